Context: an optimization exercise on an open-source flow, tuned for small area, a short achievable clock period and few clock cycles per item. The choices shown serve that exercise and are no tape-out recipe.
Where RTL was checked, it was by simulation tests only, not by an equivalence proof against the original.
Runs are listed by start time; runs that overlapped did not see each other's results, and the first one shown may already differ from the original design.
Not every run is shown, and edits may drop behaviour that the tests do not exercise.
Only the layout flow was run in run 2; the RTL was not checked for function there.

## run.sh

```bash
#!/bin/bash
# synth_recipe.tcl (not shown) runs the flow's synth.tcl, then flattens the netlist and writes it again
# the make line also repeats each setting of config.mk as NAME=value (left out here)
make -C /OpenROAD-flow-scripts/flow DESIGN_CONFIG=/design/flow/config.mk WORK_HOME=/design/flow/orfs CLKGATE_MAP_FILE= SYNTH_SCRIPT=/design/flow/synth_recipe.tcl finish
```

## config.mk

```make
export PLATFORM = sky130hd
export DESIGN_NAME = top_k_priority_queue
export DESIGN_NICKNAME = top_k_priority_queue
export VERILOG_FILES = /design/flow/design.v
export SDC_FILE = /design/flow/constraint.sdc
export NUM_CORES = 4
export LEC_CHECK = 0
export CAP_MARGIN = 40
export CORE_AREA = 5 5 455 455
export DIE_AREA = 0 0 460 460
export PLACE_DENSITY = 0.45
export SLEW_MARGIN = 50
```

## constraint.sdc

```tcl
create_clock -name core_clock -period 7.0 [get_ports {clk}]
set_input_delay 1.4000 -clock core_clock [delete_from_list [all_inputs] [get_ports {clk}]]
set_output_delay 1.4000 -clock core_clock [all_outputs]
set_load 0.01 [all_outputs]
```

## design.v

```verilog
`timescale 1ns / 1ps
module top_k_priority_queue #(
    parameter int K = 8,
    parameter int EMBEDDING_DIM = 2
) (
    input  logic                                    clk,
    input  logic                                    rst_n,
    input  logic                                    push,
    output logic                                    done,
    input  logic [31:0]                             similarity,
    input  logic [31:0]                             doc_index,
    input  logic [EMBEDDING_DIM-1:0][31:0]          vector,
    output logic [K-1:0][31:0]                      topk_similarities,
    output logic [K-1:0][31:0]                      topk_indices,
    output logic [K-1:0][EMBEDDING_DIM-1:0][31:0]   topk_vectors
);
    typedef enum logic [2:0] {
        PQ_IDLE,
        PQ_FIND_POSITION,
        PQ_SHIFT_ELEMENTS,
        PQ_INSERT,
        PQ_FINISHED
    } pq_state_t;
    pq_state_t current_state, next_state;
    logic [$clog2(K):0] position;        
    logic [$clog2(K):0] shift_idx;       
    logic insertion_needed;              
    logic found;                         
    always_ff @(posedge clk or negedge rst_n) begin
        if (!rst_n) begin
            current_state <= PQ_IDLE;
            position <= K;   
            shift_idx <= '0;
            insertion_needed <= 1'b0;
            done <= 1'b0;
            for (int i = 0; i < K; i++) begin
                topk_similarities[i] <= '0;
                topk_indices[i] <= '0;
                topk_vectors[i] <= '0;
            end
        end else begin
            current_state <= next_state;
            case (current_state)
                PQ_IDLE: begin
                    if (push) begin
                        position <= K;   
                        shift_idx <= K - 1;
                        insertion_needed <= 1'b0;
                        done <= 1'b0;
                    end
                end
                PQ_FIND_POSITION: begin
                    insertion_needed <= 1'b0;
                    found = 1'b0;
                    for (int i = 0; i < K; i++) begin
                        if (!found && similarity > topk_similarities[i]) begin
                            position <= i;
                            insertion_needed <= 1'b1;
                            found = 1'b1;
                        end
                    end
                end
                PQ_SHIFT_ELEMENTS: begin
                    if (insertion_needed) begin
                        if (shift_idx > position) begin
                            topk_similarities[shift_idx] <= topk_similarities[shift_idx-1];
                            topk_indices[shift_idx] <= topk_indices[shift_idx-1];
                            topk_vectors[shift_idx] <= topk_vectors[shift_idx-1];
                            shift_idx <= shift_idx - 1;
                        end
                    end
                end
                PQ_INSERT: begin
                    if (insertion_needed) begin
                        topk_similarities[position] <= similarity;
                        topk_indices[position] <= doc_index;
                        topk_vectors[position] <= vector;
                    end
                end
                PQ_FINISHED: begin
                    done <= 1'b1;
                end
            endcase
        end
    end
    always_comb begin
        next_state = current_state;
        case (current_state)
            PQ_IDLE: begin
                if (push) begin
                    next_state = PQ_FIND_POSITION;
                end
            end
            PQ_FIND_POSITION: begin
                next_state = PQ_SHIFT_ELEMENTS;
            end
            PQ_SHIFT_ELEMENTS: begin
                if (!insertion_needed || shift_idx <= position) begin
                    next_state = PQ_INSERT;
                end
            end
            PQ_INSERT: begin
                next_state = PQ_FINISHED;
            end
            PQ_FINISHED: begin
                next_state = PQ_IDLE;
            end
            default: next_state = PQ_IDLE;
        endcase
    end
endmodule
```

==> notes.md, run 1 <==
async set-or-reset flop fraction in the synthesized netlist: 1.00
first-pass GRT wire length: 568,000 microns
CP max-delay cell: dfrtp_4
total global-route track usage: 0.372
R2R cell count: 12
r2r startpoint: shift_idx[0]
crit path kind: reg -> reg
Critical Path RT: 7660 ps
post-synth top area share: 0.392
clock slew at reported path FFs: 60 ps
post-route setup TNS: 0 ps
reg2reg end: topk_vectors[330]
largest area contributor in the netlist: dfrtp_1
GPL Wtd Cong: 0.919
adder and majority cell fraction of the synthesized area: 0.0506
Max clock buf depth: 3
flop2flop setup slack: 2570 ps
Post-DRT Antenna Nets: 0
unrepaired setup endpoints after global routing: no
delay-heaviest family, CP: buffers and inverters
Distinct cells, synth: 68
Pre-antenna DRT Iters: 7
register area share after synthesis: 0.392
std cell rows: 165
CTS Buf Count: 138
Final setup viols: 0
Initial Utilization: 0.328
slew margin rel.: 0.461
FF/Latch Area: 0.0260 sq mm
fmax: 0.226 GHz
Post-synth top flop: dfrtp_1
Critical Path Sink Type: flop
Yosys reg bits: 1,037
status: complete, no violations
worst-margin pin slew: 809 ps
Mapped Area: 0.0662 sq mm
Simple-Gate Fraction of Synth Area: 0.0960
cts hold-fix bufs: 0
Layout area overhead: 29.6%
Filler Cell Count: 19,678
Top Ports: 1,156
final hold slack: 505 ps
mux cell area share after synthesis: 0.0876
average wire per standard cell: 37.9 microns
largest stage delay on the critical path: 650 ps
# clock sinks: 1,037
DR vias/cell: 6.58
Detailed Route Iter0 Violations: 9,384
xor-xnor portion of the synthesized cell area: 0.000132
type of the worst min-delay path: in -> async
buffer count from post-CTS setup fixing: 0
clock skew: 27.8 ps
Total Wirelength: 409,000 microns
Mapped Avg Cell Area: 9.10 sq um
fin crit share: 0.633
ratio of cells with drive above 1 in the final layout: 0.105
Multi-input gate area: 0.0367 sq mm
Chip Width: 460 microns
Layout Cells excl Fill: 10,789
Slew Viols, Final: 0
Compound-Gate Fraction of Synth Area: 0.312
CTS tree: done
CTS Root Cell: clkbuf_16
worst-path fanout max: 76
top post-synthesis cells by area: dfrtp_1, a22oi_1, mux4_2
detailed-route DRC error count: 0
worst-path cell chain: inv_1 -> ha_1 -> nor2b_1 -> o21a_1 -> o21a_1 -> o21ai_1 -> a211o_4 -> buf_12 -> buf_16 -> buf_12 -> buf_16 -> o21ai_0
yosys synthesis warning count: 1
largest net degree at the start of global routing: 108
Post-synth EDFFs: 0
crit path DAT: 5090 ps
most common cell after layout, fill and taps aside: clkdlybuf4s50_1
commonest cells after routing, fill and taps aside: clkdlybuf4s50_1, dfrtp_1, nand2_1
Cells after DPL: 10,528
Nets: 8,397
initial antenna violation count: 31
hpwl dp: 260,000 microns
vias in the first global route: 68,439
crit path buf inv count: 5
depth of the CTS H-tree: 4
core area: 0.202 sq mm
crit path time final: 4430 ps
CP startpoint kind: flop
Max Cap Violations: 0
largest family of logic cells by synthesized area: compound AO/OA/AOI/OAI gates
I/O Buffers: 1,155
post-layout util: 0.425
Worst-Skew Late Latency: 820 ps
Hold Vio Cnt, Final: 0
via count: 70,948
PostCTS Resize Cnt: 0
Die Height: 460 microns
Post-Syn Instances: 7,274
GR Overflow Total: 0
die area: 0.212 sq mm
==> cells in the mapped netlist, types with 9 or more instances <==
cell type / instances
o21ai_0: 480
clkbuf_1: 546
nor4_1: 15
buf_2: 141
dfrtp_1: 1036
nand2_1: 890
and3_1: 9
a22o_1: 411
a21o_1: 20
a21oi_1: 604
a21oi_2: 110
buf_1: 63
nor2_2: 9
nor3_1: 17
nor2_1: 493
a22oi_1: 768
o22ai_1: 269
nand4_1: 53
ha_1: 268
nor2b_1: 13
buf_4: 9
mux4_2: 256
nand3_1: 43
o21ai_1: 258
inv_1: 269
a221o_1: 124
a221oi_1: 9
==> per-layer routing <==
metal | vias up | wire (microns) | GRT usage
li1 | 28788 | - | -
met1 | 36600 | 162000 | 0.485
met2 | 4617 | 179000 | 0.560
met3 | 925 | 42900 | 0.106
met4 | 18 | 24900 | 0.195
met5 | - | 127 | 0
==> sequential cells by signal (all words and copies together), names as in the netlist <==
signal and flops:
topk_vectors 512, topk_indices 256, topk_similarities 256, position 4, shift_idx 4, current_state 3
done 1, insertion_needed 1
==> worst register-to-register path, delay by kind of cell, from the launching register on <==
kind / cells / cell delay, ps
simple gates: 1 / 50
flops: 1 / 650
compound gates: 5 / 1660
buf+inv: 5 / 1760
fa+ha+maj: 1 / 200
==> cell type report <==
class                           count  share of cell area
Multi-Input combinational cell   5205               0.427
Clock inverter                     39             0.00589
Clock buffer                      202              0.0473
Timing Repair Buffer             1345               0.166
Inverter                          271              0.0120
Tap cell                         2672              0.0390
Antenna cell                       18            0.000525
Sequential cell                  1037               0.302
==> worst max-delay path by stage <==
stage | from | end | slack (ps) | cells past startpoint
after floorplan | similarity[27] | position[3] | 3390 | 9
after global placement | similarity[9] | position[0] | 1400 | 9
after detailed placement | similarity[15] | position[3] | 1930 | 10
after CTS | shift_idx[0] | topk_vectors[330] | 2610 | 12
after global routing | shift_idx[0] | topk_vectors[86] | 2400 | 12
final | shift_idx[0] | topk_vectors[330] | 2570 | 12
==> stage by stage <==
stage | instance area (sq um) | setup WS, ps
2_1_floorplan | 66200 | 3390
3_3_place_gp | 79900 | 1400
3_5_place_dp | 81100 | 1930
4_1_cts | 85700 | 2610
5_1_grt | 85800 | 2400
6_report | 85800 | 2570
==> cell families (layout without fill, tap and decap cells) <==
logic type,count (synthesis),after routing
and+or+nand+nor,1572,1572
xor gates and xnor gates,1,1
other,0,18
adders and majority gates,268,268
DFF,1037,1037
AOI/OAI and AO/OA,3105,3105
buffers and inverters,1032,1857
muxes,259,259
Testbench counts, summed over its fixed seeds: cycles 121,005, items 24,000.
Power of run 1 is not shown: the default activity estimate is doubtful for this run.
==> run 2, diff against run 1 <==
==> design.v (replaced) <==
`timescale 1ns / 1ps
module top_k_priority_queue #(
    parameter int K = 8,
    parameter int EMBEDDING_DIM = 2
) (
    input  logic                                    clk,
    input  logic                                    rst_n,
    input  logic                                    push,
    output logic                                    done,
    input  logic [31:0]                             similarity,
    input  logic [31:0]                             doc_index,
    input  logic [EMBEDDING_DIM-1:0][31:0]          vector,
    output logic [K-1:0][31:0]                      topk_similarities,
    output logic [K-1:0][31:0]                      topk_indices,
    output logic [K-1:0][EMBEDDING_DIM-1:0][31:0]   topk_vectors
);
    localparam int W = 64 + 32 * EMBEDDING_DIM;    
    logic [W-1:0] entry [K];
    logic [W-1:0] item;
    logic [K-1:0] gt;           
    assign item = {vector, doc_index, similarity};
    always_ff @(posedge clk or negedge rst_n) begin
        if (!rst_n) done <= 1'b0;
        else if (push) done <= 1'b1;
    end
    for (genvar i = 0; i < K; i++) begin : g_entry
        logic [W-1:0] prev;
        logic         sel_prev, sel_new, sel_hold;
        assign gt[i] = push && (similarity > entry[i][31:0]);
        if (i == 0) begin : g_first
            assign prev     = '0;
            assign sel_prev = 1'b0;
        end else begin : g_rest
            assign prev     = entry[i-1];
            assign sel_prev = gt[i-1];
        end
        assign sel_new  = gt[i] && !sel_prev;
        assign sel_hold = !gt[i];
        logic [W-1:0] nxt;
        topk_sel3 #(.W(W)) u_sel (
            .sel_a(sel_prev), .a(prev),
            .sel_b(sel_new),  .b(item),
            .sel_c(sel_hold), .c(entry[i]),
            .y(nxt)
        );
        always_ff @(posedge clk or negedge rst_n) begin
            if (!rst_n) entry[i] <= '0;
            else        entry[i] <= nxt;
        end
        assign topk_similarities[i] = entry[i][31:0];
        assign topk_indices[i]      = entry[i][63:32];
        assign topk_vectors[i]      = entry[i][W-1:64];
    end
endmodule
module topk_sel3 #(
    parameter int W = 128
) (
    input  logic         sel_a,
    input  logic [W-1:0] a,
    input  logic         sel_b,
    input  logic [W-1:0] b,
    input  logic         sel_c,
    input  logic [W-1:0] c,
    output logic [W-1:0] y
);
    assign y = ({W{sel_a}} & a) | ({W{sel_b}} & b) | ({W{sel_c}} & c);
endmodule
--- a/config.mk
+++ b/config.mk
@@ -6,7 +6,8 @@
 export NUM_CORES = 4
 export LEC_CHECK = 0
 export CAP_MARGIN = 40
-export CORE_AREA = 5 5 455 455
-export DIE_AREA = 0 0 460 460
-export PLACE_DENSITY = 0.45
+export CORE_AREA = 5 5 325 325
+export DIE_AREA = 0 0 330 330
+export PLACE_DENSITY = 0.6
 export SLEW_MARGIN = 50
+export SYNTH_HIERARCHICAL = 1
==> run 2 against run 1 <==
- global-route usage up 6.4 points
- clock-buffer cell count fell by 28
- area after synthesis decreased by 25%
- clock skew shrank 0.81 ps
- register-to-register slack better by 540 ps
- highest routed layer unchanged
- via count shrank 35%
- hold slack got worse by 26 ps
- die area fell by 49%
- maximum frequency fell by 12%
- cell count shrank 35%
- sequential share of layout area rose by 8.7 points
==> notes.md, run 2 <==
CTS tree: done (unchanged)
GPL Wtd Cong: 0.970 (was 0.919)
worst-path fanout max: 59 (was 76)
Post-Syn Instances: 4,343 (was 7,274)
CTS Root Cell: clkbuf_16 (unchanged)
post-route setup TNS: 0 ps (unchanged)
post-synth top area share: 0.518 (was 0.392)
most frequent cell after synthesis: inv_1 (was dfrtp_1)
slew margin rel.: 0.493 (was 0.461)
worst-margin pin slew: 760 ps (was 809 ps)
largest stage delay on the critical path: 800 ps (was 650 ps)
flop2flop setup slack: 3110 ps (was 2570 ps)
GR Overflow Total: 0 (unchanged)
cts hold-fix bufs: 0 (unchanged)
Critical Path RT: 7650 ps (was 7660 ps)
Slew Viols, Final: 0 (unchanged)
clock slew at reported path FFs: 60 ps (about the same)
largest area contributor in the netlist: dfrtp_1 (unchanged)
average wire per standard cell: 35.3 microns (was 37.9 microns)
Worst-Skew Late Latency: 720 ps (was 820 ps)
detailed-route DRC error count: 0 (unchanged)
async set-or-reset flop fraction in the synthesized netlist: 1.00 (unchanged)
yosys synthesis warning count: 9 (was 1)
Chip Width: 330 microns (was 460 microns)
top post-synthesis cells by area: dfrtp_1, a222oi_1, inv_1 (was dfrtp_1, a22oi_1, mux4_2)
reg2reg end: entry[0][88] (was topk_vectors[330])
R2R cell count: 11 (was 12)
Post-DRT Antenna Nets: 0 (unchanged)
largest net degree at the start of global routing: 109 (was 108)
crit path time final: 5020 ps (was 4430 ps)
placed inst area: 0.0617 sq mm (was 0.0811 sq mm)
Hold Vio Cnt, Final: 0 (unchanged)
max FFs per register: 1,024 (was 512)
fin crit share: 0.718 (was 0.633)
DR vias/cell: 6.60 (was 6.58)
Top Ports: 1,156 (unchanged)
std cell rows: 117 (was 165)
register area share after synthesis: 0.518 (was 0.392)
core area: 0.102 sq mm (was 0.202 sq mm)
Largest Register: entry (was topk_vectors)
unrepaired setup endpoints after global routing: no (unchanged)
Total Wirelength: 248,000 microns (was 409,000 microns)
commonest cells after routing, fill and taps aside: inv_1, clkdlybuf4s50_1, dfrtp_1 (was clkdlybuf4s50_1, dfrtp_1, nand2_1)
Max Cap Violations: 0 (unchanged)
total global-route track usage: 0.435 (was 0.372)
fmax: 0.199 GHz (was 0.226 GHz)
depth of the CTS H-tree: 3 (was 4)
CP max-delay cell: clkdlybuf4s50_1 (was dfrtp_4)
crit path DAT: 5670 ps (was 5090 ps)
Design Area, Final: 0.0658 sq mm (was 0.0858 sq mm)
crit path kind: in -> reg (was reg -> reg)
Distinct cells, synth: 56 (was 68)
status: complete, no violations (unchanged)
post-layout util: 0.647 (was 0.425)
Mapped Avg Cell Area: 11.4 sq um (was 9.10 sq um)
Initial Utilization: 0.487 (was 0.328)
CTS Buf Count: 112 (was 138)
Yosys reg bits: 1,025 (was 1,037)
Detailed Route Iter0 Violations: 10,557 (was 9,384)
synth cell count leaders: inv_1, dfrtp_1, a222oi_1 (was dfrtp_1, nand2_1, a22oi_1)
buffer count from post-CTS setup fixing: 0 (unchanged)
ratio of cells with drive above 1 in the final layout: 0.0594 (was 0.105)
die area: 0.109 sq mm (was 0.212 sq mm)
r2r startpoint: entry[0][27] (was shift_idx[0])
clock skew: 27.0 ps (was 27.8 ps)
Layout area overhead: 32.9% (was 29.6%)
Critical Path Sink Type: flop (unchanged)
CP startpoint kind: input port (was flop)
hpwl dp: 179,000 microns (was 260,000 microns)
hold_sp: done
Die Height: 330 microns (was 460 microns)
I/O Buffers: 1,155 (unchanged)
first-pass GRT wire length: 343,000 microns (was 568,000 microns)
via count: 46,301 (was 70,948)
hold path cells: 1
most common cell after layout, fill and taps aside: inv_1 (was clkdlybuf4s50_1)
Filler Cell Count: 8,083 (was 19,678)
Mapped Area: 0.0495 sq mm (was 0.0662 sq mm)
Post-synth top flop: dfrtp_1 (unchanged)
Largest regs: entry: 1024 flops, done: 1 flops (was topk_vectors: 512 flops, topk_indices: 256 flops, topk_similarities: 256 flops)
# clock sinks: 1,025 (was 1,037)
initial antenna violation count: 60 (was 31)
Max clock buf depth: 3 (unchanged)
WHS Endpoint: done
Nets: 5,894 (was 8,397)
worst-path cell chain: clkdlybuf4s50_1 -> ha_1 -> nand4_1 -> nor4_1 -> o41ai_1 -> a41oi_2 -> o21ai_4 -> inv_6 -> buf_4 -> a222oi_1 -> inv_1 (was inv_1 -> ha_1 -> nor2b_1 -> o21a_1 -> o21a_1 -> o21ai_1 -> a211o_4 -> buf_12 -> buf_16 -> buf_12 -> buf_16 -> o21ai_0)
Post-synth EDFFs: 0 (unchanged)
Pre-antenna DRT Iters: 14 (was 7)
Final setup viols: 0 (unchanged)
type of the worst min-delay path: reg -> reg (was in -> async)
vias in the first global route: 43,002 (was 68,439)
PostCTS Resize Cnt: 0 (unchanged)
## run 2: cell count changes in the layout (fill, tap and decap cells not counted), sizes merged, moves of 480 or more
cell    before   now
o21ai      739    41
a21oi      716   105
nor2       502    22
nand2      890    49
a222oi       0  1024
inv        275  1285
a22oi      768     1
## run 2: layout make-up
class / count / area, sq um / area share
clock inverter: 36 / 489 / 0.00744
clock buffer: 174 / 3450 / 0.0524
multi-input combinational: 1828 / 16600 / 0.252
tap: 1368 / 1710 / 0.0260
antenna: 44 / 110 / 0.00167
sequential: 1025 / 25600 / 0.390
inverter: 1282 / 4830 / 0.0734
timing repair buffer: 1258 / 13000 / 0.197
## run 2: worst max-delay path: cells and delay by family
kind                       cells  cell delay (ps)
and+or+nand+nor                2              920
adders and majority gates      1              550
buffers and inverters          4             1900
AOI/OAI and AO/OA              4              850
## run 2: cell families after synthesis
group,count (synthesis),synth area share
buf+inv,1619,0.160
compound gates,1249,0.235
flops,1025,0.518
fa+ha+maj,256,0.0647
simple gates,193,0.0221
other cells,1,0.0000758
## run 2: worst max-delay path by stage
| stage | slack [ps] | end | startpoint |
|---|---|---|---|
| after floorplan | 3300 | entry[1][10] | similarity[31] |
| after global placement | 1250 | entry[3][6] | similarity[29] |
| after detailed placement | 1280 | entry[7][116] | similarity[23] |
| after CTS | 2020 | entry[7][124] | similarity[23] |
| after global routing | 1850 | entry[0][65] | similarity[9] |
| final | 1980 | entry[7][124] | similarity[23] |
## run 2: per-layer routing
metal	wire length [microns]	vias up	track usage
met5	266	-	0
met4	21400	24	0.295
met3	37300	731	0.182
met2	104000	3772	0.618
met1	84500	23019	0.541
li1	-	18755	-
## run 2: metrics by stage
| stage | worst slack, ps | cells | hold WS (ps) |
|---|---|---|---|
| 6_report | 1980 | 7015 | 480 |
| 5_1_grt | 1850 | 6999 | 499 |
| 4_1_cts | 2020 | 6970 | 483 |
| 3_5_place_dp | 1280 | 6760 | 452 |
| 3_3_place_gp | 1250 | 6743 | 451 |
| 2_1_floorplan | 3300 | 4472 | 510 |
Power of run 2 is not shown: the default activity estimate is doubtful for this run.
==> run 3, diff against run 2 <==
--- a/design.v
+++ b/design.v
@@ -17,32 +17,34 @@
     localparam int W = 64 + 32 * EMBEDDING_DIM;    
     logic [W-1:0] entry [K];
     logic [W-1:0] item;
-    logic [K-1:0] gt;           
-    assign item = {vector, doc_index, similarity};
+    logic [K-1:0] above;        
+    assign item  = {vector, doc_index, similarity};
     always_ff @(posedge clk or negedge rst_n) begin
         if (!rst_n) done <= 1'b0;
         else if (push) done <= 1'b1;
     end
     for (genvar i = 0; i < K; i++) begin : g_entry
-        logic [W-1:0] prev;
+        logic [W-1:0] nxt;
         logic         sel_prev, sel_new, sel_hold;
-        assign gt[i] = push && (similarity > entry[i][31:0]);
+        topk_gt32 u_cmp (.a(similarity), .b(entry[i][31:0]), .gt(above[i]));
+        assign sel_hold = !(push && above[i]);
         if (i == 0) begin : g_first
-            assign prev     = '0;
-            assign sel_prev = 1'b0;
+            assign sel_new = push && above[i];
+            topk_sel2 #(.W(W)) u_sel (
+                .sel_a(sel_new),  .a(item),
+                .sel_b(sel_hold), .b(entry[i]),
+                .y(nxt)
+            );
         end else begin : g_rest
-            assign prev     = entry[i-1];
-            assign sel_prev = gt[i-1];
+            assign sel_prev = push && above[i-1];
+            assign sel_new  = push && above[i] && !above[i-1];
+            topk_sel3 #(.W(W)) u_sel (
+                .sel_a(sel_prev), .a(entry[i-1]),
+                .sel_b(sel_new),  .b(item),
+                .sel_c(sel_hold), .c(entry[i]),
+                .y(nxt)
+            );
         end
-        assign sel_new  = gt[i] && !sel_prev;
-        assign sel_hold = !gt[i];
-        logic [W-1:0] nxt;
-        topk_sel3 #(.W(W)) u_sel (
-            .sel_a(sel_prev), .a(prev),
-            .sel_b(sel_new),  .b(item),
-            .sel_c(sel_hold), .c(entry[i]),
-            .y(nxt)
-        );
         always_ff @(posedge clk or negedge rst_n) begin
             if (!rst_n) entry[i] <= '0;
             else        entry[i] <= nxt;
@@ -63,5 +65,103 @@
     input  logic [W-1:0] c,
     output logic [W-1:0] y
 );
-    assign y = ({W{sel_a}} & a) | ({W{sel_b}} & b) | ({W{sel_c}} & c);
+    logic [W-1:0] ab_n, c_n;
+    topk_aoi22 #(.W(W)) u_ab (.s0(sel_a), .d0(a), .s1(sel_b), .d1(b), .y_n(ab_n));
+    topk_nand2 #(.W(W)) u_c  (.a({W{sel_c}}), .b(c), .y_n(c_n));
+    topk_nand2 #(.W(W)) u_y  (.a(ab_n), .b(c_n), .y_n(y));
 endmodule
+module topk_aoi22 #(
+    parameter int W = 128
+) (
+    input  logic         s0,
+    input  logic [W-1:0] d0,
+    input  logic         s1,
+    input  logic [W-1:0] d1,
+    output logic [W-1:0] y_n
+);
+    assign y_n = ~(({W{s0}} & d0) | ({W{s1}} & d1));
+endmodule
+module topk_nand2 #(
+    parameter int W = 128
+) (
+    input  logic [W-1:0] a,
+    input  logic [W-1:0] b,
+    output logic [W-1:0] y_n
+);
+    assign y_n = ~(a & b);
+endmodule
+module topk_sel2 #(
+    parameter int W = 128
+) (
+    input  logic         sel_a,
+    input  logic [W-1:0] a,
+    input  logic         sel_b,
+    input  logic [W-1:0] b,
+    output logic [W-1:0] y
+);
+    assign y = ({W{sel_a}} & a) | ({W{sel_b}} & b);
+endmodule
+module topk_gt32 (
+    input  logic [31:0] a,
+    input  logic [31:0] b,
+    output logic        gt
+);
+    logic [31:0] b_n;
+    logic [31:0] g0_n, e0_n;
+    logic [15:0] g1, e1;
+    logic [7:0]  g2_n, e2_n;
+    logic [3:0]  g3, e3;
+    logic [1:0]  g4_n, e4_n;
+    assign b_n = ~b;
+    for (genvar j = 0; j < 32; j++) begin : g_l0
+        topk_cmp_leaf u (.a(a[j]), .b_n(b_n[j]), .g_n(g0_n[j]), .e_n(e0_n[j]));
+    end
+    for (genvar j = 0; j < 16; j++) begin : g_l1
+        topk_cmp_oai u (.g_hi_n(g0_n[2*j+1]), .e_hi_n(e0_n[2*j+1]),
+                        .g_lo_n(g0_n[2*j]), .e_lo_n(e0_n[2*j]), .g(g1[j]), .e(e1[j]));
+    end
+    for (genvar j = 0; j < 8; j++) begin : g_l2
+        topk_cmp_aoi u (.g_hi(g1[2*j+1]), .e_hi(e1[2*j+1]), .g_lo(g1[2*j]), .e_lo(e1[2*j]),
+                        .g_n(g2_n[j]), .e_n(e2_n[j]));
+    end
+    for (genvar j = 0; j < 4; j++) begin : g_l3
+        topk_cmp_oai u (.g_hi_n(g2_n[2*j+1]), .e_hi_n(e2_n[2*j+1]),
+                        .g_lo_n(g2_n[2*j]), .e_lo_n(e2_n[2*j]), .g(g3[j]), .e(e3[j]));
+    end
+    for (genvar j = 0; j < 2; j++) begin : g_l4
+        topk_cmp_aoi u (.g_hi(g3[2*j+1]), .e_hi(e3[2*j+1]), .g_lo(g3[2*j]), .e_lo(e3[2*j]),
+                        .g_n(g4_n[j]), .e_n(e4_n[j]));
+    end
+    assign gt = !(g4_n[1] && (e4_n[1] || g4_n[0]));
+endmodule
+module topk_cmp_leaf (
+    input  logic a,
+    input  logic b_n,
+    output logic g_n,
+    output logic e_n
+);
+    assign g_n = !(a && b_n);
+    assign e_n = !(a || b_n);
+endmodule
+module topk_cmp_aoi (
+    input  logic g_hi,
+    input  logic e_hi,
+    input  logic g_lo,
+    input  logic e_lo,
+    output logic g_n,
+    output logic e_n
+);
+    assign g_n = !(g_hi || (e_hi && g_lo));
+    assign e_n = !(g_hi || (e_hi && e_lo));
+endmodule
+module topk_cmp_oai (
+    input  logic g_hi_n,
+    input  logic e_hi_n,
+    input  logic g_lo_n,
+    input  logic e_lo_n,
+    output logic g,
+    output logic e
+);
+    assign g = !(g_hi_n && (e_hi_n || g_lo_n));
+    assign e = !(g_hi_n && (e_hi_n || e_lo_n));
+endmodule
==> flow/run.sh (new file) <==
#!/bin/bash
export BUFFER_PORTS_ARGS="-buffer_cell sky130_fd_sc_hd__buf_1"
bash standard.sh > standard.log 2>&1
==> standard.sh (new file) <==
#!/bin/bash
# synth_recipe.tcl (not shown) runs the flow's synth.tcl, then flattens the netlist and writes it again
# the make line also repeats each setting of config.mk as NAME=value (left out here)
make -C /OpenROAD-flow-scripts/flow DESIGN_CONFIG=/design/flow/config.mk WORK_HOME=/design/flow/orfs CLKGATE_MAP_FILE= SYNTH_SCRIPT=/design/flow/synth_recipe.tcl "${@:-finish}"
--- a/config.mk
+++ b/config.mk
@@ -6,8 +6,9 @@
 export NUM_CORES = 4
 export LEC_CHECK = 0
 export CAP_MARGIN = 40
-export CORE_AREA = 5 5 325 325
-export DIE_AREA = 0 0 330 330
-export PLACE_DENSITY = 0.6
+export CORE_AREA = 5 5 395 395
+export DIE_AREA = 0 0 400 400
+export PLACE_DENSITY = 0.45
+export SETUP_SLACK_MARGIN = 3.9
 export SLEW_MARGIN = 50
 export SYNTH_HIERARCHICAL = 1
removed: run.sh
==> run 3 against run 2 <==
- still clean
- global-route usage decreased by 13 points
- first-iteration DRC count decreased by 60%
- clock skew increased by 26 ps
- largest cell class unchanged
==> notes.md, run 3 <==
ratio of cells with drive above 1 in the final layout: 0.153 (was 0.0594)
status: complete, no violations (unchanged)
yosys synthesis warning count: 9 (unchanged)
worst-path fanout max: 23 (was 59)
fmax: 0.320 GHz (was 0.199 GHz)
CP startpoint kind: input port (unchanged)
first-pass GRT wire length: 352,000 microns (was 343,000 microns)
CTS Buf Count: 120 (was 112)
most common cell after layout, fill and taps aside: nand2_1 (was inv_1)
Pre-antenna DRT Iters: 6 (was 14)
Critical Path Sink Type: flop (unchanged)
crit path time final: 3130 ps (was 5020 ps)
crit path DAT: 3730 ps (was 5670 ps)
Hold Vio Cnt, Final: 0 (unchanged)
flop2flop setup slack: 4150 ps (was 3110 ps)
GR Overflow Total: 0 (unchanged)
Multi-input gate area: 0.0216 sq mm (was 0.0166 sq mm)
Max clock buf depth: 3 (unchanged)
hpwl dp: 171,000 microns (was 179,000 microns)
Nets: 6,748 (was 5,894)
std cell rows: 143 (was 117)
average wire per standard cell: 30.2 microns (was 35.3 microns)
DR vias/cell: 5.41 (was 6.60)
Filler Cell Count: 15,294 (was 8,083)
crit path kind: in -> reg (unchanged)
post-route setup TNS: 0 ps (unchanged)
Chip Width: 400 microns (was 330 microns)
Detailed Route Iter0 Violations: 4,203 (was 10,557)
Largest regs: entry: 1024 flops, done: 1 flops (unchanged)
Top Ports: 1,156 (unchanged)
Total Wirelength: 264,000 microns (was 248,000 microns)
Slew Viols, Final: 0 (unchanged)
Die Height: 400 microns (was 330 microns)
Max Cap Violations: 0 (unchanged)
type of the worst min-delay path: reg -> reg (unchanged)
Worst-Skew Late Latency: 760 ps (was 720 ps)
clock skew: 53.0 ps (was 27.0 ps)
CP startpoint: similarity[0] (was similarity[23])
I/O Buffers: 1,155 (unchanged)
slew margin rel.: 0.501 (was 0.493)
Final setup viols: 0 (unchanged)
Post-Syn Instances: 5,306 (was 4,343)
# clock sinks: 1,025 (unchanged)
via count: 47,371 (was 46,301)
Design Area, Final: 0.0634 sq mm (was 0.0658 sq mm)
total global-route track usage: 0.303 (was 0.435)
Layout area overhead: 28.7% (was 32.9%)
hold_sp: entry[7][124] (was done)
clock slew at reported path FFs: 60 ps (about the same)
largest net degree at the start of global routing: 112 (was 109)
Mapped Area: 0.0492 sq mm (was 0.0495 sq mm)
vias in the first global route: 44,579 (was 43,002)
max FFs per register: 1,024 (unchanged)
FF/Latch Area: 0.0257 sq mm (was 0.0256 sq mm)
Critical Path RT: 7610 ps (was 7650 ps)
r2r startpoint: entry[4][25] (was entry[0][27])
unrepaired setup endpoints after global routing: yes (was no)
CTS tree: done (unchanged)
detailed-route DRC error count: 0 (unchanged)
worst-margin pin slew: 749 ps (was 760 ps)
Initial Utilization: 0.325 (was 0.487)
commonest cells after routing, fill and taps aside: nand2_1, buf_1, dfrtp_1 (was inv_1, clkdlybuf4s50_1, dfrtp_1)
fin crit share: 0.447 (was 0.718)
initial antenna violation count: 8 (was 60)
CTS Root Cell: clkbuf_16 (unchanged)
die area: 0.160 sq mm (was 0.109 sq mm)
core area: 0.152 sq mm (was 0.102 sq mm)
depth of the CTS H-tree: 3 (unchanged)
GPL Wtd Cong: 0.849 (was 0.970)
post-layout util: 0.418 (was 0.647)
Largest Register: entry (unchanged)
Mapped Avg Cell Area: 9.28 sq um (was 11.4 sq um)
cts hold-fix bufs: 0 (unchanged)
Post-DRT Antenna Nets: 0 (unchanged)
placed inst area: 0.0561 sq mm (was 0.0617 sq mm)
run 3: cell count changes in the layout (fill, tap and decap cells not counted), moves of 582 or more:
| cell | delta |
|---|---|
| clkdlybuf4s50_1 | -1146 |
| inv_1 | -1024 |
| buf_1 | +1110 |
| a222oi_1 | -1024 |
| a22oi_1 | +582 |
| nand2_1 | +2001 |
run 3: area by class of cell:
type                    count  area share
clock buffers             165      0.0526
clock inverters            60     0.00890
multi-input cells        3808       0.341
well taps                2030      0.0401
diodes                      4    0.000158
flip-flops and latches   1025       0.405
inverters                 256      0.0152
repair buffers           1406       0.138
run 3: layer usage:
layer / routed length, microns / up-vias / global-route usage
li1: - / 20924 / -
met1: 107000 / 23968 / 0.388
met2: 123000 / 2052 / 0.496
met3: 22000 / 425 / 0.0742
met4: 12500 / 2 / 0.116
met5: 9 / - / 0
run 3: repair_timing:
| item | 4_1_cts | 5_1_grt |
|---|---|---|
| endpoints found under the setup margin | 1035 | 944 |
| buffers inserted | 58 | 11 |
| gates resized for setup | 159 | 180 |
| cloned | 26 | 34 |
| hold endpoints to repair | 0 | 0 |
| pin swaps | 9 | 39 |
run 3: path summary, 6_finish.rpt:
path / endpoint / cells after the start
max in group asynchronous: entry[2][57] / 4
min in group asynchronous: entry[3][0] / 1
max reg2reg: entry[5][104] / 13
max: entry[0][57] / 11
min: entry[7][124] / 2
min reg2reg: entry[7][124] / 2
run 3: stage by stage:
stage	setup WS (ps)	hold slack, ps	std cells
after detailed placement	1910	453	8393
after global placement	1470	449	8371
after CTS	3890	466	8702
final	3870	463	8754
after floorplan	3530	507	5306
after global routing	3830	476	8752
run 3: worst max-delay path: stages:
cell       delay (ps)
buf_6             160
nand2_1            80
o21ai_2           170
a21oi_1           170
o21ai_4           340
a21oi_4           140
o21ai_4           210
buf_4             170
nand2_8           240
clkbuf_16         370
a22o_1            230
Testbench counts for the RTL of run 3, summed over its fixed seeds: cycles 24,008, items 24,000.
Power of run 3 is not shown: the default activity estimate is doubtful for this run.
==> run 4, diff against run 3 <==
--- a/design.v
+++ b/design.v
@@ -26,18 +26,18 @@
     for (genvar i = 0; i < K; i++) begin : g_entry
         logic [W-1:0] nxt;
         logic         sel_prev, sel_new, sel_hold;
-        topk_gt32 u_cmp (.a(similarity), .b(entry[i][31:0]), .gt(above[i]));
-        assign sel_hold = !(push && above[i]);
+        topk_gt32 u_cmp (.en(push), .a(similarity), .b(entry[i][31:0]), .gt(above[i]));
+        assign sel_hold = !above[i];
         if (i == 0) begin : g_first
-            assign sel_new = push && above[i];
+            assign sel_new = above[i];
             topk_sel2 #(.W(W)) u_sel (
                 .sel_a(sel_new),  .a(item),
                 .sel_b(sel_hold), .b(entry[i]),
                 .y(nxt)
             );
         end else begin : g_rest
-            assign sel_prev = push && above[i-1];
-            assign sel_new  = push && above[i] && !above[i-1];
+            assign sel_prev = above[i-1];
+            assign sel_new  = above[i] && !above[i-1];
             topk_sel3 #(.W(W)) u_sel (
                 .sel_a(sel_prev), .a(entry[i-1]),
                 .sel_b(sel_new),  .b(item),
@@ -102,6 +102,7 @@
     assign y = ({W{sel_a}} & a) | ({W{sel_b}} & b);
 endmodule
 module topk_gt32 (
+    input  logic        en,
     input  logic [31:0] a,
     input  logic [31:0] b,
     output logic        gt
@@ -113,9 +114,10 @@
     logic [3:0]  g3, e3;
     logic [1:0]  g4_n, e4_n;
     assign b_n = ~b;
-    for (genvar j = 0; j < 32; j++) begin : g_l0
+    for (genvar j = 0; j < 31; j++) begin : g_l0
         topk_cmp_leaf u (.a(a[j]), .b_n(b_n[j]), .g_n(g0_n[j]), .e_n(e0_n[j]));
     end
+    topk_cmp_leaf_en u_l0_msb (.en(en), .a(a[31]), .b_n(b_n[31]), .g_n(g0_n[31]), .e_n(e0_n[31]));
     for (genvar j = 0; j < 16; j++) begin : g_l1
         topk_cmp_oai u (.g_hi_n(g0_n[2*j+1]), .e_hi_n(e0_n[2*j+1]),
                         .g_lo_n(g0_n[2*j]), .e_lo_n(e0_n[2*j]), .g(g1[j]), .e(e1[j]));
@@ -143,6 +145,16 @@
     assign g_n = !(a && b_n);
     assign e_n = !(a || b_n);
 endmodule
+module topk_cmp_leaf_en (
+    input  logic en,
+    input  logic a,
+    input  logic b_n,
+    output logic g_n,
+    output logic e_n
+);
+    assign g_n = !(en && a && b_n);
+    assign e_n = !(en && (a || b_n));
+endmodule
 module topk_cmp_aoi (
     input  logic g_hi,
     input  logic e_hi,
--- a/config.mk
+++ b/config.mk
@@ -7,6 +7,8 @@
 export LEC_CHECK = 0
 export CAP_MARGIN = 40
 export CORE_AREA = 5 5 395 395
+export CTS_CLUSTER_DIAMETER = 80
+export CTS_CLUSTER_SIZE = 50
 export DIE_AREA = 0 0 400 400
 export PLACE_DENSITY = 0.45
 export SETUP_SLACK_MARGIN = 3.9
==> run 4 against run 3 <==
- critical path type unchanged
- worst setup slack got worse by 54 ps
- still clean
- clock-buffer cell count decreased by 83
- critical endpoint is now entry[6][5]
- die area unchanged
- clock skew increased by 11 ps
==> notes.md, run 4 <==
status: complete, no violations (unchanged)
initial antenna violation count: 13 (was 8)
depth of the CTS H-tree: 3 (unchanged)
crit path kind: in -> reg (unchanged)
Mapped Avg Cell Area: 9.29 sq um (was 9.28 sq um)
CTS Root Cell: clkbuf_16 (unchanged)
WHS Endpoint: entry[7][87] (was entry[7][124])
# clock sinks: 1,025 (unchanged)
Slew Viols, Final: 0 (unchanged)
core area: 0.152 sq mm (unchanged)
Largest Register: entry (unchanged)
largest net degree at the start of global routing: 114 (was 112)
type of the worst min-delay path: reg -> reg (unchanged)
R2R cell count: 15 (was 13)
Worst-Skew Late Latency: 740 ps (was 760 ps)
GR Overflow Total: 0 (unchanged)
max FFs per register: 1,024 (unchanged)
Final setup viols: 0 (unchanged)
Setup WS post-layout: 3820 ps (was 3870 ps)
Max clock buf depth: 3 (unchanged)
Top Ports: 1,156 (unchanged)
worst-margin pin slew: 762 ps (was 749 ps)
worst-path fanout max: 8 (was 23)
die area: 0.160 sq mm (unchanged)
reg2reg end: entry[6][5] (was entry[5][104])
first-pass GRT wire length: 346,000 microns (was 352,000 microns)
detailed-route DRC error count: 0 (unchanged)
hold path cells: 2 (unchanged)
Detailed Route Iter0 Violations: 4,287 (was 4,203)
Most Frequent Cell on Critical Path: o21ai_4 (unchanged)
Post-Syn Instances: 5,297 (was 5,306)
Filler Cell Count: 15,381 (was 15,294)
crit path DAT: 3820 ps (was 3730 ps)
most common cell after layout, fill and taps aside: nand2_1 (unchanged)
Place WS: 1870 ps (was 1910 ps)
unrepaired setup endpoints after global routing: yes (unchanged)
ratio of cells with drive above 1 in the final layout: 0.171 (was 0.153)
FF/Latch Area: 0.0256 sq mm (was 0.0257 sq mm)
crit path buf inv count: 7 (was 3)
GPL Wtd Cong: 0.864 (was 0.849)
clock slew at reported path FFs: 90 ps (was 60 ps)
Chip Width: 400 microns (unchanged)
average wire per standard cell: 30.8 microns (was 30.2 microns)
slew margin rel.: 0.492 (was 0.501)
CP startpoint kind: input port (unchanged)
Layout area overhead: 31.3% (was 28.7%)
Layout Cells excl Fill: 8,748 (was 8,754)
Hold Vio Cnt, Final: 0 (unchanged)
via count: 48,211 (was 47,371)
Total Wirelength: 269,000 microns (was 264,000 microns)
vias in the first global route: 44,631 (was 44,579)
fin crit share: 0.454 (was 0.447)
hold_sp: entry[7][87] (was entry[7][124])
Critical Path RT: 7640 ps (was 7610 ps)
CTS Buf Count: 74 (was 120)
Max Cap Violations: 0 (unchanged)
Critical Path Sink Type: flop (unchanged)
fmax: 0.314 GHz (was 0.320 GHz)
hpwl dp: 166,000 microns (was 171,000 microns)
largest stage delay on the critical path: 340 ps (was 370 ps)
post-route setup TNS: 0 ps (unchanged)
crit path time final: 3180 ps (was 3130 ps)
Post-DRT Antenna Nets: 0 (unchanged)
worst-path cell chain: buf_16 -> buf_12 -> o21ai_4 -> o21ai_4 -> a21oi_2 -> o21ai_2 -> buf_4 -> a21oi_4 -> o21ai_4 -> buf_6 -> and2b_4 -> buf_12 -> buf_4 -> clkbuf_16 -> a22oi_1 -> nand2_1 (was buf_6 -> nand2_1 -> o21ai_2 -> a21oi_1 -> o21ai_4 -> a21oi_4 -> o21ai_4 -> buf_4 -> nand2_8 -> clkbuf_16 -> a22o_1)
Nets: 6,781 (was 6,748)
total global-route track usage: 0.296 (was 0.303)
Cells after DPL: 8,402 (was 8,393)
Mapped Area: 0.0492 sq mm (about the same)
CP max-delay cell: and2b_4 (was clkbuf_16)
CTS tree: done (unchanged)
CP startpoint: similarity[31] (was similarity[0])
Multi-input gate area: 0.0220 sq mm (was 0.0216 sq mm)
commonest cells after routing, fill and taps aside: nand2_1, buf_1, dfrtp_1 (unchanged)
r2r startpoint: entry[5][31] (was entry[4][25])
flop2flop setup slack: 4230 ps (was 4150 ps)
delay-heaviest family, CP: buffers and inverters (was compound AO/OA/AOI/OAI gates)
DR vias/cell: 5.51 (was 5.41)
Die Height: 400 microns (unchanged)
Initial Utilization: 0.325 (about the same)
yosys synthesis warning count: 9 (unchanged)
std cell rows: 143 (unchanged)
Pre-antenna DRT Iters: 7 (was 6)
clock skew: 64.4 ps (was 53.0 ps)
Largest regs: entry: 1024 flops, done: 1 flops (unchanged)
I/O Buffers: 1,155 (unchanged)
[run 4: cell count changes in the layout (fill, tap and decap cells not counted), sizes merged, moves of 6 or more]
cell	change
o21ai	+8
nor2b	+6
buf	+59
clkinv	-13
nand3	+8
inv	+22
and3b	-8
nand2	-21
clkbuf	-57
bufbuf	+8
and2	-10
nor2	-8
[run 4: layout make-up]
cell class                 count  area share
clock inverter                55      0.0122
timing repair buffer        1499       0.165
clock buffer                  82      0.0301
multi-input combinational   3784       0.340
antenna                        7    0.000271
sequential                  1025       0.397
tap                         2030      0.0393
timing repair inverter         2    0.000310
inverter                     264      0.0162
[run 4: per-layer routing]
| metal | up-vias | part of all wire | track usage |
|---|---|---|---|
| met5 | - | 0.000048 | 0 |
| met4 | 2 | 0.046 | 0.105 |
| met3 | 440 | 0.085 | 0.0800 |
| met2 | 2097 | 0.48 | 0.491 |
| met1 | 24701 | 0.39 | 0.371 |
| li1 | 20971 | - | - |
[run 4: how the worst max path moves through the flow]
stage,to,slack [ps],cells after the start
floorplan,entry[6][100],3250,9
global placement,entry[4][70],1560,11
detailed placement,entry[5][0],1870,11
CTS,entry[6][2],3860,14
global route,entry[6][22],3790,15
finish,entry[6][5],3820,16
[run 4: what timing repair did]
action,4_1_cts,5_1_grt
pin swaps,19,155
buffers inserted,52,43
endpoints found under the setup margin,1024,936
hold buffers,0,0
resized for setup,181,333
cloned,31,74
[run 4: per-stage QoR]
step	util	area, sq um	hold WS (ps)
2_1_floorplan	-	49500	504
3_3_place_gp	0.368	55700	451
3_5_place_dp	0.372	56400	457
4_1_cts	0.404	61200	478
5_1_grt	0.426	64600	494
6_report	0.426	64600	472
[run 4: worst register-to-register path: cells and delay by family, from the launching register on]
kind | cells | cell delay (ps)
buffers and inverters | 6 | 910
AO/OA/AOI/OAI | 7 | 910
flip-flops | 1 | 440
AND/OR/NAND/NOR | 2 | 440
Testbench counts for the RTL of run 4, summed over its fixed seeds: cycles 24,008, items 24,000.
Power of run 4 is not shown: the default activity estimate is doubtful for this run.
==> run 5, diff against run 4 <==
--- a/design.v
+++ b/design.v
@@ -26,18 +26,18 @@
     for (genvar i = 0; i < K; i++) begin : g_entry
         logic [W-1:0] nxt;
         logic         sel_prev, sel_new, sel_hold;
-        topk_gt32 u_cmp (.en(push), .a(similarity), .b(entry[i][31:0]), .gt(above[i]));
-        assign sel_hold = !above[i];
+        topk_gt32 u_cmp (.a(similarity), .b(entry[i][31:0]), .gt(above[i]));
+        assign sel_hold = !(push && above[i]);
         if (i == 0) begin : g_first
-            assign sel_new = above[i];
+            assign sel_new = push && above[i];
             topk_sel2 #(.W(W)) u_sel (
                 .sel_a(sel_new),  .a(item),
                 .sel_b(sel_hold), .b(entry[i]),
                 .y(nxt)
             );
         end else begin : g_rest
-            assign sel_prev = above[i-1];
-            assign sel_new  = above[i] && !above[i-1];
+            assign sel_prev = push && above[i-1];
+            assign sel_new  = push && above[i] && !above[i-1];
             topk_sel3 #(.W(W)) u_sel (
                 .sel_a(sel_prev), .a(entry[i-1]),
                 .sel_b(sel_new),  .b(item),
@@ -102,7 +102,6 @@
     assign y = ({W{sel_a}} & a) | ({W{sel_b}} & b);
 endmodule
 module topk_gt32 (
-    input  logic        en,
     input  logic [31:0] a,
     input  logic [31:0] b,
     output logic        gt
@@ -114,10 +113,9 @@
     logic [3:0]  g3, e3;
     logic [1:0]  g4_n, e4_n;
     assign b_n = ~b;
-    for (genvar j = 0; j < 31; j++) begin : g_l0
+    for (genvar j = 0; j < 32; j++) begin : g_l0
         topk_cmp_leaf u (.a(a[j]), .b_n(b_n[j]), .g_n(g0_n[j]), .e_n(e0_n[j]));
     end
-    topk_cmp_leaf_en u_l0_msb (.en(en), .a(a[31]), .b_n(b_n[31]), .g_n(g0_n[31]), .e_n(e0_n[31]));
     for (genvar j = 0; j < 16; j++) begin : g_l1
         topk_cmp_oai u (.g_hi_n(g0_n[2*j+1]), .e_hi_n(e0_n[2*j+1]),
                         .g_lo_n(g0_n[2*j]), .e_lo_n(e0_n[2*j]), .g(g1[j]), .e(e1[j]));
@@ -145,16 +143,6 @@
     assign g_n = !(a && b_n);
     assign e_n = !(a || b_n);
 endmodule
-module topk_cmp_leaf_en (
-    input  logic en,
-    input  logic a,
-    input  logic b_n,
-    output logic g_n,
-    output logic e_n
-);
-    assign g_n = !(en && a && b_n);
-    assign e_n = !(en && (a || b_n));
-endmodule
 module topk_cmp_aoi (
     input  logic g_hi,
     input  logic e_hi,
--- a/config.mk
+++ b/config.mk
@@ -7,10 +7,8 @@
 export LEC_CHECK = 0
 export CAP_MARGIN = 40
 export CORE_AREA = 5 5 395 395
-export CTS_CLUSTER_DIAMETER = 80
-export CTS_CLUSTER_SIZE = 50
 export DIE_AREA = 0 0 400 400
 export PLACE_DENSITY = 0.45
-export SETUP_SLACK_MARGIN = 3.9
+export SETUP_SLACK_MARGIN = 3.8
 export SLEW_MARGIN = 50
 export SYNTH_HIERARCHICAL = 1
==> run 5 against run 4 <==
- still clean on timing, DRC and antenna
- area after synthesis grew 0.11%
- worst setup slack got worse by 4.3 ps
- sequential share of layout area is 1.3 points higher
- sequential cell count unchanged
- global-route usage grew 0.058 points
- non-clock buffer count fell by 114
- register-to-register slack worse by 150 ps
- synthesized cell count rose by 0.17%
==> notes.md, run 5 <==
status: complete, no violations (unchanged)
CTS tree: done (unchanged)
fin crit share: 0.455 (was 0.454)
final hold slack: 463 ps (was 472 ps)
average wire per standard cell: 29.6 microns (was 30.8 microns)
initial antenna violation count: 12 (was 13)
worst-margin pin slew: 807 ps (was 762 ps)
crit path kind: in -> reg (unchanged)
Largest Register: entry (unchanged)
unrepaired setup endpoints after global routing: yes (unchanged)
std cell rows: 143 (unchanged)
I/O Buffers: 1,155 (unchanged)
max FFs per register: 1,024 (unchanged)
FF/Latch Area: 0.0256 sq mm (unchanged)
type of the worst min-delay path: reg -> reg (unchanged)
hpwl dp: 171,000 microns (was 166,000 microns)
CP startpoint kind: input port (unchanged)
Mapped Avg Cell Area: 9.28 sq um (was 9.29 sq um)
Multi-input gate area: 0.0213 sq mm (was 0.0220 sq mm)
clock slew at reported path FFs: 60 ps (was 90 ps)
Layout Cells excl Fill: 8,736 (was 8,748)
Post-Syn Instances: 5,306 (was 5,297)
Filler Cell Count: 15,382 (was 15,381)
Worst-Skew Late Latency: 760 ps (was 740 ps)
GR Overflow Total: 0 (unchanged)
largest stage delay on the critical path: 420 ps (was 340 ps)
yosys synthesis warning count: 9 (unchanged)
Largest regs: entry: 1024 flops, done: 1 flops (unchanged)
commonest cells after routing, fill and taps aside: nand2_1, buf_1, dfrtp_1 (unchanged)
Detailed Route Iter0 Violations: 4,229 (was 4,287)
CTS Buf Count: 120 (was 74)
worst-path fanout max: 22 (was 8)
fmax: 0.314 GHz (about the same)
Post-DRT Antenna Nets: 0 (unchanged)
ratio of cells with drive above 1 in the final layout: 0.140 (was 0.171)
largest net degree at the start of global routing: 112 (was 114)
Top Ports: 1,156 (unchanged)
delay-heaviest family, CP: compound AO/OA/AOI/OAI gates (was buffers and inverters)
Nets: 6,727 (was 6,781)
post-route setup TNS: 0 ps (unchanged)
first-pass GRT wire length: 346,000 microns (about the same)
Critical Path Sink Type: flop (unchanged)
crit path buf inv count: 3 (was 7)
Cells after DPL: 8,393 (was 8,402)
CP max-delay cell: and3b_4 (was and2b_4)
GPL Wtd Cong: 0.849 (was 0.864)
Max clock buf depth: 3 (unchanged)
Initial Utilization: 0.325 (about the same)
Max Cap Violations: 0 (unchanged)
Hold Vio Cnt, Final: 0 (unchanged)
clock skew: 60.0 ps (was 64.4 ps)
crit path time final: 3180 ps (about the same)
vias in the first global route: 44,269 (was 44,631)
Chip Width: 400 microns (unchanged)
core area: 0.152 sq mm (unchanged)
Layout area overhead: 27.2% (was 31.3%)
detailed-route DRC error count: 0 (unchanged)
Slew Viols, Final: 0 (unchanged)
die area: 0.160 sq mm (unchanged)
Mapped Area: 0.0492 sq mm (about the same)
via count: 47,070 (was 48,211)
CTS Root Cell: clkbuf_16 (unchanged)
slew margin rel.: 0.462 (was 0.492)
depth of the CTS H-tree: 3 (unchanged)
Most Frequent Cell on Critical Path: o21ai_4 (unchanged)
crit path DAT: 3860 ps (was 3820 ps)
most common cell after layout, fill and taps aside: nand2_1 (unchanged)
worst-path cell chain: buf_6 -> nor2_1 -> o21ai_2 -> a21oi_1 -> o21ai_4 -> a21oi_4 -> o21ai_4 -> and3b_4 -> buf_12 -> clkbuf_16 -> a22oi_1 -> nand2_1 (was buf_16 -> buf_12 -> o21ai_4 -> o21ai_4 -> a21oi_2 -> o21ai_2 -> buf_4 -> a21oi_4 -> o21ai_4 -> buf_6 -> and2b_4 -> buf_12 -> buf_4 -> clkbuf_16 -> a22oi_1 -> nand2_1)
Critical Path RT: 7670 ps (was 7640 ps)
Pre-antenna DRT Iters: 6 (was 7)
# clock sinks: 1,025 (unchanged)
Final setup viols: 0 (unchanged)
DR vias/cell: 5.39 (was 5.51)
Die Height: 400 microns (unchanged)
Total Wirelength: 258,000 microns (was 269,000 microns)
total global-route track usage: 0.296 (about the same)
[run 5: cell types whose count changed in the layout (fill, tap and decap cells not counted), sizes merged, moves of 3 or more]
cell,before,now
clkbuf,146,200
nand2,2040,2061
inv,283,261
and2,0,10
buf,1421,1346
and3b,0,8
nor2b,6,0
bufbuf,14,4
o21ai,320,312
nor2,240,248
nand3,8,0
clkinv,28,41
bufinv,2,5
[run 5: path summary, 6_finish.rpt]
kind | from | cells past startpoint | slack [ps] | to
max | similarity[1] | 12 | 3820 | entry[1][73]
min | entry[7][124] | 2 | 460 | entry[7][124]
min in group asynchronous | rst_n | 1 | 600 | entry[3][0]
max reg2reg | entry[0][7] | 12 | 4080 | entry[1][73]
min reg2reg | entry[7][124] | 2 | 460 | entry[7][124]
max in group asynchronous | rst_n | 4 | 4840 | entry[2][57]
[run 5: worst min-delay path: stages, from the launching register on]
cell,delay (ps)
dfrtp_1,330
nand2_1,50
nand2_1,50
[run 5: cell type report]
class,count,area share
antenna,7,0.000280
clock buffer,165,0.0532
clock inverter,60,0.00901
inverter,256,0.0153
multi-input combinational,3808,0.341
sequential,1025,0.410
tap,2030,0.0406
timing repair buffer,1385,0.131
[run 5: timing repair]
item / 4_1_cts / 5_1_grt
gates cloned: 18 / 26
setup endpoints to repair: 1027 / 960
setup buffers: 50 / 15
pin swaps: 7 / 15
gates resized for setup: 96 / 156
hold buffers: 0 / 0
[run 5: per-stage QoR]
step / instance area (sq um) / setup WS (ps) / util
after floorplan: 49300 / 3530 / -
after global placement: 55500 / 1470 / 0.366
after detailed placement: 56100 / 1910 / 0.370
after CTS: 61200 / 3740 / 0.404
after global routing: 62600 / 3750 / 0.413
final: 62600 / 3820 / 0.413
[run 5: layer usage]
layer / track usage / part of all wire / up-vias
li1: - / - / 20897
met1: 0.380 / 0.41 / 23870
met2: 0.485 / 0.47 / 1912
met3: 0.0710 / 0.078 / 389
met4: 0.111 / 0.043 / 2
met5: 0 / 0.000035 / -
Testbench counts for the RTL of run 5, summed over its fixed seeds: cycles 24,008, items 24,000.
Power of run 5 is not shown: the default activity estimate is doubtful for this run.
==> run 6, diff against run 5 <==
--- a/design.v
+++ b/design.v
@@ -113,25 +113,33 @@
     logic [3:0]  g3, e3;
     logic [1:0]  g4_n, e4_n;
     assign b_n = ~b;
-    for (genvar j = 0; j < 32; j++) begin : g_l0
+    topk_cmp_leaf_g u_l0_lsb (.a(a[0]), .b_n(b_n[0]), .g_n(g0_n[0]));
+    assign e0_n[0] = 1'b0;
+    for (genvar j = 1; j < 32; j++) begin : g_l0
         topk_cmp_leaf u (.a(a[j]), .b_n(b_n[j]), .g_n(g0_n[j]), .e_n(e0_n[j]));
     end
-    for (genvar j = 0; j < 16; j++) begin : g_l1
+    topk_cmp_oai_g u_l1_lsb (.g_hi_n(g0_n[1]), .e_hi_n(e0_n[1]), .g_lo_n(g0_n[0]), .g(g1[0]));
+    assign e1[0] = 1'b0;
+    for (genvar j = 1; j < 16; j++) begin : g_l1
         topk_cmp_oai u (.g_hi_n(g0_n[2*j+1]), .e_hi_n(e0_n[2*j+1]),
                         .g_lo_n(g0_n[2*j]), .e_lo_n(e0_n[2*j]), .g(g1[j]), .e(e1[j]));
     end
-    for (genvar j = 0; j < 8; j++) begin : g_l2
+    topk_cmp_aoi_g u_l2_lsb (.g_hi(g1[1]), .e_hi(e1[1]), .g_lo(g1[0]), .g_n(g2_n[0]));
+    assign e2_n[0] = 1'b0;
+    for (genvar j = 1; j < 8; j++) begin : g_l2
         topk_cmp_aoi u (.g_hi(g1[2*j+1]), .e_hi(e1[2*j+1]), .g_lo(g1[2*j]), .e_lo(e1[2*j]),
                         .g_n(g2_n[j]), .e_n(e2_n[j]));
     end
-    for (genvar j = 0; j < 4; j++) begin : g_l3
+    topk_cmp_oai_g u_l3_lsb (.g_hi_n(g2_n[1]), .e_hi_n(e2_n[1]), .g_lo_n(g2_n[0]), .g(g3[0]));
+    assign e3[0] = 1'b0;
+    for (genvar j = 1; j < 4; j++) begin : g_l3
         topk_cmp_oai u (.g_hi_n(g2_n[2*j+1]), .e_hi_n(e2_n[2*j+1]),
                         .g_lo_n(g2_n[2*j]), .e_lo_n(e2_n[2*j]), .g(g3[j]), .e(e3[j]));
     end
-    for (genvar j = 0; j < 2; j++) begin : g_l4
-        topk_cmp_aoi u (.g_hi(g3[2*j+1]), .e_hi(e3[2*j+1]), .g_lo(g3[2*j]), .e_lo(e3[2*j]),
-                        .g_n(g4_n[j]), .e_n(e4_n[j]));
-    end
+    topk_cmp_aoi_g u_l4_lsb (.g_hi(g3[1]), .e_hi(e3[1]), .g_lo(g3[0]), .g_n(g4_n[0]));
+    assign e4_n[0] = 1'b0;
+    topk_cmp_aoi u_l4_msb (.g_hi(g3[3]), .e_hi(e3[3]), .g_lo(g3[2]), .e_lo(e3[2]),
+                           .g_n(g4_n[1]), .e_n(e4_n[1]));
     assign gt = !(g4_n[1] && (e4_n[1] || g4_n[0]));
 endmodule
 module topk_cmp_leaf (
@@ -142,6 +150,29 @@
 );
     assign g_n = !(a && b_n);
     assign e_n = !(a || b_n);
+endmodule
+module topk_cmp_leaf_g (
+    input  logic a,
+    input  logic b_n,
+    output logic g_n
+);
+    assign g_n = !(a && b_n);
+endmodule
+module topk_cmp_aoi_g (
+    input  logic g_hi,
+    input  logic e_hi,
+    input  logic g_lo,
+    output logic g_n
+);
+    assign g_n = !(g_hi || (e_hi && g_lo));
+endmodule
+module topk_cmp_oai_g (
+    input  logic g_hi_n,
+    input  logic e_hi_n,
+    input  logic g_lo_n,
+    output logic g
+);
+    assign g = !(g_hi_n && (e_hi_n || g_lo_n));
 endmodule
 module topk_cmp_aoi (
     input  logic g_hi,
--- a/config.mk
+++ b/config.mk
@@ -7,8 +7,10 @@
 export LEC_CHECK = 0
 export CAP_MARGIN = 40
 export CORE_AREA = 5 5 395 395
+export CTS_CLUSTER_DIAMETER = 70
+export CTS_CLUSTER_SIZE = 40
 export DIE_AREA = 0 0 400 400
 export PLACE_DENSITY = 0.45
-export SETUP_SLACK_MARGIN = 3.8
+export SETUP_SLACK_MARGIN = 3.9
 export SLEW_MARGIN = 50
 export SYNTH_HIERARCHICAL = 1
==> run 6 against run 5 <==
- non-clock buffer count grew 37
- design area rose by 0.51%
- clock-buffer cell count down 60
- global-route usage decreased by 1.0 points
- critical endpoint is now entry[6][54]
==> notes.md, run 6 <==
Post-Syn Instances: 5,306 (unchanged)
Layout Cells excl Fill: 8,736 (unchanged)
final hold slack: 465 ps (was 463 ps)
status: complete, no violations (unchanged)
Cells after DPL: 8,418 (was 8,393)
Distinct cells, synth: 16
largest net degree at the start of global routing: 113 (was 112)
first-pass GRT wire length: 337,000 microns (was 346,000 microns)
GPL Wtd Cong: 0.858 (was 0.849)
Yosys reg bits: 1,025
max FFs per register: 1,024 (unchanged)
CP startpoint kind: input port (unchanged)
worst-path cell chain: buf_4 -> nand2_1 -> o21ai_2 -> a21oi_2 -> o21ai_2 -> a21oi_4 -> o21ai_4 -> and3b_4 -> buf_12 -> clkbuf_16 -> a22oi_1 -> nand2_1 (was buf_6 -> nor2_1 -> o21ai_2 -> a21oi_1 -> o21ai_4 -> a21oi_4 -> o21ai_4 -> and3b_4 -> buf_12 -> clkbuf_16 -> a22oi_1 -> nand2_1)
most frequent cell after synthesis: nand2_1
type of the worst min-delay path: reg -> reg (unchanged)
Largest regs: entry: 1024 flops, done: 1 flops (unchanged)
Critical Path RT: 7620 ps (was 7670 ps)
worst-margin pin slew: 805 ps (was 807 ps)
Total Wirelength: 247,000 microns (was 258,000 microns)
Post-synth top flop: dfrtp_1
cts hold-fix bufs: 0 (unchanged)
Final setup viols: 0 (unchanged)
GR Overflow Total: 0 (unchanged)
r2r startpoint: entry[5][1] (was entry[0][7])
initial antenna violation count: 17 (was 12)
flop2flop setup slack: 4200 ps (was 4080 ps)
hold_sp: entry[7][83] (was entry[7][124])
slew margin rel.: 0.463 (was 0.462)
unrepaired setup endpoints after global routing: yes (unchanged)
Max Cap Violations: 0 (unchanged)
Worst-Skew Late Latency: 770 ps (was 760 ps)
Mapped Area: 0.0493 sq mm (was 0.0492 sq mm)
Post-synth EDFFs: 0
CP max-delay cell: o21ai_4 (was and3b_4)
Detailed Route Iter0 Violations: 3,503 (was 4,229)
fin crit share: 0.447 (was 0.455)
Max clock buf depth: 3 (unchanged)
top post-synthesis cells by area: dfrtp_1, nand2_1, a22oi_1
Top Ports: 1,156 (unchanged)
async set-or-reset flop fraction in the synthesized netlist: 1.00
DR vias/cell: 5.36 (was 5.39)
via count: 46,844 (was 47,070)
detailed-route DRC error count: 0 (unchanged)
worst-path fanout max: 16 (was 22)
crit path DAT: 3750 ps (was 3860 ps)
ratio of cells with drive above 1 in the final layout: 0.149 (was 0.140)
Nets: 6,745 (was 6,727)
clock slew at reported path FFs: 70 ps (was 60 ps)
largest area contributor in the netlist: dfrtp_1
post-synth top area share: 0.520
depth of the CTS H-tree: 3 (unchanged)
# clock sinks: 1,025 (unchanged)
CTS tree: done (unchanged)
CTS Root Cell: clkbuf_16 (unchanged)
Slew Viols, Final: 0 (unchanged)
I/O Buffers: 1,155 (unchanged)
CP startpoint: similarity[0] (was similarity[1])
most common cell after layout, fill and taps aside: nand2_1 (unchanged)
post-route setup TNS: 0 ps (unchanged)
hold path cells: 2 (unchanged)
Mapped Avg Cell Area: 9.29 sq um (was 9.28 sq um)
hpwl dp: 166,000 microns (was 171,000 microns)
Filler Cell Count: 15,399 (was 15,382)
yosys synthesis warning count: 9 (unchanged)
Hold Vio Cnt, Final: 0 (unchanged)
synth cell count leaders: nand2_1, dfrtp_1, a22oi_1
crit path kind: in -> reg (unchanged)
commonest cells after routing, fill and taps aside: nand2_1, buf_1, dfrtp_1 (unchanged)
reg2reg end: entry[6][54] (was entry[1][73])
average wire per standard cell: 28.3 microns (was 29.6 microns)
CTS Buf Count: 98 (was 120)
total global-route track usage: 0.286 (was 0.296)
Critical Path Sink Type: flop (unchanged)
Layout area overhead: 27.6% (was 27.2%)
vias in the first global route: 44,255 (was 44,269)
fmax: 0.320 GHz (was 0.314 GHz)
Die Height: 400 microns (unchanged)
Largest Register: entry (unchanged)
Initial Utilization: 0.325 (about the same)
largest stage delay on the critical path: 300 ps (was 420 ps)
die area: 0.160 sq mm (unchanged)
crit path time final: 3130 ps (was 3180 ps)
Chip Width: 400 microns (unchanged)
register area share after synthesis: 0.520
core area: 0.152 sq mm (unchanged)
R2R cell count: 12 (unchanged)
WHS Endpoint: entry[7][83] (was entry[7][124])
Pre-antenna DRT Iters: 8 (was 6)
clock skew: 59.7 ps (was 60.0 ps)
Post-DRT Antenna Nets: 0 (unchanged)
std cell rows: 143 (unchanged)
## run 6: stage by stage
step	setup WS [ps]	area [sq um]	util
CTS	3850	61400	0.405
global placement	1520	55700	0.368
global route	3860	62900	0.415
floorplan	3530	49300	-
detailed placement	1750	56300	0.372
finish	3870	62900	0.415
## run 6: layout make-up
type                       instances  area (sq um)  area share
clock inverter                    81          1080      0.0171
multi-input combinational       3811         21400       0.340
antenna                            6          15.0    0.000239
inverter                         256           961      0.0153
tap                             2030          2540      0.0404
timing repair buffer            1422          8790       0.140
clock buffer                     105          2530      0.0402
sequential                      1025         25600       0.408
## run 6: timing repair
action,CTS,global route
resized for setup,132,150
endpoints found under the setup margin,1033,893
setup buffers,51,17
gates cloned,21,33
pin swaps,9,32
## run 6: worst max-delay path: cells and delay by family
kind	cells	cell delay (ps)
AO/OA/AOI/OAI	6	1150
buffers and inverters	3	630
AND/OR/NAND/NOR	3	480
## run 6: worst max-delay path by stage
stage / to / cells past startpoint
2_1_floorplan: entry[1][0] / 9
3_3_place_gp: entry[3][29] / 12
3_5_place_dp: entry[6][77] / 11
4_1_cts: entry[0][32] / 12
5_1_grt: entry[5][68] / 14
6_report: entry[6][54] / 12
## run 6: cell families after synthesis
logic type	after synthesis	synth area share
AOI/OAI and AO/OA	1480	0.241
DFF	1025	0.520
and+or+nand+nor	2319	0.178
buffers and inverters	482	0.0608
## run 6: per-module statistics from Yosys, one instance, submodules excluded, excerpt
| module | area [sq um] | flip-flops and latches |
|---|---|---|
| topk_cmp_leaf | 7.51 | 0 |
| topk_cmp_aoi | 13.8 | 0 |
| topk_cmp_oai | 10.0 | 0 |
| topk_gt32 | 125 | 0 |
| topk_cmp_oai_g | 5.00 | 0 |
| topk_cmp_aoi_g | 8.76 | 0 |
| top_k_priority_queue | 25800 | 1025 |
| topk_cmp_leaf_g | 3.75 | 0 |
## run 6: layer usage
| metal | up-vias | wire [microns] | GRT usage |
|---|---|---|---|
| li1 | 20924 | - | - |
| met5 | - | 40 | 0 |
| met4 | 6 | 11300 | 0.112 |
| met1 | 23806 | 101000 | 0.367 |
| met3 | 382 | 19100 | 0.0735 |
| met2 | 1726 | 116000 | 0.464 |
Testbench counts for the RTL of run 6, summed over its fixed seeds: cycles 24,008, items 24,000.
Power of run 6 is not shown: the default activity estimate is doubtful for this run.
==> run 7, diff against run 6 <==
--- a/config.mk
+++ b/config.mk
@@ -5,12 +5,12 @@
 export SDC_FILE = /design/flow/constraint.sdc
 export NUM_CORES = 4
 export LEC_CHECK = 0
-export CAP_MARGIN = 40
+export CAP_MARGIN = 20
 export CORE_AREA = 5 5 395 395
 export CTS_CLUSTER_DIAMETER = 70
 export CTS_CLUSTER_SIZE = 40
 export DIE_AREA = 0 0 400 400
 export PLACE_DENSITY = 0.45
 export SETUP_SLACK_MARGIN = 3.9
-export SLEW_MARGIN = 50
+export SLEW_MARGIN = 20
 export SYNTH_HIERARCHICAL = 1
==> run 7 against run 6 <==
- non-clock buffer count grew 31
- hold slack lost 0.87 ps
- synthesized cell count is the same
- clock skew grew 13 ps
- cell count grew 0.52%
- maximum frequency shrank 0.28%
- clock-buffer cell count shrank 5
- global-route usage grew 1.4 points
- routed wire length grew 6.7%
- utilization grew 0.55 points
- worst setup slack lost 8.8 ps
- die area is the same
==> notes.md, run 7 <==
largest net degree at the start of global routing: 139 (was 113)
status: complete, no violations (unchanged)
r2r startpoint: entry[5][1] (unchanged)
CP startpoint: similarity[18] (was similarity[0])
via count: 48,020 (was 46,844)
hpwl dp: 161,000 microns (was 166,000 microns)
fmax: 0.319 GHz (was 0.320 GHz)
Place WS: 1610 ps (was 1750 ps)
Detailed Route Iter0 Violations: 4,272 (was 3,503)
FF/Latch Area: 0.0256 sq mm (unchanged)
Mapped Avg Cell Area: 9.29 sq um (unchanged)
Yosys reg bits: 1,025 (unchanged)
Hold Vio Cnt, Final: 0 (unchanged)
std cell rows: 143 (unchanged)
die area: 0.160 sq mm (unchanged)
Design Area, Final: 0.0638 sq mm (was 0.0629 sq mm)
DR vias/cell: 5.47 (was 5.36)
CTS Buf Count: 98 (unchanged)
Largest Register: entry (unchanged)
Pre-antenna DRT Iters: 7 (was 8)
GPL Wtd Cong: 0.858 (unchanged)
commonest cells after routing, fill and taps aside: nand2_1, buf_1, dfrtp_1 (unchanged)
Die Height: 400 microns (unchanged)
type of the worst min-delay path: reg -> reg (unchanged)
ratio of cells with drive above 1 in the final layout: 0.169 (was 0.149)
Post-Syn Instances: 5,306 (unchanged)
synth cell count leaders: nand2_1, dfrtp_1, a22oi_1 (unchanged)
clock slew at reported path FFs: 90 ps (was 70 ps)
final hold slack: 464 ps (was 465 ps)
crit path DAT: 3740 ps (was 3750 ps)
Post-DRT Antenna Nets: 0 (unchanged)
placed inst area: 0.0557 sq mm (was 0.0563 sq mm)
GR Overflow Total: 0 (unchanged)
I/O Buffers: 1,155 (unchanged)
Critical Path Sink Type: flop (unchanged)
# clock sinks: 1,025 (unchanged)
most common cell after layout, fill and taps aside: nand2_1 (unchanged)
CTS Root Cell: clkbuf_16 (unchanged)
vias in the first global route: 44,511 (was 44,255)
Nets: 6,794 (was 6,745)
reg2reg end: entry[6][77] (was entry[6][54])
Final setup viols: 0 (unchanged)
critical path depth in cells: 15 (was 12)
top post-synthesis cells by area: dfrtp_1, nand2_1, a22oi_1 (unchanged)
Critical Path RT: 7610 ps (was 7620 ps)
crit path kind: in -> reg (unchanged)
flop2flop setup slack: 4120 ps (was 4200 ps)
core area: 0.152 sq mm (unchanged)
Layout area overhead: 29.3% (was 27.6%)
Total Wirelength: 264,000 microns (was 247,000 microns)
total global-route track usage: 0.300 (was 0.286)
CTS tree: done (unchanged)
largest area contributor in the netlist: dfrtp_1 (unchanged)
Top Ports: 1,156 (unchanged)
Distinct cells, synth: 16 (unchanged)
yosys synthesis warning count: 9 (unchanged)
post-synth top area share: 0.520 (unchanged)
R2R cell count: 14 (was 12)
depth of the CTS H-tree: 3 (unchanged)
worst-path cell chain: clkbuf_4 -> buf_12 -> nor2_2 -> o21ai_2 -> a21oi_2 -> o21ai_1 -> a21oi_2 -> o21ai_4 -> buf_6 -> buf_4 -> and3b_4 -> buf_12 -> clkbuf_16 -> a22oi_1 -> nand2_1 (was buf_4 -> nand2_1 -> o21ai_2 -> a21oi_2 -> o21ai_2 -> a21oi_4 -> o21ai_4 -> and3b_4 -> buf_12 -> clkbuf_16 -> a22oi_1 -> nand2_1)
Filler Cell Count: 15,340 (was 15,399)
crit path buf inv count: 6 (was 3)
largest stage delay on the critical path: 350 ps (was 300 ps)
unrepaired setup endpoints after global routing: yes (unchanged)
CP max-delay cell: a22oi_1 (was o21ai_4)
Max Cap Violations: 0 (unchanged)
Setup crit end: entry[6][77] (was entry[6][54])
max FFs per register: 1,024 (unchanged)
Max clock buf depth: 3 (unchanged)
initial antenna violation count: 15 (was 17)
register area share after synthesis: 0.520 (unchanged)
delay-heaviest family, CP: compound AO/OA/AOI/OAI gates (unchanged)
most frequent cell after synthesis: nand2_1 (unchanged)
clock skew: 72.2 ps (was 59.7 ps)
first-pass GRT wire length: 348,000 microns (was 337,000 microns)
Chip Width: 400 microns (unchanged)
fin crit share: 0.448 (was 0.447)
async set-or-reset flop fraction in the synthesized netlist: 1.00 (unchanged)
CP startpoint kind: input port (unchanged)
cts hold-fix bufs: 0 (unchanged)
Post-synth EDFFs: 0 (unchanged)
Mapped Area: 0.0493 sq mm (unchanged)
Initial Utilization: 0.325 (unchanged)
Post-synth top flop: dfrtp_1 (unchanged)
crit path time final: 3140 ps (was 3130 ps)
worst-margin pin slew: 1200 ps (was 805 ps)
Multi-input gate area: 0.0220 sq mm (was 0.0214 sq mm)
Slew Viols, Final: 0 (unchanged)
Largest regs: entry: 1024 flops, done: 1 flops (unchanged)
worst-path fanout max: 12 (was 16)
post-route setup TNS: 0 ps (unchanged)
Setup WS post-layout: 3860 ps (was 3870 ps)
Worst-Skew Late Latency: 770 ps (about the same)
slew margin rel.: 0.201 (was 0.463)
average wire per standard cell: 30.1 microns (was 28.3 microns)
detailed-route DRC error count: 0 (unchanged)
run 7: cell counts after synthesis:
No cell type changed its count.
run 7: final cells by class:
| cell class | count | area share |
|---|---|---|
| inverters | 256 | 0.0151 |
| well taps | 2030 | 0.0398 |
| clock inverters | 84 | 0.0170 |
| flip-flops and latches | 1025 | 0.402 |
| multi-input cells | 3829 | 0.345 |
| repair buffers | 1453 | 0.142 |
| clock buffers | 100 | 0.0386 |
| diodes | 4 | 0.000157 |
run 7: Yosys stat by module, one instance, submodules excluded, a selection:
module                times used  flops+latches
topk_cmp_leaf_g                8              0
top_k_priority_queue           1           1025
topk_cmp_oai                 144              0
topk_cmp_aoi_g                16              0
topk_cmp_oai_g                16              0
topk_cmp_aoi                  64              0
topk_cmp_leaf                248              0
topk_gt32                      8              0
run 7: worst register-to-register path: cells and delay by family, from the launching register on:
family                 cells  cell delay [ps]
AO/OA/AOI/OAI              6             1190
buffers and inverters      5              710
flip-flops                 1              480
AND/OR/NAND/NOR            3              370
run 7: timing repair:
action	in CTS	in global routing
gates resized for setup	251	230
gates cloned	43	42
setup buffers	78	34
pin swaps	24	77
hold endpoints to repair	0	0
endpoints found under the setup margin	1034	937
run 7: per-stage QoR:
stage	util	instances
after floorplan	-	5306
after global placement	0.368	8395
after detailed placement	0.368	8396
after CTS	0.406	8701
after global routing	0.421	8779
final	0.421	8781
run 7: logic make-up (layout without fill, tap and decap cells):
family / after synthesis / after routing / share of synthesized area
DFF: 1025 / 1025 / 0.520
AOI/OAI and AO/OA: 1480 / 1480 / 0.241
other: 0 / 4 / 0
and+or+nand+nor: 2319 / 2349 / 0.178
buffers and inverters: 482 / 1893 / 0.0608
run 7: how the worst min path moves through the flow:
| stage | startpoint | to | slack (ps) | cells past startpoint |
|---|---|---|---|---|
| 6_report | entry[7][85] | entry[7][85] | 460 | 2 |
| 5_1_grt | entry[7][89] | entry[7][89] | 490 | 2 |
| 4_1_cts | entry[7][85] | entry[7][85] | 470 | 2 |
| 3_5_place_dp | done | done | 450 | 1 |
| 3_3_place_gp | entry[7][89] | entry[7][89] | 450 | 2 |
| 2_1_floorplan | entry[7][100] | entry[7][100] | 510 | 2 |
run 7: routing by layer:
layer / share of wire / vias up / track usage
met5: 0.000072 / - / 0
met4: 0.048 / 4 / 0.117
met3: 0.083 / 444 / 0.0813
met2: 0.46 / 2005 / 0.482
met1: 0.41 / 24532 / 0.386
li1: - / 21035 / -
Power of run 7 is not shown: the default activity estimate is doubtful for this run.
==> run 8, diff against run 7 <==
==> config.mk (replaced) <==
export PLATFORM = sky130hd
export DESIGN_NAME = top_k_priority_queue
export DESIGN_NICKNAME = top_k_priority_queue
export VERILOG_FILES = /design/flow/design.v
export SDC_FILE = /design/flow/constraint.sdc
export NUM_CORES = 4
export LEC_CHECK = 0
export CAP_MARGIN = 40
export CORE_AREA = 5 5 355 355
export CTS_CLUSTER_DIAMETER = 70
export CTS_CLUSTER_SIZE = 40
export DIE_AREA = 0 0 360 360
export PLACE_DENSITY = 0.55
export SETUP_SLACK_MARGIN = 3.9
export SLEW_MARGIN = 50
export SYNTH_HIERARCHICAL = 1
==> run 8 against run 7 <==
- register-to-register slack improved by 200 ps
- hold slack improved by 5.3 ps
- still clean
- critical path type unchanged
- synthesized cell count did not move
- maximum frequency rose by 0.67%
- global-route usage rose by 3.5 points
- clock skew fell by 18 ps
==> notes.md, run 8 <==
total global-route track usage: 0.335 (was 0.300)
most frequent cell after synthesis: nand2_1 (unchanged)
die area: 0.130 sq mm (was 0.160 sq mm)
Post-DRT Antenna Nets: 0 (unchanged)
async set-or-reset flop fraction in the synthesized netlist: 1.00 (unchanged)
initial antenna violation count: 15 (unchanged)
Hold Vio Cnt, Final: 0 (unchanged)
Nets: 6,718 (was 6,794)
CTS Root Cell: clkbuf_16 (unchanged)
CTS tree: done (unchanged)
Largest regs: entry: 1024 flops, done: 1 flops (unchanged)
Compound-Gate Fraction of Synth Area: 0.241 (unchanged)
GPL Wtd Cong: 0.904 (was 0.858)
type of the worst min-delay path: reg -> reg (unchanged)
Worst-Skew Late Latency: 700 ps (was 770 ps)
commonest cells after routing, fill and taps aside: nand2_1, buf_1, dfrtp_1 (unchanged)
mux cell area share after synthesis: 0 (unchanged)
vias in the first global route: 44,076 (was 44,511)
worst-margin pin slew: 774 ps (was 1200 ps)
Yosys reg bits: 1,025 (unchanged)
CP startpoint kind: input port (unchanged)
Largest Register: entry (unchanged)
via count: 48,037 (was 48,020)
Critical Path Sink Type: flop (unchanged)
fmax: 0.321 GHz (was 0.319 GHz)
Final setup viols: 0 (unchanged)
DR vias/cell: 5.79 (was 5.47)
std cell rows: 128 (was 143)
most common cell after layout, fill and taps aside: nand2_1 (unchanged)
ratio of cells with drive above 1 in the final layout: 0.149 (was 0.169)
top post-synthesis cells by area: dfrtp_1, nand2_1, a22oi_1 (unchanged)
crit path kind: in -> reg (unchanged)
Distinct cells, synth: 16 (unchanged)
Die Height: 360 microns (was 400 microns)
Chip Width: 360 microns (was 400 microns)
Critical Path RT: 7550 ps (was 7610 ps)
Max Cap Violations: 0 (unchanged)
Multi-input gate area: 0.0215 sq mm (was 0.0220 sq mm)
# clock sinks: 1,025 (unchanged)
largest family of logic cells by synthesized area: compound AO/OA/AOI/OAI gates (unchanged)
GR Overflow Total: 0 (unchanged)
cts hold-fix bufs: 0 (unchanged)
Simple-Gate Fraction of Synth Area: 0.178 (unchanged)
largest area contributor in the netlist: dfrtp_1 (unchanged)
detailed-route DRC error count: 0 (unchanged)
xor-xnor portion of the synthesized cell area: 0 (unchanged)
CTS Buf Count: 83 (was 98)
first-pass GRT wire length: 326,000 microns (was 348,000 microns)
crit path time final: 3120 ps (was 3140 ps)
largest net degree at the start of global routing: 91 (was 139)
fin crit share: 0.445 (was 0.448)
slew margin rel.: 0.484 (was 0.201)
worst-path fanout max: 6 (was 12)
Slew Viols, Final: 0 (unchanged)
Mapped Avg Cell Area: 9.29 sq um (unchanged)
Post-Syn Instances: 5,306 (unchanged)
clock skew: 53.9 ps (was 72.2 ps)
Mapped Area: 0.0493 sq mm (unchanged)
average wire per standard cell: 29.3 microns (was 30.1 microns)
FF/Latch Area: 0.0256 sq mm (unchanged)
Layout area overhead: 26.6% (was 29.3%)
depth of the CTS H-tree: 3 (unchanged)
adder and majority cell fraction of the synthesized area: 0 (unchanged)
register area share after synthesis: 0.520 (unchanged)
Initial Utilization: 0.405 (was 0.325)
Detailed Route Iter0 Violations: 5,314 (was 4,272)
status: complete, no violations (unchanged)
unrepaired setup endpoints after global routing: yes (unchanged)
Total Wirelength: 243,000 microns (was 264,000 microns)
max FFs per register: 1,024 (unchanged)
crit path DAT: 3670 ps (was 3740 ps)
Filler Cell Count: 11,556 (was 15,340)
post-route setup TNS: 0 ps (unchanged)
Post-synth top flop: dfrtp_1 (unchanged)
hpwl dp: 156,000 microns (was 161,000 microns)
clock slew at reported path FFs: 80 ps (was 90 ps)
Max clock buf depth: 3 (unchanged)
post-synth top area share: 0.520 (unchanged)
Pre-antenna DRT Iters: 6 (was 7)
Top Ports: 1,156 (unchanged)
I/O Buffers: 1,155 (unchanged)
synth cell count leaders: nand2_1, dfrtp_1, a22oi_1 (unchanged)
core area: 0.122 sq mm (was 0.152 sq mm)
Post-synth EDFFs: 0 (unchanged)
yosys synthesis warning count: 9 (unchanged)
-- run 8: cell count changes in the layout (fill, tap and decap cells not counted), sizes merged --
cell	previous run	this run
and2	17	7
and3b	13	10
nand2	2070	2060
clkbuf	145	140
diode	4	10
buf	1404	1359
bufbuf	4	5
clkinv	28	24
clkinvlp	6	7
inv	302	286
-- run 8: logic make-up after synthesis --
family,after synthesis
AND/OR/NAND/NOR,2319
AO/OA/AOI/OAI,1480
flip-flops,1025
buffers and inverters,482
-- run 8: worst max-delay path: stages --
cell and delay (ps):
buf_4 150, buf_12 140, nor2_1 50, o21ai_1 150, a21oi_2 80, o21ai_2 230
a21oi_2 130, o21ai_4 270, buf_6 150, and3b_4 240, buf_12 140, clkbuf_16 160
buf_4 160, a22oi_2 140, nand2_1 70
-- run 8: what timing repair did --
item	4_1_cts	5_1_grt
pin swaps	12	37
endpoints found under the setup margin	1025	962
setup buffers	48	24
gates resized for setup	119	237
cloned	22	54
-- run 8: path summary, 6_finish.rpt --
path,from,end,slack [ps],depth (start not counted)
setup / recovery,similarity[5],entry[5][92],3880,15
hold / removal,entry[7][34],entry[7][34],470,2
setup reg to reg,entry[4][7],entry[5][92],4320,14
hold reg to reg,entry[7][34],entry[7][34],470,2
max in group asynchronous,rst_n,entry[6][29],4950,4
min in group asynchronous,rst_n,entry[4][125],640,1
-- run 8: stage by stage --
stage | instance area, sq um | util | worst slack [ps] | std cells | hold slack, ps
after floorplan | 49300 | - | 3530 | 5306 | 507
after global placement | 54800 | 0.451 | 1620 | 7949 | 447
after detailed placement | 55600 | 0.457 | 2000 | 7979 | 454
after CTS | 60100 | 0.493 | 3850 | 8203 | 469
after global routing | 62400 | 0.513 | 3850 | 8288 | 487
final | 62400 | 0.513 | 3880 | 8291 | 470
-- run 8: final cells by class --
type                            instances  share of cell area
Timing Repair Buffer                 1415               0.149
Clock buffer                           89              0.0348
Clock inverter                         65              0.0125
Tap cell                             1625              0.0326
Sequential cell                      1025               0.411
Multi-Input combinational cell       3806               0.345
Inverter                              256              0.0154
Antenna cell                           10            0.000401
-- run 8: modules after synthesis, one instance, submodules excluded, a selection --
module | times used | cells | area, sq um
topk_cmp_oai | 144 | 2 | 10.0
topk_cmp_leaf | 248 | 2 | 7.51
top_k_priority_queue | 1 | 1050 | 25800
topk_cmp_aoi_g | 16 | 1 | 8.76
topk_cmp_leaf_g | 8 | 1 | 3.75
topk_cmp_aoi | 64 | 2 | 13.8
topk_gt32 | 8 | 33 | 125
topk_cmp_oai_g | 16 | 1 | 5.00
-- run 8: metal layers --
layer	global-route usage	part of all wire	vias to the layer above
met4	0.168	0.062	4
li1	-	-	20843
met1	0.435	0.39	24119
met5	0	0.000099	-
met2	0.527	0.45	2561
met3	0.0796	0.10	510
Power of run 8 is not shown: the default activity estimate is doubtful for this run.
==> run 9, diff against run 8 <==
--- a/config.mk
+++ b/config.mk
@@ -6,11 +6,11 @@
 export NUM_CORES = 4
 export LEC_CHECK = 0
 export CAP_MARGIN = 40
-export CORE_AREA = 5 5 355 355
+export CORE_AREA = 5 5 335 335
 export CTS_CLUSTER_DIAMETER = 70
 export CTS_CLUSTER_SIZE = 40
-export DIE_AREA = 0 0 360 360
-export PLACE_DENSITY = 0.55
+export DIE_AREA = 0 0 340 340
+export PLACE_DENSITY = 0.6
 export SETUP_SLACK_MARGIN = 3.9
 export SLEW_MARGIN = 50
 export SYNTH_HIERARCHICAL = 1
==> run 9 against run 8 <==
- still clean on timing, DRC and antenna
- hold slack got worse by 0.92 ps
- register-to-register slack about the same
- die area fell by 11%
- first-iteration DRC count up 14%
- utilization up 6.8 points
- largest cell class unchanged
- highest routed layer unchanged
==> notes.md, run 9 <==
register area share after synthesis: 0.520 (unchanged)
via count: 50,329 (was 48,037)
WHS Endpoint: done (was entry[7][34])
post-route setup TNS: 0 ps (unchanged)
Largest Register: entry (unchanged)
status: complete, no violations (unchanged)
initial antenna violation count: 22 (was 15)
first-pass GRT wire length: 336,000 microns (was 326,000 microns)
hold_sp: done (was entry[7][34])
post-layout util: 0.581 (was 0.513)
DR vias/cell: 6.21 (was 5.79)
Mapped Area: 0.0493 sq mm (unchanged)
largest stage delay on the critical path: 270 ps (about the same)
largest area contributor in the netlist: dfrtp_1 (unchanged)
Mapped Avg Cell Area: 9.29 sq um (unchanged)
Nets: 6,756 (was 6,718)
async set-or-reset flop fraction in the synthesized netlist: 1.00 (unchanged)
crit path DAT: 3740 ps (was 3670 ps)
Detailed Route Iter0 Violations: 6,055 (was 5,314)
hpwl dp: 157,000 microns (was 156,000 microns)
Initial Utilization: 0.454 (was 0.405)
fmax: 0.314 GHz (was 0.321 GHz)
Layout area overhead: 27.9% (was 26.6%)
Critical Path RT: 7550 ps (about the same)
depth of the CTS H-tree: 3 (unchanged)
GR Overflow Total: 0 (unchanged)
type of the worst min-delay path: reg -> reg (unchanged)
Largest regs: entry: 1024 flops, done: 1 flops (unchanged)
r2r startpoint: entry[2][31] (was entry[4][7])
final hold slack: 469 ps (was 470 ps)
Post-Syn Instances: 5,306 (unchanged)
Filler Cell Count: 9,617 (was 11,556)
crit path kind: in -> reg (unchanged)
GPL Wtd Cong: 0.906 (was 0.904)
reg2reg end: entry[3][64] (was entry[5][92])
post-synth top area share: 0.520 (unchanged)
crit path time final: 3190 ps (was 3120 ps)
Worst-Skew Late Latency: 710 ps (was 700 ps)
Hold Vio Cnt, Final: 0 (unchanged)
Final setup viols: 0 (unchanged)
Distinct cells, synth: 16 (unchanged)
hold path cells: 1 (was 2)
Top Ports: 1,156 (unchanged)
Post-synth EDFFs: 0 (unchanged)
yosys synthesis warning count: 9 (unchanged)
worst-path fanout max: 30 (was 6)
fin crit share: 0.456 (was 0.445)
I/O Buffers: 1,155 (unchanged)
clock slew at reported path FFs: 80 ps (about the same)
CTS Buf Count: 75 (was 83)
Max Cap Violations: 0 (unchanged)
vias in the first global route: 44,861 (was 44,076)
most frequent cell after synthesis: nand2_1 (unchanged)
cts hold-fix bufs: 0 (unchanged)
Total Wirelength: 256,000 microns (was 243,000 microns)
CTS Root Cell: clkbuf_16 (unchanged)
unrepaired setup endpoints after global routing: yes (unchanged)
# clock sinks: 1,025 (unchanged)
Slew Viols, Final: 0 (unchanged)
clock skew: 53.6 ps (was 53.9 ps)
Die Height: 340 microns (was 360 microns)
std cell rows: 121 (was 128)
Chip Width: 340 microns (was 360 microns)
Max clock buf depth: 3 (unchanged)
commonest cells after routing, fill and taps aside: nand2_1, buf_1, dfrtp_1 (unchanged)
Critical Path Sink Type: flop (unchanged)
Setup WS post-layout: 3810 ps (was 3880 ps)
detailed-route DRC error count: 0 (unchanged)
total global-route track usage: 0.392 (was 0.335)
most common cell after layout, fill and taps aside: nand2_1 (unchanged)
largest net degree at the start of global routing: 104 (was 91)
slew margin rel.: 0.446 (was 0.484)
flop2flop setup slack: 4320 ps (about the same)
CP startpoint kind: input port (unchanged)
delay-heaviest family, CP: compound AO/OA/AOI/OAI gates (unchanged)
average wire per standard cell: 31.5 microns (was 29.3 microns)
R2R cell count: 12 (was 14)
Post-DRT Antenna Nets: 0 (unchanged)
Place WS: 2120 ps (was 2000 ps)
worst-margin pin slew: 831 ps (was 774 ps)
ratio of cells with drive above 1 in the final layout: 0.161 (was 0.149)
CP max-delay cell: clkbuf_16 (was o21ai_4)
Post-synth top flop: dfrtp_1 (unchanged)
crit path buf inv count: 5 (was 6)
Yosys reg bits: 1,025 (unchanged)
synth cell count leaders: nand2_1, dfrtp_1, a22oi_1 (unchanged)
top post-synthesis cells by area: dfrtp_1, nand2_1, a22oi_1 (unchanged)
Pre-antenna DRT Iters: 6 (unchanged)
core area: 0.109 sq mm (was 0.122 sq mm)
max FFs per register: 1,024 (unchanged)
CTS tree: done (unchanged)
worst-path cell chain: buf_4 -> buf_12 -> buf_4 -> nor2_1 -> o21ai_1 -> a21oi_1 -> o21ai_2 -> a21oi_2 -> o21ai_4 -> buf_12 -> and2_4 -> clkbuf_16 -> a22oi_1 -> nand2_1 (was buf_4 -> buf_12 -> nor2_1 -> o21ai_1 -> a21oi_2 -> o21ai_2 -> a21oi_2 -> o21ai_4 -> buf_6 -> and3b_4 -> buf_12 -> clkbuf_16 -> buf_4 -> a22oi_2 -> nand2_1)
die area: 0.116 sq mm (was 0.130 sq mm)
[run 9: cell counts after synthesis]
Identical to the previous run, type by type.
[run 9: cells by family (layout without fill, tap and decap cells)]
group | Yosys count | after routing | share of synthesized area
AO/OA/AOI/OAI | 1480 | 1480 | 0.241
buffers and inverters | 482 | 1848 | 0.0608
other | 0 | 10 | 0
flip-flops | 1025 | 1025 | 0.520
AND/OR/NAND/NOR | 2319 | 2334 | 0.178
[run 9: per-module statistics from Yosys (local to each module, per instance), a selection]
module,times used,flops+latches
topk_cmp_aoi_g,16,0
top_k_priority_queue,1,1025
topk_gt32,8,0
topk_cmp_leaf_g,8,0
topk_cmp_oai,144,0
topk_cmp_oai_g,16,0
topk_cmp_aoi,64,0
[run 9: worst reg2reg max path, delay by kind of cell (launching register included)]
kind                   cells  cell delay, ps
buffers and inverters      3             620
AO/OA/AOI/OAI              6            1140
flip-flops                 1             430
AND/OR/NAND/NOR            3             440
[run 9: cell type report]
type / count / area, sq um / area share
antenna: 10 / 25.0 / 0.000397
sequential: 1025 / 25600 / 0.407
inverter: 256 / 961 / 0.0152
tap: 1414 / 1770 / 0.0280
multi-input combinational: 3814 / 21900 / 0.347
clock inverter: 52 / 709 / 0.0112
clock buffer: 87 / 2080 / 0.0330
timing repair buffer: 1453 / 10000 / 0.159
[run 9: worst max-delay path by stage]
stage	cells past startpoint	slack, ps	startpoint	endpoint
6_report	14	3810	similarity[5]	entry[5][31]
3_5_place_dp	12	2120	similarity[7]	entry[1][93]
3_3_place_gp	12	1980	similarity[6]	entry[1][77]
2_1_floorplan	9	3530	similarity[26]	entry[1][0]
4_1_cts	13	3830	similarity[7]	entry[1][7]
5_1_grt	14	3750	similarity[5]	entry[5][31]
[run 9: through the flow]
stage | instance area (sq um) | std cells
2_1_floorplan | 49300 | 5306
3_3_place_gp | 54600 | 7745
3_5_place_dp | 55300 | 7770
4_1_cts | 60100 | 7997
5_1_grt | 63100 | 8101
6_report | 63100 | 8111
[run 9: metal layers]
layer  vias to the layer above  GRT usage  share of wire
met2                      3486      0.593           0.43
met1                     25192      0.521           0.37
met4                        14      0.195          0.070
met5                         -          0        0.00039
met3                       719      0.111           0.13
li1                      20918          -              -
[run 9: timing repair]
item,4_1_cts,5_1_grt
resized for setup,168,308
endpoints found under the setup margin,1022,1013
gates cloned,37,72
pin swaps,17,50
buffers inserted,51,31
Power of run 9 is not shown: the default activity estimate is doubtful for this run.
==> run 10, diff against run 9 <==
--- a/config.mk
+++ b/config.mk
@@ -6,11 +6,11 @@
 export NUM_CORES = 4
 export LEC_CHECK = 0
 export CAP_MARGIN = 40
-export CORE_AREA = 5 5 335 335
+export CORE_AREA = 5 5 355 355
 export CTS_CLUSTER_DIAMETER = 70
 export CTS_CLUSTER_SIZE = 40
-export DIE_AREA = 0 0 340 340
-export PLACE_DENSITY = 0.6
-export SETUP_SLACK_MARGIN = 3.9
+export DIE_AREA = 0 0 360 360
+export PLACE_DENSITY = 0.55
+export SETUP_SLACK_MARGIN = 3.85
 export SLEW_MARGIN = 50
 export SYNTH_HIERARCHICAL = 1
==> run 10 against run 9 <==
- first-iteration DRC count shrank 18%
- synthesized cell count is the same
- largest cell class unchanged
- maximum frequency grew 0.91%
- area after synthesis is the same
- global-route usage shrank 6.0 points
- non-clock buffer count shrank 63
- critical path depth grew 1
- die area grew 12%
- still clean
==> notes.md, run 10 <==
delay-heaviest family, CP: buffers and inverters (was compound AO/OA/AOI/OAI gates)
cts hold-fix bufs: 0 (unchanged)
final hold slack: 470 ps (was 469 ps)
vias in the first global route: 43,928 (was 44,861)
post-layout util: 0.505 (was 0.581)
fin crit share: 0.452 (was 0.456)
Post-DRT Antenna Nets: 0 (unchanged)
average wire per standard cell: 28.4 microns (was 31.5 microns)
Hold Vio Cnt, Final: 0 (unchanged)
DR vias/cell: 5.74 (was 6.21)
Max clock buf depth: 3 (unchanged)
first-pass GRT wire length: 325,000 microns (was 336,000 microns)
Total Wirelength: 235,000 microns (was 256,000 microns)
via count: 47,429 (was 50,329)
# clock sinks: 1,025 (unchanged)
Initial Utilization: 0.405 (was 0.454)
Final setup viols: 0 (unchanged)
max FFs per register: 1,024 (unchanged)
largest area contributor in the netlist: dfrtp_1 (unchanged)
met1 Usage GRT: 0.433 (was 0.521)
Post-synth top flop: dfrtp_1 (unchanged)
Layout Cells excl Fill: 8,265 (was 8,111)
initial antenna violation count: 15 (was 22)
synth cell count leaders: nand2_1, dfrtp_1, a22oi_1 (unchanged)
Critical Path Sink Type: flop (unchanged)
status: complete, no violations (unchanged)
Distinct cells, synth: 16 (unchanged)
register area share after synthesis: 0.520 (unchanged)
post-synth top area share: 0.520 (unchanged)
Detailed Route Iter0 Violations: 4,975 (was 6,055)
core area: 0.122 sq mm (was 0.109 sq mm)
crit path kind: in -> reg (unchanged)
Max Cap Violations: 0 (unchanged)
die area: 0.130 sq mm (was 0.116 sq mm)
Cells after DPL: 7,979 (was 7,770)
hpwl dp: 156,000 microns (was 157,000 microns)
I/O Buffers: 1,155 (unchanged)
GPL Wtd Cong: 0.904 (was 0.906)
Mapped Area: 0.0493 sq mm (unchanged)
CTS Buf Count: 83 (was 75)
largest stage delay on the critical path: 250 ps (was 270 ps)
crit path time final: 3160 ps (was 3190 ps)
GR Overflow Total: 0 (unchanged)
most common cell after layout, fill and taps aside: nand2_1 (unchanged)
CTS tree: done (unchanged)
CP max-delay cell: clkbuf_16 (unchanged)
unrepaired setup endpoints after global routing: yes (unchanged)
GR peak layer: met2 (unchanged)
met2 usage: 0.524 (was 0.593)
Chip Width: 360 microns (was 340 microns)
crit path buf inv count: 6 (was 5)
std cell rows: 128 (was 121)
crit path DAT: 3720 ps (was 3740 ps)
Mapped Avg Cell Area: 9.29 sq um (unchanged)
clock skew: 51.2 ps (was 53.6 ps)
Pre-antenna DRT Iters: 6 (unchanged)
Largest regs: entry: 1024 flops, done: 1 flops (unchanged)
slew margin rel.: 0.477 (was 0.446)
detailed-route DRC error count: 0 (unchanged)
top post-synthesis cells by area: dfrtp_1, nand2_1, a22oi_1 (unchanged)
ratio of cells with drive above 1 in the final layout: 0.140 (was 0.161)
post-route setup TNS: 0 ps (unchanged)
Top Ports: 1,156 (unchanged)
worst-path fanout max: 32 (was 30)
fmax: 0.316 GHz (was 0.314 GHz)
Layout area overhead: 24.7% (was 27.9%)
CTS Root Cell: clkbuf_16 (unchanged)
worst-path cell chain: buf_2 -> buf_12 -> nor2_1 -> o21ai_2 -> a21oi_2 -> o21ai_2 -> a21oi_2 -> o21ai_4 -> buf_4 -> nand2_8 -> buf_16 -> buf_16 -> clkbuf_16 -> nand2_1 -> nand2_1 (was buf_4 -> buf_12 -> buf_4 -> nor2_1 -> o21ai_1 -> a21oi_1 -> o21ai_2 -> a21oi_2 -> o21ai_4 -> buf_12 -> and2_4 -> clkbuf_16 -> a22oi_1 -> nand2_1)
Die Height: 360 microns (was 340 microns)
met3 usage: 0.0791 (was 0.111)
CP startpoint kind: input port (unchanged)
Critical Path RT: 7560 ps (was 7550 ps)
async set-or-reset flop fraction in the synthesized netlist: 1.00 (unchanged)
Yosys reg bits: 1,025 (unchanged)
Post-Syn Instances: 5,306 (unchanged)
commonest cells after routing, fill and taps aside: nand2_1, buf_1, dfrtp_1 (unchanged)
Nets: 6,692 (was 6,756)
Slew Viols, Final: 0 (unchanged)
clock slew at reported path FFs: 90 ps (was 80 ps)
worst-margin pin slew: 785 ps (was 831 ps)
type of the worst min-delay path: reg -> reg (unchanged)
largest net degree at the start of global routing: 91 (was 104)
yosys synthesis warning count: 9 (unchanged)
Post-synth EDFFs: 0 (unchanged)
most frequent cell after synthesis: nand2_1 (unchanged)
depth of the CTS H-tree: 3 (unchanged)
total global-route track usage: 0.333 (was 0.392)
Worst-Skew Late Latency: 700 ps (was 710 ps)
Largest Register: entry (unchanged)
[run 10: worst register-to-register path, delay by kind of cell, from the launching register on]
| kind | cells | cell delay, ps |
|---|---|---|
| AOI/OAI and AO/OA | 6 | 930 |
| and+or+nand+nor | 3 | 670 |
| DFF | 1 | 400 |
| buffers and inverters | 4 | 630 |
[run 10: final cells by class]
cell class | instances | area, sq um
diodes | 10 | 25.0
multi-input cells | 3805 | 21400
repair buffers | 1390 | 8460
fillers | 11653 | 60200
clock inverters | 65 | 781
well taps | 1625 | 2030
flip-flops and latches | 1025 | 25600
inverters | 256 | 961
clock buffers | 89 | 2170
[run 10: worst paths after layout]
check,start,endpoint,slack [ps],cells after the start
worst max-delay path,similarity[6],entry[4][59],3840,15
min in group asynchronous,rst_n,entry[4][125],620,1
worst max register to register,entry[4][31],entry[5][85],4310,13
max in group asynchronous,rst_n,entry[6][29],4950,4
worst min-delay path,entry[7][73],entry[7][73],470,2
worst min register to register,entry[7][73],entry[7][73],470,2
[run 10: Yosys stat by module, one instance, submodules excluded, a selection]
module	times used	flip-flops and latches	cells inside	area [sq um]
top_k_priority_queue	1	1025	1050	25800
topk_cmp_aoi	64	0	2	13.8
topk_cmp_aoi_g	16	0	1	8.76
topk_cmp_leaf	248	0	2	7.51
topk_cmp_leaf_g	8	0	1	3.75
topk_cmp_oai	144	0	2	10.0
topk_cmp_oai_g	16	0	1	5.00
topk_gt32	8	0	33	125
[run 10: metrics by stage]
step	setup WS (ps)	area, sq um
after floorplan	3530	49300
after global placement	1620	54800
after detailed placement	2000	55600
after CTS	3820	59900
after global routing	3790	61500
final	3840	61500
[run 10: logic make-up (layout without fill, tap and decap cells)]
kind of cell | count (synthesis) | after routing | share of synthesized area
flip-flops | 1025 | 1025 | 0.520
AO/OA/AOI/OAI | 1480 | 1480 | 0.241
AND/OR/NAND/NOR | 2319 | 2325 | 0.178
other | 0 | 10 | 0
buffers and inverters | 482 | 1800 | 0.0608
[run 10: timing repair]
| item | 4_1_cts | 5_1_grt |
|---|---|---|
| cloned | 19 | 27 |
| setup buffers | 39 | 37 |
| gates resized for setup | 102 | 161 |
| endpoints found under the setup margin | 1024 | 882 |
| pin swaps | 12 | 18 |
[run 10: metal layers]
metal / share of wire / vias up
li1: - / 20775
met1: 0.39 / 23833
met2: 0.45 / 2310
met3: 0.092 / 505
met4: 0.062 / 6
met5: 0.00020 / -
Power of run 10 is not shown: the default activity estimate is doubtful for this run.
==> run 11, diff against run 10 <==
--- a/design.v
+++ b/design.v
@@ -25,25 +25,28 @@
     end
     for (genvar i = 0; i < K; i++) begin : g_entry
         logic [W-1:0] nxt;
-        logic         sel_prev, sel_new, sel_hold;
         topk_gt32 u_cmp (.a(similarity), .b(entry[i][31:0]), .gt(above[i]));
-        assign sel_hold = !(push && above[i]);
-        if (i == 0) begin : g_first
-            assign sel_new = push && above[i];
-            topk_sel2 #(.W(W)) u_sel (
-                .sel_a(sel_new),  .a(item),
-                .sel_b(sel_hold), .b(entry[i]),
-                .y(nxt)
-            );
-        end else begin : g_rest
-            assign sel_prev = push && above[i-1];
-            assign sel_new  = push && above[i] && !above[i-1];
-            topk_sel3 #(.W(W)) u_sel (
-                .sel_a(sel_prev), .a(entry[i-1]),
-                .sel_b(sel_new),  .b(item),
-                .sel_c(sel_hold), .c(entry[i]),
-                .y(nxt)
-            );
+        for (genvar h = 0; h < 2; h++) begin : g_half
+            localparam int L = h * (W / 2);
+            logic sel_prev, sel_new, sel_hold;
+            if (i == 0) begin : g_first
+                topk_selgen u_gen (.push(push), .above(above[i]), .above_prev(1'b0),
+                                   .sel_prev(sel_prev), .sel_new(sel_new), .sel_hold(sel_hold));
+                topk_sel2 #(.W(W/2)) u_sel (
+                    .sel_a(sel_new),  .a(item[L +: W/2]),
+                    .sel_b(sel_hold), .b(entry[i][L +: W/2]),
+                    .y(nxt[L +: W/2])
+                );
+            end else begin : g_rest
+                topk_selgen u_gen (.push(push), .above(above[i]), .above_prev(above[i-1]),
+                                   .sel_prev(sel_prev), .sel_new(sel_new), .sel_hold(sel_hold));
+                topk_sel3 #(.W(W/2)) u_sel (
+                    .sel_a(sel_prev), .a(entry[i-1][L +: W/2]),
+                    .sel_b(sel_new),  .b(item[L +: W/2]),
+                    .sel_c(sel_hold), .c(entry[i][L +: W/2]),
+                    .y(nxt[L +: W/2])
+                );
+            end
         end
         always_ff @(posedge clk or negedge rst_n) begin
             if (!rst_n) entry[i] <= '0;
@@ -53,6 +56,18 @@
         assign topk_indices[i]      = entry[i][63:32];
         assign topk_vectors[i]      = entry[i][W-1:64];
     end
+endmodule
+module topk_selgen (
+    input  logic push,
+    input  logic above,
+    input  logic above_prev,
+    output logic sel_prev,
+    output logic sel_new,
+    output logic sel_hold
+);
+    assign sel_prev = push && above_prev;
+    assign sel_new  = push && above && !above_prev;
+    assign sel_hold = !(push && above);
 endmodule
 module topk_sel3 #(
     parameter int W = 128
--- a/config.mk
+++ b/config.mk
@@ -11,6 +11,6 @@
 export CTS_CLUSTER_SIZE = 40
 export DIE_AREA = 0 0 360 360
 export PLACE_DENSITY = 0.55
-export SETUP_SLACK_MARGIN = 3.85
+export SETUP_SLACK_MARGIN = 3.9
 export SLEW_MARGIN = 50
 export SYNTH_HIERARCHICAL = 1
==> run 11 against run 10 <==
- register-to-register slack got worse by 150 ps
- sequential share of layout area decreased by 0.72 points
- worst setup slack improved by 58 ps
- non-clock buffer count increased by 37
- first-iteration DRC count rose by 4.2%
- critical path depth unchanged
- design area up 1.8%
- routed wire length is 6.2% higher
- critical endpoint is now entry[6][66]
==> notes.md, run 11 <==
Layout area overhead: 26.8% (was 24.7%)
Chip Width: 360 microns (unchanged)
Mapped Area: 0.0493 sq mm (about the same)
crit path time final: 3100 ps (was 3160 ps)
I/O Buffers: 1,155 (unchanged)
Total Wirelength: 249,000 microns (was 235,000 microns)
Worst-Skew Late Latency: 720 ps (was 700 ps)
unrepaired setup endpoints after global routing: yes (unchanged)
Max clock buf depth: 3 (unchanged)
post-route setup TNS: 0 ps (unchanged)
Detailed Route Iter0 Violations: 5,185 (was 4,975)
type of the worst min-delay path: reg -> reg (unchanged)
post-layout util: 0.514 (was 0.505)
die area: 0.130 sq mm (unchanged)
CTS Root Cell: clkbuf_16 (unchanged)
first-pass GRT wire length: 335,000 microns (was 325,000 microns)
Filler Cell Count: 11,830 (was 11,653)
Hold Vio Cnt, Final: 0 (unchanged)
CTS tree: done (unchanged)
# clock sinks: 1,025 (unchanged)
GPL Wtd Cong: 0.915 (was 0.904)
Post-DRT Antenna Nets: 0 (unchanged)
depth of the CTS H-tree: 3 (unchanged)
via count: 48,076 (was 47,429)
clock slew at reported path FFs: 90 ps (about the same)
Largest regs: entry: 1024 flops, done: 1 flops (unchanged)
Pre-antenna DRT Iters: 7 (was 6)
Slew Viols, Final: 0 (unchanged)
largest net degree at the start of global routing: 112 (was 91)
std cell rows: 128 (unchanged)
initial antenna violation count: 21 (was 15)
average wire per standard cell: 29.9 microns (was 28.4 microns)
hpwl dp: 165,000 microns (was 156,000 microns)
CTS Buf Count: 83 (unchanged)
DR vias/cell: 5.76 (was 5.74)
Mapped Avg Cell Area: 9.26 sq um (was 9.29 sq um)
Top Ports: 1,156 (unchanged)
slew margin rel.: 0.450 (was 0.477)
core area: 0.122 sq mm (unchanged)
fin crit share: 0.443 (was 0.452)
yosys synthesis warning count: 9 (unchanged)
Multi-input gate area: 0.0219 sq mm (was 0.0214 sq mm)
worst-margin pin slew: 825 ps (was 785 ps)
worst-path fanout max: 20 (was 32)
Final setup viols: 0 (unchanged)
Post-Syn Instances: 5,329 (was 5,306)
ratio of cells with drive above 1 in the final layout: 0.152 (was 0.140)
Initial Utilization: 0.405 (about the same)
Die Height: 360 microns (unchanged)
Max Cap Violations: 0 (unchanged)
GR Overflow Total: 0 (unchanged)
crit path DAT: 3690 ps (was 3720 ps)
Nets: 6,769 (was 6,692)
CP startpoint kind: input port (unchanged)
Critical Path RT: 7590 ps (was 7560 ps)
Layout Cells excl Fill: 8,353 (was 8,265)
Critical Path Sink Type: flop (unchanged)
fmax: 0.322 GHz (was 0.316 GHz)
Cells after DPL: 7,998 (was 7,979)
max FFs per register: 1,024 (unchanged)
FF/Latch Area: 0.0256 sq mm (unchanged)
clock skew: 60.8 ps (was 51.2 ps)
cts hold-fix bufs: 0 (unchanged)
Largest Register: entry (unchanged)
detailed-route DRC error count: 0 (unchanged)
total global-route track usage: 0.348 (was 0.333)
crit path kind: in -> reg (unchanged)
status: complete, no violations (unchanged)
vias in the first global route: 44,348 (was 43,928)
most common cell after layout, fill and taps aside: nand2_1 (unchanged)
final hold slack: 469 ps (was 470 ps)
commonest cells after routing, fill and taps aside: nand2_1, buf_1, dfrtp_1 (unchanged)
flop2flop setup slack: 4160 ps (was 4310 ps)
## run 11: worst max-delay path, cell delays in order
cell	delay, ps
buf_12	130
buf_6	140
nor2_4	110
o21ai_2	90
a21oi_4	230
o21ai_4	120
a21oi_4	230
o21ai_4	90
buf_6	140
buf_6	140
and3b_4	240
buf_12	160
clkbuf_16	200
a22oi_2	160
nand2_1	70
## run 11: final cells by class
| type | count | share of cell area |
|---|---|---|
| Sequential cell | 1025 | 0.410 |
| Multi-Input combinational cell | 3845 | 0.351 |
| Timing Repair Buffer | 1427 | 0.141 |
| Clock buffer | 88 | 0.0336 |
| Tap cell | 1625 | 0.0325 |
| Clock inverter | 68 | 0.0161 |
| Inverter | 256 | 0.0154 |
| Antenna cell | 19 | 0.000760 |
## run 11: through the flow
stage / setup slack (ps) / instance area [sq um]
2_1_floorplan: 3630 / 49400
3_3_place_gp: 1680 / 54200
3_5_place_dp: 2000 / 55000
4_1_cts: 3850 / 59700
5_1_grt: 3850 / 62600
6_report: 3900 / 62600
## run 11: repair_timing
action / 4_1_cts / 5_1_grt
setup buffers: 64 / 39
pin swaps: 31 / 68
endpoints found under the setup margin: 1025 / 831
cloned: 21 / 51
resized for setup: 186 / 318
hold endpoints to repair: 0 / 0
## run 11: metal layers
layer / up-vias / routed length, microns / track usage
li1: 21015 / - / -
met1: 24053 / 87800 / 0.401
met4: 0 / 20800 / 0.217
met3: 621 / 21400 / 0.0869
met2: 2387 / 119000 / 0.582
met5: - / 0 / 0
## run 11: final timing paths
check | startpoint | end | depth (start not counted)
hold / removal | entry[7][79] | entry[7][79] | 2
max in group asynchronous | rst_n | entry[7][5] | 4
min in group asynchronous | rst_n | entry[5][68] | 1
setup / recovery | similarity[29] | entry[6][66] | 15
hold reg to reg | entry[7][79] | entry[7][79] | 2
setup reg to reg | entry[6][15] | entry[6][66] | 14
Testbench counts for the RTL of run 11, summed over its fixed seeds: cycles 24,008, items 24,000.
Power of run 11 is not shown: the default activity estimate is doubtful for this run.
==> run 12, diff against run 11 <==
--- a/design.v
+++ b/design.v
@@ -25,12 +25,12 @@
     end
     for (genvar i = 0; i < K; i++) begin : g_entry
         logic [W-1:0] nxt;
-        topk_gt32 u_cmp (.a(similarity), .b(entry[i][31:0]), .gt(above[i]));
+        topk_gt32 u_cmp (.en(push), .a(similarity), .b(entry[i][31:0]), .gt(above[i]));
         for (genvar h = 0; h < 2; h++) begin : g_half
             localparam int L = h * (W / 2);
             logic sel_prev, sel_new, sel_hold;
             if (i == 0) begin : g_first
-                topk_selgen u_gen (.push(push), .above(above[i]), .above_prev(1'b0),
+                topk_selgen u_gen (.above(above[i]), .above_prev(1'b0),
                                    .sel_prev(sel_prev), .sel_new(sel_new), .sel_hold(sel_hold));
                 topk_sel2 #(.W(W/2)) u_sel (
                     .sel_a(sel_new),  .a(item[L +: W/2]),
@@ -38,7 +38,7 @@
                     .y(nxt[L +: W/2])
                 );
             end else begin : g_rest
-                topk_selgen u_gen (.push(push), .above(above[i]), .above_prev(above[i-1]),
+                topk_selgen u_gen (.above(above[i]), .above_prev(above[i-1]),
                                    .sel_prev(sel_prev), .sel_new(sel_new), .sel_hold(sel_hold));
                 topk_sel3 #(.W(W/2)) u_sel (
                     .sel_a(sel_prev), .a(entry[i-1][L +: W/2]),
@@ -58,16 +58,15 @@
     end
 endmodule
 module topk_selgen (
-    input  logic push,
     input  logic above,
     input  logic above_prev,
     output logic sel_prev,
     output logic sel_new,
     output logic sel_hold
 );
-    assign sel_prev = push && above_prev;
-    assign sel_new  = push && above && !above_prev;
-    assign sel_hold = !(push && above);
+    assign sel_prev = above_prev;
+    assign sel_new  = above && !above_prev;
+    assign sel_hold = !above;
 endmodule
 module topk_sel3 #(
     parameter int W = 128
@@ -117,6 +116,7 @@
     assign y = ({W{sel_a}} & a) | ({W{sel_b}} & b);
 endmodule
 module topk_gt32 (
+    input  logic        en,
     input  logic [31:0] a,
     input  logic [31:0] b,
     output logic        gt
@@ -128,33 +128,26 @@
     logic [3:0]  g3, e3;
     logic [1:0]  g4_n, e4_n;
     assign b_n = ~b;
-    topk_cmp_leaf_g u_l0_lsb (.a(a[0]), .b_n(b_n[0]), .g_n(g0_n[0]));
-    assign e0_n[0] = 1'b0;
-    for (genvar j = 1; j < 32; j++) begin : g_l0
+    for (genvar j = 0; j < 31; j++) begin : g_l0
         topk_cmp_leaf u (.a(a[j]), .b_n(b_n[j]), .g_n(g0_n[j]), .e_n(e0_n[j]));
     end
-    topk_cmp_oai_g u_l1_lsb (.g_hi_n(g0_n[1]), .e_hi_n(e0_n[1]), .g_lo_n(g0_n[0]), .g(g1[0]));
-    assign e1[0] = 1'b0;
-    for (genvar j = 1; j < 16; j++) begin : g_l1
+    topk_cmp_leaf_en u_l0_msb (.en(en), .a(a[31]), .b_n(b_n[31]), .g_n(g0_n[31]), .e_n(e0_n[31]));
+    for (genvar j = 0; j < 16; j++) begin : g_l1
         topk_cmp_oai u (.g_hi_n(g0_n[2*j+1]), .e_hi_n(e0_n[2*j+1]),
                         .g_lo_n(g0_n[2*j]), .e_lo_n(e0_n[2*j]), .g(g1[j]), .e(e1[j]));
     end
-    topk_cmp_aoi_g u_l2_lsb (.g_hi(g1[1]), .e_hi(e1[1]), .g_lo(g1[0]), .g_n(g2_n[0]));
-    assign e2_n[0] = 1'b0;
-    for (genvar j = 1; j < 8; j++) begin : g_l2
+    for (genvar j = 0; j < 8; j++) begin : g_l2
         topk_cmp_aoi u (.g_hi(g1[2*j+1]), .e_hi(e1[2*j+1]), .g_lo(g1[2*j]), .e_lo(e1[2*j]),
                         .g_n(g2_n[j]), .e_n(e2_n[j]));
     end
-    topk_cmp_oai_g u_l3_lsb (.g_hi_n(g2_n[1]), .e_hi_n(e2_n[1]), .g_lo_n(g2_n[0]), .g(g3[0]));
-    assign e3[0] = 1'b0;
-    for (genvar j = 1; j < 4; j++) begin : g_l3
+    for (genvar j = 0; j < 4; j++) begin : g_l3
         topk_cmp_oai u (.g_hi_n(g2_n[2*j+1]), .e_hi_n(e2_n[2*j+1]),
                         .g_lo_n(g2_n[2*j]), .e_lo_n(e2_n[2*j]), .g(g3[j]), .e(e3[j]));
     end
-    topk_cmp_aoi_g u_l4_lsb (.g_hi(g3[1]), .e_hi(e3[1]), .g_lo(g3[0]), .g_n(g4_n[0]));
-    assign e4_n[0] = 1'b0;
-    topk_cmp_aoi u_l4_msb (.g_hi(g3[3]), .e_hi(e3[3]), .g_lo(g3[2]), .e_lo(e3[2]),
-                           .g_n(g4_n[1]), .e_n(e4_n[1]));
+    for (genvar j = 0; j < 2; j++) begin : g_l4
+        topk_cmp_aoi u (.g_hi(g3[2*j+1]), .e_hi(e3[2*j+1]), .g_lo(g3[2*j]), .e_lo(e3[2*j]),
+                        .g_n(g4_n[j]), .e_n(e4_n[j]));
+    end
     assign gt = !(g4_n[1] && (e4_n[1] || g4_n[0]));
 endmodule
 module topk_cmp_leaf (
@@ -166,28 +159,15 @@
     assign g_n = !(a && b_n);
     assign e_n = !(a || b_n);
 endmodule
-module topk_cmp_leaf_g (
+module topk_cmp_leaf_en (
+    input  logic en,
     input  logic a,
     input  logic b_n,
-    output logic g_n
+    output logic g_n,
+    output logic e_n
 );
-    assign g_n = !(a && b_n);
-endmodule
-module topk_cmp_aoi_g (
-    input  logic g_hi,
-    input  logic e_hi,
-    input  logic g_lo,
-    output logic g_n
-);
-    assign g_n = !(g_hi || (e_hi && g_lo));
-endmodule
-module topk_cmp_oai_g (
-    input  logic g_hi_n,
-    input  logic e_hi_n,
-    input  logic g_lo_n,
-    output logic g
-);
-    assign g = !(g_hi_n && (e_hi_n || g_lo_n));
+    assign g_n = !(en && a && b_n);
+    assign e_n = !(en && (a || b_n));
 endmodule
 module topk_cmp_aoi (
     input  logic g_hi,
==> run 12 against run 11 <==
- largest cell class unchanged
- highest routed layer is now met5
- via count rose by 0.98%
- design area is 0.68% higher
- clock-buffer cell count fell by 2
- die area did not move
- worst setup slack got worse by 28 ps
==> notes.md, run 12 <==
status: complete, no violations (unchanged)
WHS Endpoint: entry[7][100] (was entry[7][79])
CP startpoint kind: input port (unchanged)
worst-path fanout max: 7 (was 20)
unrepaired setup endpoints after global routing: yes (unchanged)
hold path cells: 2 (unchanged)
crit path kind: in -> reg (unchanged)
Critical Path RT: 7630 ps (was 7590 ps)
Chip Width: 360 microns (unchanged)
Largest regs: entry: 1024 flops, done: 1 flops (unchanged)
flop2flop setup slack: 4200 ps (was 4160 ps)
reg2reg end: entry[4][45] (was entry[6][66])
CP max-delay cell: a21oi_2 (was and3b_4)
delay-heaviest family, CP: buffers and inverters (was compound AO/OA/AOI/OAI gates)
Layout area overhead: 27.6% (was 26.8%)
Pre-antenna DRT Iters: 6 (was 7)
first-pass GRT wire length: 346,000 microns (was 335,000 microns)
hold_sp: entry[7][100] (was entry[7][79])
Worst-Skew Late Latency: 710 ps (was 720 ps)
type of the worst min-delay path: reg -> reg (unchanged)
post-route setup TNS: 0 ps (unchanged)
Detailed Route Iter0 Violations: 5,816 (was 5,185)
crit path buf inv count: 7 (was 6)
DR vias/cell: 5.81 (was 5.76)
commonest cells after routing, fill and taps aside: nand2_1, buf_1, dfrtp_1 (unchanged)
Slew Viols, Final: 0 (unchanged)
Die Height: 360 microns (unchanged)
Post-DRT Antenna Nets: 0 (unchanged)
largest net degree at the start of global routing: 101 (was 112)
r2r startpoint: entry[3][5] (was entry[6][15])
fmax: 0.319 GHz (was 0.322 GHz)
fin crit share: 0.447 (was 0.443)
die area: 0.130 sq mm (unchanged)
worst-path cell chain: buf_6 -> buf_12 -> nor2_1 -> o21ai_1 -> a21oi_2 -> o21ai_4 -> a21oi_4 -> o21ai_4 -> buf_12 -> buf_16 -> buf_8 -> nor2b_4 -> buf_12 -> clkbuf_16 -> a22oi_1 -> nand2_1 (was buf_12 -> buf_6 -> nor2_4 -> o21ai_2 -> a21oi_4 -> o21ai_4 -> a21oi_4 -> o21ai_4 -> buf_6 -> buf_6 -> and3b_4 -> buf_12 -> clkbuf_16 -> a22oi_2 -> nand2_1)
Initial Utilization: 0.406 (was 0.405)
CTS Root Cell: clkbuf_16 (unchanged)
Max Cap Violations: 0 (unchanged)
CTS tree: done (unchanged)
Most Frequent Cell on Critical Path: buf_12 (was buf_6)
clock slew at reported path FFs: 100 ps (was 90 ps)
Largest Register: entry (unchanged)
Final setup viols: 0 (unchanged)
via count: 48,546 (was 48,076)
Mapped Avg Cell Area: 9.27 sq um (was 9.26 sq um)
GR Overflow Total: 0 (unchanged)
Nets: 6,780 (was 6,769)
worst-margin pin slew: 747 ps (was 825 ps)
# clock sinks: 1,025 (unchanged)
largest stage delay on the critical path: 290 ps (was 240 ps)
CTS Buf Count: 79 (was 83)
vias in the first global route: 45,609 (was 44,348)
Filler Cell Count: 11,664 (was 11,830)
crit path DAT: 3760 ps (was 3690 ps)
Total Wirelength: 252,000 microns (was 249,000 microns)
clock skew: 56.3 ps (was 60.8 ps)
initial antenna violation count: 27 (was 21)
placed inst area: 0.0551 sq mm (was 0.0550 sq mm)
Max clock buf depth: 3 (unchanged)
core area: 0.122 sq mm (unchanged)
Top Ports: 1,156 (unchanged)
total global-route track usage: 0.360 (was 0.348)
slew margin rel.: 0.502 (was 0.450)
Cells after DPL: 8,013 (was 7,998)
max FFs per register: 1,024 (unchanged)
Hold Vio Cnt, Final: 0 (unchanged)
Layout Cells excl Fill: 8,355 (was 8,353)
Mapped Area: 0.0494 sq mm (was 0.0493 sq mm)
GPL Wtd Cong: 0.919 (was 0.915)
Post-Syn Instances: 5,329 (unchanged)
depth of the CTS H-tree: 3 (unchanged)
crit path time final: 3130 ps (was 3100 ps)
std cell rows: 128 (unchanged)
average wire per standard cell: 30.2 microns (was 29.9 microns)
detailed-route DRC error count: 0 (unchanged)
Critical Path Sink Type: flop (unchanged)
hpwl dp: 163,000 microns (was 165,000 microns)
Design Area, Final: 0.0630 sq mm (was 0.0626 sq mm)
ratio of cells with drive above 1 in the final layout: 0.154 (was 0.152)
I/O Buffers: 1,155 (unchanged)
yosys synthesis warning count: 9 (unchanged)
R2R cell count: 15 (was 14)
most common cell after layout, fill and taps aside: nand2_1 (unchanged)
## run 12: metal layers
| layer | global-route usage | part of all wire | up-vias | wire, microns |
|---|---|---|---|---|
| met4 | 0.206 | 0.078 | 6 | 19700 |
| met5 | 0 | 0.00018 | - | 45 |
| met1 | 0.436 | 0.37 | 24347 | 92900 |
| met3 | 0.0960 | 0.088 | 668 | 22100 |
| met2 | 0.582 | 0.47 | 2550 | 118000 |
| li1 | - | - | 20975 | - |
## run 12: worst register-to-register path: stages (launching register included)
cell       delay, ps
dfrtp_1          570
inv_1            120
nor2_2           140
o21ai_1          110
a21oi_2          200
o21ai_4          110
a21oi_4          260
o21ai_4           90
buf_12           150
buf_16           140
buf_8            120
nor2b_4          150
buf_12           200
clkbuf_16        230
a22oi_1           80
nand2_1           90
## run 12: repair_timing
item,4_1_cts,5_1_grt
setup buffers,82,24
cloned,39,34
pin swaps,29,92
resized for setup,274,268
hold buffers,0,0
endpoints found under the setup margin,1024,983
## run 12: how the worst max path moves through the flow
stage	startpoint	depth (start not counted)	end	slack (ps)
after floorplan	push	9	entry[6][101]	3670
after global placement	similarity[11]	11	entry[5][100]	1540
after detailed placement	similarity[4]	13	entry[3][63]	1790
after CTS	similarity[3]	16	entry[4][54]	3860
after global routing	similarity[19]	15	entry[2][83]	3810
final	similarity[2]	16	entry[4][45]	3870
## run 12: area by class of cell
| type | count | area (sq um) | share of cell area |
|---|---|---|---|
| diodes | 15 | 37.5 | 0.000596 |
| clock buffers | 86 | 2040 | 0.0324 |
| clock inverters | 61 | 922 | 0.0146 |
| inverters | 272 | 1090 | 0.0172 |
| multi-input cells | 3795 | 21300 | 0.339 |
| flip-flops and latches | 1025 | 25600 | 0.407 |
| well taps | 1625 | 2030 | 0.0323 |
| repair buffers | 1473 | 9880 | 0.157 |
| repair inverters | 3 | 20.0 | 0.000318 |
## run 12: per-stage QoR
step           setup slack (ps)   util  hold slack (ps)
2_1_floorplan              3670      -              504
3_3_place_gp               1540  0.448              447
3_5_place_dp               1790  0.453              450
4_1_cts                    3860  0.501              474
5_1_grt                    3810  0.518              489
6_report                   3870  0.518              471
Testbench counts for the RTL of run 12, summed over its fixed seeds: cycles 24,008, items 24,000.
Power of run 12 is not shown: the default activity estimate is doubtful for this run.
==> run 13, diff against run 12 <==
--- a/design.v
+++ b/design.v
@@ -25,26 +25,26 @@
     end
     for (genvar i = 0; i < K; i++) begin : g_entry
         logic [W-1:0] nxt;
-        topk_gt32 u_cmp (.en(push), .a(similarity), .b(entry[i][31:0]), .gt(above[i]));
-        for (genvar h = 0; h < 2; h++) begin : g_half
-            localparam int L = h * (W / 2);
+        topk_gt32 u_cmp (.a(similarity), .b(entry[i][31:0]), .gt(above[i]));
+        for (genvar h = 0; h < 4; h++) begin : g_part
+            localparam int L = h * (W / 4);
             logic sel_prev, sel_new, sel_hold;
             if (i == 0) begin : g_first
-                topk_selgen u_gen (.above(above[i]), .above_prev(1'b0),
+                topk_selgen u_gen (.push(push), .above(above[i]), .above_prev(1'b0),
                                    .sel_prev(sel_prev), .sel_new(sel_new), .sel_hold(sel_hold));
-                topk_sel2 #(.W(W/2)) u_sel (
-                    .sel_a(sel_new),  .a(item[L +: W/2]),
-                    .sel_b(sel_hold), .b(entry[i][L +: W/2]),
-                    .y(nxt[L +: W/2])
+                topk_sel2 #(.W(W/4)) u_sel (
+                    .sel_a(sel_new),  .a(item[L +: W/4]),
+                    .sel_b(sel_hold), .b(entry[i][L +: W/4]),
+                    .y(nxt[L +: W/4])
                 );
             end else begin : g_rest
-                topk_selgen u_gen (.above(above[i]), .above_prev(above[i-1]),
+                topk_selgen u_gen (.push(push), .above(above[i]), .above_prev(above[i-1]),
                                    .sel_prev(sel_prev), .sel_new(sel_new), .sel_hold(sel_hold));
-                topk_sel3 #(.W(W/2)) u_sel (
-                    .sel_a(sel_prev), .a(entry[i-1][L +: W/2]),
-                    .sel_b(sel_new),  .b(item[L +: W/2]),
-                    .sel_c(sel_hold), .c(entry[i][L +: W/2]),
-                    .y(nxt[L +: W/2])
+                topk_sel3 #(.W(W/4)) u_sel (
+                    .sel_a(sel_prev), .a(entry[i-1][L +: W/4]),
+                    .sel_b(sel_new),  .b(item[L +: W/4]),
+                    .sel_c(sel_hold), .c(entry[i][L +: W/4]),
+                    .y(nxt[L +: W/4])
                 );
             end
         end
@@ -58,15 +58,16 @@
     end
 endmodule
 module topk_selgen (
+    input  logic push,
     input  logic above,
     input  logic above_prev,
     output logic sel_prev,
     output logic sel_new,
     output logic sel_hold
 );
-    assign sel_prev = above_prev;
-    assign sel_new  = above && !above_prev;
-    assign sel_hold = !above;
+    assign sel_prev = push && above_prev;
+    assign sel_new  = push && above && !above_prev;
+    assign sel_hold = !(push && above);
 endmodule
 module topk_sel3 #(
     parameter int W = 128
@@ -116,7 +117,6 @@
     assign y = ({W{sel_a}} & a) | ({W{sel_b}} & b);
 endmodule
 module topk_gt32 (
-    input  logic        en,
     input  logic [31:0] a,
     input  logic [31:0] b,
     output logic        gt
@@ -128,26 +128,33 @@
     logic [3:0]  g3, e3;
     logic [1:0]  g4_n, e4_n;
     assign b_n = ~b;
-    for (genvar j = 0; j < 31; j++) begin : g_l0
+    topk_cmp_leaf_g u_l0_lsb (.a(a[0]), .b_n(b_n[0]), .g_n(g0_n[0]));
+    assign e0_n[0] = 1'b0;
+    for (genvar j = 1; j < 32; j++) begin : g_l0
         topk_cmp_leaf u (.a(a[j]), .b_n(b_n[j]), .g_n(g0_n[j]), .e_n(e0_n[j]));
     end
-    topk_cmp_leaf_en u_l0_msb (.en(en), .a(a[31]), .b_n(b_n[31]), .g_n(g0_n[31]), .e_n(e0_n[31]));
-    for (genvar j = 0; j < 16; j++) begin : g_l1
+    topk_cmp_oai_g u_l1_lsb (.g_hi_n(g0_n[1]), .e_hi_n(e0_n[1]), .g_lo_n(g0_n[0]), .g(g1[0]));
+    assign e1[0] = 1'b0;
+    for (genvar j = 1; j < 16; j++) begin : g_l1
         topk_cmp_oai u (.g_hi_n(g0_n[2*j+1]), .e_hi_n(e0_n[2*j+1]),
                         .g_lo_n(g0_n[2*j]), .e_lo_n(e0_n[2*j]), .g(g1[j]), .e(e1[j]));
     end
-    for (genvar j = 0; j < 8; j++) begin : g_l2
+    topk_cmp_aoi_g u_l2_lsb (.g_hi(g1[1]), .e_hi(e1[1]), .g_lo(g1[0]), .g_n(g2_n[0]));
+    assign e2_n[0] = 1'b0;
+    for (genvar j = 1; j < 8; j++) begin : g_l2
         topk_cmp_aoi u (.g_hi(g1[2*j+1]), .e_hi(e1[2*j+1]), .g_lo(g1[2*j]), .e_lo(e1[2*j]),
                         .g_n(g2_n[j]), .e_n(e2_n[j]));
     end
-    for (genvar j = 0; j < 4; j++) begin : g_l3
+    topk_cmp_oai_g u_l3_lsb (.g_hi_n(g2_n[1]), .e_hi_n(e2_n[1]), .g_lo_n(g2_n[0]), .g(g3[0]));
+    assign e3[0] = 1'b0;
+    for (genvar j = 1; j < 4; j++) begin : g_l3
         topk_cmp_oai u (.g_hi_n(g2_n[2*j+1]), .e_hi_n(e2_n[2*j+1]),
                         .g_lo_n(g2_n[2*j]), .e_lo_n(e2_n[2*j]), .g(g3[j]), .e(e3[j]));
     end
-    for (genvar j = 0; j < 2; j++) begin : g_l4
-        topk_cmp_aoi u (.g_hi(g3[2*j+1]), .e_hi(e3[2*j+1]), .g_lo(g3[2*j]), .e_lo(e3[2*j]),
-                        .g_n(g4_n[j]), .e_n(e4_n[j]));
-    end
+    topk_cmp_aoi_g u_l4_lsb (.g_hi(g3[1]), .e_hi(e3[1]), .g_lo(g3[0]), .g_n(g4_n[0]));
+    assign e4_n[0] = 1'b0;
+    topk_cmp_aoi u_l4_msb (.g_hi(g3[3]), .e_hi(e3[3]), .g_lo(g3[2]), .e_lo(e3[2]),
+                           .g_n(g4_n[1]), .e_n(e4_n[1]));
     assign gt = !(g4_n[1] && (e4_n[1] || g4_n[0]));
 endmodule
 module topk_cmp_leaf (
@@ -159,15 +166,28 @@
     assign g_n = !(a && b_n);
     assign e_n = !(a || b_n);
 endmodule
-module topk_cmp_leaf_en (
-    input  logic en,
+module topk_cmp_leaf_g (
     input  logic a,
     input  logic b_n,
-    output logic g_n,
-    output logic e_n
-);
-    assign g_n = !(en && a && b_n);
-    assign e_n = !(en && (a || b_n));
+    output logic g_n
+);
+    assign g_n = !(a && b_n);
+endmodule
+module topk_cmp_aoi_g (
+    input  logic g_hi,
+    input  logic e_hi,
+    input  logic g_lo,
+    output logic g_n
+);
+    assign g_n = !(g_hi || (e_hi && g_lo));
+endmodule
+module topk_cmp_oai_g (
+    input  logic g_hi_n,
+    input  logic e_hi_n,
+    input  logic g_lo_n,
+    output logic g
+);
+    assign g = !(g_hi_n && (e_hi_n || g_lo_n));
 endmodule
 module topk_cmp_aoi (
     input  logic g_hi,
==> run 13 against run 12 <==
- critical path depth decreased by 3
- clock skew is 15 ps lower
- hold slack worse by 3.3 ps
- critical path type unchanged
- largest cell class unchanged
==> notes.md, run 13 <==
Worst-Skew Late Latency: 700 ps (was 710 ps)
Detailed Route Iter0 Violations: 5,215 (was 5,816)
average wire per standard cell: 27.7 microns (was 30.2 microns)
yosys synthesis warning count: 9 (unchanged)
met1 Usage GRT: 0.403 (was 0.436)
crit path time final: 3150 ps (was 3130 ps)
GR Overflow Total: 0 (unchanged)
met2 usage: 0.516 (was 0.582)
r2r startpoint: entry[1][29] (was entry[3][5])
Critical Path Sink Type: flop (unchanged)
clock skew: 40.8 ps (was 56.3 ps)
crit path DAT: 3760 ps (about the same)
CTS Buf Count: 81 (was 79)
hpwl dp: 158,000 microns (was 163,000 microns)
Critical Path RT: 7610 ps (was 7630 ps)
unrepaired setup endpoints after global routing: yes (unchanged)
post-route setup TNS: 0 ps (unchanged)
status: complete, no violations (unchanged)
Max clock buf depth: 3 (unchanged)
WHS Endpoint: entry[7][34] (was entry[7][100])
R2R cell count: 14 (was 15)
slew margin rel.: 0.411 (was 0.502)
ratio of cells with drive above 1 in the final layout: 0.106 (was 0.154)
fin crit share: 0.450 (was 0.447)
Mapped Area: 0.0479 sq mm (was 0.0494 sq mm)
commonest cells after routing, fill and taps aside: nand2_1, buf_1, dfrtp_1 (unchanged)
worst-margin pin slew: 883 ps (was 747 ps)
Layout area overhead: 24.4% (was 27.6%)
detailed-route DRC error count: 0 (unchanged)
Top Ports: 1,156 (unchanged)
Mapped Avg Cell Area: 8.97 sq um (was 9.27 sq um)
Total Wirelength: 229,000 microns (was 252,000 microns)
Initial Utilization: 0.394 (was 0.406)
total global-route track usage: 0.323 (was 0.360)
std cell rows: 128 (unchanged)
hold path cells: 2 (unchanged)
Largest Register: entry (unchanged)
Nets: 6,701 (was 6,780)
fmax: 0.318 GHz (was 0.319 GHz)
crit path kind: in -> reg (unchanged)
flop2flop setup slack: 4250 ps (was 4200 ps)
Hold Vio Cnt, Final: 0 (unchanged)
Max Cap Violations: 0 (unchanged)
Post-DRT Antenna Nets: 0 (unchanged)
GPL Wtd Cong: 0.939 (was 0.919)
reg2reg end: entry[1][84] (was entry[4][45])
core area: 0.122 sq mm (unchanged)
clock slew at reported path FFs: 80 ps (was 100 ps)
CTS tree: done (unchanged)
first-pass GRT wire length: 316,000 microns (was 346,000 microns)
cts hold-fix bufs: 0 (unchanged)
Pre-antenna DRT Iters: 6 (unchanged)
Filler Cell Count: 12,007 (was 11,664)
type of the worst min-delay path: reg -> reg (unchanged)
# clock sinks: 1,025 (unchanged)
Chip Width: 360 microns (unchanged)
Final setup viols: 0 (unchanged)
Slew Viols, Final: 0 (unchanged)
CP startpoint kind: input port (unchanged)
Die Height: 360 microns (unchanged)
I/O Buffers: 1,155 (unchanged)
via count: 46,795 (was 48,546)
initial antenna violation count: 19 (was 27)
most common cell after layout, fill and taps aside: nand2_1 (unchanged)
largest net degree at the start of global routing: 121 (was 101)
max FFs per register: 1,024 (unchanged)
Largest regs: entry: 1024 flops, done: 1 flops (unchanged)
vias in the first global route: 43,025 (was 45,609)
depth of the CTS H-tree: 3 (unchanged)
DR vias/cell: 5.65 (was 5.81)
Post-Syn Instances: 5,343 (was 5,329)
GR peak layer: met2 (unchanged)
die area: 0.130 sq mm (unchanged)
worst-path fanout max: 14 (was 7)
CTS Root Cell: clkbuf_16 (unchanged)
hold_sp: entry[7][34] (was entry[7][100])
met3 usage: 0.0750 (was 0.0960)
==> run 13: cell types whose count changed in the layout (fill, tap and decap cells not counted), sizes merged, moves of 8 or more <==
cell / change
buf: -151
and2: +44
nand2: +40
and3b: +35
clkinvlp: -18
nor2b: -16
clkinv: +10
bufbuf: -9
nand3: -8
nor2: +8
o21ai: -8
==> run 13: worst max-delay path, cell delays in order <==
cell and delay [ps]:
buf_4 170, buf_12 160, nor2_2 110, o21ai_1 160, a21oi_4 240, o21ai_4 120, a21oi_4 230, o21ai_4 100
buf_8 150, and3b_4 430, buf_6 250, a22oi_1 90, nand2_1 100
==> run 13: stage by stage <==
step	util	setup slack, ps	cells	instance area, sq um	hold slack [ps]
floorplan	-	3930	5346	48000	504
global placement	0.439	1810	8019	53500	447
detailed placement	0.442	2330	8027	53800	454
CTS	0.472	3850	8201	57500	473
global route	0.490	3840	8281	59600	491
finish	0.490	3850	8282	59600	468
==> run 13: worst max path at each step <==
stage	cells past startpoint	end	slack (ps)	from
CTS	13	entry[5][27]	3850	similarity[21]
finish	13	entry[7][44]	3850	similarity[29]
detailed placement	11	entry[7][31]	2330	similarity[31]
global placement	10	entry[4][18]	1810	similarity[3]
floorplan	9	entry[7][0]	3930	similarity[26]
global route	14	entry[1][87]	3840	similarity[23]
==> run 13: area by class of cell <==
type	count	area (sq um)	area share
Sequential cell	1025	25600	0.430
Multi-Input combinational cell	3892	21100	0.354
Timing Repair Buffer	1314	6850	0.115
Clock buffer	85	2070	0.0347
Tap cell	1625	2030	0.0341
Inverter	256	961	0.0161
Clock inverter	66	896	0.0150
Antenna cell	19	47.5	0.000797
==> run 13: layer usage <==
layer  wire length, microns  up-vias  share of wire
met1                  87900    23239           0.38
met3                  19100      477          0.083
met5                      0        -              0
met4                  15500        0          0.068
met2                 107000     2163           0.47
li1                       -    20916              -
==> run 13: what timing repair did <==
| action | in CTS | in global routing |
|---|---|---|
| setup buffers | 16 | 27 |
| endpoints found under the setup margin | 1026 | 1013 |
| resized for setup | 130 | 335 |
| pin swaps | 8 | 64 |
| gates cloned | 7 | 34 |
Testbench counts for the RTL of run 13, summed over its fixed seeds: cycles 24,008, items 24,000.
Power of run 13 is not shown: the default activity estimate is doubtful for this run.
==> run 14, diff against run 13 <==
--- a/design.v
+++ b/design.v
@@ -26,25 +26,25 @@
     for (genvar i = 0; i < K; i++) begin : g_entry
         logic [W-1:0] nxt;
         topk_gt32 u_cmp (.a(similarity), .b(entry[i][31:0]), .gt(above[i]));
-        for (genvar h = 0; h < 4; h++) begin : g_part
-            localparam int L = h * (W / 4);
+        for (genvar h = 0; h < 8; h++) begin : g_part
+            localparam int L = h * (W / 8);
             logic sel_prev, sel_new, sel_hold;
             if (i == 0) begin : g_first
                 topk_selgen u_gen (.push(push), .above(above[i]), .above_prev(1'b0),
                                    .sel_prev(sel_prev), .sel_new(sel_new), .sel_hold(sel_hold));
-                topk_sel2 #(.W(W/4)) u_sel (
-                    .sel_a(sel_new),  .a(item[L +: W/4]),
-                    .sel_b(sel_hold), .b(entry[i][L +: W/4]),
-                    .y(nxt[L +: W/4])
+                topk_sel2 #(.W(W/8)) u_sel (
+                    .sel_a(sel_new),  .a(item[L +: W/8]),
+                    .sel_b(sel_hold), .b(entry[i][L +: W/8]),
+                    .y(nxt[L +: W/8])
                 );
             end else begin : g_rest
                 topk_selgen u_gen (.push(push), .above(above[i]), .above_prev(above[i-1]),
                                    .sel_prev(sel_prev), .sel_new(sel_new), .sel_hold(sel_hold));
-                topk_sel3 #(.W(W/4)) u_sel (
-                    .sel_a(sel_prev), .a(entry[i-1][L +: W/4]),
-                    .sel_b(sel_new),  .b(item[L +: W/4]),
-                    .sel_c(sel_hold), .c(entry[i][L +: W/4]),
-                    .y(nxt[L +: W/4])
+                topk_sel3 #(.W(W/8)) u_sel (
+                    .sel_a(sel_prev), .a(entry[i-1][L +: W/8]),
+                    .sel_b(sel_new),  .b(item[L +: W/8]),
+                    .sel_c(sel_hold), .c(entry[i][L +: W/8]),
+                    .y(nxt[L +: W/8])
                 );
             end
         end
==> run 14 against run 13 <==
- area after synthesis grew 10%
- critical path depth grew 2
- sequential cell count is the same
- maximum frequency grew 0.24%
- global-route usage shrank 0.69 points
- non-clock buffer count grew 28
- synthesized cell count grew 2.9%
- routed wire length shrank 4.6%
- die area is the same
- register-to-register slack is essentially flat
- via count grew 0.62%
- design area grew 6.1%
==> notes.md, run 14 <==
Worst-Skew Late Latency: 710 ps (was 700 ps)
CTS tree: done (unchanged)
worst-path fanout max: 12 (was 14)
die area: 0.130 sq mm (unchanged)
unrepaired setup endpoints after global routing: yes (unchanged)
WHS Endpoint: done (was entry[7][34])
fmax: 0.318 GHz (about the same)
Post-Syn Instances: 5,499 (was 5,343)
largest net degree at the start of global routing: 126 (was 121)
# clock sinks: 1,025 (unchanged)
r2r startpoint: entry[7][15] (was entry[1][29])
Setup WS post-layout: 3860 ps (was 3850 ps)
Die Height: 360 microns (unchanged)
first-pass GRT wire length: 312,000 microns (was 316,000 microns)
fin crit share: 0.449 (was 0.450)
crit path DAT: 3690 ps (was 3760 ps)
Largest Register: entry (unchanged)
Critical Path Sink Type: flop (unchanged)
Max Cap Violations: 0 (unchanged)
DR vias/cell: 5.61 (was 5.65)
cts hold-fix bufs: 0 (unchanged)
clock slew at reported path FFs: 90 ps (was 80 ps)
CP max-delay cell: and3b_4 (unchanged)
Filler Cell Count: 11,647 (was 12,007)
Design Area, Final: 0.0633 sq mm (was 0.0596 sq mm)
Critical Path RT: 7550 ps (was 7610 ps)
reg2reg end: entry[7][114] (was entry[1][84])
Final setup viols: 0 (unchanged)
status: complete, no violations (unchanged)
largest stage delay on the critical path: 210 ps (was 430 ps)
std cell rows: 128 (unchanged)
worst-margin pin slew: 899 ps (was 883 ps)
Post-DRT Antenna Nets: 0 (unchanged)
CP startpoint kind: input port (unchanged)
Chip Width: 360 microns (unchanged)
clock skew: 51.2 ps (was 40.8 ps)
via count: 47,086 (was 46,795)
total global-route track usage: 0.316 (was 0.323)
most common cell after layout, fill and taps aside: nand2_1 (unchanged)
Nets: 6,820 (was 6,701)
flop2flop setup slack: 4260 ps (was 4250 ps)
Largest regs: entry: 1024 flops, done: 1 flops (unchanged)
Top Ports: 1,156 (unchanged)
slew margin rel.: 0.400 (was 0.411)
detailed-route DRC error count: 0 (unchanged)
hpwl dp: 166,000 microns (was 158,000 microns)
initial antenna violation count: 14 (was 19)
Layout area overhead: 19.5% (was 24.4%)
Max clock buf depth: 3 (unchanged)
crit path time final: 3140 ps (was 3150 ps)
yosys synthesis warning count: 9 (unchanged)
crit path kind: in -> reg (unchanged)
Detailed Route Iter0 Violations: 4,504 (was 5,215)
Slew Viols, Final: 0 (unchanged)
commonest cells after routing, fill and taps aside: nand2_1, buf_1, dfrtp_1 (unchanged)
placed inst area: 0.0574 sq mm (was 0.0538 sq mm)
average wire per standard cell: 26.1 microns (was 27.7 microns)
type of the worst min-delay path: reg -> reg (unchanged)
Total Wirelength: 219,000 microns (was 229,000 microns)
Pre-antenna DRT Iters: 5 (was 6)
core area: 0.122 sq mm (unchanged)
CTS Buf Count: 80 (was 81)
I/O Buffers: 1,155 (unchanged)
post-route setup TNS: 0 ps (unchanged)
post-layout util: 0.520 (was 0.490)
vias in the first global route: 44,035 (was 43,025)
Place WS: 2320 ps (was 2330 ps)
GR Overflow Total: 0 (unchanged)
CTS Root Cell: clkbuf_16 (unchanged)
GPL Wtd Cong: 0.936 (was 0.939)
R2R cell count: 12 (was 14)
Mapped Avg Cell Area: 9.63 sq um (was 8.97 sq um)
Hold Vio Cnt, Final: 0 (unchanged)
hold_sp: done (was entry[7][34])
depth of the CTS H-tree: 3 (unchanged)
Initial Utilization: 0.435 (was 0.394)
Mapped Area: 0.0529 sq mm (was 0.0479 sq mm)
delay-heaviest family, CP: buffers and inverters (was compound AO/OA/AOI/OAI gates)
max FFs per register: 1,024 (unchanged)
ratio of cells with drive above 1 in the final layout: 0.215 (was 0.106)
crit path buf inv count: 6 (was 4)
worst-path cell chain: clkbuf_4 -> buf_6 -> nor2_1 -> o21ai_1 -> a21oi_2 -> o21ai_1 -> a21oi_2 -> o21ai_4 -> buf_12 -> buf_12 -> buf_8 -> and3b_4 -> buf_4 -> a22oi_2 -> nand2_1 (was buf_4 -> buf_12 -> nor2_2 -> o21ai_1 -> a21oi_4 -> o21ai_4 -> a21oi_4 -> o21ai_4 -> buf_8 -> and3b_4 -> buf_6 -> a22oi_1 -> nand2_1)
hold path cells: 1 (was 2)
## run 14: cell count changes in the layout (fill, tap and decap cells not counted), moves of 19 or more
cell / before / now
and3b_4: 7 / 56
buf_12: 40 / 59
buf_1: 1117 / 1087
a22o_2: 8 / 48
a22oi_1: 838 / 277
nand2_2: 8 / 44
o21ai_2: 56 / 83
and3b_1: 23 / 3
a22oi_2: 58 / 619
buf_4: 54 / 102
a22o_1: 120 / 80
## run 14: worst register-to-register path, delay by kind of cell (launching register included)
family,cells,cell delay [ps]
AOI/OAI and AO/OA,6,1080
DFF,1,620
and+or+nand+nor,3,470
buffers and inverters,3,450
## run 14: metrics by stage
step                instances  hold WS, ps
floorplan                5506          504
global placement         8082          449
detailed placement       8105          454
CTS                      8273          473
global route             8387          497
finish                   8388          468
## run 14: cell type report
| class | count | area, sq um | share of cell area |
|---|---|---|---|
| tap | 1625 | 2030 | 0.0321 |
| multi-input combinational | 3984 | 24600 | 0.389 |
| clock buffer | 86 | 2110 | 0.0333 |
| inverter | 256 | 961 | 0.0152 |
| timing repair buffer | 1342 | 7000 | 0.111 |
| sequential | 1025 | 25600 | 0.405 |
| clock inverter | 61 | 903 | 0.0143 |
| antenna | 9 | 22.5 | 0.000356 |
## run 14: how the worst max path moves through the flow
stage                               from      endpoint  slack, ps  cells past startpoint
final                     similarity[19]  entry[1][50]       3860                     15
after global routing      similarity[19]  entry[1][95]       3800                     15
after CTS                  similarity[9]  entry[7][67]       3830                     12
after detailed placement  similarity[30]  entry[0][50]       2320                     12
after global placement     similarity[3]  entry[2][35]       1520                     11
after floorplan           similarity[27]  entry[3][10]       3890                     11
## run 14: what timing repair did
item	CTS	global route
pin swaps	7	15
cloned	1	19
setup endpoints to repair	1027	976
buffers inserted	20	84
resized for setup	171	247
## run 14: layer usage
layer	up-vias	wire length, microns	GRT usage
li1	21283	-	-
met1	23589	89000	0.409
met2	1823	101000	0.502
met3	391	16900	0.0789
met4	0	12200	0.147
met5	-	0	0
Testbench counts for the RTL of run 14, summed over its fixed seeds: cycles 24,008, items 24,000.
Power of run 14 is not shown: the default activity estimate is doubtful for this run.
==> run 15, diff against run 14 <==
--- a/design.v
+++ b/design.v
@@ -26,25 +26,25 @@
     for (genvar i = 0; i < K; i++) begin : g_entry
         logic [W-1:0] nxt;
         topk_gt32 u_cmp (.a(similarity), .b(entry[i][31:0]), .gt(above[i]));
-        for (genvar h = 0; h < 8; h++) begin : g_part
-            localparam int L = h * (W / 8);
+        for (genvar h = 0; h < 16; h++) begin : g_part
+            localparam int L = h * (W / 16);
             logic sel_prev, sel_new, sel_hold;
             if (i == 0) begin : g_first
                 topk_selgen u_gen (.push(push), .above(above[i]), .above_prev(1'b0),
                                    .sel_prev(sel_prev), .sel_new(sel_new), .sel_hold(sel_hold));
-                topk_sel2 #(.W(W/8)) u_sel (
-                    .sel_a(sel_new),  .a(item[L +: W/8]),
-                    .sel_b(sel_hold), .b(entry[i][L +: W/8]),
-                    .y(nxt[L +: W/8])
+                topk_sel2 #(.W(W/16)) u_sel (
+                    .sel_a(sel_new),  .a(item[L +: W/16]),
+                    .sel_b(sel_hold), .b(entry[i][L +: W/16]),
+                    .y(nxt[L +: W/16])
                 );
             end else begin : g_rest
                 topk_selgen u_gen (.push(push), .above(above[i]), .above_prev(above[i-1]),
                                    .sel_prev(sel_prev), .sel_new(sel_new), .sel_hold(sel_hold));
-                topk_sel3 #(.W(W/8)) u_sel (
-                    .sel_a(sel_prev), .a(entry[i-1][L +: W/8]),
-                    .sel_b(sel_new),  .b(item[L +: W/8]),
-                    .sel_c(sel_hold), .c(entry[i][L +: W/8]),
-                    .y(nxt[L +: W/8])
+                topk_sel3 #(.W(W/16)) u_sel (
+                    .sel_a(sel_prev), .a(entry[i-1][L +: W/16]),
+                    .sel_b(sel_new),  .b(item[L +: W/16]),
+                    .sel_c(sel_hold), .c(entry[i][L +: W/16]),
+                    .y(nxt[L +: W/16])
                 );
             end
         end
==> run 15 against run 14 <==
- clock skew is 14 ps lower
- synthesized cell count rose by 3.3%
- still clean on timing, DRC and antenna
- via count increased by 3.3%
- critical path type unchanged
- die area unchanged
- area after synthesis grew 5.7%
==> notes.md, run 15 <==
status: complete, no violations (unchanged)
CTS tree: done (unchanged)
largest net degree at the start of global routing: 129 (was 126)
clock skew: 37.2 ps (was 51.2 ps)
Setup WS post-layout: 3920 ps (was 3860 ps)
FF/Latch Area: 0.0256 sq mm (unchanged)
Critical Path RT: 7580 ps (was 7550 ps)
worst-path fanout max: 20 (was 12)
Post-DRT Antenna Nets: 0 (unchanged)
reg2reg end: entry[5][73] (was entry[7][114])
first-pass GRT wire length: 333,000 microns (was 312,000 microns)
Setup crit end: entry[3][103] (was entry[1][50])
GPL Wtd Cong: 0.924 (was 0.936)
Place WS: 2190 ps (was 2320 ps)
initial antenna violation count: 13 (was 14)
flop2flop setup slack: 4360 ps (was 4260 ps)
Detailed Route Iter0 Violations: 4,512 (was 4,504)
Mapped Area: 0.0559 sq mm (was 0.0529 sq mm)
worst-margin pin slew: 756 ps (was 899 ps)
R2R cell count: 12 (unchanged)
DR vias/cell: 5.74 (was 5.61)
Top Ports: 1,156 (unchanged)
max FFs per register: 1,024 (unchanged)
GR Overflow Total: 0 (unchanged)
commonest cells after routing, fill and taps aside: nand2_1, buf_1, dfrtp_1 (unchanged)
clock slew at reported path FFs: 80 ps (was 90 ps)
Multi-input gate area: 0.0279 sq mm (was 0.0246 sq mm)
average wire per standard cell: 27.1 microns (was 26.1 microns)
Slew Viols, Final: 0 (unchanged)
cts hold-fix bufs: 0 (unchanged)
post-route setup TNS: 0 ps (unchanged)
crit path kind: in -> reg (unchanged)
total global-route track usage: 0.339 (was 0.316)
CTS Buf Count: 84 (was 80)
Largest regs: entry: 1024 flops, done: 1 flops (unchanged)
Mapped Avg Cell Area: 9.84 sq um (was 9.63 sq um)
CP startpoint: similarity[28] (was similarity[19])
# clock sinks: 1,025 (unchanged)
Pre-antenna DRT Iters: 5 (unchanged)
slew margin rel.: 0.496 (was 0.400)
via count: 48,654 (was 47,086)
detailed-route DRC error count: 0 (unchanged)
Nets: 6,906 (was 6,820)
Total Wirelength: 230,000 microns (was 219,000 microns)
crit path DAT: 3660 ps (was 3690 ps)
std cell rows: 128 (unchanged)
I/O Buffers: 1,155 (unchanged)
unrepaired setup endpoints after global routing: yes (unchanged)
CP startpoint kind: input port (unchanged)
Hold Vio Cnt, Final: 0 (unchanged)
die area: 0.130 sq mm (unchanged)
Initial Utilization: 0.460 (was 0.435)
hpwl dp: 170,000 microns (was 166,000 microns)
Post-Syn Instances: 5,683 (was 5,499)
Die Height: 360 microns (unchanged)
yosys synthesis warning count: 9 (unchanged)
Max Cap Violations: 0 (unchanged)
Largest Register: entry (unchanged)
Chip Width: 360 microns (unchanged)
ratio of cells with drive above 1 in the final layout: 0.246 (was 0.215)
Layout area overhead: 17.8% (was 19.5%)
Worst-Skew Late Latency: 710 ps (about the same)
Max clock buf depth: 3 (unchanged)
depth of the CTS H-tree: 3 (unchanged)
type of the worst min-delay path: reg -> reg (unchanged)
fmax: 0.325 GHz (was 0.318 GHz)
vias in the first global route: 46,808 (was 44,035)
CTS Root Cell: clkbuf_16 (unchanged)
r2r startpoint: entry[5][15] (was entry[7][15])
Critical Path Sink Type: flop (unchanged)
fin crit share: 0.440 (was 0.449)
crit path time final: 3080 ps (was 3140 ps)
most common cell after layout, fill and taps aside: nand2_1 (unchanged)
Filler Cell Count: 11,265 (was 11,647)
core area: 0.122 sq mm (unchanged)
Final setup viols: 0 (unchanged)
[run 15: timing repair]
item	CTS	global route
endpoints found under the setup margin	1026	942
gates cloned	4	4
pin swaps	6	12
gates resized for setup	222	128
setup buffers	9	7
[run 15: layout make-up]
cell class / instances / share of cell area
antenna: 3 / 0.000114
clock buffer: 95 / 0.0338
clock inverter: 60 / 0.0130
inverter: 256 / 0.0146
multi-input combinational: 4161 / 0.424
sequential: 1025 / 0.389
tap: 1625 / 0.0309
timing repair buffer: 1247 / 0.0942
[run 15: critical path: stages]
cell and delay (ps):
clkbuf_2 200, buf_12 180, nor2_1 50, o21ai_1 190, a21oi_2 120, o21ai_4 220
a21oi_2 110, o21ai_4 230, buf_12 190, buf_12 170, and3b_2 320, a22oi_2 160
nand2_1 70
[run 15: how the worst min path moves through the flow]
stage                  start       endpoint  slack [ps]  cells past startpoint
4_1_cts                 done           done         480                      1
5_1_grt                 done           done         480                      1
6_report       entry[7][115]  entry[7][115]         470                      2
2_1_floorplan           done           done         500                      1
3_5_place_dp            done           done         450                      1
3_3_place_gp            done           done         450                      1
[run 15: routing by layer]
metal  vias up  part of all wire  global-route usage
met5         -                 0                   0
met4         0             0.062               0.170
met2      2008              0.46               0.535
li1      21717                 -                   -
met1     24444              0.39               0.432
met3       485             0.087              0.0928
[run 15: per-stage QoR]
| step | area [sq um] | utilization | cells | hold slack (ps) |
|---|---|---|---|---|
| 2_1_floorplan | 56900 | - | 5698 | 504 |
| 3_3_place_gp | 61000 | 0.501 | 8276 | 451 |
| 3_5_place_dp | 61300 | 0.504 | 8286 | 452 |
| 4_1_cts | 65200 | 0.536 | 8454 | 475 |
| 5_1_grt | 65900 | 0.541 | 8472 | 482 |
| 6_report | 65900 | 0.541 | 8472 | 475 |
Testbench counts for the RTL of run 15, summed over its fixed seeds: cycles 24,008, items 24,000.
Power of run 15 is not shown: the default activity estimate is doubtful for this run.
==> run 16, diff against run 15 <==
--- a/design.v
+++ b/design.v
@@ -26,25 +26,25 @@
     for (genvar i = 0; i < K; i++) begin : g_entry
         logic [W-1:0] nxt;
         topk_gt32 u_cmp (.a(similarity), .b(entry[i][31:0]), .gt(above[i]));
-        for (genvar h = 0; h < 16; h++) begin : g_part
-            localparam int L = h * (W / 16);
+        for (genvar h = 0; h < 4; h++) begin : g_part
+            localparam int L = h * (W / 4);
             logic sel_prev, sel_new, sel_hold;
             if (i == 0) begin : g_first
                 topk_selgen u_gen (.push(push), .above(above[i]), .above_prev(1'b0),
                                    .sel_prev(sel_prev), .sel_new(sel_new), .sel_hold(sel_hold));
-                topk_sel2 #(.W(W/16)) u_sel (
-                    .sel_a(sel_new),  .a(item[L +: W/16]),
-                    .sel_b(sel_hold), .b(entry[i][L +: W/16]),
-                    .y(nxt[L +: W/16])
+                topk_sel2 #(.W(W/4)) u_sel (
+                    .sel_a(sel_new),  .a(item[L +: W/4]),
+                    .sel_b(sel_hold), .b(entry[i][L +: W/4]),
+                    .y(nxt[L +: W/4])
                 );
             end else begin : g_rest
                 topk_selgen u_gen (.push(push), .above(above[i]), .above_prev(above[i-1]),
                                    .sel_prev(sel_prev), .sel_new(sel_new), .sel_hold(sel_hold));
-                topk_sel3 #(.W(W/16)) u_sel (
-                    .sel_a(sel_prev), .a(entry[i-1][L +: W/16]),
-                    .sel_b(sel_new),  .b(item[L +: W/16]),
-                    .sel_c(sel_hold), .c(entry[i][L +: W/16]),
-                    .y(nxt[L +: W/16])
+                topk_sel3 #(.W(W/4)) u_sel (
+                    .sel_a(sel_prev), .a(entry[i-1][L +: W/4]),
+                    .sel_b(sel_new),  .b(item[L +: W/4]),
+                    .sel_c(sel_hold), .c(entry[i][L +: W/4]),
+                    .y(nxt[L +: W/4])
                 );
             end
         end
--- a/config.mk
+++ b/config.mk
@@ -11,6 +11,6 @@
 export CTS_CLUSTER_SIZE = 40
 export DIE_AREA = 0 0 360 360
 export PLACE_DENSITY = 0.55
-export SETUP_SLACK_MARGIN = 3.9
+export SETUP_SLACK_MARGIN = 3.95
 export SLEW_MARGIN = 50
 export SYNTH_HIERARCHICAL = 1
==> run 16 against run 15 <==
- sequential cell count unchanged
- non-clock buffer count increased by 86
- clock skew increased by 2.9 ps
- die area unchanged
- hold slack got worse by 9.7 ps
- cell count decreased by 2.0%
==> notes.md, run 16 <==
Hold Vio Cnt, Final: 0 (unchanged)
Largest regs: entry: 1024 flops, done: 1 flops (unchanged)
Final setup viols: 0 (unchanged)
Chip Width: 360 microns (unchanged)
hpwl dp: 158,000 microns (was 170,000 microns)
Die Height: 360 microns (unchanged)
Multi-input gate area: 0.0216 sq mm (was 0.0279 sq mm)
largest stage delay on the critical path: 300 ps (was 320 ps)
Layout area overhead: 27.0% (was 17.8%)
average wire per standard cell: 28.2 microns (was 27.1 microns)
worst-path cell chain: buf_12 -> buf_12 -> nor2_4 -> o21ai_4 -> buf_6 -> a21oi_4 -> o21ai_4 -> a21oi_4 -> o21ai_4 -> buf_4 -> buf_4 -> and3b_2 -> buf_12 -> a22oi_2 -> nand2_1 (was clkbuf_2 -> buf_12 -> nor2_1 -> o21ai_1 -> a21oi_2 -> o21ai_4 -> a21oi_2 -> o21ai_4 -> buf_12 -> buf_12 -> and3b_2 -> a22oi_2 -> nand2_1)
Critical Path RT: 7550 ps (was 7580 ps)
status: complete, no violations (unchanged)
commonest cells after routing, fill and taps aside: nand2_1, buf_1, dfrtp_1 (unchanged)
hold_sp: entry[7][80] (was entry[7][115])
unrepaired setup endpoints after global routing: yes (unchanged)
worst-path fanout max: 8 (was 20)
slew margin rel.: 0.464 (was 0.496)
Initial Utilization: 0.394 (was 0.460)
CP max-delay cell: and3b_2 (unchanged)
clock skew: 40.0 ps (was 37.2 ps)
fmax: 0.314 GHz (was 0.325 GHz)
cts hold-fix bufs: 0 (unchanged)
core area: 0.122 sq mm (unchanged)
Place WS: 2260 ps (was 2190 ps)
Post-DRT Antenna Nets: 0 (unchanged)
CTS Buf Count: 81 (was 84)
vias in the first global route: 42,952 (was 46,808)
r2r startpoint: entry[5][31] (was entry[5][15])
Max clock buf depth: 3 (unchanged)
Post-Syn Instances: 5,343 (was 5,683)
Critical Path Sink Type: flop (unchanged)
crit path buf inv count: 6 (was 4)
final hold slack: 465 ps (was 475 ps)
crit path kind: in -> reg (unchanged)
yosys synthesis warning count: 9 (unchanged)
via count: 47,387 (was 48,654)
detailed-route DRC error count: 0 (unchanged)
Worst-Skew Late Latency: 690 ps (was 710 ps)
CTS tree: done (unchanged)
worst-margin pin slew: 804 ps (was 756 ps)
crit path DAT: 3740 ps (was 3660 ps)
delay-heaviest family, CP: compound AO/OA/AOI/OAI gates (unchanged)
CP startpoint: similarity[31] (was similarity[28])
Nets: 6,721 (was 6,906)
post-route setup TNS: 0 ps (unchanged)
depth of the CTS H-tree: 3 (unchanged)
crit path time final: 3190 ps (was 3080 ps)
Slew Viols, Final: 0 (unchanged)
GR Overflow Total: 0 (unchanged)
die area: 0.130 sq mm (unchanged)
Mapped Avg Cell Area: 8.97 sq um (was 9.84 sq um)
Top Ports: 1,156 (unchanged)
most common cell after layout, fill and taps aside: nand2_1 (unchanged)
Filler Cell Count: 11,919 (was 11,265)
CP startpoint kind: input port (unchanged)
initial antenna violation count: 27 (was 13)
fin crit share: 0.456 (was 0.440)
std cell rows: 128 (unchanged)
Detailed Route Iter0 Violations: 4,975 (was 4,512)
GPL Wtd Cong: 0.966 (was 0.924)
ratio of cells with drive above 1 in the final layout: 0.125 (was 0.246)
type of the worst min-delay path: reg -> reg (unchanged)
I/O Buffers: 1,155 (unchanged)
Max Cap Violations: 0 (unchanged)
max FFs per register: 1,024 (unchanged)
Largest Register: entry (unchanged)
DR vias/cell: 5.71 (was 5.74)
Pre-antenna DRT Iters: 6 (was 5)
FF/Latch Area: 0.0256 sq mm (unchanged)
flop2flop setup slack: 4160 ps (was 4360 ps)
first-pass GRT wire length: 313,000 microns (was 333,000 microns)
CTS Root Cell: clkbuf_16 (unchanged)
clock slew at reported path FFs: 80 ps (about the same)
# clock sinks: 1,025 (unchanged)
Setup WS post-layout: 3810 ps (was 3920 ps)
Total Wirelength: 234,000 microns (was 230,000 microns)
total global-route track usage: 0.320 (was 0.339)
Mapped Area: 0.0479 sq mm (was 0.0559 sq mm)
largest net degree at the start of global routing: 110 (was 129)
-- run 16: layout make-up --
class / instances / share of cell area
Tap cell: 1625 / 0.0334
Clock buffer: 89 / 0.0350
Clock inverter: 63 / 0.0136
Multi-Input combinational cell: 3893 / 0.355
Antenna cell: 22 / 0.000905
Inverter: 256 / 0.0158
Sequential cell: 1025 / 0.421
Timing Repair Buffer: 1333 / 0.125
-- run 16: timing repair --
action / in CTS / in global routing
gates cloned: 4 / 62
endpoints found under the setup margin: 1028 / 1021
gates resized for setup: 106 / 519
pin swaps: 6 / 171
setup buffers: 16 / 21
-- run 16: metal layers --
metal | part of all wire | track usage | routed length [microns]
met5 | 0 | 0 | 0
met1 | 0.38 | 0.398 | 90000
met4 | 0.072 | 0.195 | 16800
met3 | 0.086 | 0.0790 | 20200
met2 | 0.46 | 0.505 | 107000
-- run 16: metrics by stage --
| step | instance area, sq um | std cells | utilization |
|---|---|---|---|
| global placement | 53600 | 8022 | 0.440 |
| finish | 60900 | 8306 | 0.500 |
| detailed placement | 53800 | 8028 | 0.442 |
| floorplan | 48100 | 5346 | - |
| global route | 60800 | 8300 | 0.500 |
| CTS | 57400 | 8200 | 0.471 |
-- run 16: path summary, 6_finish.rpt --
check	endpoint	cells past startpoint
worst min-delay path	entry[7][80]	2
worst max register to register	entry[5][13]	14
max in group asynchronous	entry[5][55]	3
worst max-delay path	entry[5][13]	15
worst min register to register	entry[7][80]	2
min in group asynchronous	entry[5][76]	1
-- run 16: worst min-delay path, delay by kind of cell, from the launching register on --
family | cells | cell delay, ps
simple gates | 2 | 90
flops | 1 | 340
Testbench counts for the RTL of run 16, summed over its fixed seeds: cycles 24,008, items 24,000.
Power of run 16 is not shown: the default activity estimate is doubtful for this run.
==> run 17, diff against run 16 <==
--- a/config.mk
+++ b/config.mk
@@ -11,6 +11,6 @@
 export CTS_CLUSTER_SIZE = 40
 export DIE_AREA = 0 0 360 360
 export PLACE_DENSITY = 0.55
-export SETUP_SLACK_MARGIN = 3.95
+export SETUP_SLACK_MARGIN = 3.8
 export SLEW_MARGIN = 50
 export SYNTH_HIERARCHICAL = 1
==> run 17 against run 16 <==
- still clean
- synthesized cell count is the same
- utilization shrank 2.4 points
- die area unchanged
- critical path type unchanged
- highest routed layer is now met5
==> notes.md, run 17 <==
worst-margin pin slew: 803 ps (was 804 ps)
Initial Utilization: 0.394 (unchanged)
Largest Register: entry (unchanged)
largest net degree at the start of global routing: 120 (was 110)
Slew Viols, Final: 0 (unchanged)
ratio of cells with drive above 1 in the final layout: 0.0765 (was 0.125)
delay-heaviest family, CP: compound AO/OA/AOI/OAI gates (unchanged)
Post-DRT Antenna Nets: 0 (unchanged)
detailed-route DRC error count: 0 (unchanged)
Critical Path Sink Type: flop (unchanged)
clock slew at reported path FFs: 90 ps (was 80 ps)
crit path DAT: 3830 ps (was 3740 ps)
GR Overflow Total: 0 (unchanged)
CP startpoint kind: input port (unchanged)
vias in the first global route: 43,051 (was 42,952)
Final setup viols: 0 (unchanged)
cts hold-fix bufs: 0 (unchanged)
clock skew: 51.4 ps (was 40.0 ps)
average wire per standard cell: 26.2 microns (was 28.2 microns)
Critical Path RT: 7590 ps (was 7550 ps)
Filler Cell Count: 12,307 (was 11,919)
initial antenna violation count: 20 (was 27)
Max Cap Violations: 0 (unchanged)
CTS tree: done (unchanged)
total global-route track usage: 0.315 (was 0.320)
crit path time final: 3240 ps (was 3190 ps)
CTS Root Cell: clkbuf_16 (unchanged)
first-pass GRT wire length: 310,000 microns (was 313,000 microns)
die area: 0.130 sq mm (unchanged)
final hold slack: 469 ps (was 465 ps)
Chip Width: 360 microns (unchanged)
Layout Cells excl Fill: 8,252 (was 8,306)
Cells after DPL: 8,046 (was 8,028)
Pre-antenna DRT Iters: 6 (unchanged)
type of the worst min-delay path: reg -> reg (unchanged)
depth of the CTS H-tree: 3 (unchanged)
Largest regs: entry: 1024 flops, done: 1 flops (unchanged)
worst-path fanout max: 24 (was 8)
fmax: 0.308 GHz (was 0.314 GHz)
GPL Wtd Cong: 0.937 (was 0.966)
max FFs per register: 1,024 (unchanged)
Die Height: 360 microns (unchanged)
hpwl dp: 155,000 microns (was 158,000 microns)
Hold Vio Cnt, Final: 0 (unchanged)
worst-path cell chain: buf_1 -> buf_12 -> nor2_1 -> o21ai_2 -> a21oi_2 -> o21ai_2 -> a21oi_2 -> o21ai_4 -> buf_12 -> buf_4 -> and2_2 -> a22oi_1 -> nand2_1 (was buf_12 -> buf_12 -> nor2_4 -> o21ai_4 -> buf_6 -> a21oi_4 -> o21ai_4 -> a21oi_4 -> o21ai_4 -> buf_4 -> buf_4 -> and3b_2 -> buf_12 -> a22oi_2 -> nand2_1)
post-route setup TNS: 0 ps (unchanged)
fin crit share: 0.463 (was 0.456)
yosys synthesis warning count: 9 (unchanged)
Total Wirelength: 217,000 microns (was 234,000 microns)
Layout area overhead: 21.0% (was 27.0%)
DR vias/cell: 5.57 (was 5.71)
crit path buf inv count: 4 (was 6)
Max clock buf depth: 3 (unchanged)
Post-Syn Instances: 5,343 (unchanged)
crit path kind: in -> reg (unchanged)
CTS Buf Count: 81 (unchanged)
most common cell after layout, fill and taps aside: nand2_1 (unchanged)
largest stage delay on the critical path: 540 ps (was 300 ps)
flop2flop setup slack: 4280 ps (was 4160 ps)
std cell rows: 128 (unchanged)
CP max-delay cell: and2_2 (was and3b_2)
slew margin rel.: 0.465 (was 0.464)
commonest cells after routing, fill and taps aside: nand2_1, buf_1, dfrtp_1 (unchanged)
Mapped Avg Cell Area: 8.97 sq um (unchanged)
# clock sinks: 1,025 (unchanged)
Nets: 6,678 (was 6,721)
Mapped Area: 0.0479 sq mm (unchanged)
core area: 0.122 sq mm (unchanged)
I/O Buffers: 1,155 (unchanged)
post-layout util: 0.476 (was 0.500)
via count: 45,939 (was 47,387)
status: complete, no violations (unchanged)
unrepaired setup endpoints after global routing: yes (unchanged)
Detailed Route Iter0 Violations: 4,347 (was 4,975)
Top Ports: 1,156 (unchanged)
Worst-Skew Late Latency: 690 ps (about the same)
-- run 17: layer usage --
layer | global-route usage | routed length (microns) | part of all wire | vias to the layer above
met5 | 0 | 16 | 0.000074 | -
li1 | - | - | - | 20830
met1 | 0.401 | 85500 | 0.39 | 22793
met4 | 0.155 | 12800 | 0.059 | 2
met2 | 0.504 | 100000 | 0.46 | 1926
met3 | 0.0789 | 18000 | 0.083 | 388
-- run 17: path summary, 6_finish.rpt --
check | startpoint | endpoint | depth (start not counted)
hold reg to reg | entry[7][68] | entry[7][68] | 2
min in group asynchronous | rst_n | entry[6][89] | 1
max in group asynchronous | rst_n | entry[7][51] | 4
setup reg to reg | entry[5][31] | entry[6][72] | 12
hold / removal | entry[7][68] | entry[7][68] | 2
setup / recovery | similarity[31] | entry[6][72] | 13
-- run 17: cell type report --
type                       count  area (sq um)  area share
antenna                       15          37.5    0.000647
sequential                  1025         25600       0.442
clock buffer                  86          2100      0.0362
inverter                     256           961      0.0166
multi-input combinational   3885         20200       0.348
clock inverter                62           875      0.0151
timing repair buffer        1298          6130       0.106
tap                         1625          2030      0.0351
-- run 17: what timing repair did --
action                     4_1_cts  5_1_grt
cloned                           4       10
resized for setup               48      139
setup endpoints to repair     1024     1009
pin swaps                        9       12
setup buffers                   19        6
-- run 17: worst reg2reg max path: stages (launching register included) --
cell and delay, ps:
dfrtp_1 450, inv_1 90, nor2_1 230, o21ai_2 110, a21oi_1 250, o21ai_2 150, a21oi_2 210, o21ai_4 100
buf_12 160, buf_4 170, and2_2 380, a22oi_1 250, nand2_1 80
-- run 17: per-stage QoR --
step	area (sq um)	setup WS, ps
floorplan	47900	3710
global placement	53700	1770
detailed placement	53800	2380
CTS	57200	3800
global route	58000	3710
finish	58000	3760
Power of run 17 is not shown: the default activity estimate is doubtful for this run.
==> run 18, diff against run 17 <==
--- a/config.mk
+++ b/config.mk
@@ -11,6 +11,6 @@
 export CTS_CLUSTER_SIZE = 40
 export DIE_AREA = 0 0 360 360
 export PLACE_DENSITY = 0.55
-export SETUP_SLACK_MARGIN = 3.8
+export SETUP_SLACK_MARGIN = 3.7
 export SLEW_MARGIN = 50
 export SYNTH_HIERARCHICAL = 1
==> run 18 against run 17 <==
- hold slack better by 1.1 ps
- register-to-register slack better by 40 ps
- cell count is 0.15% lower
- clock-buffer cell count stayed put
- worst setup slack better by 15 ps
- global-route usage is 0.15 points lower
- largest cell class unchanged
==> notes.md, run 18 <==
unrepaired setup endpoints after global routing: no (was yes)
most common cell after layout, fill and taps aside: nand2_1 (unchanged)
via count: 45,688 (was 45,939)
depth of the CTS H-tree: 3 (unchanged)
CTS Root Cell: clkbuf_16 (unchanged)
Filler Cell Count: 12,350 (was 12,307)
post-route setup TNS: 0 ps (unchanged)
Final setup viols: 0 (unchanged)
# clock sinks: 1,025 (unchanged)
commonest cells after routing, fill and taps aside: nand2_1, buf_1, dfrtp_1 (unchanged)
total global-route track usage: 0.314 (was 0.315)
crit path kind: in -> reg (unchanged)
detailed-route DRC error count: 0 (unchanged)
yosys synthesis warning count: 9 (unchanged)
first-pass GRT wire length: 309,000 microns (was 310,000 microns)
Die Height: 360 microns (unchanged)
Critical Path RT: 7540 ps (was 7590 ps)
Slew Viols, Final: 0 (unchanged)
crit path time final: 3230 ps (was 3240 ps)
worst-path fanout max: 32 (was 24)
Layout area overhead: 20.2% (was 21.0%)
Mapped Avg Cell Area: 8.97 sq um (unchanged)
ratio of cells with drive above 1 in the final layout: 0.0708 (was 0.0765)
Hold Vio Cnt, Final: 0 (unchanged)
status: complete, no violations (unchanged)
Nets: 6,665 (was 6,678)
Critical Path Sink Type: flop (unchanged)
fmax: 0.310 GHz (was 0.308 GHz)
max FFs per register: 1,024 (unchanged)
Post-Syn Instances: 5,343 (unchanged)
core area: 0.122 sq mm (unchanged)
type of the worst min-delay path: reg -> reg (unchanged)
Max Cap Violations: 0 (unchanged)
Top Ports: 1,156 (unchanged)
top layer in use: met5 (unchanged)
hpwl dp: 155,000 microns (unchanged)
die area: 0.130 sq mm (unchanged)
average wire per standard cell: 25.9 microns (was 26.2 microns)
WL met2: 99,100 microns (was 100,000 microns)
largest net degree at the start of global routing: 120 (unchanged)
GPL Wtd Cong: 0.937 (unchanged)
cts hold-fix bufs: 0 (unchanged)
Chip Width: 360 microns (unchanged)
vias in the first global route: 42,966 (was 43,051)
I/O Buffers: 1,155 (unchanged)
CTS tree: done (unchanged)
CTS Buf Count: 81 (unchanged)
Post-DRT Antenna Nets: 0 (unchanged)
fin crit share: 0.461 (was 0.463)
Detailed Route Iter0 Violations: 4,408 (was 4,347)
CP startpoint kind: input port (unchanged)
Routed met1 length: 84,100 microns (was 85,500 microns)
slew margin rel.: 0.500 (was 0.465)
clock skew: 53.0 ps (was 51.4 ps)
DR vias/cell: 5.54 (was 5.57)
Worst-Skew Late Latency: 700 ps (was 690 ps)
Multi-input gate area: 0.0200 sq mm (was 0.0202 sq mm)
Largest Register: entry (unchanged)
Mapped Area: 0.0479 sq mm (unchanged)
crit path DAT: 3760 ps (was 3830 ps)
Pre-antenna DRT Iters: 6 (unchanged)
worst-margin pin slew: 750 ps (was 803 ps)
clock slew at reported path FFs: 80 ps (was 90 ps)
GR Overflow Total: 0 (unchanged)
met3 WL post-DR: 18,200 microns (was 18,000 microns)
Max clock buf depth: 3 (unchanged)
Initial Utilization: 0.394 (unchanged)
FF/Latch Area: 0.0256 sq mm (unchanged)
std cell rows: 128 (unchanged)
Total Wirelength: 214,000 microns (was 217,000 microns)
initial antenna violation count: 19 (was 20)
Largest regs: entry: 1024 flops, done: 1 flops (unchanged)
-- run 18: worst max-delay path: stages --
cell and delay [ps]:
buf_1 90, buf_8 160, nor2_1 140, o21ai_1 120, a21oi_1 250, o21ai_2 140, a21oi_2 240, o21ai_4 90
buf_12 150, buf_4 170, and3b_1 190, buf_6 190, a22oi_1 310, nand2_1 90
-- run 18: what timing repair did --
item,in CTS,in global routing
gates resized for setup,32,79
setup endpoints to repair,1024,932
cloned,1,5
pin swaps,9,3
setup buffers,19,1
-- run 18: final cells by class --
type / instances / share of cell area
antenna: 16 / 0.000695
clock buffer: 86 / 0.0364
clock inverter: 62 / 0.0152
inverter: 256 / 0.0167
multi-input combinational: 3878 / 0.348
sequential: 1025 / 0.445
tap: 1625 / 0.0353
timing repair buffer: 1292 / 0.103
-- run 18: per-stage QoR --
| step | utilization | instances | hold slack [ps] | worst slack, ps | cell area [sq um] |
|---|---|---|---|---|---|
| finish | 0.473 | 8240 | 470 | 3770 | 57600 |
| global route | 0.473 | 8237 | 478 | 3690 | 57600 |
| CTS | 0.469 | 8214 | 473 | 3670 | 57100 |
| detailed placement | 0.442 | 8046 | 452 | 2380 | 53800 |
| global placement | 0.441 | 8045 | 450 | 1770 | 53700 |
| floorplan | - | 5346 | 504 | 3710 | 47900 |
-- run 18: metal layers --
layer / vias up / global-route usage
met2: 1824 / 0.502
met4: 2 / 0.153
li1: 20816 / -
met3: 362 / 0.0794
met5: - / 0
met1: 22684 / 0.399
-- run 18: worst paths after layout --
path / endpoint / slack, ps / cells past startpoint / start
worst min-delay path: entry[7][117] / 470 / 2 / entry[7][117]
worst max register to register: entry[3][47] / 4320 / 11 / entry[2][29]
worst max-delay path: entry[7][79] / 3770 / 14 / similarity[31]
max in group asynchronous: entry[7][51] / 4810 / 4 / rst_n
worst min register to register: entry[7][117] / 470 / 2 / entry[7][117]
min in group asynchronous: entry[6][89] / 670 / 1 / rst_n
Power of run 18 is not shown: the default activity estimate is doubtful for this run.
==> run 19, diff against run 18 <==
--- a/design.v
+++ b/design.v
@@ -80,30 +80,7 @@
     input  logic [W-1:0] c,
     output logic [W-1:0] y
 );
-    logic [W-1:0] ab_n, c_n;
-    topk_aoi22 #(.W(W)) u_ab (.s0(sel_a), .d0(a), .s1(sel_b), .d1(b), .y_n(ab_n));
-    topk_nand2 #(.W(W)) u_c  (.a({W{sel_c}}), .b(c), .y_n(c_n));
-    topk_nand2 #(.W(W)) u_y  (.a(ab_n), .b(c_n), .y_n(y));
-endmodule
-module topk_aoi22 #(
-    parameter int W = 128
-) (
-    input  logic         s0,
-    input  logic [W-1:0] d0,
-    input  logic         s1,
-    input  logic [W-1:0] d1,
-    output logic [W-1:0] y_n
-);
-    assign y_n = ~(({W{s0}} & d0) | ({W{s1}} & d1));
-endmodule
-module topk_nand2 #(
-    parameter int W = 128
-) (
-    input  logic [W-1:0] a,
-    input  logic [W-1:0] b,
-    output logic [W-1:0] y_n
-);
-    assign y_n = ~(a & b);
+    assign y = ({W{sel_a}} & a) | ({W{sel_b}} & b) | ({W{sel_c}} & c);
 endmodule
 module topk_sel2 #(
     parameter int W = 128
--- a/config.mk
+++ b/config.mk
@@ -11,6 +11,6 @@
 export CTS_CLUSTER_SIZE = 40
 export DIE_AREA = 0 0 360 360
 export PLACE_DENSITY = 0.55
-export SETUP_SLACK_MARGIN = 3.7
+export SETUP_SLACK_MARGIN = 3.8
 export SLEW_MARGIN = 50
 export SYNTH_HIERARCHICAL = 1
==> run 19 against run 18 <==
- utilization decreased by 0.18 points
- sequential cell count unchanged
- global-route usage up 1.3 points
- critical path depth grew 1
- largest cell class unchanged
- highest routed layer unchanged
==> notes.md, run 19 <==
Critical Path RT: 7580 ps (was 7540 ps)
Detailed Route Iter0 Violations: 9,240 (was 4,408)
Post-Syn Instances: 4,531 (was 5,343)
largest net degree at the start of global routing: 99 (was 120)
Chip Width: 360 microns (unchanged)
Worst-Skew Late Latency: 710 ps (was 700 ps)
slew margin rel.: 0.475 (was 0.500)
Final setup viols: 0 (unchanged)
clock slew at reported path FFs: 100 ps (was 80 ps)
Mapped Area: 0.0472 sq mm (was 0.0479 sq mm)
Top Ports: 1,156 (unchanged)
CP startpoint kind: input port (unchanged)
I/O Buffers: 1,155 (unchanged)
fin crit share: 0.458 (was 0.461)
CTS Root Cell: clkbuf_16 (unchanged)
hold path cells: 2 (unchanged)
first-pass GRT wire length: 319,000 microns (was 309,000 microns)
DR vias/cell: 6.21 (was 5.54)
crit path time final: 3210 ps (was 3230 ps)
Layout area overhead: 21.5% (was 20.2%)
die area: 0.130 sq mm (unchanged)
post-route setup TNS: 0 ps (unchanged)
total global-route track usage: 0.327 (was 0.314)
WHS Endpoint: entry[7][83] (was entry[7][117])
hold_sp: entry[7][83] (was entry[7][117])
GR Overflow Total: 0 (unchanged)
Hold Vio Cnt, Final: 0 (unchanged)
status: complete, no violations (unchanged)
std cell rows: 128 (unchanged)
CTS tree: done (unchanged)
Post-DRT Antenna Nets: 0 (unchanged)
Mapped Avg Cell Area: 10.4 sq um (was 8.97 sq um)
GPL Wtd Cong: 0.935 (was 0.937)
Die Height: 360 microns (unchanged)
crit path DAT: 3790 ps (was 3760 ps)
Largest regs: entry: 1024 flops, done: 1 flops (unchanged)
commonest cells after routing, fill and taps aside: inv_1, buf_1, dfrtp_1 (was nand2_1, buf_1, dfrtp_1)
R2R cell count: 14 (was 11)
average wire per standard cell: 31.1 microns (was 25.9 microns)
Pre-antenna DRT Iters: 14 (was 6)
# clock sinks: 1,025 (unchanged)
crit path kind: in -> reg (unchanged)
Max Cap Violations: 0 (unchanged)
clock skew: 49.2 ps (was 53.0 ps)
worst-margin pin slew: 790 ps (was 750 ps)
core area: 0.122 sq mm (unchanged)
Largest Register: entry (unchanged)
fmax: 0.312 GHz (was 0.310 GHz)
Nets: 5,794 (was 6,665)
via count: 45,744 (was 45,688)
cts hold-fix bufs: 0 (unchanged)
yosys synthesis warning count: 9 (unchanged)
Critical Path Sink Type: flop (unchanged)
Max clock buf depth: 3 (unchanged)
Initial Utilization: 0.388 (was 0.394)
flop2flop setup slack: 4140 ps (was 4320 ps)
max FFs per register: 1,024 (unchanged)
depth of the CTS H-tree: 3 (unchanged)
CTS Buf Count: 79 (was 81)
Total Wirelength: 229,000 microns (was 214,000 microns)
hpwl dp: 158,000 microns (was 155,000 microns)
initial antenna violation count: 24 (was 19)
detailed-route DRC error count: 0 (unchanged)
most common cell after layout, fill and taps aside: inv_1 (was nand2_1)
vias in the first global route: 42,069 (was 42,966)
unrepaired setup endpoints after global routing: yes (was no)
type of the worst min-delay path: reg -> reg (unchanged)
r2r startpoint: entry[1][13] (was entry[2][29])
ratio of cells with drive above 1 in the final layout: 0.105 (was 0.0708)
Slew Viols, Final: 0 (unchanged)
worst-path fanout max: 8 (was 32)
reg2reg end: entry[1][59] (was entry[3][47])
run 19: changes by cell type in the layout (fill, tap and decap cells not counted), moves of 9 or more:
cell	change
a21oi_1	-16
a21oi_2	+12
a222oi_1	+896
a22oi_1	-894
buf_1	-22
buf_12	+9
buf_6	+20
inv_1	+896
nand2_1	-1789
nor2_1	-28
nor2_2	+23
o21ai_1	-48
o21ai_2	+50
run 19: routing by layer:
layer	GRT usage	share of wire	vias to the layer above
li1	-	-	19085
met1	0.413	0.36	23090
met2	0.507	0.45	3039
met3	0.105	0.12	526
met4	0.162	0.061	4
met5	0	0.000092	-
run 19: worst max-delay path by stage:
stage / start / endpoint / slack, ps / depth (start not counted)
floorplan: similarity[26] / entry[1][100] / 3880 / 10
global placement: similarity[31] / entry[4][42] / 1870 / 10
detailed placement: similarity[23] / entry[1][94] / 2100 / 12
CTS: similarity[23] / entry[2][123] / 3760 / 13
global route: similarity[26] / entry[2][123] / 3750 / 12
finish: similarity[13] / entry[1][59] / 3790 / 15
run 19: critical path, stage by stage:
cell       delay [ps]
buf_12            120
buf_12            140
nor2_4            130
o21ai_2            80
a21oi_2           200
o21ai_2           110
a21oi_4           250
o21ai_4           120
buf_12            140
buf_12            120
buf_6             110
and3b_4           250
clkbuf_16         200
a222oi_1          310
inv_1              80
run 19: cell type report:
type,instances,area [sq um]
Antenna cell,16,40.0
Clock buffer,85,2040
Clock inverter,63,832
Fill cell,11672,64300
Inverter,1152,4320
Multi-Input combinational cell,2088,15900
Sequential cell,1025,25600
Tap cell,1625,2030
Timing Repair Buffer,1317,6570
run 19: repair_timing:
| action | in CTS | in global routing |
|---|---|---|
| endpoints found under the setup margin | 1024 | 1011 |
| buffers inserted | 17 | 8 |
| cloned | 2 | 18 |
| resized for setup | 90 | 229 |
| pin swaps | 13 | 100 |
run 19: through the flow:
step                cells  setup WS [ps]  instance area (sq um)  hold WS, ps   util
detailed placement   7162           2100                  52700          472  0.433
finish               7371           3790                  57400          491  0.471
floorplan            4534           3880                  47300          504      -
global placement     7159           1870                  52600          467  0.432
global route         7367           3750                  57400          512  0.471
CTS                  7329           3760                  56200          495  0.462
Testbench counts for the RTL of run 19, summed over its fixed seeds: cycles 24,008, items 24,000.
Power of run 19 is not shown: the default activity estimate is doubtful for this run.
==> run 20, diff against run 19 <==
--- a/design.v
+++ b/design.v
@@ -80,7 +80,30 @@
     input  logic [W-1:0] c,
     output logic [W-1:0] y
 );
-    assign y = ({W{sel_a}} & a) | ({W{sel_b}} & b) | ({W{sel_c}} & c);
+    logic [W-1:0] ab_n, c_n;
+    topk_aoi22 #(.W(W)) u_ab (.s0(sel_a), .d0(a), .s1(sel_b), .d1(b), .y_n(ab_n));
+    topk_nand2 #(.W(W)) u_c  (.a({W{sel_c}}), .b(c), .y_n(c_n));
+    topk_nand2 #(.W(W)) u_y  (.a(ab_n), .b(c_n), .y_n(y));
+endmodule
+module topk_aoi22 #(
+    parameter int W = 128
+) (
+    input  logic         s0,
+    input  logic [W-1:0] d0,
+    input  logic         s1,
+    input  logic [W-1:0] d1,
+    output logic [W-1:0] y_n
+);
+    assign y_n = ~(({W{s0}} & d0) | ({W{s1}} & d1));
+endmodule
+module topk_nand2 #(
+    parameter int W = 128
+) (
+    input  logic [W-1:0] a,
+    input  logic [W-1:0] b,
+    output logic [W-1:0] y_n
+);
+    assign y_n = ~(a & b);
 endmodule
 module topk_sel2 #(
     parameter int W = 128
--- a/config.mk
+++ b/config.mk
@@ -11,6 +11,6 @@
 export CTS_CLUSTER_SIZE = 40
 export DIE_AREA = 0 0 360 360
 export PLACE_DENSITY = 0.55
-export SETUP_SLACK_MARGIN = 3.8
+export SETUP_SLACK_MARGIN = 3.5
 export SLEW_MARGIN = 50
 export SYNTH_HIERARCHICAL = 1
==> run 20 against run 19 <==
- register-to-register slack worse by 110 ps
- area after synthesis is 1.5% higher
- worst setup slack worse by 260 ps
- still clean on timing, DRC and antenna
- non-clock buffer count is 28 lower
- design area down 0.18%
- synthesized cell count is 18% higher
- via count fell by 0.31%
- sequential cell count did not move
- highest routed layer unchanged
- clock skew increased by 1.6 ps
- first-iteration DRC count fell by 55%
- routed wire length is 7.4% lower
- critical endpoint is now entry[3][41]
==> notes.md, run 20 <==
Max clock buf depth: 3 (unchanged)
total global-route track usage: 0.312 (was 0.327)
Max Cap Violations: 0 (unchanged)
CP startpoint: similarity[27] (was similarity[13])
DR vias/cell: 5.54 (was 6.21)
Final setup viols: 0 (unchanged)
Critical Path RT: 7580 ps (about the same)
Setup crit end: entry[3][41] (was entry[1][59])
FF/Latch Area: 0.0256 sq mm (unchanged)
Nets: 6,659 (was 5,794)
Filler Cell Count: 12,379 (was 11,672)
commonest cells after routing, fill and taps aside: nand2_1, buf_1, dfrtp_1 (was inv_1, buf_1, dfrtp_1)
Mapped Area: 0.0479 sq mm (was 0.0472 sq mm)
Largest regs: entry: 1024 flops, done: 1 flops (unchanged)
Post-Syn Instances: 5,343 (was 4,531)
Total Wirelength: 212,000 microns (was 229,000 microns)
crit path kind: in -> reg (unchanged)
flop2flop setup slack: 4030 ps (was 4140 ps)
Layout area overhead: 19.5% (was 21.5%)
fmax: 0.288 GHz (was 0.312 GHz)
initial antenna violation count: 19 (was 24)
reg2reg end: entry[3][41] (was entry[1][59])
crit path time final: 3470 ps (was 3210 ps)
Die Height: 360 microns (unchanged)
via count: 45,600 (was 45,744)
crit path DAT: 4050 ps (was 3790 ps)
hpwl dp: 155,000 microns (was 158,000 microns)
CTS Root Cell: clkbuf_16 (unchanged)
worst-margin pin slew: 733 ps (was 790 ps)
Worst-Skew Late Latency: 690 ps (was 710 ps)
Mapped Avg Cell Area: 8.97 sq um (was 10.4 sq um)
depth of the CTS H-tree: 3 (unchanged)
R2R cell count: 11 (was 14)
worst-path fanout max: 32 (was 8)
Cells after DPL: 8,046 (was 7,162)
max FFs per register: 1,024 (unchanged)
slew margin rel.: 0.511 (was 0.475)
I/O Buffers: 1,155 (unchanged)
Layout Cells excl Fill: 8,235 (was 7,371)
CTS Buf Count: 81 (was 79)
GPL Wtd Cong: 0.937 (was 0.935)
first-pass GRT wire length: 308,000 microns (was 319,000 microns)
fin crit share: 0.495 (was 0.458)
GR Overflow Total: 0 (unchanged)
Pre-antenna DRT Iters: 6 (was 14)
ratio of cells with drive above 1 in the final layout: 0.0655 (was 0.105)
unrepaired setup endpoints after global routing: yes (unchanged)
post-route setup TNS: 0 ps (unchanged)
CP startpoint kind: input port (unchanged)
Critical Path Sink Type: flop (unchanged)
clock slew at reported path FFs: 80 ps (was 100 ps)
average wire per standard cell: 25.7 microns (was 31.1 microns)
Chip Width: 360 microns (unchanged)
Slew Viols, Final: 0 (unchanged)
yosys synthesis warning count: 9 (unchanged)
Post-DRT Antenna Nets: 0 (unchanged)
Initial Utilization: 0.394 (was 0.388)
type of the worst min-delay path: reg -> reg (unchanged)
# clock sinks: 1,025 (unchanged)
core area: 0.122 sq mm (unchanged)
most common cell after layout, fill and taps aside: nand2_1 (was inv_1)
Multi-input gate area: 0.0199 sq mm (was 0.0159 sq mm)
Hold Vio Cnt, Final: 0 (unchanged)
die area: 0.130 sq mm (unchanged)
status: complete, no violations (unchanged)
Largest Register: entry (unchanged)
CTS tree: done (unchanged)
r2r startpoint: entry[2][27] (was entry[1][13])
largest net degree at the start of global routing: 120 (was 99)
detailed-route DRC error count: 0 (unchanged)
Detailed Route Iter0 Violations: 4,186 (was 9,240)
clock skew: 50.8 ps (was 49.2 ps)
Top Ports: 1,156 (unchanged)
std cell rows: 128 (unchanged)
vias in the first global route: 42,886 (was 42,069)
run 20: per-stage QoR:
step | hold slack, ps | worst slack (ps) | util | cell area (sq um)
floorplan | 504 | 3710 | - | 47900
global placement | 450 | 1770 | 0.441 | 53700
detailed placement | 452 | 2380 | 0.442 | 53800
CTS | 473 | 3500 | 0.467 | 56800
global route | 478 | 3420 | 0.470 | 57300
finish | 470 | 3530 | 0.471 | 57300
run 20: metal layers:
layer | vias up | global-route usage | wire length [microns] | share of wire
met5 | - | 0 | 16 | 0.000075
met4 | 2 | 0.154 | 12300 | 0.058
met3 | 359 | 0.0781 | 17400 | 0.082
met2 | 1812 | 0.500 | 98000 | 0.46
met1 | 22620 | 0.397 | 84200 | 0.40
li1 | 20807 | - | - | -
run 20: area by class of cell:
| class | count | area share |
|---|---|---|
| timing repair buffer | 1289 | 0.0999 |
| antenna | 17 | 0.000743 |
| clock buffer | 86 | 0.0366 |
| tap | 1625 | 0.0355 |
| clock inverter | 62 | 0.0153 |
| inverter | 256 | 0.0168 |
| sequential | 1025 | 0.448 |
| multi-input combinational | 3875 | 0.347 |
run 20: timing repair:
action | 4_1_cts | 5_1_grt
setup buffers | 2 | 15
gates cloned | 0 | 2
setup endpoints to repair | 951 | 763
pin swaps | 1 | 8
gates resized for setup | 20 | 11
hold buffers | 0 | 0
run 20: worst max-delay path, stage by stage:
cell and delay, ps:
buf_1 80, buf_4 210, nor2_1 160, o21ai_1 120
a21oi_1 190, o21ai_1 170, a21oi_1 400, o21ai_4 120
buf_12 180, and3b_4 670, a22oi_1 160, nand2_1 110
run 20: worst min path at each step:
stage | startpoint | end | slack [ps] | cells past startpoint
3_5_place_dp | done | done | 450 | 1
2_1_floorplan | done | done | 500 | 1
4_1_cts | entry[7][116] | entry[7][116] | 470 | 2
5_1_grt | done | done | 480 | 1
6_report | entry[7][116] | entry[7][116] | 470 | 2
3_3_place_gp | entry[7][75] | entry[7][75] | 450 | 2
Testbench counts for the RTL of run 20, summed over its fixed seeds: cycles 24,008, items 24,000.
Power of run 20 is not shown: the default activity estimate is doubtful for this run.

re-timing with driven ports:
The results above use ideal ports. As a check the final layouts listed here were re-extracted and re-timed, cells and wires unchanged. Step 1 sets driving cells, clkbuf_16 on the clock port and buf_2 on the other inputs (assumed; they add their load-dependent delay and slew). Step 2 moves the port delays by t, midway between the first and last clock arrival at a register: inputs arrive t later, outputs are due t later. That takes back most of the time a late clock gives input paths. a / b / c = ideal ports / drivers / drivers and shift; a / b = the first two.
run | t, ns | setup WS [ns] | slew at the worst register clock pin (ns)
run 1 | 0.896 | 2.571 / 2.571 / 1.847 | 0.07 / 0.07
run 2 | 0.794 | 1.977 / 2.034 / 1.240 | 0.07 / 0.07
run 3 | 0.824 | 3.874 / 3.863 / 3.066 | 0.07 / 0.07
run 4 | 0.796 | 3.820 / 3.804 / 3.008 | 0.12 / 0.12
run 5 | 0.822 | 3.816 / 3.776 / 2.954 | 0.07 / 0.07
run 6 | 0.822 | 3.871 / 3.843 / 3.021 | 0.11 / 0.11
run 7 | 0.821 | 3.862 / 3.838 / 3.018 | 0.11 / 0.11
run 8 | 0.759 | 3.883 / 3.830 / 3.167 | 0.10 / 0.10
run 9 | 0.754 | 3.810 / 3.814 / 3.060 | 0.12 / 0.12
run 10 | 0.760 | 3.839 / 3.851 / 3.129 | 0.10 / 0.10
run 11 | 0.766 | 3.898 / 3.888 / 3.123 | 0.11 / 0.11
run 12 | 0.752 | 3.869 / 3.871 / 3.119 | 0.11 / 0.11
run 13 | 0.748 | 3.853 / 3.876 / 3.145 | 0.11 / 0.11
run 14 | 0.756 | 3.860 / 3.871 / 3.115 | 0.11 / 0.11
run 15 | 0.763 | 3.922 / 3.816 / 3.053 | 0.10 / 0.10
run 16 | 0.750 | 3.811 / 3.825 / 3.075 | 0.11 / 0.11
run 17 | 0.741 | 3.758 / 3.806 / 3.065 | 0.11 / 0.11
run 18 | 0.744 | 3.772 / 3.823 / 3.080 | 0.11 / 0.11
run 19 | 0.751 | 3.791 / 3.764 / 3.057 | 0.12 / 0.12
run 20 | 0.740 | 3.532 / 3.587 / 2.847 | 0.11 / 0.11
After both steps setup and hold are still met in every run listed. For run 15, which loses most, drivers alone change the setup slack by -0.106 ns; drivers and shift together by -0.869 ns.
